Context: an optimization exercise on an open-source flow, tuned for small area. The choices shown serve that exercise and are no tape-out recipe. At most, simulation tests tie the RTL to the original design; equivalence was not proved. Runs are listed by start time; runs that overlapped did not see each other's results, and the first one shown may already differ from the original design. Some runs may be left out. An edit can pass the tests and still lose a function that they never use. Function not checked in run 15: the RTL went through the layout flow alone. The clock input has no modelled driver; a real chip could not lean on it and would need a root buffer or a full tree. Power is estimated from default activity; no workload was simulated.

`run.sh`:
```
#!/bin/bash
# synth_recipe.tcl (not shown) runs the flow's synth.tcl, then flattens the netlist and writes it again
# the make line also repeats each setting of config.mk as NAME=value (left out here)
make -C /OpenROAD-flow-scripts/flow DESIGN_CONFIG=/design/flow/config.mk WORK_HOME=/design/flow/orfs CLKGATE_MAP_FILE= SYNTH_SCRIPT=/design/flow/synth_recipe.tcl finish
```
`config.mk`:
```
export PLATFORM = sky130hd
export DESIGN_NAME = main
export DESIGN_NICKNAME = main
export VERILOG_FILES = /design/flow/design.v
export SDC_FILE = /design/flow/constraint.sdc
export NUM_CORES = 4
export LEC_CHECK = 0
export CAP_MARGIN = 20
export CORE_MARGIN = 2
export CORE_UTILIZATION = 40
export PLACE_DENSITY = 0.6
export SLEW_MARGIN = 20
```
`constraint.sdc`:
```
create_clock -name core_clock -period 6.0 [get_ports {clk}]
set_input_delay 1.2000 -clock core_clock [delete_from_list [all_inputs] [get_ports {clk}]]
set_output_delay 1.2000 -clock core_clock [all_outputs]
set_load 0.01 [all_outputs]
```
`design.v`:
```
`timescale 1ns / 1ps
module bintochar(bin, char);
    input [4:0] bin;
	 output reg[6:0] char;
	 always @(bin)
	 begin
		case(bin) 
		5'b00000: char =7'b0000001; 
		5'b00001: char =7'b1001111; 
		5'b00010: char =7'b0010010; 
		5'b00011: char =7'b0000110; 
		5'b00100: char =7'b1001100; 
		5'b00101: char =7'b0100100; 
		5'b00110: char =7'b0100000; 
		5'b00111: char =7'b0001111; 
		5'b01000: char =7'b0000000; 
		5'b01001: char =7'b0000100; 
		5'b01010: char =7'b0001000; 
		5'b01011: char =7'b1100000; 
		5'b01100: char =7'b0110001; 
		5'b01101: char =7'b1000010; 
		5'b01110: char =7'b0110000; 
		5'b01111: char =7'b0111000; 
		5'b10000: char =7'b1110001; 
		5'b10001: char =7'b0011000; 
		5'b10010: char =7'b1101010; 
		5'b10011: char =7'b1000001; 
		5'b10100: char =7'b1111110; 
		5'b10101: char =7'b1110111; 
		5'b10110: char =7'b1111111; 
		default: char =7'b1111111; 
		endcase
	end
endmodule
`timescale 1ns / 1ps
module SSD_Driver(
   input             clk,
	input             rst,
	input             en,  
	input      [19:0] in,
	output reg [3:0]  AN_out,
	output reg [6:0]  CN_out
);
	reg  [1:0] count;
	wire [6:0] wire_disp0_out;
	wire [6:0] wire_disp1_out;
	wire [6:0] wire_disp2_out;
	wire [6:0] wire_disp3_out;
	bintochar disp0(in[4:0], wire_disp0_out);
	bintochar disp1(in[9:5], wire_disp1_out);
	bintochar disp2(in[14:10], wire_disp2_out);
	bintochar disp3(in[19:15], wire_disp3_out);
	always @ (posedge clk or posedge rst) begin
		if (rst) begin
			count <= 2'b00;
			AN_out <= 4'b1111;
			CN_out <= 7'b1111111;
		end
		else if (en) begin
		count <= count + 1;
		case (count)
			2'b00: begin
				AN_out <= 4'b1110;
				CN_out <= wire_disp0_out;
			end
			2'b01: begin
				AN_out <= 4'b1101;
				CN_out <= wire_disp1_out;
			end
			2'b10: begin
				AN_out <= 4'b1011;
				CN_out <= wire_disp2_out;
			end
			2'b11: begin
				AN_out <= 4'b0111;
				CN_out <= wire_disp3_out;
			end
		endcase
		end
	end
endmodule
`timescale 1ns / 1ps
module Clk_Divider(
input clk_in,
	input rst,
	output reg divided_clk,
	output tick  
    );
parameter toggle_value = 5'd31;
reg[4:0] cnt;
assign tick = (cnt==toggle_value) & ~divided_clk;
always@(posedge clk_in or posedge rst)
begin
	if (rst==1) begin
		cnt <= 0;
		divided_clk <= 0;
	end
	else begin
		if (cnt==toggle_value) begin
			cnt <= 0;
			divided_clk <= ~divided_clk;
		end
		else begin
			cnt <= cnt +1;
			divided_clk <= divided_clk;		
		end
	end
end
endmodule
`timescale 1ns / 1ps
module fast_clock(
input clk_in,
	input rst,
	output reg divided_clk,
	output tick  
    );
parameter toggle_value = 1'b1;
reg[0:0] cnt;
assign tick = (cnt==toggle_value) & ~divided_clk;
always@(posedge clk_in or posedge rst)
begin
	if (rst==1) begin
		cnt <= 0;
		divided_clk <= 0;
	end
	else begin
		if (cnt==toggle_value) begin
			cnt <= 0;
			divided_clk <= ~divided_clk;
		end
		else begin
			cnt <= cnt +1;
			divided_clk <= divided_clk;		
		end
	end
end
endmodule
`timescale 1ns / 1ps
module Debouncer(
	input 		clk,
	input 		rst,
	input 		en,  
	input 		noisy_in,  
	output reg 	clean_out  
);
reg noisy_in_reg;
reg clean_out_tmp1;  
reg clean_out_tmp2;  
always @(posedge clk or posedge rst)
begin
	if (rst==1'b1) begin
		noisy_in_reg <= 0;
		clean_out_tmp1 <= 0;
		clean_out_tmp2 <= 0;
		clean_out <= 0;
	end
	else if (en) begin
		noisy_in_reg <= noisy_in;
		clean_out_tmp1 <= noisy_in_reg;
		clean_out_tmp2 <= clean_out_tmp1;
		clean_out <= ~clean_out_tmp2 & clean_out_tmp1;  
	end
end
endmodule
module ASM (
	output reg [2:0]  led,
	output reg [19:0] ssd,
	input clk,
	input en,  
	input rst,
	input clr,
	input enter,
	input change,
	input [3:0] switch
); 
	reg [15:0] passwd;
	reg [15:0] in_passwd;
	reg [2:0]  current_state;
	reg [2:0]  next_state;
	reg [2:0]  counter_enter;
	reg [2:0]  backdoor_ct;
	reg [8:0]  timer;
	reg lockedflag;
	parameter idle                = 3'b000;
	parameter locked              = 3'b001;
	parameter enter_pass          = 3'b010;
	parameter unlocked            = 3'b011;
	parameter change_pass         = 3'b100;
	parameter await_in            = 3'b101;
	parameter backdoor            = 3'b110;
	parameter lockout             = 3'b111;
	parameter zero = 5'b00000; 
	parameter one = 5'b00001; 
	parameter two = 5'b00010; 
	parameter three = 5'b00011; 
	parameter four = 5'b00100; 
	parameter five = 5'b00101; 
	parameter six = 5'b00110; 
	parameter seven = 5'b00111; 
	parameter eight = 5'b01000; 
	parameter nine = 5'b01001; 
	parameter A = 5'b01010;  
	parameter B = 5'b01011;  
	parameter C = 5'b01100;  
	parameter D = 5'b01101;  
	parameter E = 5'b01110;   
	parameter F =  5'b01111;  
	parameter L = 5'b10000;  
	parameter P = 5'b10001;  
	parameter N = 5'b10010;  
	parameter V = 5'b10011;  
	parameter dash = 5'b10100;  
	parameter underscore = 5'b10101;  
	parameter blank = 5'b10110;  
always @ (posedge clk or posedge rst)
begin
	if (rst == 1)
		current_state <= idle;
	else if (en)
		current_state <= next_state;
end
always @ (*) begin
	if (current_state == idle ) begin
		if (backdoor_ct == 3'b110)
			next_state = backdoor;
		else if (enter == 1 && switch != 4'b1111)  
			next_state = await_in;  
		else
			next_state = current_state;
	end
	else if ( current_state == locked ) begin
		if (backdoor_ct == 3'b110)
			next_state = backdoor;
		if (enter == 1 && switch != 4'b1111)  
			next_state = await_in;
		else
			next_state = current_state;
	end
	else if ( current_state == await_in ) begin
		if (enter == 1) begin
			if (lockedflag == 1)
				next_state = enter_pass;  
			else
				next_state = change_pass;  
		end
		else if (rst == 1)
				next_state = idle;
		else if (timer == 9'b100101100 && !rst)
			next_state = lockout;
		else
			next_state = current_state;
	end
	else if ( current_state == enter_pass )
   begin
		if (counter_enter == 3'b100) 
		begin
			if (passwd == in_passwd) 
			begin
				if (lockedflag == 1)
					next_state = unlocked;
				else
					next_state = locked;
			end
		else 
		begin
				if (lockedflag == 1)
				begin
					next_state = locked;
				end
				else
				begin
					next_state = unlocked;
				end
			end
		 end
		else if (timer == 9'b100101100 && !rst)
		begin
			next_state = lockout;
		end
		else if (rst == 1)
		begin
			next_state = idle;
		end
		else
			next_state = current_state;
	end
	else if ( current_state == unlocked ) begin
		if (enter == 1)
			next_state = enter_pass;
		else if (change == 1)
			next_state = await_in;
		else if (timer == 9'b100101100 && !rst)
			next_state = lockout;
		else if (rst == 1)
			next_state = idle;
		else
			next_state = current_state;
	end
	else if ( current_state == change_pass )  begin
		if (counter_enter == 3'b101)
			next_state = unlocked;	
		else if (timer == 9'b100101100 && !rst)
			next_state = lockout;
		else if (rst == 1)
			next_state = idle;
		else
			next_state = current_state;
	end
	else if ( current_state == lockout ) begin
		if (timer == 9'b101101000)
			next_state = locked;
		else
			next_state = current_state;
	end
	else if ( current_state == backdoor ) begin
		if (timer == 9'b101000001)
			next_state = locked;
		else
			next_state = current_state;
	end
	else
		next_state = current_state;  
end
always @ (posedge clk or posedge rst) begin
	if (rst) begin
		in_passwd       <= 16'b0000000000000000;  
		passwd          <= 16'b0000000000000000;  
		counter_enter   <= 3'b000;
		backdoor_ct     <= 3'b000;
		timer           <= 9'b000000000;
		lockedflag      <= 1'b1;
	end
	else if (en) begin
		if ( current_state == idle ) begin
			if (switch == 4'b1111 && enter == 1)
				backdoor_ct <= backdoor_ct + 1'b1;
			else begin
				lockedflag <= 1'b1;
				timer <= 9'b000000000;
				counter_enter <= 3'b000;
				passwd <= 16'b0000000000000000;  
			end
		end
		else if ( current_state == unlocked ) begin
			counter_enter <= 3'b000;
			backdoor_ct <= 3'b000;
			timer <= timer + 1'b1;
			lockedflag <= 1'b0;
		end
		else if ( current_state == locked ) begin
			if (switch == 4'b1111 && enter == 1)
				backdoor_ct <= backdoor_ct + 1'b1;
			else begin
				lockedflag <= 1'b1;
				timer <= 9'b000000000;
				counter_enter <= 3'b000;  
			end
		end
		else if ( current_state == backdoor ) begin
			timer <= timer + 1'b1;
			passwd <= 16'b0011010001010110;
			backdoor_ct <= 0;
		end
		else if ( current_state == await_in ) begin
			if (enter == 1)
				timer <= 9'b000000000;  
			else begin
				timer <= timer + 1'b1;
				counter_enter <= 3'b000;
			end
		end
		else if ( current_state == lockout )
			timer <= timer + 1'b1;
		else if ( current_state == enter_pass ) begin
			if (enter == 1 && counter_enter == 3'b000) begin  
				timer <= 9'b000000000;
				counter_enter <= counter_enter + 1'b1;
				in_passwd[15:12] <= switch[3:0];
			end
			if (enter == 1 && counter_enter == 3'b001) begin  
				timer <= 9'b000000000;
				counter_enter <= counter_enter + 1'b1;
				in_passwd[11:8] <= switch[3:0];
			end
			if (enter == 1 && counter_enter == 3'b010) begin  
				timer <= 9'b000000000;
				counter_enter <= counter_enter + 1'b1;
				in_passwd[7:4] <= switch[3:0];
			end
			if (enter == 1 && counter_enter == 3'b011) begin  
				timer <= 9'b000000000;
				counter_enter <= counter_enter + 1'b1;
				in_passwd[3:0] <= switch[3:0];
			end
			else if (clr == 1) begin  
				counter_enter <= 3'b000;
				timer <= 9'b000000000;
				in_passwd <= 16'b0000000000000000;  
			end
			else  
				timer <= timer + 1'b1;
		end
		else if ( current_state == change_pass ) begin
			if (enter == 1 && counter_enter == 3'b000) begin  
				timer <= 9'b000000000;
				counter_enter <= counter_enter + 1'b1;
				in_passwd[15:12] <= switch[3:0];
			end
			if (enter == 1 && counter_enter == 3'b001) begin  
				timer <= 9'b000000000;
				counter_enter <= counter_enter + 1'b1;
				in_passwd[11:8] <= switch[3:0];
			end
			if (enter == 1 && counter_enter == 3'b010) begin  
				timer <= 9'b000000000;
				counter_enter <= counter_enter + 1'b1;
				in_passwd[7:4] <= switch[3:0];
			end
			if (enter == 1 && counter_enter == 3'b011) begin  
				timer <= 9'b000000000;
				counter_enter <= counter_enter + 1'b1;
				in_passwd[3:0] <= switch[3:0];
			end
			if (enter == 1 && counter_enter == 3'b100) begin  
				counter_enter <= counter_enter + 1'b1;
				passwd[15:0] <= in_passwd;
			end
			else if (clr == 1) begin  
				counter_enter <= 3'b000;
				timer <= 9'b000000000;
				in_passwd <= 16'b0000000000000000;  
			end
			else  
				timer <= timer + 1'b1;
		end
	end  
end  
always @ (posedge clk or posedge rst) begin
	if (rst) begin
		ssd <= {C, L, five, D};
		led <= 3'b000;
	end
	else if (!en) begin
	end
	else if (current_state == idle) begin
		ssd <= {C, L, five, D};	 
	end
	else if (current_state == locked)  begin
		ssd <= {C, L, five, D};	 
	end
	else if (current_state == unlocked) begin
		ssd <= {zero, P, E, N};  
		led[2:0] <= unlocked;
	end
	else if (current_state == await_in) begin
		ssd <= {underscore, underscore, underscore, underscore};
		led[2:0] <= await_in;
	end
	else if (current_state == enter_pass && counter_enter == 3'b000) begin
		ssd <= { 1'b0, switch, underscore, underscore, underscore};
		led[2:0] <= enter_pass;
	end 
	else if (current_state == enter_pass && counter_enter == 3'b001) begin
		ssd <= { dash, 1'b0, switch, underscore, underscore};
		led[2:0] <= enter_pass;
	end 
	else if (current_state == enter_pass && counter_enter == 3'b010) begin
		ssd <= {dash, dash, 1'b0, switch, underscore};
		led[2:0] <= enter_pass;
	end 
	else if (current_state == enter_pass && counter_enter == 3'b011) begin
		ssd <= {dash, dash, dash, 1'b0, switch};
		led[2:0] <= enter_pass;
	end 
	else if (current_state == change_pass && counter_enter == 3'b000) begin
		ssd <= { 1'b0, switch, underscore, underscore, underscore};
		led[2:0] <= change_pass;
	end 
	else if (current_state == change_pass && counter_enter == 3'b001) begin
		ssd <= {1'b0, in_passwd[15:12], switch, underscore, underscore};
		led[2:0] <= change_pass;
	end 
	else if (current_state == change_pass && counter_enter == 3'b010) begin
		ssd <= {1'b0, in_passwd[15:12], 1'b0, in_passwd[11:8], 1'b0, switch, underscore};
		led[2:0] <= change_pass;
	end 
	else if (current_state == change_pass && counter_enter == 3'b011) begin
		ssd <= { 1'b0, in_passwd[15:12], 1'b0, in_passwd[11:8], 1'b0, in_passwd[7:4], 1'b0, switch};
		led[2:0] <= change_pass;
	end
	else if (current_state == backdoor) begin
		if (timer == 9'b000000000) begin
			led[2:0] <= backdoor;
			ssd <= {blank, blank, blank, blank};
		end
		else if (timer == 9'b000010100) begin
			led[2:0] <= backdoor;
			ssd <= {blank, blank, blank, one};
		end
		else if (timer == 9'b000101000)
		begin
			led[2:0] <= backdoor;
			ssd <= {blank, blank, one, blank};
		end
		else if (timer == 9'b000111100)
		begin
			led[2:0] <= backdoor;
			ssd <= {blank, one, blank, L};
		end
		else if (timer == 9'b001010000)
		begin
			led[2:0] <= backdoor;
			ssd <= {one, blank, L, zero};
		end
		else if (timer == 9'b001100100)
		begin
			led[2:0] <= backdoor;
			ssd <= {blank, L, zero, V};
		end
		else if (timer == 9'b001111000)
		begin
			led[2:0] <= backdoor;
			ssd <= {L, zero, V, E};
		end
		else if (timer == 9'b010001100)
		begin
			led[2:0] <= backdoor;
			ssd <= {zero, V, E, blank};
		end
		else if (timer == 9'b010100000)
		begin
			led[2:0] <= backdoor;
			ssd <= {V,E,blank,E};
		end
		else if (timer == 9'b010110100)
		begin
			led[2:0] <= backdoor;
			ssd <= {E,blank,E,C};
		end
		else if (timer == 9'b011001000)
		begin
			led[2:0] <= backdoor;
			ssd <= {blank,E,C,three};
		end
		else if (timer == 9'b011011100)
		begin
			led[2:0] <= backdoor;
			ssd <= {E,C,three,one};
		end
		else if (timer == 9'b011110000)
		begin
			led[2:0] <= backdoor;
			ssd <= {C,three,one,one};
		end
		else if (timer == 9'b100000100)
		begin
			led[2:0] <= backdoor;
			ssd <= {three,one,one,blank};
		end
		else if (timer == 9'b100011000)
		begin
			led[2:0] <= backdoor;
			ssd <= {one,one,blank,blank};
		end
		else if (timer == 9'b100101100)
		begin
			led[2:0] <= backdoor;
			ssd <= {one,blank,blank,blank};
		end
		else if (timer == 9'b101000000)
		begin
			led[2:0] <= backdoor;
			ssd <= {blank,blank,blank,blank};
		end
		end
		else if(current_state == lockout)
		begin
		if (timer == 9'b100101110 || timer == 9'b101000000 || timer == 9'b101010100)
		begin
			led[2:0] <= lockout;
			ssd <= {blank,zero,V,seven};
		end
		else if(timer == 9'b100110110 || timer == 9'b101001010 || timer == 9'b101011110)
		begin
			led[2:0] <= lockout;
			ssd <= {blank,blank,blank,blank};
		end
	end
end
endmodule
`timescale 1ns / 1ps
module main(
	output [2:0] led,
	output [3:0] AN_out,
	output [6:0] CN_out,
	input clk, rst, clear, enter, change,
	input [3:0] switch
);
	wire [19:0] wire_ssd;
	wire deb_clear, deb_enter, deb_change, fast_as_fuk_boi, slow_clk;
	wire slow_tick, fast_tick;
	Clk_Divider slow_clk_driver(clk, rst, slow_clk, slow_tick);
	fast_clock fast_clk_driver(clk, rst, fast_as_fuk_boi, fast_tick);
	SSD_Driver ssd_driver(clk, rst, fast_tick, wire_ssd, AN_out, CN_out);
	Debouncer debounce_clr(clk, rst, slow_tick, clear, deb_clear);
	Debouncer debounce_ent(clk, rst, slow_tick, enter, deb_enter);
	Debouncer debounce_cng(clk, rst, slow_tick, change, deb_change);
	ASM asm(led, wire_ssd, clk, slow_tick, rst, deb_clear, deb_enter, deb_change, switch);
endmodule
```
==> run_results.csv, run 1 <==
group,metric,value,unit
timing,hold_viol,0,
pwr,p_int,0.00117,W
grt,grt_pass1_wl,38.5,mm
synthesis,yosysWarnings,6,
worst_setup_path,crit_path_max_fanout,32,
clock_network,clock-sinks,107,
placement,dp_hpwl,17.1,mm
clock_network,cts_htree_levels,3,
clock_network,clock_latency,0.37,ns
cells_and_area,fillers,2131,
synthesis,synth_area_leader_cell,"dfrtp_1",
worst_setup_path,cp.required,6.19,ns
cells_and_area,reg_top3,"asm.ssd (20), asm.in_passwd (16), asm.passwd (16)",
timing,clock.fmax,261,MHz
worst_setup_path,endpoint_kind,"flip-flop",
job,maxCapViolCount,0,
grt,grt.total_usage,0.215,
cells_and_area,diodes,0,
routing,wl_per_cell,18.2,um
routing,drt-total-wl,23.8,mm
timing,timing.final.crit_share,0.638,
clock_network,postCtsHoldBufs,0,
floorplan,dieArea,0.0224,mm^2
floorplan,io_pins,23,
synthesis,synth_edf_count,0,
worst_setup_path,crit_chain,"clkdlybuf4s50_1 -> nand4_1 -> nor2_1 -> o21ai_0 -> nand3_1 -> o21ai_0",
floorplan,initial_utilization,0.406,
synthesis,ys_ff_latch,107,
clock_network,cts_setup_buffers,0,
synthesis,synthMuxAreaShare,0.0324,
synthesis,syn_inst,1068,
pwr,pwr-share-clk,0.366,
synthesis,synth-compound-area-share,0.275,
pwr,power.leakage,3.61,nW
clock_network,path_clk_slew,0.07,ns
cells_and_area,nNetsFinal,1082,
floorplan,coreArea,0.0210,mm^2
timing,slew_violations,0,
timing,finClkSkew,0.0126,ns
clock_network,clock_path_buffers,2,
pwr,p_comb_frac,0.162,
synthesis,synth.distinct_cells,93,
outcome,outcome,"finished clean",
synthesis,yosysTopAreaCellShare,0.256,
grt,grt_pass1_vias,7183,
floorplan,fp.dieW,150,um
cells_and_area,final_layout_size_suffix_gt1_frac,0.0812,
grt,grt_max_degree,59,
timing,tightest_slew,0.966,ns
synthesis,synthArstFlopShare,1.00,
synthesis,synth-xor-area-share,0.0247,
routing,drtPass1Iterations,6,
cells_and_area,final_cell_area,0.00907,mm^2
routing,postRouteAntennaNets,0,
synthesis,synth_top_family_by_area,"compound AO/OA/AOI/OAI gates",
routing,route.detailed.drc,0,
worst_setup_path,cp_slowest_stage_delay,0.85,ns
synthesis,synth_fa_ha_area_frac,0.0633,
floorplan,rows,53,
pwr,vdd_drop_max,135,uV
timing,setup-tns-final,0,ns
pwr,seqPwrFrac,0.472,
synthesis,syn-num-nets,1120,
floorplan,die_y,150,um
placement,place.port_buffers,22,
clock_network,cts_tree,"built",
worst_setup_path,cp_data_arrival_time,4.02,ns
timing,rsz0062_at_grt,"false",
clock_network,clock-root-buffer,"clkbuf_16",
worst_setup_path,path_delay_family,"simple AND/OR/NAND/NOR gates",
routing,drt_iter0_drc,643,
clock_network,cts_resized,0,
synthesis,synth_area_leaders,"dfrtp_1, nand2_1, o21ai_0",
worst_setup_path,path_buf_inv,1,
worst_setup_path,crit_path_start_kind,"primary input",
cells_and_area,areaGrowthSynthToFinish,6.71,%
synthesis,ys.flop_type,"dfrtp_1",
worst_setup_path,crit_slowest_cell,"clkdlybuf4s50_1",
timing,fin_crit,3.83,ns
cells_and_area,regMostFlops,"asm.ssd",
grt,overflow,0,
synthesis,syn_area_per_cell,7.96,um^2
worst_hold_path,hold_path_class,"reg -> reg",
worst_setup_path,crit_type,"in -> reg",
timing,setup_violations,0,
worst_setup_path,worst_path_most_repeated_cell,"o21ai_0",
placement,place_area,0.00878,mm^2
placement,gp_congestion,0.925,
cells_and_area,largest_reg_flops,20,
timing,slew-limit-headroom,0.354,
synthesis,syn-cell-area,0.00850,mm^2
clock_network,cts_buffers,9,
pwr,p_sw_frac,0.292,
synthesis,yosys.area_share.simple,0.233,
synthesis,seq_area_frac_synth,0.318,
routing,vias,7836,
grt,antenna_found_initial,0,
pwr,switchingPower,0.000483,W
routing,vias_per_cell,5.98,
pwr,powerDensity,183,mW/mm^2
==> cell type report <==
type                            count  area, um^2  area share
Clock buffer                       11         233      0.0257
Clock inverter                      5        61.3     0.00676
Inverter                           34         130      0.0143
Multi-Input combinational cell    851        5340       0.589
Sequential cell                   107        2700       0.298
Tap cell                          275         344      0.0379
Timing Repair Buffer               27         258      0.0284
==> cells by family after synthesis <==
group           after synthesis
simple gates                406
flops                       107
fa+ha+maj                    43
xor+xnor                     24
compound gates              354
buf+inv                     110
mux                          24
==> synth_stat cells (20+ instances only) <==
library cell / n
nand3_1: 22
a31oi_1: 21
nor2_1: 87
clkbuf_1: 51
nand2_1: 169
inv_1: 33
xnor2_1: 20
o21ai_0: 109
dfstp_2: 20
a21oi_1: 72
ha_1: 43
dfrtp_1: 87
==> layer usage <==
layer  vias to the layer above  global-route usage  share of wire  wire, um
met4                         0              0.0750          0.032       773
li1                       3784                   -              -         -
met5                         -                   0              0         0
met2                       301               0.344           0.46     11000
met1                      3684               0.302           0.45     10600
met3                        67              0.0268          0.058      1370
==> through the flow <==
step | util | power (W) | cells | setup slack (ns) | hold slack (ns)
floorplan | - | 0.000983 | 1068 | 1.48 | 0.433
global placement | 0.419 | 0.00106 | 1294 | 1.88 | 0.445
detailed placement | 0.419 | 0.00106 | 1294 | 1.80 | 0.453
CTS | 0.433 | 0.00167 | 1310 | 2.17 | 0.463
global route | 0.433 | 0.00173 | 1310 | 1.92 | 0.484
finish | 0.433 | 0.00166 | 1310 | 2.17 | 0.459
==> final timing paths <==
| path | start | to | depth (start not counted) | slack [ns] |
|---|---|---|---|---|
| hold / removal | slow_clk_driver.cnt[0] | slow_clk_driver.cnt[0] | 1 | 0.46 |
| max in group asynchronous | rst | asm.led[2] | 3 | 3.35 |
| setup / recovery | switch[2] | asm.passwd[12] | 6 | 2.17 |
| min in group asynchronous | rst | debounce_cng.clean_out | 2 | 1.49 |
| hold reg to reg | slow_clk_driver.cnt[0] | slow_clk_driver.cnt[0] | 1 | 0.46 |
| setup reg to reg | asm.current_state[1] | asm.in_passwd[10] | 7 | 2.33 |
==> placed cells by master (no fill, tap or decap), types with 19 or more instances in the layout <==
cell	Yosys	final
nand3_1	22	22
a21oi_1	72	72
nor2b_1	19	19
dfstp_2	20	20
xnor2_1	20	20
dfrtp_1	87	87
nor2_1	87	87
a31oi_1	21	21
nand2_1	169	169
clkdlybuf4s50_1	0	22
o21ai_0	109	109
ha_1	43	43
inv_1	33	32
==> power groups by stage <==
stage / logic, W / registers, W / clock network [W]
4_1_cts: 0.000267 / 0.000782 / 0.000620
2_1_floorplan: 0.000208 / 0.000775 / 0
3_5_place_dp: 0.000266 / 0.000796 / 0
3_3_place_gp: 0.000266 / 0.000795 / 0
6_report: 0.000269 / 0.000783 / 0.000606
5_1_grt: 0.000299 / 0.000788 / 0.000645
==> run 2, diff against run 1 <==
==> design.v (replaced) <==
module main(
	output [2:0] led,
	output [3:0] AN_out,
	output [6:0] CN_out,
	input clk, rst, clear, enter, change,
	input [3:0] switch
);
	reg [5:0] d;
	reg st;                        
	wire slow = (d == 6'd29);
	wire fast = (d[1:0] == 2'b11);
	always @(posedge clk or posedge rst)
		if (rst) begin d <= 6'd62; st <= 1'b0; end
		else begin d <= d + 1'b1; if (fast) st <= 1'b1; end
	reg e0, e1, e2, E;
	reg [1:0] q0, q1, q2, qp;      
	always @(posedge clk or posedge rst)
		if (rst) begin e0 <= 0; e1 <= 0; e2 <= 0; E <= 0; end
		else if (slow) begin e0 <= enter; e1 <= e0; e2 <= e1; E <= e1 & ~e2; end
	always @(posedge clk)
		if (slow) begin q0 <= {change, clear}; q1 <= q0; q2 <= q1; qp <= q1 & ~q2; end
	wire C = qp[0], G = qp[1];
	localparam [2:0] S_I = 3'd0, S_L = 3'd1, S_EP = 3'd2, S_U = 3'd3,
	                 S_CP = 3'd4, S_A = 3'd5, S_BD = 3'd6, S_LO = 3'd7;
	localparam [3:0] M_CL0 = 4'b0000, M_CL2 = 4'b0001, M_CL6 = 4'b0010, M_CL7 = 4'b0011,
	                 M_OPEN = 4'b1100, M_US = 4'b1101, M_LO = 4'b1110, M_BD = 4'b1111;
	reg [2:0] state;
	reg lf;
	reg [2:0] cnt;
	reg [4:0] th;
	reg tb;
	reg [3:0] tu;
	reg [3:0] mode;
	reg [15:0] passwd;
	reg [15:0] inp;
	wire swf = (switch == 4'hF);
	wire match = (passwd == inp);
	wire x511 = (th == 5'd25) && tb && (tu == 4'd1);
	wire t300 = (th == 5'd14) && tb && (tu == 4'd9);
	wire t360 = (th == 5'd17) && tb && (tu == 4'd9);
	wire t321 = (th == 5'd16) && !tb && (tu == 4'd0);
	wire t302 = (th == 5'd15) && !tb && (tu == 4'd1);
	wire t6   = (th == 5'd0) && !tb && (tu == 4'd5);
	reg [4:0] nth; reg ntb; reg [3:0] ntu;   
	always @(*) begin
		nth = th; ntb = tb; ntu = tu + 1'b1;
		if (x511) begin nth = 5'd0; ntb = 1'b0; ntu = 4'd0; end
		else if (tu == 4'd9) begin
			ntu = 4'd0; ntb = ~tb;
			if (tb) nth = th + 1'b1;
		end
	end
	reg [2:0] ledv;
	always @(*)
		case (mode[3:2])
			2'b00: ledv = {mode[1], mode[1] | mode[0], mode[1] & mode[0]};
			2'b01: ledv = 3'd2;
			2'b10: ledv = 3'd4;
			default: case (mode[1:0]) 2'b00: ledv = 3'd3; 2'b01: ledv = 3'd5; 2'b10: ledv = 3'd7; default: ledv = 3'd6; endcase
		endcase
	assign led = ledv;
	wire [3:0] cl_mode = (mode[3:2] == 2'b00) ? mode :
	                     (mode[3:2] == 2'b01) ? M_CL2 :
	                     mode[0] ? M_CL6 : M_CL7;
	always @(posedge clk or posedge rst)
		if (rst) begin
			state <= S_I; lf <= 1'b1; cnt <= 3'd0;
			th <= 5'd25; tb <= 1'b1; tu <= 4'd1;
			mode <= M_CL0;
		end else if (slow) begin
			case (state)
			S_I: begin
				mode <= cl_mode;
				if (t6) begin state <= S_BD; {th, tb, tu} <= {5'd25, 1'b1, 4'd1}; end
				else if (E && !swf) begin state <= S_A; {th, tb, tu} <= {5'd25, 1'b1, 4'd1}; end
				else if (E) {th, tb, tu} <= {nth, ntb, ntu};
			end
			S_L: begin
				mode <= cl_mode;
				lf <= 1'b1; cnt <= 3'd0; {th, tb, tu} <= {5'd25, 1'b1, 4'd1};
				if (E && !swf) state <= S_A;
			end
			S_A: begin
				mode <= M_US;
				if (E) begin state <= lf ? S_EP : S_CP; {th, tb, tu} <= {5'd25, 1'b1, 4'd1}; end
				else begin {th, tb, tu} <= {nth, ntb, ntu}; if (t300) state <= S_LO; end
			end
			S_EP: begin
				if (cnt == 3'd4) state <= (match == lf) ? S_U : S_L;
				else if (t300) state <= S_LO;
				if (cnt[2] == 1'b0) mode <= {2'b01, cnt[1:0]};
				if (E && cnt == 3'd3) begin cnt <= 3'd4; {th, tb, tu} <= {5'd25, 1'b1, 4'd1}; end
				else if (C) begin cnt <= 3'd0; {th, tb, tu} <= {5'd25, 1'b1, 4'd1}; end
				else begin {th, tb, tu} <= {nth, ntb, ntu}; if (E && !cnt[2]) cnt <= cnt + 1'b1; end
			end
			S_U: begin
				mode <= M_OPEN;
				cnt <= 3'd0; lf <= 1'b0; {th, tb, tu} <= {nth, ntb, ntu};
				if (E) state <= S_EP;
				else if (G) state <= S_A;
				else if (t300) state <= S_LO;
			end
			S_CP: begin
				if (cnt == 3'd5) state <= S_U;
				else if (t300) state <= S_LO;
				if (cnt[2] == 1'b0) mode <= {2'b10, cnt[1:0]};
				if (E && cnt == 3'd4) cnt <= 3'd5;
				else if (C) begin cnt <= 3'd0; {th, tb, tu} <= {5'd25, 1'b1, 4'd1}; end
				else begin {th, tb, tu} <= {nth, ntb, ntu}; if (E && !cnt[2]) cnt <= cnt + 1'b1; end
			end
			S_LO: begin
				{th, tb, tu} <= {nth, ntb, ntu};
				if (t360) state <= S_L;
				if (t302) mode <= M_LO;
			end
			S_BD: begin
				{th, tb, tu} <= {nth, ntb, ntu};
				mode <= M_BD;
				if (t321) state <= S_L;
			end
			endcase
		end
	always @(posedge clk)
		if (slow) begin
			if (state == S_I) passwd <= 16'h0000;
			else if (state == S_BD) passwd <= 16'h3456;
			else if (state == S_CP && E && cnt == 3'd4) passwd <= inp;
		end
	wire wr = slow && (state == S_EP || state == S_CP) && !cnt[2];
	always @(posedge clk) begin
		if (wr && cnt[1:0] == 2'd0) inp[15:12] <= switch;
		if (wr && cnt[1:0] == 2'd1) inp[11:8] <= switch;
		if (wr && cnt[1:0] == 2'd2) inp[7:4] <= switch;
		if (wr && cnt[1:0] == 2'd3) inp[3:0] <= switch;
	end
	localparam [4:0] G_L = 5'h10, G_P = 5'h11, G_N = 5'h12, G_V = 5'h13,
	                 G_DASH = 5'h14, G_US = 5'h15, G_BL = 5'h16;
	function [4:0] bdtext(input [4:0] i);
		case (i)
		5'd4, 5'd14, 5'd15: bdtext = 5'd1;
		5'd6: bdtext = G_L;
		5'd7: bdtext = 5'd0;
		5'd8: bdtext = G_V;
		5'd9, 5'd11: bdtext = 5'd14;
		5'd12: bdtext = 5'd12;
		5'd13: bdtext = 5'd3;
		default: bdtext = G_BL;
		endcase
	endfunction
	wire [1:0] j = ~(d[3:2] + 1'b1);    
	reg [3:0] dig;
	always @(*)
		case (j)
			2'd0: dig = inp[15:12];
			2'd1: dig = inp[11:8];
			2'd2: dig = inp[7:4];
			default: dig = inp[3:0];
		endcase
	wire [1:0] k = mode[1:0];
	reg [4:0] glyph;
	always @(*)
		case (mode[3:2])
		2'b00:  
			case (j) 2'd0: glyph = 5'd12; 2'd1: glyph = G_L; 2'd2: glyph = 5'd5; default: glyph = 5'd13; endcase
		2'b01:  
			if (j < k) glyph = G_DASH;
			else if (j == k) glyph = {1'b0, dig};
			else glyph = G_US;
		2'b10:  
			if (j > k) glyph = G_US;
			else if (k == 2'd1 && j == 2'd0) glyph = {2'b00, inp[15:13]};
			else if (k == 2'd1 && j == 2'd1) glyph = {inp[12], inp[11:8]};
			else glyph = {1'b0, dig};
		default:
			case (mode[1:0])
			2'b00: case (j) 2'd0: glyph = 5'd0; 2'd1: glyph = G_P; 2'd2: glyph = 5'd14; default: glyph = G_N; endcase
			2'b01: glyph = G_US;
			2'b10:  
				if (tb || th == 5'd18) glyph = G_BL;
				else case (j) 2'd0: glyph = G_BL; 2'd1: glyph = 5'd0; 2'd2: glyph = G_V; default: glyph = 5'd7; endcase
			default: glyph = bdtext({1'b0, th[3:0]} + {3'b0, j});
			endcase
		endcase
	reg [4:0] ch;
	always @(posedge clk or posedge rst)
		if (rst) ch <= G_BL;
		else if (fast) ch <= glyph;
	assign AN_out = st ? ~(4'b0001 << d[3:2]) : 4'b1111;
	reg [6:0] seg;
	always @(*)
		if (!ch[4]) case (ch[3:0])
			4'h0: seg = 7'b0000001;
			4'h1: seg = 7'b1001111;
			4'h2: seg = 7'b0010010;
			4'h3: seg = 7'b0000110;
			4'h4: seg = 7'b1001100;
			4'h5: seg = 7'b0100100;
			4'h6: seg = 7'b0100000;
			4'h7: seg = 7'b0001111;
			4'h8: seg = 7'b0000000;
			4'h9: seg = 7'b0000100;
			4'hA: seg = 7'b0001000;
			4'hB: seg = 7'b1100000;
			4'hC: seg = 7'b0110001;
			4'hD: seg = 7'b1000010;
			4'hE: seg = 7'b0110000;
			default: seg = 7'b0111000;
		endcase
		else if (ch[3]) seg = 7'b1111111;
		else case (ch[2:0])
			3'd0: seg = 7'b1110001;
			3'd1: seg = 7'b0011000;
			3'd2: seg = 7'b1101010;
			3'd3: seg = 7'b1000001;
			3'd4: seg = 7'b1111110;
			3'd5: seg = 7'b1110111;
			default: seg = 7'b1111111;
		endcase
	assign CN_out = seg;
endmodule
--- a/config.mk
+++ b/config.mk
@@ -5,6 +5,7 @@
 export SDC_FILE = /design/flow/constraint.sdc
 export NUM_CORES = 4
 export LEC_CHECK = 0
+export ABC_AREA = 1
 export CAP_MARGIN = 20
 export CORE_MARGIN = 2
 export CORE_UTILIZATION = 40
==> run 2 against run 1 <==
  * Still clean on timing, DRC and antenna
  * Register-to-register slack better by 0.98 ns
  * Final area fell by 33%
  * Critical path depth up 6
  * Worst hold slack lost 0.036 ns
  * Routed wire length shrank 48%
  * Synthesized area shrank 36%
  * Die area decreased by 36%
  * Sequential share of layout area grew 5.5 points
  * Synthesized cell count fell by 33%
==> run_results.csv, run 2 <==
group,metric,value,unit
synthesis,synthTopCellsByCount,"nand2_1, inv_1, nor2_1, o21ai_0, edfxtp_1",
synthesis,syn-cell-area,0.00540,mm^2
synthesis,synth.distinct_cells,51,
synthesis,seq_area_frac_synth,0.397,
job,maxCapViolCount,0,
worst_setup_path,cp.required,4.80,ns
cells_and_area,reg_top3,"inp (16), passwd (16), d (6)",
routing,drt_iter0_drc,406,
synthesis,yosysWarnings,1,
synthesis,syn_inst,718,
timing,slew_violations,0,
synthesis,synth-xor-area-share,0.0146,
clock_network,cts_setup_buffers,0,
clock_network,cts_tree,"built",
timing,fin_crit,3.61,ns
cells_and_area,diodes,0,
timing,hold_viol,0,
synthesis,syn_area_per_cell,7.52,um^2
cells_and_area,final_cell_mix,"nand2_1, inv_1, nor2_1, o21ai_0, edfxtp_1",
timing,rsz0062_at_grt,"false",
cells_and_area,nNetsFinal,787,
cells_and_area,final_layout_size_suffix_gt1_frac,0.101,
synthesis,synth_edf_count,40,
timing,timing.final.crit_share,0.602,
routing,drt-total-wl,12.4,mm
clock_network,clock-sinks,77,
timing,clock.fmax,277,MHz
grt,grt_pass1_vias,4172,
worst_setup_path,crit_type,"reg -> out",
cells_and_area,areaGrowthSynthToFinish,12.4,%
clock_network,cts_resized,0,
clock_network,cts_buffers,9,
clock_network,clock_path_buffers,2,
grt,grt.total_usage,0.178,
floorplan,die_y,120,um
timing,setup-tns-final,0,ns
routing,route.detailed.drc,0,
timing,slew-limit-headroom,0.638,
synthesis,synth-compound-area-share,0.132,
routing,vias_per_cell,4.93,
grt,grt_max_degree,38,
floorplan,dieArea,0.0144,mm^2
cells_and_area,fillers,1345,
routing,postRouteAntennaNets,0,
worst_setup_path,crit_path_max_fanout,6,
clock_network,clock_latency,0.35,ns
worst_setup_path,crit_path_start_kind,"flip-flop",
synthesis,synthMuxAreaShare,0,
synthesis,yosys.area_share.simple,0.268,
worst_setup_path,endpoint_kind,"output port",
worst_setup_path,cp_data_arrival_time,2.41,ns
grt,grt_pass1_wl,20.5,mm
timing,tightest_slew,0.537,ns
synthesis,ys_ff_latch,77,
floorplan,rows,42,
worst_hold_path,hold_path_class,"reg -> reg",
routing,drtPass1Iterations,5,
timing,hold_ws,0.423,ns
cells_and_area,layout_commonest_cell,"nand2_1",
outcome,outcome,"finished clean",
routing,wl_per_cell,13.4,um
placement,gp_congestion,0.913,
synthesis,ys.flop_type,"edfxtp_1",
timing,setup_violations,0,
synthesis,synthArstFlopShare,0.481,
synthesis,synth_area_leader_cell,"edfxtp_1",
timing,finClkSkew,0.00718,ns
floorplan,io_pins,23,
synthesis,synthMostInstantiatedCell,"nand2_1",
synthesis,synth_area_leaders,"edfxtp_1, nand2_1, dfrtp_1",
floorplan,coreArea,0.0132,mm^2
clock_network,postCtsHoldBufs,0,
routing,vias,4563,
clock_network,cts_htree_levels,3,
floorplan,fp.dieW,120,um
synthesis,yosysTopAreaCellShare,0.222,
grt,overflow,0,
floorplan,initial_utilization,0.410,
placement,dp_hpwl,9.45,mm
clock_network,clock-root-buffer,"clkbuf_16",
synthesis,synth_top_family_by_area,"simple AND/OR/NAND/NOR gates",
placement,place.port_buffers,22,
synthesis,syn-num-nets,761,
synthesis,synth_fa_ha_area_frac,0.0801,
grt,antenna_found_initial,0,
clock_network,path_clk_slew,0.06,ns
run 2: cell types whose count changed after synthesis, sizes merged, moves of 20 or more:
cell and change:
o21ai -55, edfxtp +40, inv +101, a21oi -54
clkbuf -47, buf -20, dfrtp -64
run 2: kinds of logic (layout without fill, tap and decap cells):
family          count (synthesis)  count (layout)
xor+xnor                        9               9
flops                          77              77
simple gates                  329             329
compound gates                124             124
buf+inv                       145             176
fa+ha+maj                      34              34
run 2: layout make-up:
| class | instances | area (um^2) | share of cell area |
|---|---|---|---|
| inverters | 136 | 523 | 0.0861 |
| clock buffers | 10 | 229 | 0.0377 |
| well taps | 176 | 220 | 0.0363 |
| clock inverters | 6 | 48.8 | 0.00804 |
| flip-flops and latches | 77 | 2140 | 0.353 |
| multi-input cells | 496 | 2670 | 0.440 |
| repair buffers | 24 | 235 | 0.0387 |
run 2: path summary, 6_finish.rpt:
| check | startpoint | end | slack, ns | cells past startpoint |
|---|---|---|---|---|
| min | q0[0] | q1[0] | 0.42 | 0 |
| max in group asynchronous | rst | ch[1] | 4.37 | 3 |
| max | ch[0] | CN_out[3] | 2.39 | 12 |
| min in group asynchronous | rst | cnt[0] | 1.28 | 3 |
| max reg2reg | d[2] | ch[2] | 3.31 | 12 |
| min reg2reg | q0[0] | q1[0] | 0.42 | 0 |
run 2: critical path, cell delays in order, from the launching register on:
cell	delay [ns]
dfrtp_1	0.44
inv_1	0.14
ha_1	0.22
inv_1	0.06
nor2_1	0.05
nor2_1	0.15
inv_1	0.07
nor2_1	0.09
inv_1	0.06
nand2_1	0.08
nor3_1	0.05
a21oi_1	0.12
clkdlybuf4s50_1	0.54
run 2: metal layers:
metal | vias to the layer above | track usage | part of all wire
li1 | 2364 | - | -
met1 | 2097 | 0.234 | 0.48
met2 | 82 | 0.294 | 0.47
met3 | 20 | 0.0269 | 0.027
met4 | 0 | 0.0750 | 0.023
met5 | - | 0 | 0
run 2: through the flow:
step / cells / area (um^2) / utilization / setup slack [ns]
2_1_floorplan: 718 / 5400 / - / 3.38
3_3_place_gp: 909 / 5790 / 0.439 / 2.82
3_5_place_dp: 909 / 5790 / 0.439 / 2.75
4_1_cts: 925 / 6070 / 0.460 / 2.37
5_1_grt: 925 / 6070 / 0.460 / 2.20
6_report: 925 / 6070 / 0.460 / 2.39
Power of run 2 is not shown: the default activity estimate is doubtful for this run.
==> run 3, diff against run 2 <==
==> flow/run.sh (new file) <==
#!/bin/bash
# Own layout flow: the standard flow (standard.sh), with two synthesis
# changes that only touch combinational logic: no half/full-adder cell
# extraction (ADDER_MAP_FILE empty) and a stronger area-oriented ABC script
# (flow/abc_area.script, used through a copy of the ORFS scripts folder).
# Ports get the smallest buffer cell.
set -euo pipefail
W=$(pwd)
rm -rf "$W/xscripts"
cp -r "$FLOW_HOME/scripts" "$W/xscripts"
cp "$W/flow/abc_area.script" "$W/xscripts/abc_area.script"
bash "$W/standard.sh" SCRIPTS_DIR="$W/xscripts" ADDER_MAP_FILE= ABC_AREA=1 \
	BUFFER_PORTS_ARGS="-buffer_cell sky130_fd_sc_hd__buf_1" finish > "$W/make_flow.log" 2>&1
==> flow/abc_area.script (new file) <==
strash
&get -n
&fraig -x
&put
dc2
strash
&get -n
&deepsyn -T 60
&put
strash
&get -n
&dch -f
&nf -R 1000
&put
mfs2
strash
&get -n
&dch -f
&nf -R 1000
&put
==> standard.sh (new file) <==
#!/bin/bash
# synth_recipe.tcl (not shown) runs the flow's synth.tcl, then flattens the netlist and writes it again
# the make line also repeats each setting of config.mk as NAME=value (left out here)
make -C /OpenROAD-flow-scripts/flow DESIGN_CONFIG=/design/flow/config.mk WORK_HOME=/design/flow/orfs CLKGATE_MAP_FILE= SYNTH_SCRIPT=/design/flow/synth_recipe.tcl "${@:-finish}"
removed: run.sh
==> run 3 against run 2 <==
  * Non-clock buffer count did not move
  * Cell count decreased by 32%
  * Synthesized area shrank 22%
  * Still clean
  * Fmax up 5.3%
  * Clock skew is 0.0043 ns higher
  * Global-route usage is 1.7 points higher
  * First-iteration DRC count is 5.9% lower
  * Worst hold slack barely moved
==> run_results.csv, run 3 <==
group,metric,value,unit
outcome,outcome,"finished clean",
timing,clock.fmax,292,MHz
clock_network,cts_buffers,9,
placement,dp_hpwl,7.62,mm
cells_and_area,layout_commonest_cell,"nor2_1",
grt,grt-busiest-layer,"met2",
timing,slew-limit-headroom,0.465,
timing,slew_violations,0,
timing,tightest_slew,0.799,ns
floorplan,rows,37,
routing,wl_per_cell,16.7,um
timing,finClkSkew,0.0115,ns
cells_and_area,final_layout_size_suffix_gt1_frac,0.0586,
cells_and_area,final_cell_mix,"nor2_1, nand2_1, o21ai_0, edfxtp_1, clkinv_1",
synthesis,syn_inst,455,
clock_network,clock_path_buffers,2,
floorplan,dieArea,0.0113,mm^2
worst_setup_path,crit_path_start_kind,"flip-flop",
clock_network,clock_latency,0.35,ns
grt,antenna_found_initial,0,
clock_network,postCtsHoldBufs,0,
routing,drt_iter0_drc,382,
synthesis,syn_area_per_cell,9.20,um^2
worst_setup_path,crit_type,"reg -> out",
timing,timing.final.crit_share,0.572,
grt,grt_pass1_vias,3457,
job,maxCapViolCount,0,
synthesis,syn-cell-area,0.00419,mm^2
worst_setup_path,crit_path_start,"ch[1]",
worst_hold_path,hold_start,"q0[0]",
synthesis,synthMostInstantiatedCell,"nor2_1",
grt,use_met1,0.277,
worst_hold_path,min_path_cells,0,
cells_and_area,stdcell_count,631,
timing,setup-tns-final,0,ns
cells_and_area,diodes,0,
worst_setup_path,endpoint_kind,"output port",
worst_hold_path,hold_path_class,"reg -> reg",
routing,drt-total-wl,10.6,mm
floorplan,coreArea,0.0102,mm^2
cells_and_area,fillers,979,
timing,fin_crit,3.43,ns
placement,place.port_buffers,22,
floorplan,io_pins,23,
routing,vias_per_cell,5.93,
grt,grt.total_usage,0.195,
placement,dpl.cell_count,615,
synthesis,ys.flop_type,"edfxtp_1",
routing,route.detailed.drc,0,
clock_network,clock-sinks,77,
placement,gp_congestion,0.945,
worst_setup_path,r2r_start,"d[3]",
routing,drtPass1Iterations,5,
synthesis,synth.distinct_cells,53,
clock_network,path_clk_slew,0.08,ns
synthesis,synth_area_leader_cell,"edfxtp_1",
synthesis,synthArstFlopShare,0.481,
synthesis,yosysWarnings,1,
grt,grtUsageMet3,0.0386,
timing,hold_viol,0,
synthesis,synth_edf_count,40,
clock_network,cts_resized,0,
timing,setup_violations,0,
floorplan,fp.dieW,106,um
timing,rsz0062_at_grt,"false",
clock_network,cts_tree,"built",
routing,vias,3740,
clock_network,cts_htree_levels,3,
synthesis,ys_ff_latch,77,
worst_setup_path,cp_data_arrival_time,2.23,ns
floorplan,initial_utilization,0.409,
grt,grt_pass1_wl,17.5,mm
synthesis,seq_area_frac_synth,0.512,
grt,use_met2,0.298,
floorplan,die_y,106,um
synthesis,yosysTopAreaCellShare,0.287,
synthesis,synthTopCellsByCount,"nor2_1, nand2_1, o21ai_0, edfxtp_1, clkinv_1",
clock_network,cts_setup_buffers,0,
cells_and_area,reg_top3,"inp (16), passwd (16), d (6)",
clock_network,clock-root-buffer,"clkbuf_8",
grt,overflow,0,
routing,postRouteAntennaNets,0,
worst_setup_path,reg2reg_depth,10,
grt,grt_max_degree,38,
cells_and_area,areaGrowthSynthToFinish,10.5,%
synthesis,syn-num-nets,464,
worst_setup_path,crit_path_max_fanout,11,
worst_setup_path,cp.required,4.80,ns
synthesis,synth_area_leaders,"edfxtp_1, dfrtp_1, dfstp_2",
cells_and_area,nNetsFinal,499,
run 3: final timing paths:
check / endpoint / slack [ns]
max: CN_out[1] / 2.57
max reg2reg: th[4] / 3.00
min in group asynchronous: mode[0] / 0.92
max in group asynchronous: d[3] / 4.72
min: q1[0] / 0.42
min reg2reg: q1[0] / 0.42
run 3: stage by stage:
| stage | instance area (um^2) | hold slack (ns) | utilization | setup WS (ns) |
|---|---|---|---|---|
| final | 4630 | 0.423 | 0.452 | 2.57 |
| after global routing | 4630 | 0.432 | 0.452 | 2.41 |
| after CTS | 4630 | 0.424 | 0.452 | 2.55 |
| after detailed placement | 4460 | 0.405 | 0.435 | 2.95 |
| after global placement | 4460 | 0.406 | 0.435 | 3.05 |
| after floorplan | 4190 | 0.400 | - | 3.18 |
run 3: logic make-up (layout without fill, tap and decap cells):
family          after synthesis  in the layout  share of synthesized area
simple gates                192            192                      0.218
compound gates              144            144                      0.219
flops                        77             77                      0.512
xor+xnor                     11             11                     0.0230
buf+inv                      31             71                     0.0278
run 3: area by class of cell:
cell class,instances,area [um^2],share of cell area
multi-input cells,347,1930,0.416
clock buffers,14,163,0.0351
repair buffers,24,97.6,0.0211
inverters,31,116,0.0251
well taps,136,170,0.0368
clock inverters,2,10.0,0.00216
flip-flops and latches,77,2140,0.463
run 3: critical path, stage by stage (launching register included):
cell and delay [ns]:
dfstp_2 0.63, nor2b_1 0.24, o21ai_0 0.10, o21ai_0 0.11, a21oi_1 0.10, a21o_1 0.20
a211o_1 0.29, nand2_1 0.06, buf_1 0.15
run 3: per-layer routing:
metal,wire length [um],share of wire,up-vias
met5,0,0,-
met4,232,0.022,0
met3,653,0.062,23
met2,4790,0.45,155
met1,4890,0.46,1785
li1,-,-,1777
Power of run 3 is not shown: the default activity estimate is doubtful for this run.
==> run 4, diff against run 3 <==
--- a/config.mk
+++ b/config.mk
@@ -8,6 +8,9 @@
 export ABC_AREA = 1
 export CAP_MARGIN = 20
 export CORE_MARGIN = 2
-export CORE_UTILIZATION = 40
-export PLACE_DENSITY = 0.6
+export CORE_UTILIZATION = 60
+export CTS_BUF_LIST = sky130_fd_sc_hd__clkbuf_4
+export CTS_CLUSTER_DIAMETER = 60
+export CTS_CLUSTER_SIZE = 12
+export PLACE_DENSITY = 0.75
 export SLEW_MARGIN = 20
==> run 4 against run 3 <==
  * First-iteration DRC count grew 9.2%
  * Sequential share of layout area grew 1.1 points
  * Routed wire length shrank 6.9%
  * Fmax shrank 1.2%
  * Clock skew grew 0.0062 ns
  * Critical path type unchanged
  * Highest routed layer unchanged
==> run_results.csv, run 4 <==
group,metric,value,unit
routing,m1WireLength,4.31,mm
synthesis,synth_edf_count,40,
job,maxCapViolCount,0,
timing,setup_violations,0,
routing,vias,3822,
floorplan,rows,30,
synthesis,seq_area_frac_synth,0.512,
clock_network,cts_setup_buffers,0,
cells_and_area,diodes,0,
routing,vias_per_cell,6.65,
worst_setup_path,r2r-end,"th[4]",
clock_network,path_clk_slew,0.13,ns
cells_and_area,final_layout_size_suffix_gt1_frac,0.0646,
clock_network,clock_latency,0.41,ns
clock_network,clock-sinks,77,
floorplan,io_pins,23,
routing,drt_iter0_drc,417,
timing,fin_crit,3.47,ns
routing,met2_length,4.70,mm
clock_network,clock-root-buffer,"clkbuf_4",
synthesis,yosysTopAreaCellShare,0.287,
worst_setup_path,crit_path_max_fanout,11,
synthesis,syn-num-nets,464,
timing,slew-limit-headroom,0.517,
worst_setup_path,cp_data_arrival_time,2.27,ns
worst_setup_path,r2r_start,"d[3]",
synthesis,synth_area_leader_cell,"edfxtp_1",
timing,rsz0062_at_grt,"false",
floorplan,initial_utilization,0.620,
cells_and_area,final_cell_mix,"nor2_1, nand2_1, o21ai_0, edfxtp_1, clkinv_1",
clock_network,postCtsHoldBufs,0,
clock_network,cts_resized,0,
synthesis,ys.flop_type,"edfxtp_1",
worst_setup_path,r2r_setup_slack,2.94,ns
routing,maxUsedRoutingLayer,"met4",
worst_setup_path,path_delay_family,"compound AO/OA/AOI/OAI gates",
synthesis,yosysWarnings,1,
worst_setup_path,cp_slowest_stage_delay,0.63,ns
floorplan,fp.dieW,87.5,um
synthesis,synthTopCellsByCount,"nor2_1, nand2_1, o21ai_0, edfxtp_1, clkinv_1",
cells_and_area,areaGrowthSynthToFinish,8.04,%
floorplan,dieArea,0.00766,mm^2
worst_setup_path,endpoint_kind,"output port",
synthesis,syn-cell-area,0.00419,mm^2
clock_network,cts_buffers,9,
timing,setup-tns-final,0,ns
worst_hold_path,worst_hold_path.endpoint,"q1[0]",
cells_and_area,final_cell_area,0.00452,mm^2
timing,hold_viol,0,
grt,grt.total_usage,0.275,
worst_setup_path,reg2reg_depth,10,
timing,tightest_slew,0.721,ns
grt,grt_max_degree,38,
worst_setup_path,crit_chain,"nor2b_1 -> o21ai_0 -> o21ai_0 -> a21oi_1 -> a21o_1 -> a211o_1 -> nand2_1 -> buf_1",
cells_and_area,reg_top3,"inp (16), passwd (16), d (6)",
worst_setup_path,worst_path_most_repeated_cell,"o21ai_0",
grt,grt_pass1_vias,3458,
synthesis,synthMostInstantiatedCell,"nor2_1",
grt,grt_pass1_wl,16.5,mm
timing,finClkSkew,0.0177,ns
grt,antenna_found_initial,0,
synthesis,synth.distinct_cells,53,
clock_network,clock_path_buffers,2,
worst_setup_path,path_buf_inv,1,
worst_setup_path,crit_type,"reg -> out",
synthesis,ys_ff_latch,77,
placement,place.port_buffers,22,
placement,place_area,0.00439,mm^2
worst_setup_path,cp.depth,8,
routing,postRouteAntennaNets,0,
timing,timing.final.crit_share,0.579,
cells_and_area,nNetsFinal,499,
worst_setup_path,crit_path_start,"ch[1]",
worst_setup_path,crit_path_start_kind,"flip-flop",
routing,drt-total-wl,9.84,mm
timing,slew_violations,0,
cells_and_area,finish.utilization,0.670,
worst_hold_path,hold_start,"q0[0]",
clock_network,cts_tree,"built",
routing,route.detailed.drc,0,
floorplan,die_y,87.5,um
synthesis,synth_area_leaders,"edfxtp_1, dfrtp_1, dfstp_2",
worst_hold_path,min_path_cells,0,
synthesis,syn_inst,455,
synthesis,syn_area_per_cell,9.20,um^2
worst_hold_path,hold_path_class,"reg -> reg",
outcome,outcome,"finished clean",
worst_setup_path,cp.required,4.80,ns
routing,wl_met3,668,um
clock_network,cts_htree_levels,3,
worst_setup_path,crit_slowest_cell,"dfstp_2",
timing,clock.fmax,288,MHz
grt,overflow,0,
synthesis,synthArstFlopShare,0.481,
placement,gp_congestion,0.958,
placement,dp_hpwl,7.11,mm
cells_and_area,layout_commonest_cell,"nor2_1",
floorplan,coreArea,0.00676,mm^2
routing,wl_per_cell,17.1,um
routing,drtPass1Iterations,5,
==> run 4: cell count changes in the layout (fill, tap and decap cells not counted) <==
cell        delta
inv_4          +1
clkinv_2       -1
clkinvlp_4     +1
clkbuf_1       -3
clkbuf_4      +12
bufinv_16      +1
clkbuf_8      -11
==> run 4: how the worst max path moves through the flow <==
stage / end
2_1_floorplan: CN_out[6]
5_1_grt: CN_out[1]
4_1_cts: CN_out[1]
3_3_place_gp: CN_out[1]
3_5_place_dp: CN_out[1]
6_report: CN_out[1]
==> run 4: cell families (layout without fill, tap and decap cells) <==
logic type                count (synthesis)  in the layout  share of synthesized area
AOI/OAI and AO/OA                       144            144                      0.219
xor gates and xnor gates                 11             11                     0.0230
buffers and inverters                    31             71                     0.0278
DFF                                      77             77                      0.512
and+or+nand+nor                         192            192                      0.218
==> run 4: layout make-up <==
cell class                      instances  area [um^2]
Fill cell                             553         2230
Sequential cell                        77         2140
Multi-Input combinational cell        347         1930
Inverter                               31          116
Tap cell                               80          100
Timing Repair Buffer                   24         97.6
Clock buffer                           12         90.1
Clock inverter                          4         48.8
==> run 4: through the flow <==
step           hold slack (ns)  cells  worst slack (ns)
3_3_place_gp             0.404    559              3.06
3_5_place_dp             0.407    559              2.96
6_report                 0.441    575              2.53
5_1_grt                  0.459    575              2.32
4_1_cts                  0.439    575              2.50
2_1_floorplan            0.400    455              3.18
==> run 4: layer usage <==
metal  vias up  GRT usage
li1       1785          -
met1      1844      0.378
met2       174      0.451
met3        19     0.0537
met4         0     0.0797
met5         -          0
Power of run 4 is not shown: the default activity estimate is doubtful for this run.
==> run 5, diff against run 4 <==
==> flow/run.sh (replaced) <==
#!/bin/bash
# Own layout flow: the standard flow (standard.sh) with these changes:
# - synthesis: no half/full-adder cell extraction (ADDER_MAP_FILE empty) and a
#   stronger area-oriented ABC script (flow/abc_area.script, used through a
#   copy of the ORFS scripts folder); registers and their names are unchanged;
# - ports are buffered with the smallest buffer cell;
# - clock tree: small buffers and no dummy loads.
set -euo pipefail
W=$(pwd)
rm -rf "$W/xscripts"
cp -r "$FLOW_HOME/scripts" "$W/xscripts"
cp "$W/flow/abc_area.script" "$W/xscripts/abc_area.script"
CTS="-sink_clustering_enable -repair_clock_nets -dont_use_dummy_load -buf_list sky130_fd_sc_hd__clkbuf_4 -sink_clustering_size 8 -sink_clustering_max_diameter 40"
bash "$W/standard.sh" SCRIPTS_DIR="$W/xscripts" ADDER_MAP_FILE= ABC_AREA=1 \
	BUFFER_PORTS_ARGS="-buffer_cell sky130_fd_sc_hd__buf_1" \
	CTS_ARGS="$CTS" finish > "$W/make_flow.log" 2>&1
--- a/config.mk
+++ b/config.mk
@@ -9,8 +9,5 @@
 export CAP_MARGIN = 20
 export CORE_MARGIN = 2
 export CORE_UTILIZATION = 60
-export CTS_BUF_LIST = sky130_fd_sc_hd__clkbuf_4
-export CTS_CLUSTER_DIAMETER = 60
-export CTS_CLUSTER_SIZE = 12
 export PLACE_DENSITY = 0.75
 export SLEW_MARGIN = 20
==> run 5 against run 4 <==
  * Global-route usage grew 0.080 points
  * Clock skew is 0.011 ns higher
  * Synthesized area unchanged
  * Fmax grew 0.38%
==> run_results.csv, run 5 <==
group,metric,value,unit
outcome,outcome,"finished clean",
floorplan,fp.dieW,87.5,um
clock_network,postCtsHoldBufs,0,
routing,vias_per_cell,6.65,
cells_and_area,fillers,559,
clock_network,path_clk_slew,0.12,ns
clock_network,cts_setup_buffers,0,
clock_network,clock_latency,0.41,ns
worst_setup_path,crit_path_start_kind,"flip-flop",
floorplan,rows,30,
clock_network,clock-sinks,77,
placement,post-place-ws,2.96,ns
clock_network,cts_buffers,9,
cells_and_area,register_area,0.00214,mm^2
cells_and_area,diodes,0,
routing,route.detailed.drc,0,
synthesis,syn-num-nets,464,
timing,hold_ws,0.439,ns
grt,grt_pass1_wl,16.5,mm
timing,finClkSkew,0.0289,ns
synthesis,synthTopCellsByCount,"nor2_1, nand2_1, o21ai_0, edfxtp_1, clkinv_1",
worst_setup_path,crit_chain,"nor2b_1 -> o21ai_0 -> o21ai_0 -> a21oi_1 -> a21o_1 -> a211o_1 -> nand2_1 -> buf_1",
cells_and_area,multi_input_area,0.00193,mm^2
grt,grt_pass1_vias,3448,
synthesis,yosysWarnings,1,
timing,setup-tns-final,0,ns
floorplan,die_y,87.5,um
floorplan,dieArea,0.00766,mm^2
grt,grt_max_degree,38,
clock_network,cts_htree_levels,3,
cells_and_area,layout_commonest_cell,"nor2_1",
timing,tightest_slew,0.705,ns
worst_setup_path,cp_data_arrival_time,2.26,ns
cells_and_area,nNetsFinal,499,
worst_setup_path,endpoint_kind,"output port",
grt,grt.total_usage,0.276,
timing,slew-limit-headroom,0.528,
worst_setup_path,cp_slowest_stage_delay,0.62,ns
synthesis,synth_edf_count,40,
worst_setup_path,crit_type,"reg -> out",
timing,timing.final.crit_share,0.576,
timing,clock.fmax,289,MHz
floorplan,initial_utilization,0.620,
worst_setup_path,cp.required,4.80,ns
synthesis,syn-cell-area,0.00419,mm^2
floorplan,coreArea,0.00676,mm^2
synthesis,ys.flop_type,"edfxtp_1",
synthesis,syn_inst,455,
synthesis,synth_area_leaders,"edfxtp_1, dfrtp_1, dfstp_2",
timing,slew_violations,0,
worst_hold_path,hold_path_class,"reg -> reg",
routing,drtPass1Iterations,5,
timing,fin_crit,3.46,ns
placement,place.port_buffers,22,
timing,rsz0062_at_grt,"false",
clock_network,cts_tree,"built",
worst_setup_path,crit_path_max_fanout,11,
worst_setup_path,worst_path_most_repeated_cell,"o21ai_0",
synthesis,synth_area_leader_cell,"edfxtp_1",
worst_setup_path,crit_slowest_cell,"dfstp_2",
job,maxCapViolCount,0,
floorplan,io_pins,23,
synthesis,synth.distinct_cells,53,
placement,gp_congestion,0.958,
grt,overflow,0,
synthesis,syn_area_per_cell,9.20,um^2
synthesis,synthArstFlopShare,0.481,
cells_and_area,reg_top3,"inp (16), passwd (16), d (6)",
cells_and_area,finish.utilization,0.659,
cells_and_area,final_layout_size_suffix_gt1_frac,0.0512,
grt,antenna_found_initial,0,
timing,setup_violations,0,
clock_network,cts_resized,0,
synthesis,ys_ff_latch,77,
clock_network,clock_path_buffers,2,
routing,drt_iter0_drc,338,
timing,worst_slack,2.54,ns
cells_and_area,final_cell_mix,"nor2_1, nand2_1, o21ai_0, edfxtp_1, clkinv_1",
synthesis,synthMostInstantiatedCell,"nor2_1",
timing,hold_viol,0,
routing,wl_per_cell,17.4,um
routing,postRouteAntennaNets,0,
synthesis,yosysTopAreaCellShare,0.287,
placement,dp_hpwl,7.11,mm
clock_network,clock-root-buffer,"clkbuf_4",
cells_and_area,areaGrowthSynthToFinish,6.33,%
synthesis,seq_area_frac_synth,0.512,
routing,drt-total-wl,9.87,mm
routing,vias,3778,
[run 5: area by class of cell]
| cell class | count | area share |
|---|---|---|
| Inverter | 31 | 0.0261 |
| Clock buffer | 9 | 0.0152 |
| Timing Repair Buffer | 24 | 0.0219 |
| Tap cell | 80 | 0.0225 |
| Multi-Input combinational cell | 347 | 0.433 |
| Sequential cell | 77 | 0.482 |
[run 5: cell families after synthesis]
family	Yosys count	synth area share
AO/OA/AOI/OAI	144	0.219
XOR/XNOR	11	0.0230
buffers and inverters	31	0.0278
AND/OR/NAND/NOR	192	0.218
flip-flops	77	0.512
[run 5: worst max-delay path, delay by kind of cell, from the launching register on]
kind                   cells  cell delay, ns
DFF                        1            0.62
AOI/OAI and AO/OA          5            0.82
and+or+nand+nor            2            0.29
buffers and inverters      1            0.15
[run 5: routing by layer]
metal	wire length, um	up-vias	track usage
li1	-	1778	-
met1	4270	1795	0.375
met2	4680	179	0.449
met3	705	26	0.0660
met4	214	0	0.0769
met5	0	-	0
[run 5: path summary, 6_finish.rpt]
| path | startpoint | to | slack (ns) | cells after the start |
|---|---|---|---|---|
| setup reg to reg | d[3] | th[4] | 2.93 | 10 |
| setup / recovery | ch[1] | CN_out[1] | 2.54 | 8 |
| hold reg to reg | q0[0] | q1[0] | 0.44 | 0 |
| hold / removal | q0[0] | q1[0] | 0.44 | 0 |
| min in group asynchronous | rst | d[0] | 0.83 | 3 |
| max in group asynchronous | rst | ch[2] | 4.77 | 3 |
[run 5: through the flow]
stage | instances | cell area (um^2)
2_1_floorplan | 455 | 4190
3_3_place_gp | 559 | 4390
3_5_place_dp | 559 | 4390
4_1_cts | 568 | 4450
5_1_grt | 568 | 4450
6_report | 568 | 4450
Power of run 5 is not shown: the default activity estimate is doubtful for this run.
==> run 6, diff against run 5 <==
--- a/flow/run.sh
+++ b/flow/run.sh
@@ -10,7 +10,7 @@
 rm -rf "$W/xscripts"
 cp -r "$FLOW_HOME/scripts" "$W/xscripts"
 cp "$W/flow/abc_area.script" "$W/xscripts/abc_area.script"
-CTS="-sink_clustering_enable -repair_clock_nets -dont_use_dummy_load -buf_list sky130_fd_sc_hd__clkbuf_4 -sink_clustering_size 8 -sink_clustering_max_diameter 40"
+CTS="-sink_clustering_enable -repair_clock_nets -dont_use_dummy_load -buf_list sky130_fd_sc_hd__clkbuf_8"
 bash "$W/standard.sh" SCRIPTS_DIR="$W/xscripts" ADDER_MAP_FILE= ABC_AREA=1 \
 	BUFFER_PORTS_ARGS="-buffer_cell sky130_fd_sc_hd__buf_1" \
 	CTS_ARGS="$CTS" finish > "$W/make_flow.log" 2>&1
==> run 6 against run 5 <==
  * Clock skew shrank 0.011 ns
  * Critical path type unchanged
  * Setup slack gained 0.071 ns
  * Highest routed layer unchanged
  * Synthesized area is the same
  * Sequential share of layout area shrank 0.60 points
  * Via count shrank 1.4%
  * Still clean on timing, DRC and antenna
  * Register-to-register slack is essentially flat
  * Fmax grew 2.1%
  * Final area grew 1.3%
  * Synthesized cell count is the same
==> run_results.csv, run 6 <==
group,metric,value,unit
placement,gp_congestion,0.958,
routing,vias,3726,
clock_network,clock-root-buffer,"clkbuf_8",
routing,vias_per_cell,6.56,
floorplan,coreArea,0.00676,mm^2
cells_and_area,reg_top3,"inp (16), passwd (16), d (6)",
routing,drt_iter0_drc,350,
synthesis,synth_area_leader_cell,"edfxtp_1",
worst_setup_path,reg2reg_depth,10,
clock_network,cts_tree,"built",
synthesis,synthArstFlopShare,0.481,
grt,grt_max_degree,38,
floorplan,rows,30,
clock_network,clock-sinks,77,
placement,place.port_buffers,22,
clock_network,cts_buffers,9,
worst_setup_path,r2r_start,"d[3]",
timing,clock.fmax,295,MHz
timing,rsz0062_at_grt,"false",
clock_network,cts_setup_buffers,0,
routing,drtPass1Iterations,7,
cells_and_area,final_cell_area,0.00451,mm^2
timing,slew_violations,0,
grt,grt-busiest-layer,"met2",
grt,grt_pass1_vias,3457,
placement,dp_hpwl,7.11,mm
placement,dpl.cell_count,559,
clock_network,clock_path_buffers,2,
synthesis,seq_area_frac_synth,0.512,
timing,setup-tns-final,0,ns
synthesis,synth_edf_count,40,
worst_setup_path,crit_path_start,"ch[1]",
outcome,outcome,"finished clean",
clock_network,cts_resized,0,
grt,overflow,0,
synthesis,syn-num-nets,464,
worst_setup_path,crit_type,"reg -> out",
timing,hold_viol,0,
synthesis,yosysWarnings,1,
timing,timing.final.crit_share,0.565,
timing,tightest_slew,0.709,ns
routing,drt-total-wl,9.81,mm
clock_network,clock_latency,0.34,ns
timing,setup_violations,0,
cells_and_area,nNetsFinal,499,
synthesis,ys.flop_type,"edfxtp_1",
timing,fin_crit,3.39,ns
synthesis,yosysTopAreaCellShare,0.287,
worst_setup_path,endpoint_kind,"output port",
clock_network,path_clk_slew,0.08,ns
cells_and_area,final_cell_mix,"nor2_1, nand2_1, o21ai_0, edfxtp_1, clkinv_1",
floorplan,initial_utilization,0.620,
grt,use_met1,0.366,
cells_and_area,diodes,0,
floorplan,dieArea,0.00766,mm^2
synthesis,synthTopCellsByCount,"nor2_1, nand2_1, o21ai_0, edfxtp_1, clkinv_1",
cells_and_area,stdcell_count,568,
placement,post-place-ws,2.96,ns
cells_and_area,final_layout_size_suffix_gt1_frac,0.0512,
routing,postRouteAntennaNets,0,
timing,finClkSkew,0.0183,ns
synthesis,ys_ff_latch,77,
clock_network,postCtsHoldBufs,0,
worst_setup_path,r2r-end,"th[4]",
timing,slew-limit-headroom,0.526,
clock_network,cts_htree_levels,3,
floorplan,die_y,87.5,um
grt,antenna_found_initial,0,
routing,route.detailed.drc,0,
job,maxCapViolCount,0,
worst_setup_path,r2r_setup_slack,2.93,ns
worst_setup_path,crit_path_max_fanout,11,
worst_hold_path,hold_path_class,"reg -> reg",
worst_setup_path,cp_data_arrival_time,2.19,ns
synthesis,synth.distinct_cells,53,
synthesis,syn_area_per_cell,9.20,um^2
synthesis,synth_area_leaders,"edfxtp_1, dfrtp_1, dfstp_2",
grt,use_met2,0.455,
grt,grtUsageMet3,0.0622,
timing,worst_slack,2.61,ns
cells_and_area,layout_commonest_cell,"nor2_1",
floorplan,fp.dieW,87.5,um
synthesis,syn-cell-area,0.00419,mm^2
synthesis,synthMostInstantiatedCell,"nor2_1",
cells_and_area,areaGrowthSynthToFinish,7.68,%
placement,place_area,0.00439,mm^2
worst_setup_path,cp.required,4.80,ns
synthesis,syn_inst,455,
grt,grt.total_usage,0.275,
grt,grt_pass1_wl,16.4,mm
floorplan,io_pins,23,
worst_setup_path,crit_path_start_kind,"flip-flop",
routing,wl_per_cell,17.3,um
worst_hold_path,hold_start,"q0[0]",
worst_setup_path,crit_end,"CN_out[1]",
[run 6: how the worst min path moves through the flow]
stage            end  slack [ns]  cells after the start
3_5_place_dp   q1[0]        0.41                      0
4_1_cts        q1[0]        0.43                      0
2_1_floorplan  q1[0]        0.40                      0
6_report       q1[0]        0.43                      0
3_3_place_gp   q1[1]        0.40                      0
5_1_grt        q1[0]        0.45                      0
[run 6: cell families after synthesis]
| logic type | after synthesis | synth area share |
|---|---|---|
| compound gates | 144 | 0.219 |
| xor+xnor | 11 | 0.0230 |
| buf+inv | 31 | 0.0278 |
| flops | 77 | 0.512 |
| simple gates | 192 | 0.218 |
[run 6: stage by stage]
| step | utilization | hold WS [ns] |
|---|---|---|
| 4_1_cts | 0.667 | 0.427 |
| 5_1_grt | 0.667 | 0.447 |
| 6_report | 0.667 | 0.428 |
| 2_1_floorplan | - | 0.400 |
| 3_5_place_dp | 0.649 | 0.407 |
| 3_3_place_gp | 0.649 | 0.404 |
[run 6: worst max-delay path, stage by stage, from the launching register on]
cell	delay [ns]
dfstp_2	0.61
nor2b_1	0.23
o21ai_0	0.10
o21ai_0	0.11
a21oi_1	0.10
a21o_1	0.21
a211o_1	0.30
nand2_1	0.06
buf_1	0.15
[run 6: cell type report]
| class | instances | area [um^2] |
|---|---|---|
| multi-input cells | 347 | 1930 |
| flip-flops and latches | 77 | 2140 |
| well taps | 80 | 100 |
| repair buffers | 24 | 97.6 |
| fillers | 554 | 2250 |
| clock buffers | 9 | 124 |
| inverters | 31 | 116 |
[run 6: layer usage]
metal,wire [um],share of wire
met5,0,0
met4,170,0.017
met1,4230,0.43
met3,745,0.076
met2,4670,0.48
Power of run 6 is not shown: the default activity estimate is doubtful for this run.
==> run 7, diff against run 6 <==
--- a/design.v
+++ b/design.v
@@ -6,12 +6,11 @@
 	input [3:0] switch
 );
 	reg [5:0] d;
-	reg st;                        
 	wire slow = (d == 6'd29);
 	wire fast = (d[1:0] == 2'b11);
 	always @(posedge clk or posedge rst)
-		if (rst) begin d <= 6'd62; st <= 1'b0; end
-		else begin d <= d + 1'b1; if (fast) st <= 1'b1; end
+		if (rst) d <= 6'd62;
+		else d <= d + 1'b1;
 	reg e0, e1, e2, E;
 	reg [1:0] q0, q1, q2, qp;      
 	always @(posedge clk or posedge rst)
@@ -35,17 +34,18 @@
 	reg [15:0] inp;
 	wire swf = (switch == 4'hF);
 	wire match = (passwd == inp);
-	wire x511 = (th == 5'd25) && tb && (tu == 4'd1);
-	wire t300 = (th == 5'd14) && tb && (tu == 4'd9);
-	wire t360 = (th == 5'd17) && tb && (tu == 4'd9);
-	wire t321 = (th == 5'd16) && !tb && (tu == 4'd0);
-	wire t302 = (th == 5'd15) && !tb && (tu == 4'd1);
-	wire t6   = (th == 5'd0) && !tb && (tu == 4'd5);
+	wire tu9  = tu[3] & tu[0];
+	wire x511 = th[4] & th[3] & th[0] & tb & tu[0];
+	wire t300 = (th == 5'd14) & tb & tu9;
+	wire t360 = th[4] & th[0] & tb & tu9;         
+	wire t321 = th[4] & ~th[3];                    
+	wire t302 = (th == 5'd15) & ~tb & (tu == 4'd1);  
+	wire t6   = tu[2] & tu[0];                     
 	reg [4:0] nth; reg ntb; reg [3:0] ntu;   
 	always @(*) begin
 		nth = th; ntb = tb; ntu = tu + 1'b1;
 		if (x511) begin nth = 5'd0; ntb = 1'b0; ntu = 4'd0; end
-		else if (tu == 4'd9) begin
+		else if (tu9) begin
 			ntu = 4'd0; ntb = ~tb;
 			if (tb) nth = th + 1'b1;
 		end
@@ -169,7 +169,7 @@
 		2'b10:  
 			if (j > k) glyph = G_US;
 			else if (k == 2'd1 && j == 2'd0) glyph = {2'b00, inp[15:13]};
-			else if (k == 2'd1 && j == 2'd1) glyph = {inp[12], inp[11:8]};
+			else if (k == 2'd1 && j == 2'd1) glyph = {inp[12], inp[11:9], inp[8] & ~&inp[12:9]};
 			else glyph = {1'b0, dig};
 		default:
 			case (mode[1:0])
@@ -183,8 +183,9 @@
 		endcase
 	reg [4:0] ch;
 	always @(posedge clk or posedge rst)
-		if (rst) ch <= G_BL;
+		if (rst) ch <= 5'b11111;    
 		else if (fast) ch <= glyph;
+	wire st = ~&ch;
 	assign AN_out = st ? ~(4'b0001 << d[3:2]) : 4'b1111;
 	reg [6:0] seg;
 	always @(*)
--- a/flow/run.sh
+++ b/flow/run.sh
@@ -10,7 +10,7 @@
 rm -rf "$W/xscripts"
 cp -r "$FLOW_HOME/scripts" "$W/xscripts"
 cp "$W/flow/abc_area.script" "$W/xscripts/abc_area.script"
-CTS="-sink_clustering_enable -repair_clock_nets -dont_use_dummy_load -buf_list sky130_fd_sc_hd__clkbuf_8"
+CTS="-sink_clustering_enable -repair_clock_nets -dont_use_dummy_load -buf_list {sky130_fd_sc_hd__clkbuf_4 sky130_fd_sc_hd__clkbuf_8} -sink_clustering_size 8 -sink_clustering_max_diameter 40"
 bash "$W/standard.sh" SCRIPTS_DIR="$W/xscripts" ADDER_MAP_FILE= ABC_AREA=1 \
 	BUFFER_PORTS_ARGS="-buffer_cell sky130_fd_sc_hd__buf_1" \
 	CTS_ARGS="$CTS" finish > "$W/make_flow.log" 2>&1
==> flow/abc_area.script (replaced) <==
strash
&get -n
&fraig -x
&put
dc2
strash
&get -n
&deepsyn -T 120
&put
strash
&get -n
&dch -f
&nf -R 1000
&put
mfs2
strash
&get -n
&dch -f
&nf -R 1000
&put
mfs2
strash
&get -n
&dch -f
&nf -R 1000
&put
==> run 7 against run 6 <==
  * Highest routed layer unchanged
  * Synthesized area shrank 2.4%
  * Worst hold slack lost 0.0035 ns
  * Critical path depth is 2 lower
  * Register-to-register slack got worse by 0.40 ns
  * Fmax decreased by 2.3%
==> run_results.csv, run 7 <==
group,metric,value,unit
synthesis,syn_inst,446,
routing,drtPass1Iterations,5,
synthesis,synthMostInstantiatedCell,"nor2_1",
placement,dp_hpwl,6.90,mm
outcome,outcome,"finished clean",
floorplan,dieArea,0.00749,mm^2
job,maxCapViolCount,0,
grt,grt.total_usage,0.270,
routing,drt-total-wl,9.48,mm
floorplan,coreArea,0.00668,mm^2
synthesis,synth.distinct_cells,49,
timing,worst_slack,2.53,ns
grt,overflow,0,
timing,slew_violations,0,
worst_setup_path,crit_path_max_fanout,17,
worst_setup_path,cp.required,5.97,ns
cells_and_area,register_area,0.00212,mm^2
cells_and_area,areaGrowthSynthToFinish,8.05,%
worst_setup_path,r2r_start,"d[2]",
worst_setup_path,r2r_setup_slack,2.53,ns
worst_setup_path,cp_data_arrival_time,3.44,ns
clock_network,cts_setup_buffers,0,
routing,route.detailed.drc,0,
timing,hold_viol,0,
routing,vias_per_cell,6.35,
clock_network,clock-root-buffer,"clkbuf_8",
timing,hold_ws,0.424,ns
placement,place.port_buffers,22,
timing,slew-limit-headroom,0.335,
clock_network,path_clk_slew,0.07,ns
synthesis,synth_area_leader_cell,"edfxtp_1",
timing,setup-tns-final,0,ns
routing,vias,3555,
grt,grt_max_degree,37,
grt,grt_pass1_vias,3270,
synthesis,yosysTopAreaCellShare,0.294,
cells_and_area,reg_top3,"inp (16), passwd (16), d (6)",
timing,clock.fmax,288,MHz
synthesis,syn-num-nets,455,
cells_and_area,diodes,0,
worst_setup_path,crit_type,"reg -> reg",
clock_network,cts_buffers,9,
clock_network,clock_path_buffers,2,
cells_and_area,finish.utilization,0.661,
worst_setup_path,reg2reg_depth,6,
worst_hold_path,worst_hold_path.endpoint,"q1[0]",
synthesis,ys.flop_type,"edfxtp_1",
grt,antenna_found_initial,0,
cells_and_area,nNetsFinal,491,
routing,wl_per_cell,16.9,um
cells_and_area,fillers,587,
clock_network,postCtsHoldBufs,0,
worst_hold_path,hold_path_class,"reg -> reg",
floorplan,initial_utilization,0.612,
timing,timing.final.crit_share,0.578,
clock_network,cts_htree_levels,3,
routing,postRouteAntennaNets,0,
timing,rsz0062_at_grt,"false",
worst_setup_path,crit_path_start_kind,"flip-flop",
synthesis,synthArstFlopShare,0.474,
timing,finClkSkew,0.0288,ns
clock_network,cts_resized,0,
floorplan,fp.dieW,86.6,um
floorplan,io_pins,23,
floorplan,die_y,86.6,um
cells_and_area,final_layout_size_suffix_gt1_frac,0.0583,
routing,drt_iter0_drc,300,
placement,gp_congestion,0.897,
timing,tightest_slew,0.993,ns
worst_setup_path,r2r-end,"inp[11]",
synthesis,seq_area_frac_synth,0.519,
worst_hold_path,min_path_cells,0,
cells_and_area,multi_input_area,0.00189,mm^2
clock_network,clock-sinks,76,
synthesis,syn_area_per_cell,9.17,um^2
timing,fin_crit,3.47,ns
placement,post-place-ws,2.55,ns
synthesis,synth_edf_count,40,
synthesis,yosysWarnings,1,
synthesis,synthTopCellsByCount,"nor2_1, nand2_1, edfxtp_1, a21oi_1, o21ai_0",
cells_and_area,final_cell_mix,"nor2_1, nand2_1, edfxtp_1, a21oi_1, o21ai_0",
timing,setup_violations,0,
worst_hold_path,hold_start,"q0[0]",
worst_setup_path,endpoint_kind,"flip-flop",
cells_and_area,layout_commonest_cell,"nor2_1",
floorplan,rows,30,
clock_network,cts_tree,"built",
clock_network,clock_latency,0.35,ns
synthesis,ys_ff_latch,76,
synthesis,syn-cell-area,0.00409,mm^2
grt,grt_pass1_wl,15.7,mm
synthesis,synth_area_leaders,"edfxtp_1, dfrtp_1, dfstp_2",
run 7: kinds of logic (layout without fill, tap and decap cells):
logic type / after synthesis / in the layout / share of synthesized area
muxes: 3 / 3 / 0.00796
buffers and inverters: 21 / 55 / 0.0193
DFF: 76 / 76 / 0.519
AOI/OAI and AO/OA: 118 / 118 / 0.186
and+or+nand+nor: 214 / 214 / 0.237
xor gates and xnor gates: 14 / 14 / 0.0300
run 7: how the worst max path moves through the flow:
stage	from	endpoint	slack (ns)	depth (start not counted)
after floorplan	d[2]	inp[10]	3.15	6
after global placement	d[2]	inp[8]	2.71	6
after detailed placement	d[2]	inp[9]	2.55	6
after CTS	d[2]	inp[11]	2.52	6
after global routing	d[2]	inp[11]	2.26	6
final	d[2]	inp[11]	2.53	6
run 7: layer usage:
| layer | track usage | part of all wire |
|---|---|---|
| met5 | 0 | 0 |
| met1 | 0.358 | 0.44 |
| met2 | 0.437 | 0.48 |
| met3 | 0.0448 | 0.048 |
| met4 | 0.125 | 0.026 |
run 7: layout make-up:
class	count	share of cell area
Sequential cell	76	0.480
Timing Repair Buffer	25	0.0238
Multi-Input combinational cell	349	0.427
Inverter	21	0.0178
Clock buffer	9	0.0280
Tap cell	80	0.0227
run 7: critical path: stages, from the launching register on:
cell and delay (ns):
dfstp_2 0.69, and2_0 0.40, nand3_1 0.11, or3_1 0.51, clkinv_1 0.36, nand2_1 0.20
nor4b_1 0.82
run 7: metrics by stage:
step	area (um^2)	cells
CTS	4420	560
global route	4420	560
floorplan	4090	446
detailed placement	4290	551
finish	4420	560
global placement	4290	551
Power of run 7 is not shown: the default activity estimate is doubtful for this run.
==> run 8, diff against run 7 <==
--- a/flow/run.sh
+++ b/flow/run.sh
@@ -10,7 +10,7 @@
 rm -rf "$W/xscripts"
 cp -r "$FLOW_HOME/scripts" "$W/xscripts"
 cp "$W/flow/abc_area.script" "$W/xscripts/abc_area.script"
-CTS="-sink_clustering_enable -repair_clock_nets -dont_use_dummy_load -buf_list {sky130_fd_sc_hd__clkbuf_4 sky130_fd_sc_hd__clkbuf_8} -sink_clustering_size 8 -sink_clustering_max_diameter 40"
+CTS="-sink_clustering_enable -repair_clock_nets -dont_use_dummy_load -root_buf sky130_fd_sc_hd__clkbuf_8 -buf_list sky130_fd_sc_hd__clkbuf_4 -sink_clustering_size 8 -sink_clustering_max_diameter 40"
 bash "$W/standard.sh" SCRIPTS_DIR="$W/xscripts" ADDER_MAP_FILE= ABC_AREA=1 \
 	BUFFER_PORTS_ARGS="-buffer_cell sky130_fd_sc_hd__buf_1" \
 	CTS_ARGS="$CTS" finish > "$W/make_flow.log" 2>&1
==> run 8 against run 7 <==
  * Setup slack is the same
  * Via count is the same
  * Clock-buffer cell count is the same
  * Synthesized cell count is the same
  * Synthesized area is the same
  * First-iteration DRC count is the same
  * Worst hold slack is the same
  * Non-clock buffer count is the same
  * Routed wire length is the same
  * Fmax is the same
  * Die area is the same
  * Final area is the same
  * Critical path type unchanged
  * Critical endpoint unchanged
==> run_results.csv, run 8 <==
group,metric,value,unit
outcome,outcome,"finished clean",
floorplan,initial_utilization,0.612,
synthesis,seq_area_frac_synth,0.519,
worst_setup_path,endpoint_kind,"flip-flop",
clock_network,clock_path_buffers,2,
synthesis,syn_inst,446,
clock_network,cts_buffers,9,
placement,dp_hpwl,6.90,mm
timing,tightest_slew,0.993,ns
clock_network,postCtsHoldBufs,0,
worst_setup_path,crit_type,"reg -> reg",
routing,drt_iter0_drc,300,
floorplan,dieArea,0.00749,mm^2
worst_hold_path,min_path_cells,0,
timing,setup-tns-final,0,ns
synthesis,synth_area_leaders,"edfxtp_1, dfrtp_1, dfstp_2",
clock_network,path_clk_slew,0.07,ns
timing,rsz0062_at_grt,"false",
grt,grt_max_degree,37,
timing,slew-limit-headroom,0.335,
clock_network,cts_tree,"built",
grt,antenna_found_initial,0,
synthesis,synthTopCellsByCount,"nor2_1, nand2_1, edfxtp_1, a21oi_1, o21ai_0",
timing,timing.final.crit_share,0.578,
grt,grt_pass1_vias,3270,
worst_setup_path,r2r_start,"d[2]",
clock_network,clock-sinks,76,
floorplan,die_y,86.6,um
placement,gp_congestion,0.897,
timing,hold_viol,0,
grt,use_met1,0.358,
floorplan,rows,30,
cells_and_area,diodes,0,
synthesis,syn-num-nets,455,
timing,setup_violations,0,
clock_network,clock-root-buffer,"clkbuf_8",
worst_hold_path,worst_hold_path.endpoint,"q1[0]",
worst_hold_path,hold_path_class,"reg -> reg",
worst_setup_path,crit_path_start_kind,"flip-flop",
worst_setup_path,cp.depth,6,
worst_setup_path,crit_path_max_fanout,17,
timing,fin_crit,3.47,ns
timing,clock.fmax,288,MHz
synthesis,synth_edf_count,40,
worst_hold_path,hold_start,"q0[0]",
synthesis,synth.distinct_cells,49,
clock_network,cts_resized,0,
worst_setup_path,cp.required,5.97,ns
worst_setup_path,path_delay_family,"simple AND/OR/NAND/NOR gates",
worst_setup_path,r2r_setup_slack,2.53,ns
worst_setup_path,cp_data_arrival_time,3.44,ns
worst_setup_path,r2r-end,"inp[11]",
grt,overflow,0,
routing,route.detailed.drc,0,
synthesis,syn_area_per_cell,9.17,um^2
floorplan,io_pins,23,
clock_network,cts_setup_buffers,0,
synthesis,yosysTopAreaCellShare,0.294,
routing,drtPass1Iterations,5,
grt,grtUsageMet3,0.0448,
routing,wl_per_cell,16.9,um
floorplan,coreArea,0.00668,mm^2
cells_and_area,reg_top3,"inp (16), passwd (16), d (6)",
cells_and_area,final_layout_size_suffix_gt1_frac,0.0583,
job,maxCapViolCount,0,
synthesis,ys.flop_type,"edfxtp_1",
placement,place.port_buffers,22,
routing,drt-total-wl,9.48,mm
synthesis,yosysWarnings,1,
worst_setup_path,crit_slowest_cell,"nor4b_1",
floorplan,fp.dieW,86.6,um
synthesis,synthArstFlopShare,0.474,
grt,use_met2,0.437,
routing,postRouteAntennaNets,0,
clock_network,cts_htree_levels,3,
cells_and_area,final_cell_mix,"nor2_1, nand2_1, edfxtp_1, a21oi_1, o21ai_0",
routing,vias_per_cell,6.35,
synthesis,ys_ff_latch,76,
routing,vias,3555,
synthesis,synthMostInstantiatedCell,"nor2_1",
timing,slew_violations,0,
synthesis,syn-cell-area,0.00409,mm^2
cells_and_area,nNetsFinal,491,
grt,grt-busiest-layer,"met2",
cells_and_area,areaGrowthSynthToFinish,8.05,%
timing,finClkSkew,0.0288,ns
grt,grt.total_usage,0.270,
cells_and_area,fillers,587,
worst_setup_path,cp_slowest_stage_delay,0.82,ns
worst_setup_path,reg2reg_depth,6,
worst_setup_path,path_buf_inv,1,
worst_setup_path,crit_chain,"and2_0 -> nand3_1 -> or3_1 -> clkinv_1 -> nand2_1 -> nor4b_1",
synthesis,synth_area_leader_cell,"edfxtp_1",
clock_network,clock_latency,0.35,ns
cells_and_area,layout_commonest_cell,"nor2_1",
grt,grt_pass1_wl,15.7,mm
## run 8: routing by layer
metal / vias to the layer above / wire length [um]
met3: 25 / 458
met2: 134 / 4570
met5: - / 0
li1: 1726 / -
met1: 1670 / 4200
met4: 0 / 250
## run 8: area by class of cell
class / count / area (um^2) / share of cell area
inverter: 21 / 78.8 / 0.0178
sequential: 76 / 2120 / 0.480
timing repair buffer: 25 / 105 / 0.0238
clock buffer: 9 / 124 / 0.0280
tap: 80 / 100 / 0.0227
multi-input combinational: 349 / 1890 / 0.427
## run 8: how the worst max path moves through the flow
| stage | from | end | slack, ns |
|---|---|---|---|
| 2_1_floorplan | d[2] | inp[10] | 3.15 |
| 3_3_place_gp | d[2] | inp[8] | 2.71 |
| 3_5_place_dp | d[2] | inp[9] | 2.55 |
| 4_1_cts | d[2] | inp[11] | 2.52 |
| 5_1_grt | d[2] | inp[11] | 2.26 |
| 6_report | d[2] | inp[11] | 2.53 |
## run 8: cells by family (layout without fill, tap and decap cells)
group | Yosys count | after routing | synth area share
buffers and inverters | 21 | 55 | 0.0193
AND/OR/NAND/NOR | 214 | 214 | 0.237
XOR/XNOR | 14 | 14 | 0.0300
flip-flops | 76 | 76 | 0.519
multiplexers | 3 | 3 | 0.00796
AO/OA/AOI/OAI | 118 | 118 | 0.186
## run 8: metrics by stage
step | worst slack, ns | cells | cell area, um^2 | hold slack (ns) | utilization
2_1_floorplan | 3.15 | 446 | 4090 | 0.400 | -
6_report | 2.53 | 560 | 4420 | 0.424 | 0.661
3_5_place_dp | 2.55 | 551 | 4290 | 0.408 | 0.643
3_3_place_gp | 2.71 | 551 | 4290 | 0.404 | 0.643
4_1_cts | 2.52 | 560 | 4420 | 0.425 | 0.661
5_1_grt | 2.26 | 560 | 4420 | 0.438 | 0.661
Power of run 8 is not shown: the default activity estimate is doubtful for this run.
==> run 9, diff against run 8 <==
--- a/flow/run.sh
+++ b/flow/run.sh
@@ -10,7 +10,7 @@
 rm -rf "$W/xscripts"
 cp -r "$FLOW_HOME/scripts" "$W/xscripts"
 cp "$W/flow/abc_area.script" "$W/xscripts/abc_area.script"
-CTS="-sink_clustering_enable -repair_clock_nets -dont_use_dummy_load -root_buf sky130_fd_sc_hd__clkbuf_8 -buf_list sky130_fd_sc_hd__clkbuf_4 -sink_clustering_size 8 -sink_clustering_max_diameter 40"
+CTS="-sink_clustering_enable -repair_clock_nets -dont_use_dummy_load -buf_list sky130_fd_sc_hd__clkbuf_8 -sink_clustering_size 25 -sink_clustering_max_diameter 150"
 bash "$W/standard.sh" SCRIPTS_DIR="$W/xscripts" ADDER_MAP_FILE= ABC_AREA=1 \
 	BUFFER_PORTS_ARGS="-buffer_cell sky130_fd_sc_hd__buf_1" \
 	CTS_ARGS="$CTS" finish > "$W/make_flow.log" 2>&1
==> run 9 against run 8 <==
  * First-iteration DRC count is 12% higher
  * Critical path depth up 2
  * Core utilization up 0.14 points
  * Synthesized area increased by 1.4%
  * Global-route usage grew 0.33 points
  * Worst hold slack improved by 0.0077 ns
  * Die area rose by 1.4%
  * Sequential share of layout area shrank 0.63 points
  * Critical endpoint is now CN_out[5]
==> run_results.csv, run 9 <==
group,metric,value,unit
synthesis,ys_ff_latch,76,
synthesis,seq_area_frac_synth,0.512,
clock_network,cts_buffers,9,
outcome,outcome,"finished clean",
floorplan,fp.dieW,87.1,um
clock_network,cts_setup_buffers,0,
worst_setup_path,endpoint_kind,"output port",
worst_setup_path,crit_type,"reg -> out",
routing,route.detailed.drc,0,
synthesis,synth.distinct_cells,46,
cells_and_area,final_cell_mix,"nand2_1, nor2_1, edfxtp_1, o21ai_0, a21oi_1",
grt,grt_pass1_vias,3378,
timing,finClkSkew,0.0283,ns
synthesis,yosysWarnings,1,
clock_network,cts_resized,0,
clock_network,path_clk_slew,0.07,ns
worst_setup_path,cp.required,4.80,ns
cells_and_area,reg_top3,"inp (16), passwd (16), d (6)",
timing,hold_viol,0,
timing,worst_slack,2.52,ns
synthesis,synthArstFlopShare,0.474,
floorplan,dieArea,0.00759,mm^2
floorplan,initial_utilization,0.614,
worst_hold_path,hold_path_class,"reg -> reg",
synthesis,synth_area_leader_cell,"edfxtp_1",
cells_and_area,nNetsFinal,495,
synthesis,synthTopCellsByCount,"nand2_1, nor2_1, edfxtp_1, o21ai_0, a21oi_1",
routing,drt-total-wl,9.67,mm
floorplan,coreArea,0.00676,mm^2
timing,fin_crit,3.48,ns
synthesis,synthMostInstantiatedCell,"nand2_1",
timing,setup_violations,0,
routing,vias,3573,
placement,dp_hpwl,6.99,mm
clock_network,cts_tree,"built",
clock_network,cts_htree_levels,3,
floorplan,rows,30,
cells_and_area,layout_commonest_cell,"nand2_1",
timing,clock.fmax,287,MHz
timing,timing.final.crit_share,0.580,
routing,wl_per_cell,17.1,um
grt,grt.total_usage,0.273,
timing,slew_violations,0,
synthesis,synth_area_leaders,"edfxtp_1, dfrtp_1, dfstp_2",
placement,gp_congestion,0.908,
cells_and_area,register_area,0.00212,mm^2
synthesis,syn_area_per_cell,9.22,um^2
synthesis,syn_inst,450,
routing,vias_per_cell,6.34,
routing,drtPass1Iterations,5,
timing,rsz0062_at_grt,"false",
cells_and_area,diodes,0,
synthesis,synth_edf_count,40,
clock_network,clock_path_buffers,2,
placement,place.port_buffers,22,
timing,setup-tns-final,0,ns
routing,postRouteAntennaNets,0,
grt,grt_pass1_wl,16.1,mm
placement,post-place-ws,2.81,ns
synthesis,yosysTopAreaCellShare,0.290,
clock_network,clock-root-buffer,"clkbuf_8",
floorplan,die_y,87.1,um
cells_and_area,final_layout_size_suffix_gt1_frac,0.0579,
job,maxCapViolCount,0,
clock_network,postCtsHoldBufs,0,
grt,overflow,0,
grt,antenna_found_initial,0,
timing,slew-limit-headroom,0.281,
synthesis,syn-num-nets,459,
worst_setup_path,crit_path_start_kind,"flip-flop",
timing,tightest_slew,1.05,ns
floorplan,io_pins,23,
grt,grt_max_degree,37,
clock_network,clock_latency,0.36,ns
worst_setup_path,crit_path_max_fanout,11,
worst_setup_path,cp_data_arrival_time,2.28,ns
clock_network,clock-sinks,76,
cells_and_area,multi_input_area,0.00195,mm^2
cells_and_area,areaGrowthSynthToFinish,7.93,%
routing,drt_iter0_drc,335,
synthesis,syn-cell-area,0.00415,mm^2
cells_and_area,fillers,585,
synthesis,ys.flop_type,"edfxtp_1",
[run 9: changes by cell type after synthesis, moves of 4 or more]
cell      previous run  this run
a222oi_1             1         5
nand2b_1             5        13
nand2_1             56        61
and3_1               2         6
a31oi_1             12         7
a21o_1               1         6
o22ai_1              7        13
o21ai_0             27        35
nor2_1              79        58
and2_0               6        12
[run 9: final cells by class]
class,count,area share
flip-flops and latches,76,0.474
clock buffers,9,0.0277
repair buffers,25,0.0235
well taps,80,0.0224
multi-input cells,354,0.436
inverters,20,0.0168
[run 9: routing by layer]
layer | wire length (um) | track usage | vias up
met1 | 4230 | 0.366 | 1686
li1 | - | - | 1729
met5 | 0 | 0 | -
met2 | 4650 | 0.447 | 134
met4 | 253 | 0.102 | 0
met3 | 533 | 0.0493 | 24
[run 9: worst max-delay path, stage by stage (launching register included)]
cell and delay (ns):
dfstp_2 0.61, nor2b_1 0.23, nor2_1 0.07, or3_1 0.43, a21o_1 0.20, nand3_1 0.08
nor2_1 0.06, xnor2_1 0.12, buf_1 0.16
[run 9: worst paths after layout]
check	from	endpoint	slack, ns	cells after the start
max reg2reg	d[3]	tb	2.77	9
min in group asynchronous	rst	cnt[1]	0.93	3
max in group asynchronous	rst	ch[0]	4.72	3
min	q0[0]	q1[0]	0.43	0
min reg2reg	q0[0]	q1[0]	0.43	0
max	ch[2]	CN_out[5]	2.52	8
[run 9: stage by stage]
stage | instances | hold WS, ns | utilization | instance area, um^2
finish | 564 | 0.432 | 0.663 | 4480
global route | 564 | 0.455 | 0.663 | 4480
CTS | 564 | 0.435 | 0.663 | 4480
detailed placement | 555 | 0.414 | 0.644 | 4350
global placement | 555 | 0.404 | 0.644 | 4350
floorplan | 450 | 0.400 | - | 4150
[run 9: cell families (layout without fill, tap and decap cells)]
| logic type | Yosys count | count (layout) | synth area share |
|---|---|---|---|
| mux | 2 | 2 | 0.00483 |
| buf+inv | 20 | 54 | 0.0181 |
| simple gates | 213 | 213 | 0.242 |
| compound gates | 122 | 122 | 0.188 |
| xor+xnor | 17 | 17 | 0.0359 |
| flops | 76 | 76 | 0.512 |
Power of run 9 is not shown: the default activity estimate is doubtful for this run.
==> run 10, diff against run 9 <==
--- a/flow/run.sh
+++ b/flow/run.sh
@@ -10,7 +10,7 @@
 rm -rf "$W/xscripts"
 cp -r "$FLOW_HOME/scripts" "$W/xscripts"
 cp "$W/flow/abc_area.script" "$W/xscripts/abc_area.script"
-CTS="-sink_clustering_enable -repair_clock_nets -dont_use_dummy_load -buf_list sky130_fd_sc_hd__clkbuf_8 -sink_clustering_size 25 -sink_clustering_max_diameter 150"
+CTS="-sink_clustering_enable -repair_clock_nets -dont_use_dummy_load -buf_list sky130_fd_sc_hd__clkbuf_16 -sink_clustering_size 40 -sink_clustering_max_diameter 300"
 bash "$W/standard.sh" SCRIPTS_DIR="$W/xscripts" ADDER_MAP_FILE= ABC_AREA=1 \
 	BUFFER_PORTS_ARGS="-buffer_cell sky130_fd_sc_hd__buf_1" \
 	CTS_ARGS="$CTS" finish > "$W/make_flow.log" 2>&1
==> flow/abc_area.script (replaced) <==
strash
&get -n
&fraig -x
&put
dc2
strash
&get -n
&dch -f
&nf -R 1000
&put
mfs2
strash
&get -n
&dch -f
&nf -R 1000
&put
==> run 10 against run 9 <==
  * Still clean
  * Setup slack worse by 0.67 ns
  * Routed wire length is 4.1% higher
  * Final area is 4.6% higher
  * Fmax is 16% lower
  * Core utilization is 2.7 points higher
  * Largest cell class unchanged
==> run_results.csv, run 10 <==
group,metric,value,unit
worst_setup_path,crit_slowest_cell,"nor2_1",
timing,clock.fmax,241,MHz
worst_setup_path,cp.required,6.25,ns
synthesis,synth_top_family_by_area,"simple AND/OR/NAND/NOR gates",
synthesis,syn-num-nets,475,
synthesis,synth_area_leader_cell,"edfxtp_1",
routing,route.detailed.drc,0,
synthesis,yosysTopAreaCellShare,0.284,
worst_setup_path,crit_type,"reg -> reg",
routing,wl_per_cell,16.9,um
grt,grt_pass1_vias,3444,
synthesis,synth.distinct_cells,41,
cells_and_area,diodes,0,
timing,fin_crit,4.15,ns
clock_network,clock_path_buffers,2,
clock_network,clock_latency,0.34,ns
synthesis,synth_edf_count,40,
routing,drt_iter0_drc,297,
grt,antenna_found_initial,0,
worst_setup_path,endpoint_kind,"flip-flop",
floorplan,die_y,88.0,um
worst_setup_path,cp_data_arrival_time,4.40,ns
synthesis,synth_fa_ha_area_frac,0,
synthesis,seq_area_frac_synth,0.501,
clock_network,cts_resized,0,
synthesis,synthMuxAreaShare,0,
synthesis,synth-compound-area-share,0.178,
synthesis,synth-xor-area-share,0.0559,
timing,hold_viol,0,
worst_hold_path,hold_path_class,"reg -> reg",
timing,setup_violations,0,
grt,grt.total_usage,0.283,
worst_setup_path,crit_path_start,"d[2]",
timing,tightest_slew,0.863,ns
clock_network,cts_tree,"built",
synthesis,syn_area_per_cell,9.09,um^2
worst_setup_path,crit_path_start_kind,"flip-flop",
clock_network,clock-root-buffer,"clkbuf_16",
floorplan,fp.dieW,88.0,um
job,maxCapViolCount,0,
outcome,outcome,"finished clean",
worst_hold_path,hold_start,"q0[0]",
cells_and_area,nNetsFinal,511,
routing,drt-total-wl,10.1,mm
synthesis,syn-cell-area,0.00423,mm^2
timing,timing.final.crit_share,0.692,
floorplan,dieArea,0.00774,mm^2
cells_and_area,reg_top3,"inp (16), passwd (16), d (6)",
cells_and_area,layout_commonest_cell,"nor2_1",
floorplan,rows,30,
worst_setup_path,crit_chain,"and2_0 -> nand4_1 -> nor2_1 -> o211ai_1 -> nor3_1 -> nor3_1 -> a21oi_1 -> nand2_1 -> nor3b_1",
timing,slew_violations,0,
synthesis,synthArstFlopShare,0.474,
synthesis,ys.flop_type,"edfxtp_1",
placement,gp_congestion,0.919,
synthesis,synthTopCellsByCount,"nor2_1, nand2_1, edfxtp_1, a21oi_1, o21ai_0",
clock_network,cts_setup_buffers,0,
grt,grt_pass1_wl,16.7,mm
worst_setup_path,path_buf_inv,0,
timing,rsz0062_at_grt,"false",
worst_setup_path,worst_path_most_repeated_cell,"nor3_1",
floorplan,initial_utilization,0.623,
cells_and_area,final_cell_mix,"nor2_1, nand2_1, edfxtp_1, a21oi_1, o21ai_0",
synthesis,yosys.area_share.simple,0.253,
clock_network,path_clk_slew,0.05,ns
synthesis,yosysWarnings,1,
timing,finClkSkew,0.0150,ns
grt,grt_max_degree,37,
clock_network,postCtsHoldBufs,0,
clock_network,cts_buffers,9,
timing,slew-limit-headroom,0.422,
worst_setup_path,cp_slowest_stage_delay,0.81,ns
worst_setup_path,crit_path_max_fanout,17,
floorplan,coreArea,0.00679,mm^2
routing,drtPass1Iterations,5,
synthesis,synthMostInstantiatedCell,"nor2_1",
cells_and_area,final_layout_size_suffix_gt1_frac,0.0560,
worst_setup_path,path_delay_family,"simple AND/OR/NAND/NOR gates",
synthesis,syn_inst,466,
routing,vias,3732,
timing,setup-tns-final,0,ns
clock_network,cts_htree_levels,3,
synthesis,synth_area_leaders,"edfxtp_1, dfrtp_1, dfstp_2",
grt,overflow,0,
placement,dp_hpwl,7.22,mm
routing,vias_per_cell,6.26,
routing,postRouteAntennaNets,0,
floorplan,io_pins,23,
worst_setup_path,r2r_start,"d[2]",
cells_and_area,areaGrowthSynthToFinish,10.6,%
clock_network,clock-sinks,76,
placement,place.port_buffers,22,
synthesis,ys_ff_latch,76,
-- run 10: cell types whose count changed after synthesis, moves of 8 or more --
cell / delta
nor2_1: +19
a21oi_1: +13
nand2_1: -11
o22ai_1: -10
o21ai_0: -9
a211oi_1: +8
-- run 10: path summary, 6_finish.rpt --
path                       slack, ns  depth (start not counted)    end
setup / recovery                1.85                          9  tu[1]
hold / removal                  0.43                          0  q1[0]
setup reg to reg                1.85                          9  tu[1]
hold reg to reg                 0.43                          0  q1[0]
max in group asynchronous       4.71                          3   d[1]
min in group asynchronous       0.93                          3  tu[3]
-- run 10: layout make-up --
cell class,instances,area (um^2)
sequential,76,2120
fill,541,2110
multi-input combinational,376,2060
clock buffer,9,225
tap,96,120
timing repair buffer,25,105
inverter,14,52.6
-- run 10: through the flow --
stage	instances	setup slack, ns	util	hold WS [ns]	cell area, um^2
finish	596	1.85	0.690	0.427	4680
global route	596	1.44	0.690	0.449	4680
CTS	596	1.91	0.690	0.437	4680
detailed placement	587	1.93	0.656	0.412	4460
global placement	587	2.11	0.656	0.401	4460
floorplan	466	2.79	-	0.400	4230
-- run 10: logic make-up after synthesis --
family / count (synthesis)
AOI/OAI and AO/OA: 121
xor gates and xnor gates: 27
buffers and inverters: 14
DFF: 76
and+or+nand+nor: 228
-- run 10: per-layer routing --
metal	share of wire	wire, um	GRT usage	vias up
met5	0	0	0	-
met4	0.027	270	0.133	0
met3	0.062	625	0.0415	25
met2	0.50	4990	0.481	172
met1	0.42	4180	0.356	1746
li1	-	-	-	1789
-- run 10: worst reg2reg max path, cell delays in order (launching register included) --
cell,delay [ns]
dfstp_2,0.69
and2_0,0.48
nand4_1,0.65
nor2_1,0.81
o211ai_1,0.17
nor3_1,0.56
nor3_1,0.23
a21oi_1,0.18
nand2_1,0.10
nor3b_1,0.20
Power of run 10 is not shown: the default activity estimate is doubtful for this run.
==> run 11, diff against run 10 <==
--- a/flow/run.sh
+++ b/flow/run.sh
@@ -10,7 +10,7 @@
 rm -rf "$W/xscripts"
 cp -r "$FLOW_HOME/scripts" "$W/xscripts"
 cp "$W/flow/abc_area.script" "$W/xscripts/abc_area.script"
-CTS="-sink_clustering_enable -repair_clock_nets -dont_use_dummy_load -buf_list sky130_fd_sc_hd__clkbuf_16 -sink_clustering_size 40 -sink_clustering_max_diameter 300"
+CTS="-sink_clustering_enable -repair_clock_nets -dont_use_dummy_load -buf_list sky130_fd_sc_hd__clkbuf_16"
 bash "$W/standard.sh" SCRIPTS_DIR="$W/xscripts" ADDER_MAP_FILE= ABC_AREA=1 \
 	BUFFER_PORTS_ARGS="-buffer_cell sky130_fd_sc_hd__buf_1" \
 	CTS_ARGS="$CTS" finish > "$W/make_flow.log" 2>&1
==> run 11 against run 10 <==
  * Still clean on timing, DRC and antenna
  * Setup slack did not move
  * Synthesized cell count did not move
  * Die area did not move
  * Clock-buffer cell count did not move
  * Sequential cell count did not move
  * Sequential share of layout area did not move
  * Non-clock buffer count did not move
  * Clock skew did not move
  * Via count did not move
  * Global-route usage did not move
==> run_results.csv, run 11 <==
group,metric,value,unit
outcome,outcome,"finished clean",
synthesis,synth-xor-area-share,0.0559,
synthesis,seq_area_frac_synth,0.501,
timing,fin_crit,4.15,ns
synthesis,synth.distinct_cells,41,
clock_network,clock-root-buffer,"clkbuf_16",
routing,vias,3732,
synthesis,syn-cell-area,0.00423,mm^2
cells_and_area,diodes,0,
grt,grt_pass1_vias,3444,
routing,drt_iter0_drc,297,
synthesis,synth_area_leaders,"edfxtp_1, dfrtp_1, dfstp_2",
synthesis,synth-compound-area-share,0.178,
cells_and_area,reg_top3,"inp (16), passwd (16), d (6)",
routing,postRouteAntennaNets,0,
timing,slew_violations,0,
worst_hold_path,hold_path_class,"reg -> reg",
timing,slew-limit-headroom,0.422,
clock_network,clock_path_buffers,2,
grt,grt.total_usage,0.283,
grt,grt_max_degree,37,
synthesis,synth_fa_ha_area_frac,0,
floorplan,fp.dieW,88.0,um
floorplan,io_pins,23,
worst_setup_path,r2r-end,"tu[1]",
worst_setup_path,worst_path_most_repeated_cell,"nor3_1",
worst_setup_path,crit_path_start_kind,"flip-flop",
timing,finClkSkew,0.0150,ns
worst_setup_path,reg2reg_depth,9,
synthesis,yosysTopAreaCellShare,0.284,
grt,grt_pass1_wl,16.7,mm
timing,worst_slack,1.85,ns
grt,grt-busiest-layer,"met2",
worst_setup_path,path_buf_inv,0,
placement,gp_congestion,0.919,
routing,wl_per_cell,16.9,um
floorplan,initial_utilization,0.623,
synthesis,synth_area_leader_cell,"edfxtp_1",
synthesis,yosys.area_share.simple,0.253,
floorplan,die_y,88.0,um
worst_setup_path,crit_slowest_cell,"nor2_1",
worst_hold_path,hold_start,"q0[0]",
worst_setup_path,crit_chain,"and2_0 -> nand4_1 -> nor2_1 -> o211ai_1 -> nor3_1 -> nor3_1 -> a21oi_1 -> nand2_1 -> nor3b_1",
clock_network,cts_setup_buffers,0,
grt,antenna_found_initial,0,
routing,vias_per_cell,6.26,
synthesis,synth_top_family_by_area,"simple AND/OR/NAND/NOR gates",
worst_setup_path,cp_slowest_stage_delay,0.81,ns
clock_network,cts_tree,"built",
grt,overflow,0,
timing,clock.fmax,241,MHz
floorplan,coreArea,0.00679,mm^2
worst_hold_path,worst_hold_path.endpoint,"q1[0]",
timing,hold_viol,0,
clock_network,cts_htree_levels,3,
routing,drt-total-wl,10.1,mm
grt,use_met2,0.481,
placement,post-place-ws,1.93,ns
synthesis,syn_inst,466,
placement,place.port_buffers,22,
worst_setup_path,endpoint_kind,"flip-flop",
worst_setup_path,cp.required,6.25,ns
timing,setup-tns-final,0,ns
cells_and_area,areaGrowthSynthToFinish,10.6,%
floorplan,dieArea,0.00774,mm^2
synthesis,ys_ff_latch,76,
cells_and_area,nNetsFinal,511,
worst_setup_path,crit_type,"reg -> reg",
synthesis,synthMuxAreaShare,0,
clock_network,cts_resized,0,
clock_network,cts_buffers,9,
clock_network,postCtsHoldBufs,0,
cells_and_area,layout_commonest_cell,"nor2_1",
worst_setup_path,path_delay_family,"simple AND/OR/NAND/NOR gates",
worst_setup_path,crit_path_max_fanout,17,
cells_and_area,final_layout_size_suffix_gt1_frac,0.0560,
synthesis,ys.flop_type,"edfxtp_1",
clock_network,clock-sinks,76,
worst_setup_path,r2r_start,"d[2]",
synthesis,synthArstFlopShare,0.474,
worst_setup_path,cp_data_arrival_time,4.40,ns
grt,grtUsageMet3,0.0415,
timing,setup_violations,0,
synthesis,syn_area_per_cell,9.09,um^2
synthesis,synthMostInstantiatedCell,"nor2_1",
clock_network,clock_latency,0.34,ns
synthesis,synth_edf_count,40,
clock_network,path_clk_slew,0.05,ns
synthesis,syn-num-nets,475,
cells_and_area,final_cell_mix,"nor2_1, nand2_1, edfxtp_1, a21oi_1, o21ai_0",
timing,timing.final.crit_share,0.692,
routing,route.detailed.drc,0,
worst_setup_path,r2r_setup_slack,1.85,ns
timing,rsz0062_at_grt,"false",
job,maxCapViolCount,0,
synthesis,synthTopCellsByCount,"nor2_1, nand2_1, edfxtp_1, a21oi_1, o21ai_0",
timing,tightest_slew,0.863,ns
grt,use_met1,0.356,
floorplan,rows,30,
placement,dp_hpwl,7.22,mm
worst_hold_path,min_path_cells,0,
routing,drtPass1Iterations,5,
worst_setup_path,cp.depth,9,
synthesis,yosysWarnings,1,
[run 11: stage by stage]
stage	cell area [um^2]	hold slack, ns	instances	util
global placement	4460	0.401	587	0.656
global route	4680	0.449	596	0.690
finish	4680	0.427	596	0.690
CTS	4680	0.437	596	0.690
floorplan	4230	0.400	466	-
detailed placement	4460	0.412	587	0.656
[run 11: final cells by class]
type                    instances  area (um^2)
clock buffers                   9          225
fillers                       541         2110
flip-flops and latches         76         2120
inverters                      14         52.6
multi-input cells             376         2060
repair buffers                 25          105
well taps                      96          120
[run 11: logic make-up (layout without fill, tap and decap cells)]
group,Yosys count,in the layout
buffers and inverters,14,48
DFF,76,76
and+or+nand+nor,228,228
xor gates and xnor gates,27,27
AOI/OAI and AO/OA,121,121
[run 11: worst reg2reg max path, delay by kind of cell, from the launching register on]
family | cells | cell delay [ns]
flops | 1 | 0.69
compound gates | 2 | 0.35
simple gates | 7 | 3.03
[run 11: worst max path at each step]
| stage | from | endpoint |
|---|---|---|
| floorplan | d[2] | tu[1] |
| global placement | d[2] | tu[1] |
| detailed placement | d[2] | tu[1] |
| CTS | d[2] | tu[1] |
| global route | d[2] | tu[1] |
| finish | d[2] | tu[1] |
[run 11: per-layer routing]
metal	vias to the layer above	wire length [um]
li1	1789	-
met1	1746	4180
met2	172	4990
met3	25	625
met4	0	270
met5	-	0
Power of run 11 is not shown: the default activity estimate is doubtful for this run.
==> run 12, diff against run 11 <==
--- a/flow/run.sh
+++ b/flow/run.sh
@@ -10,7 +10,7 @@
 rm -rf "$W/xscripts"
 cp -r "$FLOW_HOME/scripts" "$W/xscripts"
 cp "$W/flow/abc_area.script" "$W/xscripts/abc_area.script"
-CTS="-sink_clustering_enable -repair_clock_nets -dont_use_dummy_load -buf_list sky130_fd_sc_hd__clkbuf_16"
+CTS="-sink_clustering_enable -repair_clock_nets -dont_use_dummy_load -buf_list sky130_fd_sc_hd__clkbuf_8"
 bash "$W/standard.sh" SCRIPTS_DIR="$W/xscripts" ADDER_MAP_FILE= ABC_AREA=1 \
 	BUFFER_PORTS_ARGS="-buffer_cell sky130_fd_sc_hd__buf_1" \
 	CTS_ARGS="$CTS" finish > "$W/make_flow.log" 2>&1
==> run 12 against run 11 <==
  * Routed wire length fell by 1.4%
  * Critical path depth is the same
  * Synthesized area unchanged
  * Setup slack lost 0.0072 ns
  * Core utilization shrank 1.5 points
  * Worst hold slack better by 0.012 ns
  * Sequential cell count did not move
  * Final area fell by 2.2%
  * Critical path type unchanged
  * Largest cell class unchanged
==> run_results.csv, run 12 <==
group,metric,value,unit
outcome,outcome,"finished clean",
clock_network,clock_latency,0.35,ns
floorplan,die_y,88.0,um
timing,finClkSkew,0.0262,ns
timing,clock.fmax,241,MHz
worst_setup_path,worst_path_most_repeated_cell,"nor3_1",
routing,postRouteAntennaNets,0,
floorplan,coreArea,0.00679,mm^2
grt,overflow,0,
worst_setup_path,endpoint_kind,"flip-flop",
placement,gp_congestion,0.919,
synthesis,syn_area_per_cell,9.09,um^2
synthesis,synth_area_leaders,"edfxtp_1, dfrtp_1, dfstp_2",
placement,place.port_buffers,22,
clock_network,clock-root-buffer,"clkbuf_8",
floorplan,io_pins,23,
cells_and_area,layout_commonest_cell,"nor2_1",
clock_network,cts_tree,"built",
worst_setup_path,crit_type,"reg -> reg",
floorplan,initial_utilization,0.623,
cells_and_area,nNetsFinal,511,
routing,drt-total-wl,9.93,mm
synthesis,syn-num-nets,475,
timing,tightest_slew,0.833,ns
synthesis,synthTopCellsByCount,"nor2_1, nand2_1, edfxtp_1, a21oi_1, o21ai_0",
placement,place_area,0.00446,mm^2
synthesis,syn_inst,466,
job,maxCapViolCount,0,
worst_setup_path,crit_path_start_kind,"flip-flop",
timing,hold_viol,0,
clock_network,cts_htree_levels,3,
grt,grtUsageMet3,0.0481,
floorplan,rows,30,
synthesis,ys.flop_type,"edfxtp_1",
worst_setup_path,cp.required,6.26,ns
timing,rsz0062_at_grt,"false",
cells_and_area,final_cell_mix,"nor2_1, nand2_1, edfxtp_1, a21oi_1, o21ai_0",
grt,grt_max_degree,37,
grt,use_met1,0.353,
worst_setup_path,path_delay_family,"simple AND/OR/NAND/NOR gates",
cells_and_area,final_cell_area,0.00458,mm^2
clock_network,clock-sinks,76,
routing,vias_per_cell,6.20,
synthesis,yosysWarnings,1,
synthesis,syn-cell-area,0.00423,mm^2
routing,drt_iter0_drc,301,
timing,fin_crit,4.16,ns
cells_and_area,stdcell_count,596,
grt,antenna_found_initial,0,
cells_and_area,reg_top3,"inp (16), passwd (16), d (6)",
clock_network,path_clk_slew,0.07,ns
worst_setup_path,crit_path_max_fanout,17,
grt,grt_pass1_vias,3392,
clock_network,cts_resized,0,
timing,timing.final.crit_share,0.693,
worst_setup_path,crit_slowest_cell,"nor2_1",
routing,wl_per_cell,16.7,um
grt,grt.total_usage,0.275,
grt,grt_pass1_wl,16.5,mm
synthesis,synth.distinct_cells,41,
worst_setup_path,cp_data_arrival_time,4.42,ns
worst_setup_path,crit_chain,"and2_0 -> nand4_1 -> nor2_1 -> o211ai_1 -> nor3_1 -> nor3_1 -> a21oi_1 -> nand2_1 -> nor3b_1",
synthesis,ys_ff_latch,76,
worst_hold_path,hold_path_class,"reg -> reg",
synthesis,synthMostInstantiatedCell,"nor2_1",
routing,vias,3693,
placement,dp_hpwl,7.22,mm
grt,grt-busiest-layer,"met2",
synthesis,synth_edf_count,40,
timing,slew-limit-headroom,0.442,
timing,setup-tns-final,0,ns
cells_and_area,diodes,0,
synthesis,yosysTopAreaCellShare,0.284,
timing,setup_violations,0,
placement,dpl.cell_count,587,
worst_setup_path,cp_slowest_stage_delay,0.80,ns
cells_and_area,areaGrowthSynthToFinish,8.24,%
routing,drtPass1Iterations,5,
worst_setup_path,path_buf_inv,0,
floorplan,dieArea,0.00774,mm^2
routing,route.detailed.drc,0,
cells_and_area,final_layout_size_suffix_gt1_frac,0.0560,
synthesis,seq_area_frac_synth,0.501,
clock_network,cts_buffers,9,
synthesis,synthArstFlopShare,0.474,
grt,use_met2,0.466,
clock_network,cts_setup_buffers,0,
floorplan,fp.dieW,88.0,um
synthesis,synth_area_leader_cell,"edfxtp_1",
clock_network,clock_path_buffers,2,
clock_network,postCtsHoldBufs,0,
timing,hold_ws,0.438,ns
timing,slew_violations,0,
## run 12: cell counts after synthesis
Identical to the previous run, type by type.
## run 12: cell type report
class / count / area [um^2]
fill: 564 / 2210
tap: 96 / 120
multi-input combinational: 376 / 2060
inverter: 14 / 52.6
sequential: 76 / 2120
timing repair buffer: 25 / 105
clock buffer: 9 / 124
## run 12: worst register-to-register path: stages (launching register included)
cell,delay [ns]
dfstp_2,0.69
and2_0,0.51
nand4_1,0.64
nor2_1,0.81
o211ai_1,0.17
nor3_1,0.56
nor3_1,0.23
a21oi_1,0.18
nand2_1,0.10
nor3b_1,0.20
## run 12: path summary, 6_finish.rpt
path / startpoint / to / slack, ns / cells after the start
min in group asynchronous: rst / tu[3] / 0.92 / 3
max: d[2] / tu[1] / 1.84 / 9
min: q0[0] / q1[0] / 0.44 / 0
max in group asynchronous: rst / d[1] / 4.72 / 3
min reg2reg: q0[0] / q1[0] / 0.44 / 0
max reg2reg: d[2] / tu[1] / 1.84 / 9
## run 12: cells by family after synthesis
kind of cell | Yosys count | share of synthesized area
and+or+nand+nor | 228 | 0.253
AOI/OAI and AO/OA | 121 | 0.178
DFF | 76 | 0.501
xor gates and xnor gates | 27 | 0.0559
buffers and inverters | 14 | 0.0124
## run 12: stage by stage
step | utilization | worst slack (ns)
6_report | 0.675 | 1.84
5_1_grt | 0.675 | 1.44
4_1_cts | 0.675 | 1.90
3_5_place_dp | 0.656 | 1.93
3_3_place_gp | 0.656 | 2.11
2_1_floorplan | - | 2.79
## run 12: layer usage
layer  vias to the layer above  share of wire  routed length [um]
met4                         0          0.025                 249
met3                        26          0.060                 597
li1                       1787              -                   -
met1                      1718           0.43                4290
met2                       162           0.48                4790
met5                         -              0                   0
Power of run 12 is not shown: the default activity estimate is doubtful for this run.
==> run 13, diff against run 12 <==
--- a/config.mk
+++ b/config.mk
@@ -6,8 +6,9 @@
 export NUM_CORES = 4
 export LEC_CHECK = 0
 export ABC_AREA = 1
-export CAP_MARGIN = 20
+export CAP_MARGIN = 0
 export CORE_MARGIN = 2
 export CORE_UTILIZATION = 60
+export GPL_TIMING_DRIVEN = 0
 export PLACE_DENSITY = 0.75
-export SLEW_MARGIN = 20
+export SLEW_MARGIN = 0
==> run 13 against run 12 <==
  * Cell count shrank 0.50%
  * Routed wire length shrank 4.6%
  * Sequential cell count is the same
  * Register-to-register slack lost 0.27 ns
  * First-iteration DRC count grew 25%
  * Via count shrank 2.0%
  * Clock-buffer cell count is the same
  * Die area is the same
  * Setup slack lost 0.27 ns
  * Final area shrank 0.30%
==> run_results.csv, run 13 <==
group,metric,value,unit
outcome,outcome,"finished clean",
timing,setup_violations,0,
worst_hold_path,hold_path_class,"reg -> reg",
synthesis,yosysWarnings,1,
synthesis,seq_area_frac_synth,0.501,
worst_setup_path,crit_path_max_fanout,17,
synthesis,synth_top_family_by_area,"simple AND/OR/NAND/NOR gates",
grt,grt_pass1_wl,16.0,mm
clock_network,path_clk_slew,0.08,ns
worst_setup_path,crit_chain,"and2_0 -> nand4_1 -> nor2_1 -> o211ai_1 -> nor3_1 -> nor3_1 -> a21oi_1 -> nand2_1 -> nor3b_1",
cells_and_area,diodes,0,
clock_network,postCtsHoldBufs,0,
cells_and_area,final_cell_mix,"nor2_1, nand2_1, edfxtp_1, a21oi_1, o21ai_0",
grt,overflow,0,
synthesis,synth_area_leaders,"edfxtp_1, dfrtp_1, dfstp_2",
synthesis,synth.distinct_cells,41,
floorplan,die_y,88.0,um
routing,met2_length,4.61,mm
routing,drtPass1Iterations,5,
cells_and_area,final_layout_size_suffix_gt1_frac,0.0563,
timing,clock.fmax,226,MHz
clock_network,cts_resized,0,
worst_setup_path,cp_data_arrival_time,4.69,ns
synthesis,syn-num-nets,475,
synthesis,synth-compound-area-share,0.178,
routing,postRouteAntennaNets,0,
synthesis,synthArstFlopShare,0.474,
timing,slew-limit-headroom,0.385,
floorplan,fp.dieW,88.0,um
synthesis,synth_fa_ha_area_frac,0,
clock_network,clock-sinks,76,
worst_setup_path,crit_path_start_kind,"flip-flop",
timing,tightest_slew,0.920,ns
grt,grt_pass1_vias,3365,
floorplan,dieArea,0.00774,mm^2
synthesis,synth_area_leader_cell,"edfxtp_1",
synthesis,syn_inst,466,
grt,antenna_found_initial,0,
routing,vias,3618,
routing,vias_per_cell,6.10,
synthesis,yosys.area_share.simple,0.253,
worst_setup_path,endpoint_kind,"flip-flop",
floorplan,initial_utilization,0.623,
cells_and_area,fillers,587,
routing,wl_met3,450,um
worst_setup_path,crit_type,"reg -> reg",
timing,fin_crit,4.43,ns
cells_and_area,reg_top3,"inp (16), passwd (16), d (6)",
synthesis,ys.flop_type,"edfxtp_1",
timing,hold_viol,0,
synthesis,synthTopCellsByCount,"nor2_1, nand2_1, edfxtp_1, a21oi_1, o21ai_0",
synthesis,synth_edf_count,40,
routing,route.detailed.drc,0,
placement,gp_congestion,0.906,
routing,wl_per_cell,16.0,um
clock_network,cts_tree,"built",
timing,finClkSkew,0.0192,ns
clock_network,clock-root-buffer,"clkbuf_8",
synthesis,ys_ff_latch,76,
worst_setup_path,cp.required,6.26,ns
placement,dp_hpwl,6.94,mm
worst_setup_path,cp_slowest_stage_delay,0.86,ns
routing,maxUsedRoutingLayer,"met4",
clock_network,cts_htree_levels,3,
cells_and_area,layout_commonest_cell,"nor2_1",
floorplan,coreArea,0.00679,mm^2
cells_and_area,nNetsFinal,508,
job,maxCapViolCount,0,
worst_setup_path,worst_path_most_repeated_cell,"nor3_1",
cells_and_area,areaGrowthSynthToFinish,7.92,%
placement,place.port_buffers,22,
synthesis,syn-cell-area,0.00423,mm^2
timing,slew_violations,0,
synthesis,synth-xor-area-share,0.0559,
clock_network,cts_setup_buffers,0,
routing,drt-total-wl,9.47,mm
floorplan,rows,30,
synthesis,synthMuxAreaShare,0,
routing,drt_iter0_drc,376,
timing,timing.final.crit_share,0.739,
synthesis,syn_area_per_cell,9.09,um^2
timing,rsz0062_at_grt,"false",
floorplan,io_pins,23,
clock_network,cts_buffers,9,
grt,grt_max_degree,37,
timing,setup-tns-final,0,ns
routing,m1WireLength,4.18,mm
clock_network,clock_latency,0.35,ns
worst_setup_path,crit_slowest_cell,"nor2_1",
grt,grt.total_usage,0.269,
clock_network,clock_path_buffers,2,
synthesis,yosysTopAreaCellShare,0.284,
synthesis,synthMostInstantiatedCell,"nor2_1",
-- run 13: routing by layer --
metal,global-route usage,vias up
met1,0.362,1707
met3,0.0386,22
met4,0.101,0
met2,0.446,117
met5,0,-
li1,-,1772
-- run 13: final timing paths --
kind | start | endpoint | slack, ns | cells past startpoint
setup / recovery | d[2] | tu[1] | 1.57 | 9
hold / removal | q0[1] | q1[1] | 0.44 | 0
setup reg to reg | d[2] | tu[1] | 1.57 | 9
hold reg to reg | q0[1] | q1[1] | 0.44 | 0
max in group asynchronous | rst | th[1] | 4.57 | 2
min in group asynchronous | rst | state[1] | 0.95 | 2
-- run 13: worst max-delay path, delay by kind of cell, from the launching register on --
kind	cells	cell delay [ns]
simple gates	7	3.26
compound gates	2	0.36
flops	1	0.73
-- run 13: area by class of cell --
class	count	area [um^2]	area share
clock buffers	9	124	0.0271
flip-flops and latches	76	2120	0.464
multi-input cells	376	2070	0.453
repair buffers	22	82.6	0.0181
inverters	14	52.6	0.0115
well taps	96	120	0.0263
-- run 13: cell families after synthesis --
| group | count (synthesis) |
|---|---|
| and+or+nand+nor | 228 |
| buffers and inverters | 14 |
| xor gates and xnor gates | 27 |
| DFF | 76 |
| AOI/OAI and AO/OA | 121 |
-- run 13: through the flow --
step,instances,setup slack [ns],utilization,cell area (um^2),hold slack [ns]
after floorplan,466,2.79,-,4230,0.400
after global placement,584,1.63,0.653,4440,0.403
after detailed placement,584,1.61,0.653,4440,0.426
after CTS,593,1.63,0.671,4560,0.444
after global routing,593,1.14,0.673,4570,0.449
final,593,1.57,0.673,4570,0.436
Power of run 13 is not shown: the default activity estimate is doubtful for this run.
==> run 14, diff against run 13 <==
==> flow/abc_area.script (replaced) <==
strash
&get -n
&fraig -x
&put
dc2
strash
&get -n
&deepsyn -T 120
&put
strash
&get -n
&dch -f
&nf -R 1000
&put
mfs2
strash
&get -n
&dch -f
&nf -R 1000
&put
mfs2
strash
&get -n
&dch -f
&nf -R 1000
&put
==> run 14 against run 13 <==
  * Still clean on timing, DRC and antenna
  * Critical path depth is 3 lower
  * Via count is 1.5% lower
  * Register-to-register slack gained 0.75 ns
  * Global-route usage decreased by 0.41 points
  * Clock-buffer cell count unchanged
  * First-iteration DRC count decreased by 12%
  * Sequential share of layout area increased by 1.7 points
  * Routed wire length fell by 3.4%
  * Synthesized area is 3.4% lower
==> run_results.csv, run 14 <==
group,metric,value,unit
routing,drtPass1Iterations,6,
grt,grt_pass1_vias,3238,
floorplan,fp.dieW,86.6,um
worst_setup_path,crit_path_start_kind,"flip-flop",
synthesis,synth_area_leaders,"edfxtp_1, dfrtp_1, dfstp_2",
synthesis,syn-cell-area,0.00409,mm^2
clock_network,postCtsHoldBufs,0,
placement,post-place-ws,2.33,ns
floorplan,rows,30,
synthesis,synth_edf_count,40,
synthesis,synthArstFlopShare,0.474,
grt,grt_pass1_wl,15.6,mm
synthesis,syn_area_per_cell,9.17,um^2
cells_and_area,stdcell_count,558,
cells_and_area,diodes,0,
timing,hold_viol,0,
cells_and_area,final_cell_mix,"nor2_1, nand2_1, edfxtp_1, a21oi_1, o21ai_0",
grt,overflow,0,
timing,tightest_slew,0.978,ns
cells_and_area,final_layout_size_suffix_gt1_frac,0.0586,
placement,dpl.cell_count,549,
routing,vias,3563,
clock_network,cts_buffers,9,
outcome,outcome,"finished clean",
timing,finClkSkew,0.0296,ns
worst_hold_path,hold_path_class,"reg -> reg",
floorplan,initial_utilization,0.612,
cells_and_area,areaGrowthSynthToFinish,7.77,%
worst_setup_path,endpoint_kind,"flip-flop",
clock_network,cts_resized,0,
cells_and_area,fillers,569,
worst_setup_path,cp_data_arrival_time,3.66,ns
synthesis,synthTopCellsByCount,"nor2_1, nand2_1, edfxtp_1, a21oi_1, o21ai_0",
timing,hold_ws,0.423,ns
timing,clock.fmax,272,MHz
routing,postRouteAntennaNets,0,
synthesis,synth.distinct_cells,49,
synthesis,synth_area_leader_cell,"edfxtp_1",
synthesis,seq_area_frac_synth,0.519,
clock_network,path_clk_slew,0.07,ns
cells_and_area,reg_top3,"inp (16), passwd (16), d (6)",
timing,setup_violations,0,
worst_setup_path,cp.required,5.98,ns
placement,place.port_buffers,22,
routing,vias_per_cell,6.39,
floorplan,die_y,86.6,um
placement,gp_congestion,0.944,
cells_and_area,nNetsFinal,489,
timing,fin_crit,3.68,ns
floorplan,coreArea,0.00668,mm^2
synthesis,syn_inst,446,
worst_setup_path,crit_path_max_fanout,17,
floorplan,io_pins,23,
synthesis,ys_ff_latch,76,
timing,slew-limit-headroom,0.345,
routing,drt_iter0_drc,330,
clock_network,cts_htree_levels,3,
grt,grt.total_usage,0.265,
clock_network,cts_tree,"built",
synthesis,ys.flop_type,"edfxtp_1",
timing,worst_slack,2.32,ns
timing,slew_violations,0,
timing,rsz0062_at_grt,"false",
routing,drt-total-wl,9.15,mm
routing,wl_per_cell,16.4,um
routing,route.detailed.drc,0,
clock_network,cts_setup_buffers,0,
synthesis,synthMostInstantiatedCell,"nor2_1",
grt,antenna_found_initial,0,
cells_and_area,layout_commonest_cell,"nor2_1",
timing,setup-tns-final,0,ns
worst_setup_path,crit_type,"reg -> reg",
placement,dp_hpwl,6.56,mm
clock_network,clock-sinks,76,
floorplan,dieArea,0.00749,mm^2
clock_network,clock_latency,0.36,ns
synthesis,syn-num-nets,455,
timing,timing.final.crit_share,0.614,
clock_network,clock_path_buffers,2,
synthesis,yosysTopAreaCellShare,0.294,
grt,grt_max_degree,37,
clock_network,clock-root-buffer,"clkbuf_8",
job,maxCapViolCount,0,
synthesis,yosysWarnings,1,
## run 14: critical path: stages, from the launching register on
cell and delay, ns:
dfstp_2 0.72, and2_0 0.50, nand3_1 0.12, or3_1 0.57, clkinv_1 0.41, nand2_1 0.22
nor4b_1 0.77
## run 14: worst paths after layout
path | from | end | slack, ns | cells past startpoint
setup / recovery | d[2] | inp[11] | 2.32 | 6
hold / removal | q0[1] | q1[1] | 0.42 | 0
setup reg to reg | d[2] | inp[11] | 2.32 | 6
hold reg to reg | q0[1] | q1[1] | 0.42 | 0
max in group asynchronous | rst | mode[0] | 4.58 | 2
min in group asynchronous | rst | tu[1] | 0.96 | 2
## run 14: logic make-up (layout without fill, tap and decap cells)
group	count (synthesis)	count (layout)	share of synthesized area
xor gates and xnor gates	14	14	0.0300
DFF	76	76	0.519
muxes	3	3	0.00796
AOI/OAI and AO/OA	118	118	0.186
and+or+nand+nor	214	214	0.237
buffers and inverters	21	53	0.0193
## run 14: stage by stage
step | area [um^2] | util
final | 4410 | 0.660
after global routing | 4410 | 0.660
after CTS | 4400 | 0.659
after detailed placement | 4280 | 0.640
after global placement | 4270 | 0.639
after floorplan | 4090 | -
## run 14: final cells by class
type	instances	area, um^2	area share
Clock buffer	9	124	0.0281
Sequential cell	76	2120	0.482
Multi-Input combinational cell	349	1890	0.429
Inverter	21	78.8	0.0179
Tap cell	80	100	0.0227
Timing Repair Buffer	23	90.1	0.0204
## run 14: metal layers
| layer | routed length, um | track usage | share of wire | up-vias |
|---|---|---|---|---|
| li1 | - | - | - | 1723 |
| met1 | 4040 | 0.373 | 0.44 | 1672 |
| met2 | 4360 | 0.420 | 0.48 | 144 |
| met3 | 522 | 0.0467 | 0.057 | 24 |
| met4 | 223 | 0.0923 | 0.024 | 0 |
| met5 | 0 | 0 | 0 | - |
Power of run 14 is not shown: the default activity estimate is doubtful for this run.
==> run 15, diff against run 14 <==
--- a/design.v
+++ b/design.v
@@ -19,13 +19,14 @@
 	always @(posedge clk)
 		if (slow) begin q0 <= {change, clear}; q1 <= q0; q2 <= q1; qp <= q1 & ~q2; end
 	wire C = qp[0], G = qp[1];
-	localparam [2:0] S_I = 3'd0, S_L = 3'd1, S_EP = 3'd2, S_U = 3'd3,
-	                 S_CP = 3'd4, S_A = 3'd5, S_BD = 3'd6, S_LO = 3'd7;
+	localparam [3:0] S_I = 4'd0, S_L = 4'd1, S_AL = 4'd2, S_AU = 4'd3,
+	                 S_EL = 4'd4, S_EU = 4'd5, S_EL4 = 4'd6, S_EU4 = 4'd7,
+	                 S_U = 4'd8, S_CP = 4'd9, S_CP4 = 4'd10, S_CP5 = 4'd11,
+	                 S_LO = 4'd12, S_BD = 4'd13;
 	localparam [3:0] M_CL0 = 4'b0000, M_CL2 = 4'b0001, M_CL6 = 4'b0010, M_CL7 = 4'b0011,
 	                 M_OPEN = 4'b1100, M_US = 4'b1101, M_LO = 4'b1110, M_BD = 4'b1111;
-	reg [2:0] state;
-	reg lf;
-	reg [2:0] cnt;
+	reg [3:0] state;
+	reg [1:0] cnt;
 	reg [4:0] th;
 	reg tb;
 	reg [3:0] tu;
@@ -62,51 +63,72 @@
 	wire [3:0] cl_mode = (mode[3:2] == 2'b00) ? mode :
 	                     (mode[3:2] == 2'b01) ? M_CL2 :
 	                     mode[0] ? M_CL6 : M_CL7;
+	localparam [9:0] XCLR = {5'd25, 1'b1, 4'd1};
 	always @(posedge clk or posedge rst)
 		if (rst) begin
-			state <= S_I; lf <= 1'b1; cnt <= 3'd0;
-			th <= 5'd25; tb <= 1'b1; tu <= 4'd1;
+			state <= S_I; cnt <= 2'd0;
+			{th, tb, tu} <= XCLR;
 			mode <= M_CL0;
 		end else if (slow) begin
 			case (state)
 			S_I: begin
 				mode <= cl_mode;
-				if (t6) begin state <= S_BD; {th, tb, tu} <= {5'd25, 1'b1, 4'd1}; end
-				else if (E && !swf) begin state <= S_A; {th, tb, tu} <= {5'd25, 1'b1, 4'd1}; end
+				if (t6) begin state <= S_BD; {th, tb, tu} <= XCLR; end
+				else if (E && !swf) begin state <= S_AL; {th, tb, tu} <= XCLR; end
 				else if (E) {th, tb, tu} <= {nth, ntb, ntu};
 			end
 			S_L: begin
 				mode <= cl_mode;
-				lf <= 1'b1; cnt <= 3'd0; {th, tb, tu} <= {5'd25, 1'b1, 4'd1};
-				if (E && !swf) state <= S_A;
-			end
-			S_A: begin
+				cnt <= 2'd0; {th, tb, tu} <= XCLR;
+				if (E && !swf) state <= S_AL;
+			end
+			S_AL, S_AU: begin
 				mode <= M_US;
-				if (E) begin state <= lf ? S_EP : S_CP; {th, tb, tu} <= {5'd25, 1'b1, 4'd1}; end
+				if (E) begin state <= state[0] ? S_CP : S_EL; {th, tb, tu} <= XCLR; end
 				else begin {th, tb, tu} <= {nth, ntb, ntu}; if (t300) state <= S_LO; end
 			end
-			S_EP: begin
-				if (cnt == 3'd4) state <= (match == lf) ? S_U : S_L;
-				else if (t300) state <= S_LO;
-				if (cnt[2] == 1'b0) mode <= {2'b01, cnt[1:0]};
-				if (E && cnt == 3'd3) begin cnt <= 3'd4; {th, tb, tu} <= {5'd25, 1'b1, 4'd1}; end
-				else if (C) begin cnt <= 3'd0; {th, tb, tu} <= {5'd25, 1'b1, 4'd1}; end
-				else begin {th, tb, tu} <= {nth, ntb, ntu}; if (E && !cnt[2]) cnt <= cnt + 1'b1; end
+			S_EL, S_EU: begin
+				mode <= {2'b01, cnt};
+				if (E && cnt == 2'd3) begin
+					{th, tb, tu} <= XCLR;
+					state <= t300 ? S_LO : {3'b011, state[0]};
+				end else begin
+					if (t300) state <= S_LO;
+					if (C) begin cnt <= 2'd0; {th, tb, tu} <= XCLR; end
+					else begin {th, tb, tu} <= {nth, ntb, ntu}; if (E) cnt <= cnt + 1'b1; end
+				end
+			end
+			S_CP: begin
+				mode <= {2'b10, cnt};
+				if (t300) state <= S_LO;
+				else if (E && cnt == 2'd3 && !C) state <= S_CP4;
+				if (C) begin cnt <= 2'd0; {th, tb, tu} <= XCLR; end
+				else begin {th, tb, tu} <= {nth, ntb, ntu}; if (E) cnt <= cnt + 1'b1; end
+			end
+			S_EL4, S_EU4: begin
+				state <= (match ^ state[0]) ? S_U : S_L;
+				if (C) {th, tb, tu} <= XCLR;
+				else {th, tb, tu} <= {nth, ntb, ntu};
 			end
 			S_U: begin
 				mode <= M_OPEN;
-				cnt <= 3'd0; lf <= 1'b0; {th, tb, tu} <= {nth, ntb, ntu};
-				if (E) state <= S_EP;
-				else if (G) state <= S_A;
+				cnt <= 2'd0; {th, tb, tu} <= {nth, ntb, ntu};
+				if (E) state <= S_EU;
+				else if (G) state <= S_AU;
 				else if (t300) state <= S_LO;
 			end
-			S_CP: begin
-				if (cnt == 3'd5) state <= S_U;
-				else if (t300) state <= S_LO;
-				if (cnt[2] == 1'b0) mode <= {2'b10, cnt[1:0]};
-				if (E && cnt == 3'd4) cnt <= 3'd5;
-				else if (C) begin cnt <= 3'd0; {th, tb, tu} <= {5'd25, 1'b1, 4'd1}; end
-				else begin {th, tb, tu} <= {nth, ntb, ntu}; if (E && !cnt[2]) cnt <= cnt + 1'b1; end
+			S_CP4: begin
+				if (t300) state <= S_LO;
+				else if (E) state <= S_CP5;
+				else if (C) state <= S_CP;
+				if (E) ;
+				else if (C) begin cnt <= 2'd0; {th, tb, tu} <= XCLR; end
+				else {th, tb, tu} <= {nth, ntb, ntu};
+			end
+			S_CP5: begin
+				state <= S_U;
+				if (C) {th, tb, tu} <= XCLR;
+				else {th, tb, tu} <= {nth, ntb, ntu};
 			end
 			S_LO: begin
 				{th, tb, tu} <= {nth, ntb, ntu};
@@ -118,20 +140,21 @@
 				mode <= M_BD;
 				if (t321) state <= S_L;
 			end
+			default: ;
 			endcase
 		end
 	always @(posedge clk)
 		if (slow) begin
 			if (state == S_I) passwd <= 16'h0000;
 			else if (state == S_BD) passwd <= 16'h3456;
-			else if (state == S_CP && E && cnt == 3'd4) passwd <= inp;
+			else if (state == S_CP4 && E) passwd <= inp;
 		end
-	wire wr = slow && (state == S_EP || state == S_CP) && !cnt[2];
+	wire wr = slow && (state == S_EL || state == S_EU || state == S_CP);
 	always @(posedge clk) begin
-		if (wr && cnt[1:0] == 2'd0) inp[15:12] <= switch;
-		if (wr && cnt[1:0] == 2'd1) inp[11:8] <= switch;
-		if (wr && cnt[1:0] == 2'd2) inp[7:4] <= switch;
-		if (wr && cnt[1:0] == 2'd3) inp[3:0] <= switch;
+		if (wr && cnt == 2'd0) inp[15:12] <= switch;
+		if (wr && cnt == 2'd1) inp[11:8] <= switch;
+		if (wr && cnt == 2'd2) inp[7:4] <= switch;
+		if (wr && cnt == 2'd3) inp[3:0] <= switch;
 	end
 	localparam [4:0] G_L = 5'h10, G_P = 5'h11, G_N = 5'h12, G_V = 5'h13,
 	                 G_DASH = 5'h14, G_US = 5'h15, G_BL = 5'h16;
==> run 15 against run 14 <==
  * Still clean on timing, DRC and antenna
  * Cell count is 6.3% higher
  * Global-route usage up 0.31 points
  * First-iteration DRC count grew 26%
  * Synthesized area rose by 2.7%
  * Worst hold slack gained 0.0021 ns
  * Final area up 3.1%
  * Setup slack worse by 0.35 ns
  * Core utilization grew 0.91 points
  * Synthesized cell count is 4.3% higher
  * Critical endpoint is now AN_out[3]
==> run_results.csv, run 15 <==
group,metric,value,unit
timing,setup-tns-final,0,ns
routing,drt-total-wl,9.65,mm
cells_and_area,areaGrowthSynthToFinish,8.19,%
worst_setup_path,r2r_setup_slack,2.03,ns
synthesis,synth-xor-area-share,0.0313,
clock_network,cts_setup_buffers,0,
timing,slew-limit-headroom,0.413,
timing,rsz0062_at_grt,"false",
cells_and_area,final_cell_area,0.00454,mm^2
cells_and_area,final_cell_mix,"nor2_1, nand2_1, edfxtp_1, o21ai_0, a21oi_1",
clock_network,path_clk_slew,0.08,ns
clock_network,clock-root-buffer,"clkbuf_8",
grt,grt_pass1_vias,3394,
synthesis,yosysWarnings,1,
timing,fin_crit,4.03,ns
placement,dp_hpwl,6.84,mm
cells_and_area,nNetsFinal,508,
synthesis,synth_area_leader_cell,"edfxtp_1",
synthesis,synthMostInstantiatedCell,"nor2_1",
worst_hold_path,hold_path_class,"reg -> reg",
synthesis,synth_area_leaders,"edfxtp_1, dfrtp_1, dfstp_2",
synthesis,seq_area_frac_synth,0.499,
clock_network,postCtsHoldBufs,0,
worst_setup_path,path_delay_family,"simple AND/OR/NAND/NOR gates",
synthesis,synthArstFlopShare,0.467,
placement,gp_congestion,0.972,
routing,vias_per_cell,6.31,
timing,clock.fmax,248,MHz
worst_setup_path,crit_path_start,"ch[1]",
worst_setup_path,endpoint_kind,"output port",
cells_and_area,reg_top3,"inp (16), passwd (16), d (6)",
grt,grt.total_usage,0.268,
worst_setup_path,r2r_start,"d[2]",
synthesis,syn_inst,465,
cells_and_area,fillers,580,
worst_setup_path,crit_type,"reg -> out",
worst_setup_path,cp.required,4.80,ns
worst_setup_path,crit_path_start_kind,"flip-flop",
timing,setup_violations,0,
timing,tightest_slew,0.881,ns
clock_network,cts_resized,0,
clock_network,clock-sinks,75,
cells_and_area,layout_commonest_cell,"nor2_1",
placement,place.port_buffers,22,
floorplan,dieArea,0.00768,mm^2
synthesis,syn-num-nets,474,
synthesis,synth_top_family_by_area,"simple AND/OR/NAND/NOR gates",
synthesis,synth.distinct_cells,51,
worst_setup_path,crit_slowest_cell,"dfstp_2",
floorplan,fp.dieW,87.7,um
clock_network,clock_path_buffers,2,
synthesis,ys_ff_latch,75,
routing,wl_per_cell,16.3,um
timing,slew_violations,0,
synthesis,syn-cell-area,0.00420,mm^2
cells_and_area,final_layout_size_suffix_gt1_frac,0.0563,
synthesis,yosysTopAreaCellShare,0.286,
synthesis,syn_area_per_cell,9.03,um^2
worst_setup_path,reg2reg_depth,10,
worst_setup_path,crit_path_max_fanout,11,
routing,vias,3739,
synthesis,synth_fa_ha_area_frac,0,
grt,overflow,0,
routing,postRouteAntennaNets,0,
clock_network,cts_buffers,9,
floorplan,coreArea,0.00679,mm^2
synthesis,yosys.area_share.simple,0.248,
floorplan,initial_utilization,0.618,
grt,antenna_found_initial,0,
floorplan,io_pins,23,
timing,hold_viol,0,
worst_setup_path,crit_end,"AN_out[3]",
synthesis,synthTopCellsByCount,"nor2_1, nand2_1, edfxtp_1, o21ai_0, a21oi_1",
worst_setup_path,path_buf_inv,1,
worst_setup_path,cp_data_arrival_time,2.83,ns
worst_setup_path,r2r-end,"tb",
floorplan,die_y,87.7,um
floorplan,rows,30,
synthesis,ys.flop_type,"edfxtp_1",
worst_setup_path,cp.depth,13,
synthesis,synth-compound-area-share,0.204,
routing,drt_iter0_drc,415,
placement,place_area,0.00442,mm^2
clock_network,cts_htree_levels,3,
synthesis,synthMuxAreaShare,0.00268,
clock_network,clock_latency,0.36,ns
worst_setup_path,worst_path_most_repeated_cell,"nor2_1",
routing,route.detailed.drc,0,
routing,drtPass1Iterations,5,
grt,grt_pass1_wl,16.0,mm
timing,timing.final.crit_share,0.672,
clock_network,cts_tree,"built",
cells_and_area,diodes,0,
job,maxCapViolCount,0,
synthesis,synth_edf_count,40,
worst_setup_path,crit_chain,"nor2b_1 -> nor2_1 -> a21oi_1 -> o41ai_1 -> nor2_1 -> nor2_1 -> nand2_1 -> o21ai_0 -> nor3_1 -> nor2_1 -> nand2_1 -> nand2_1 -> buf_1",
outcome,outcome,"finished clean",
grt,grt_max_degree,36,
worst_setup_path,cp_slowest_stage_delay,0.63,ns
timing,finClkSkew,0.0255,ns
[run 15: changes by cell type after synthesis, moves of 5 or more]
cell     delta
nand3_1     +7
and3_1      +5
and2_0      +6
o21ai_0     +7
nor2b_1     +5
nor3_1      -6
nor2_1     -10
nand2_1     +7
[run 15: how the worst min path moves through the flow]
| stage | start | endpoint | slack (ns) | cells after the start |
|---|---|---|---|---|
| after floorplan | q0[0] | q1[0] | 0.40 | 0 |
| after global placement | q0[0] | q1[0] | 0.40 | 0 |
| after detailed placement | q0[0] | q1[0] | 0.41 | 0 |
| after CTS | q0[0] | q1[0] | 0.43 | 0 |
| after global routing | q0[0] | q1[0] | 0.46 | 0 |
| final | q0[0] | q1[0] | 0.43 | 0 |
[run 15: final cells by class]
cell class | instances | area [um^2] | share of cell area
multi-input cells | 373 | 2050 | 0.451
inverters | 17 | 63.8 | 0.0140
flip-flops and latches | 75 | 2100 | 0.461
repair buffers | 23 | 90.1 | 0.0198
well taps | 96 | 120 | 0.0264
clock buffers | 9 | 124 | 0.0273
[run 15: cells by family after synthesis]
logic type / Yosys count
buf+inv: 17
xor+xnor: 15
flops: 75
simple gates: 223
mux: 1
compound gates: 134
[run 15: metrics by stage]
stage / hold slack, ns / util / setup WS [ns] / cells
floorplan: 0.400 / - / 2.44 / 465
global placement: 0.402 / 0.648 / 1.50 / 583
detailed placement: 0.408 / 0.650 / 2.10 / 584
CTS: 0.428 / 0.668 / 2.01 / 593
global route: 0.462 / 0.669 / 1.75 / 593
finish: 0.425 / 0.669 / 1.97 / 593
[run 15: worst reg2reg max path, stage by stage, from the launching register on]
cell and delay (ns):
dfstp_2 0.67, and2_0 0.73, nand4_1 0.64, clkinv_1 0.55, o21ai_0 0.15, nor2_1 0.29, and4_1 0.31, nand2b_1 0.20
a21o_1 0.18, nand3_1 0.09, o21a_1 0.11
[run 15: layer usage]
layer  GRT usage  routed length, um  vias to the layer above
li1            -                  -                     1800
met1       0.360               4200                     1754
met2       0.439               4540                      162
met3      0.0349                673                       23
met4       0.119                233                        0
met5           0                  0                        -
Power of run 15 is not shown: the default activity estimate is doubtful for this run.
==> run 16, diff against run 15 <==
--- a/design.v
+++ b/design.v
@@ -11,22 +11,22 @@
 	always @(posedge clk or posedge rst)
 		if (rst) d <= 6'd62;
 		else d <= d + 1'b1;
-	reg e0, e1, e2, E;
-	reg [1:0] q0, q1, q2, qp;      
-	always @(posedge clk or posedge rst)
-		if (rst) begin e0 <= 0; e1 <= 0; e2 <= 0; E <= 0; end
-		else if (slow) begin e0 <= enter; e1 <= e0; e2 <= e1; E <= e1 & ~e2; end
+	reg e0, e1, e2, e3;
+	reg [1:0] q0, q1, q2, q3;      
+	always @(posedge clk or posedge rst)
+		if (rst) begin e0 <= 0; e1 <= 0; e2 <= 0; e3 <= 0; end
+		else if (slow) begin e0 <= enter; e1 <= e0; e2 <= e1; e3 <= e2; end
 	always @(posedge clk)
-		if (slow) begin q0 <= {change, clear}; q1 <= q0; q2 <= q1; qp <= q1 & ~q2; end
-	wire C = qp[0], G = qp[1];
-	localparam [3:0] S_I = 4'd0, S_L = 4'd1, S_AL = 4'd2, S_AU = 4'd3,
-	                 S_EL = 4'd4, S_EU = 4'd5, S_EL4 = 4'd6, S_EU4 = 4'd7,
-	                 S_U = 4'd8, S_CP = 4'd9, S_CP4 = 4'd10, S_CP5 = 4'd11,
-	                 S_LO = 4'd12, S_BD = 4'd13;
+		if (slow) begin q0 <= {change, clear}; q1 <= q0; q2 <= q1; q3 <= q2; end
+	wire E = e2 & ~e3;
+	wire C = q2[0] & ~q3[0], G = q2[1] & ~q3[1];
+	localparam [2:0] S_I = 3'd0, S_L = 3'd1, S_EP = 3'd2, S_U = 3'd3,
+	                 S_CP = 3'd4, S_A = 3'd5, S_BD = 3'd6, S_LO = 3'd7;
 	localparam [3:0] M_CL0 = 4'b0000, M_CL2 = 4'b0001, M_CL6 = 4'b0010, M_CL7 = 4'b0011,
 	                 M_OPEN = 4'b1100, M_US = 4'b1101, M_LO = 4'b1110, M_BD = 4'b1111;
-	reg [3:0] state;
-	reg [1:0] cnt;
+	reg [2:0] state;
+	reg lf;
+	reg [2:0] cnt;
 	reg [4:0] th;
 	reg tb;
 	reg [3:0] tu;
@@ -63,72 +63,51 @@
 	wire [3:0] cl_mode = (mode[3:2] == 2'b00) ? mode :
 	                     (mode[3:2] == 2'b01) ? M_CL2 :
 	                     mode[0] ? M_CL6 : M_CL7;
-	localparam [9:0] XCLR = {5'd25, 1'b1, 4'd1};
 	always @(posedge clk or posedge rst)
 		if (rst) begin
-			state <= S_I; cnt <= 2'd0;
-			{th, tb, tu} <= XCLR;
+			state <= S_I; lf <= 1'b1; cnt <= 3'd0;
+			th <= 5'd25; tb <= 1'b1; tu <= 4'd1;
 			mode <= M_CL0;
 		end else if (slow) begin
 			case (state)
 			S_I: begin
 				mode <= cl_mode;
-				if (t6) begin state <= S_BD; {th, tb, tu} <= XCLR; end
-				else if (E && !swf) begin state <= S_AL; {th, tb, tu} <= XCLR; end
+				if (t6) begin state <= S_BD; {th, tb, tu} <= {5'd25, 1'b1, 4'd1}; end
+				else if (E && !swf) begin state <= S_A; {th, tb, tu} <= {5'd25, 1'b1, 4'd1}; end
 				else if (E) {th, tb, tu} <= {nth, ntb, ntu};
 			end
 			S_L: begin
 				mode <= cl_mode;
-				cnt <= 2'd0; {th, tb, tu} <= XCLR;
-				if (E && !swf) state <= S_AL;
-			end
-			S_AL, S_AU: begin
+				lf <= 1'b1; cnt <= 3'd0; {th, tb, tu} <= {5'd25, 1'b1, 4'd1};
+				if (E && !swf) state <= S_A;
+			end
+			S_A: begin
 				mode <= M_US;
-				if (E) begin state <= state[0] ? S_CP : S_EL; {th, tb, tu} <= XCLR; end
+				if (E) begin state <= lf ? S_EP : S_CP; {th, tb, tu} <= {5'd25, 1'b1, 4'd1}; end
 				else begin {th, tb, tu} <= {nth, ntb, ntu}; if (t300) state <= S_LO; end
 			end
-			S_EL, S_EU: begin
-				mode <= {2'b01, cnt};
-				if (E && cnt == 2'd3) begin
-					{th, tb, tu} <= XCLR;
-					state <= t300 ? S_LO : {3'b011, state[0]};
-				end else begin
-					if (t300) state <= S_LO;
-					if (C) begin cnt <= 2'd0; {th, tb, tu} <= XCLR; end
-					else begin {th, tb, tu} <= {nth, ntb, ntu}; if (E) cnt <= cnt + 1'b1; end
-				end
-			end
-			S_CP: begin
-				mode <= {2'b10, cnt};
-				if (t300) state <= S_LO;
-				else if (E && cnt == 2'd3 && !C) state <= S_CP4;
-				if (C) begin cnt <= 2'd0; {th, tb, tu} <= XCLR; end
-				else begin {th, tb, tu} <= {nth, ntb, ntu}; if (E) cnt <= cnt + 1'b1; end
-			end
-			S_EL4, S_EU4: begin
-				state <= (match ^ state[0]) ? S_U : S_L;
-				if (C) {th, tb, tu} <= XCLR;
-				else {th, tb, tu} <= {nth, ntb, ntu};
+			S_EP: begin
+				if (cnt == 3'd4) state <= (match == lf) ? S_U : S_L;
+				else if (t300) state <= S_LO;
+				if (cnt[2] == 1'b0) mode <= {2'b01, cnt[1:0]};
+				if (E && cnt == 3'd3) begin cnt <= 3'd4; {th, tb, tu} <= {5'd25, 1'b1, 4'd1}; end
+				else if (C) begin cnt <= 3'd0; {th, tb, tu} <= {5'd25, 1'b1, 4'd1}; end
+				else begin {th, tb, tu} <= {nth, ntb, ntu}; if (E && !cnt[2]) cnt <= cnt + 1'b1; end
 			end
 			S_U: begin
 				mode <= M_OPEN;
-				cnt <= 2'd0; {th, tb, tu} <= {nth, ntb, ntu};
-				if (E) state <= S_EU;
-				else if (G) state <= S_AU;
+				cnt <= 3'd0; lf <= 1'b0; {th, tb, tu} <= {nth, ntb, ntu};
+				if (E) state <= S_EP;
+				else if (G) state <= S_A;
 				else if (t300) state <= S_LO;
 			end
-			S_CP4: begin
-				if (t300) state <= S_LO;
-				else if (E) state <= S_CP5;
-				else if (C) state <= S_CP;
-				if (E) ;
-				else if (C) begin cnt <= 2'd0; {th, tb, tu} <= XCLR; end
-				else {th, tb, tu} <= {nth, ntb, ntu};
-			end
-			S_CP5: begin
-				state <= S_U;
-				if (C) {th, tb, tu} <= XCLR;
-				else {th, tb, tu} <= {nth, ntb, ntu};
+			S_CP: begin
+				if (cnt == 3'd5) state <= S_U;
+				else if (t300) state <= S_LO;
+				if (cnt[2] == 1'b0) mode <= {2'b10, cnt[1:0]};
+				if (E && cnt == 3'd4) cnt <= 3'd5;
+				else if (C) begin cnt <= 3'd0; {th, tb, tu} <= {5'd25, 1'b1, 4'd1}; end
+				else begin {th, tb, tu} <= {nth, ntb, ntu}; if (E && !cnt[2]) cnt <= cnt + 1'b1; end
 			end
 			S_LO: begin
 				{th, tb, tu} <= {nth, ntb, ntu};
@@ -140,21 +119,20 @@
 				mode <= M_BD;
 				if (t321) state <= S_L;
 			end
-			default: ;
 			endcase
 		end
-	always @(posedge clk)
-		if (slow) begin
-			if (state == S_I) passwd <= 16'h0000;
-			else if (state == S_BD) passwd <= 16'h3456;
-			else if (state == S_CP4 && E) passwd <= inp;
+	always @(posedge clk or posedge rst)
+		if (rst) passwd <= 16'h0000;
+		else if (slow) begin
+			if (state == S_BD) passwd <= 16'h3456;
+			else if (state == S_CP && E && cnt == 3'd4) passwd <= inp;
 		end
-	wire wr = slow && (state == S_EL || state == S_EU || state == S_CP);
+	wire wr = slow && (state == S_EP || state == S_CP) && !cnt[2];
 	always @(posedge clk) begin
-		if (wr && cnt == 2'd0) inp[15:12] <= switch;
-		if (wr && cnt == 2'd1) inp[11:8] <= switch;
-		if (wr && cnt == 2'd2) inp[7:4] <= switch;
-		if (wr && cnt == 2'd3) inp[3:0] <= switch;
+		if (wr && cnt[1:0] == 2'd0) inp[15:12] <= switch;
+		if (wr && cnt[1:0] == 2'd1) inp[11:8] <= switch;
+		if (wr && cnt[1:0] == 2'd2) inp[7:4] <= switch;
+		if (wr && cnt[1:0] == 2'd3) inp[3:0] <= switch;
 	end
 	localparam [4:0] G_L = 5'h10, G_P = 5'h11, G_N = 5'h12, G_V = 5'h13,
 	                 G_DASH = 5'h14, G_US = 5'h15, G_BL = 5'h16;
==> run 16 against run 15 <==
  * Still clean
  * Die area decreased by 2.7%
  * Sequential cell count increased by 1
  * Synthesized area decreased by 2.9%
  * Clock skew increased by 0.00099 ns
  * Register-to-register slack about the same
  * Sequential share of layout area increased by 0.42 points
  * Highest routed layer unchanged
==> run_results.csv, run 16 <==
group,metric,value,unit
placement,dp_hpwl,6.78,mm
grt,grt_pass1_vias,3328,
synthesis,syn_area_per_cell,8.96,um^2
synthesis,yosysWarnings,1,
timing,fin_crit,3.98,ns
floorplan,die_y,86.5,um
timing,slew_violations,0,
routing,drt_iter0_drc,364,
timing,setup-tns-final,0,ns
clock_network,clock-sinks,76,
timing,tightest_slew,1.29,ns
routing,vias,3594,
synthesis,synth_area_leader_cell,"dfrtp_1",
floorplan,coreArea,0.00668,mm^2
worst_setup_path,cp.depth,11,
synthesis,ys_ff_latch,76,
cells_and_area,register_area,0.00204,mm^2
routing,wl_per_cell,16.8,um
synthesis,synth.distinct_cells,42,
job,maxCapViolCount,0,
worst_setup_path,cp_slowest_stage_delay,0.70,ns
floorplan,dieArea,0.00747,mm^2
worst_setup_path,crit_slowest_cell,"dfstp_2",
cells_and_area,areaGrowthSynthToFinish,7.55,%
timing,rsz0062_at_grt,"false",
timing,slew-limit-headroom,0.133,
worst_setup_path,crit_chain,"and2_0 -> nand2_1 -> or3_1 -> a311oi_1 -> and2_0 -> clkinv_1 -> nor2_1 -> and2_0 -> a21oi_1 -> a21oi_1 -> a21o_1",
routing,postRouteAntennaNets,0,
cells_and_area,nNetsFinal,497,
worst_setup_path,r2r-end,"th[3]",
routing,vias_per_cell,6.35,
clock_network,clock_path_buffers,2,
worst_setup_path,cp.required,6.28,ns
worst_hold_path,hold_path_class,"reg -> reg",
worst_setup_path,path_buf_inv,1,
worst_setup_path,r2r_setup_slack,2.02,ns
cells_and_area,fillers,593,
grt,grt_pass1_wl,15.8,mm
grt,antenna_found_initial,0,
clock_network,clock_latency,0.35,ns
clock_network,cts_tree,"built",
floorplan,fp.dieW,86.5,um
worst_setup_path,endpoint_kind,"flip-flop",
routing,drtPass1Iterations,5,
clock_network,clock-root-buffer,"clkbuf_8",
timing,setup_violations,0,
floorplan,initial_utilization,0.610,
floorplan,rows,30,
cells_and_area,final_layout_size_suffix_gt1_frac,0.0535,
timing,timing.final.crit_share,0.663,
worst_setup_path,cp_data_arrival_time,4.26,ns
cells_and_area,layout_commonest_cell,"nor2_1",
synthesis,synth_area_leaders,"dfrtp_1, edfxtp_1, dfstp_2",
floorplan,io_pins,23,
cells_and_area,reg_top3,"inp (16), passwd (16), d (6)",
worst_setup_path,worst_path_most_repeated_cell,"and2_0",
cells_and_area,diodes,0,
timing,clock.fmax,251,MHz
synthesis,yosysTopAreaCellShare,0.221,
synthesis,synth_edf_count,24,
cells_and_area,multi_input_area,0.00193,mm^2
cells_and_area,final_cell_mix,"nor2_1, nand2_1, dfrtp_1, a21oi_1, clkinv_1",
worst_setup_path,crit_path_start_kind,"flip-flop",
worst_setup_path,reg2reg_depth,11,
timing,hold_viol,0,
clock_network,postCtsHoldBufs,0,
clock_network,path_clk_slew,0.07,ns
placement,place_area,0.00426,mm^2
outcome,outcome,"finished clean",
synthesis,seq_area_frac_synth,0.501,
synthesis,synthArstFlopShare,0.684,
cells_and_area,final_cell_area,0.00439,mm^2
grt,grt_max_degree,53,
placement,place.port_buffers,22,
clock_network,cts_buffers,9,
worst_setup_path,path_delay_family,"simple AND/OR/NAND/NOR gates",
grt,grt.total_usage,0.270,
clock_network,cts_resized,0,
routing,route.detailed.drc,0,
routing,drt-total-wl,9.49,mm
clock_network,cts_setup_buffers,0,
clock_network,cts_htree_levels,3,
worst_setup_path,crit_path_start,"d[2]",
synthesis,syn-num-nets,464,
worst_setup_path,crit_type,"reg -> reg",
timing,finClkSkew,0.0265,ns
synthesis,synthMostInstantiatedCell,"nor2_1",
synthesis,synthTopCellsByCount,"nor2_1, nand2_1, dfrtp_1, a21oi_1, clkinv_1",
placement,gp_congestion,0.914,
worst_setup_path,crit_path_max_fanout,15,
synthesis,syn-cell-area,0.00408,mm^2
worst_setup_path,crit_end,"th[3]",
synthesis,syn_inst,455,
worst_setup_path,r2r_start,"d[2]",
synthesis,ys.flop_type,"dfrtp_1",
grt,overflow,0,
run 16: cell types whose count changed in the layout (fill, tap and decap cells not counted), sizes merged, moves of 8 or more:
cell    delta
dfrtp     +16
edfxtp    -16
nand2     -15
clkinv    +12
o22ai     +10
o21ai      -8
run 16: how the worst min path moves through the flow:
stage                     depth (start not counted)  startpoint    end
final                                             0       q0[1]  q1[1]
after global routing                              0       q1[0]  q2[0]
after CTS                                         0       q0[1]  q1[1]
after detailed placement                          0       q0[1]  q1[1]
after global placement                            0       q0[0]  q1[0]
after floorplan                                   0       q0[0]  q1[0]
run 16: metal layers:
metal | share of wire | vias up | global-route usage
met5 | 0 | - | 0
met1 | 0.44 | 1690 | 0.355
met2 | 0.49 | 144 | 0.447
li1 | - | 1744 | -
met3 | 0.052 | 16 | 0.0552
met4 | 0.018 | 0 | 0.0966
run 16: through the flow:
stage | worst slack, ns | util | hold slack (ns) | instances
after global placement | 2.18 | 0.638 | 0.404 | 557
final | 2.02 | 0.657 | 0.420 | 566
after CTS | 2.06 | 0.657 | 0.426 | 566
after global routing | 1.73 | 0.657 | 0.431 | 566
after floorplan | 2.81 | - | 0.400 | 455
after detailed placement | 2.07 | 0.638 | 0.406 | 557
run 16: cell families after synthesis:
kind of cell              after synthesis  synth area share
AOI/OAI and AO/OA                     145             0.232
xor gates and xnor gates               12            0.0258
DFF                                    76             0.501
and+or+nand+nor                       194             0.216
buffers and inverters                  28            0.0258
run 16: final cells by class:
type,instances,area share
well taps,80,0.0228
inverters,28,0.0242
clock buffers,9,0.0282
flip-flops and latches,76,0.465
repair buffers,22,0.0188
multi-input cells,351,0.440
Power of run 16 is not shown: the default activity estimate is doubtful for this run.
==> run 17, diff against run 16 <==
--- a/design.v
+++ b/design.v
@@ -11,15 +11,14 @@
 	always @(posedge clk or posedge rst)
 		if (rst) d <= 6'd62;
 		else d <= d + 1'b1;
-	reg e0, e1, e2, e3;
-	reg [1:0] q0, q1, q2, q3;      
-	always @(posedge clk or posedge rst)
-		if (rst) begin e0 <= 0; e1 <= 0; e2 <= 0; e3 <= 0; end
-		else if (slow) begin e0 <= enter; e1 <= e0; e2 <= e1; e3 <= e2; end
+	reg e0, e1, e2, E;
+	reg [1:0] q0, q1, q2, qp;      
+	always @(posedge clk or posedge rst)
+		if (rst) begin e0 <= 0; e1 <= 0; e2 <= 0; E <= 0; end
+		else if (slow) begin e0 <= enter; e1 <= e0; e2 <= e1; E <= e1 & ~e2; end
 	always @(posedge clk)
-		if (slow) begin q0 <= {change, clear}; q1 <= q0; q2 <= q1; q3 <= q2; end
-	wire E = e2 & ~e3;
-	wire C = q2[0] & ~q3[0], G = q2[1] & ~q3[1];
+		if (slow) begin q0 <= {change, clear}; q1 <= q0; q2 <= q1; qp <= q1 & ~q2; end
+	wire C = qp[0], G = qp[1];
 	localparam [2:0] S_I = 3'd0, S_L = 3'd1, S_EP = 3'd2, S_U = 3'd3,
 	                 S_CP = 3'd4, S_A = 3'd5, S_BD = 3'd6, S_LO = 3'd7;
 	localparam [3:0] M_CL0 = 4'b0000, M_CL2 = 4'b0001, M_CL6 = 4'b0010, M_CL7 = 4'b0011,
@@ -121,10 +120,10 @@
 			end
 			endcase
 		end
-	always @(posedge clk or posedge rst)
-		if (rst) passwd <= 16'h0000;
-		else if (slow) begin
-			if (state == S_BD) passwd <= 16'h3456;
+	always @(posedge clk)
+		if (slow) begin
+			if (state == S_I) passwd <= 16'h0000;
+			else if (state == S_BD) passwd <= 16'h3456;
 			else if (state == S_CP && E && cnt == 3'd4) passwd <= inp;
 		end
 	wire wr = slow && (state == S_EP || state == S_CP) && !cnt[2];
--- a/flow/run.sh
+++ b/flow/run.sh
@@ -4,7 +4,8 @@
 #   stronger area-oriented ABC script (flow/abc_area.script, used through a
 #   copy of the ORFS scripts folder); registers and their names are unchanged;
 # - ports are buffered with the smallest buffer cell;
-# - clock tree: small buffers and no dummy loads.
+# - clock tree: no dummy loads, and its 8 leaf buffers merged into 3
+#   (flow/cts_merge.tcl, run after CTS).
 set -euo pipefail
 W=$(pwd)
 rm -rf "$W/xscripts"
@@ -13,4 +14,4 @@
 CTS="-sink_clustering_enable -repair_clock_nets -dont_use_dummy_load -buf_list sky130_fd_sc_hd__clkbuf_8"
 bash "$W/standard.sh" SCRIPTS_DIR="$W/xscripts" ADDER_MAP_FILE= ABC_AREA=1 \
 	BUFFER_PORTS_ARGS="-buffer_cell sky130_fd_sc_hd__buf_1" \
-	CTS_ARGS="$CTS" finish > "$W/make_flow.log" 2>&1
+	CTS_ARGS="$CTS" POST_CTS_TCL="$W/flow/cts_merge.tcl" finish > "$W/make_flow.log" 2>&1
==> flow/cts_merge.tcl (new file) <==
# POST_CTS hook: the tree CTS builds here is a root buffer driving 8 leaf
# buffers of ~10 flip-flops each; merge the leaves into 3 larger buffers
# (grouped by x position, each placed at the centre of its flip-flops).
# Nothing is changed unless the tree has exactly that two-level shape.
proc merge_clock_leaves { ngroups leafmaster } {
  set block [ord::get_db_block]
  set mnew [[ord::get_db] findMaster $leafmaster]
  set root [$block findInst clkbuf_0_clk]
  if {$root eq "NULL" || $root eq ""} { puts "merge_clock_leaves: no root buffer, skipped"; return }
  set rootnet [[$root findITerm X] getNet]
  set leaves {}
  foreach it [$rootnet getITerms] {
    set inst [$it getInst]
    if {$inst eq $root} continue
    if {![string match "sky130_fd_sc_hd__clkbuf_*" [[$inst getMaster] getName]]} { puts "merge_clock_leaves: unexpected load, skipped"; return }
    set net [[$inst findITerm X] getNet]
    foreach it2 [$net getITerms] {
      if {[$it2 getInst] ne $inst && [[$it2 getMTerm] getName] ne "CLK"} { puts "merge_clock_leaves: leaf drives a non-clock pin, skipped"; return }
    }
    lappend leaves [list [lindex [$inst getLocation] 0] $inst]
  }
  if {[llength $leaves] <= $ngroups} { puts "merge_clock_leaves: [llength $leaves] leaves, skipped"; return }
  set leaves [lsort -integer -index 0 $leaves]
  set per [expr {([llength $leaves] + $ngroups - 1) / $ngroups}]
  for {set g 0} {$g < $ngroups} {incr g} {
    set grp [lrange $leaves [expr {$g * $per}] [expr {($g + 1) * $per - 1}]]
    if {[llength $grp] == 0} continue
    set keep [lindex [lindex $grp 0] 1]
    set keepnet [[$keep findITerm X] getNet]
    foreach e [lrange $grp 1 end] {
      set inst [lindex $e 1]
      set net [[$inst findITerm X] getNet]
      foreach it [$net getITerms] {
        if {[$it getInst] ne $inst} { $it disconnect; $it connect $keepnet }
      }
      odb::dbInst_destroy $inst
      odb::dbNet_destroy $net
    }
    $keep swapMaster $mnew
    set sx 0; set sy 0; set k 0
    foreach it [$keepnet getITerms] {
      if {[$it getInst] ne $keep} { set l [[$it getInst] getLocation]; incr sx [lindex $l 0]; incr sy [lindex $l 1]; incr k }
    }
    if {$k > 0} { $keep setLocation [expr {$sx / $k}] [expr {$sy / $k}] }
  }
  puts "merge_clock_leaves: [llength $leaves] leaves merged into $ngroups $leafmaster"
  detailed_placement
  check_placement -verbose
}
merge_clock_leaves 3 sky130_fd_sc_hd__clkbuf_16
==> run 17 against run 16 <==
  * Routed wire length is 4.7% lower
  * Die area is 0.23% higher
  * Critical path type unchanged
  * Still clean
  * Sequential share of layout area is 2.0 points higher
  * Setup slack better by 0.22 ns
  * First-iteration DRC count is 17% lower
  * Non-clock buffer count is 1 higher
  * Critical path depth is 5 lower
  * Largest cell class unchanged
  * Register-to-register slack better by 0.22 ns
  * Critical endpoint is now inp[11]
  * Fmax is 5.8% higher
  * Core utilization is 0.22 points lower
==> run_results.csv, run 17 <==
group,metric,value,unit
outcome,outcome,"finished clean",
worst_setup_path,crit_chain,"and2_0 -> nand3_1 -> or3_1 -> clkinv_1 -> nand2_1 -> nor4b_1",
cells_and_area,stdcell_count,553,
clock_network,path_clk_slew,0.12,ns
synthesis,synth_area_leaders,"edfxtp_1, dfrtp_1, dfstp_2",
cells_and_area,final_cell_mix,"nor2_1, nand2_1, edfxtp_1, a21oi_1, o21ai_0",
worst_setup_path,crit_path_max_fanout,17,
routing,vias,3535,
timing,slew-limit-headroom,0.356,
synthesis,synthArstFlopShare,0.474,
floorplan,initial_utilization,0.612,
job,maxCapViolCount,0,
worst_setup_path,cp.required,5.93,ns
routing,drt_iter0_drc,303,
timing,finClkSkew,0.0401,ns
timing,slew_violations,0,
synthesis,syn-cell-area,0.00409,mm^2
floorplan,die_y,86.6,um
routing,wl_per_cell,16.4,um
grt,antenna_found_initial,0,
placement,dpl.cell_count,549,
synthesis,synthMostInstantiatedCell,"nor2_1",
routing,postRouteAntennaNets,0,
synthesis,synth_area_leader_cell,"edfxtp_1",
placement,gp_congestion,0.944,
placement,post-place-ws,2.33,ns
cells_and_area,layout_commonest_cell,"nor2_1",
grt,grt_max_degree,37,
synthesis,syn_inst,446,
placement,dp_hpwl,6.56,mm
synthesis,ys.flop_type,"edfxtp_1",
floorplan,coreArea,0.00668,mm^2
timing,timing.final.crit_share,0.627,
synthesis,seq_area_frac_synth,0.519,
routing,drt-total-wl,9.04,mm
timing,fin_crit,3.76,ns
placement,place.port_buffers,22,
floorplan,fp.dieW,86.6,um
cells_and_area,areaGrowthSynthToFinish,6.92,%
timing,tightest_slew,0.962,ns
worst_hold_path,hold_path_class,"reg -> reg",
timing,setup-tns-final,0,ns
timing,worst_slack,2.24,ns
synthesis,synth.distinct_cells,49,
grt,overflow,0,
synthesis,ys_ff_latch,76,
grt,grt_pass1_vias,3220,
timing,rsz0062_at_grt,"false",
routing,route.detailed.drc,0,
worst_setup_path,crit_path_start_kind,"flip-flop",
synthesis,syn-num-nets,455,
routing,drtPass1Iterations,4,
grt,grt.total_usage,0.260,
floorplan,io_pins,23,
routing,vias_per_cell,6.39,
synthesis,synth_edf_count,40,
cells_and_area,reg_top3,"inp (16), passwd (16), d (6)",
cells_and_area,diodes,0,
timing,hold_viol,0,
cells_and_area,final_layout_size_suffix_gt1_frac,0.0486,
timing,clock.fmax,266,MHz
worst_setup_path,cp_slowest_stage_delay,0.79,ns
worst_setup_path,endpoint_kind,"flip-flop",
cells_and_area,finish.utilization,0.654,
grt,grt_pass1_wl,15.4,mm
clock_network,clock_latency,0.34,ns
floorplan,rows,30,
timing,setup_violations,0,
synthesis,yosysTopAreaCellShare,0.294,
clock_network,clock-sinks,76,
floorplan,dieArea,0.00749,mm^2
synthesis,synthTopCellsByCount,"nor2_1, nand2_1, edfxtp_1, a21oi_1, o21ai_0",
cells_and_area,nNetsFinal,484,
synthesis,yosysWarnings,1,
worst_setup_path,crit_slowest_cell,"nor4b_1",
worst_setup_path,cp_data_arrival_time,3.69,ns
worst_setup_path,crit_type,"reg -> reg",
synthesis,syn_area_per_cell,9.17,um^2
## run 17: through the flow
stage / area [um^2] / hold slack [ns]
after global routing: 4370 / 0.441
final: 4370 / 0.437
after detailed placement: 4280 / 0.411
after global placement: 4270 / 0.403
after floorplan: 4090 / 0.400
## run 17: worst paths after layout
path	from	end	slack, ns	depth (start not counted)
setup reg to reg	d[2]	inp[11]	2.24	6
max in group asynchronous	rst	mode[1]	4.56	2
min in group asynchronous	rst	d[0]	0.94	2
hold / removal	q0[1]	q1[1]	0.44	0
setup / recovery	d[2]	inp[11]	2.24	6
hold reg to reg	q0[1]	q1[1]	0.44	0
## run 17: area by class of cell
type | count | area [um^2]
multi-input combinational | 349 | 1890
sequential | 76 | 2120
tap | 80 | 100
inverter | 21 | 78.8
timing repair buffer | 23 | 90.1
clock buffer | 4 | 88.8
fill | 570 | 2310
## run 17: worst max-delay path, delay by kind of cell (launching register included)
family	cells	cell delay [ns]
buffers and inverters	1	0.42
DFF	1	0.74
and+or+nand+nor	5	2.19
## run 17: metal layers
layer / global-route usage / vias to the layer above / wire, um
li1: - / 1716 / -
met1: 0.364 / 1666 / 3980
met2: 0.428 / 135 / 4400
met3: 0.0343 / 18 / 478
met4: 0.0753 / 0 / 184
met5: 0 / - / 0
## run 17: kinds of logic after synthesis
| family | count (synthesis) | share of synthesized area |
|---|---|---|
| buf+inv | 21 | 0.0193 |
| xor+xnor | 14 | 0.0300 |
| flops | 76 | 0.519 |
| compound gates | 118 | 0.186 |
| simple gates | 214 | 0.237 |
| mux | 3 | 0.00796 |
Power of run 17 is not shown: the default activity estimate is doubtful for this run.
==> run 18, diff against run 17 <==
--- a/flow/run.sh
+++ b/flow/run.sh
@@ -4,7 +4,7 @@
 #   stronger area-oriented ABC script (flow/abc_area.script, used through a
 #   copy of the ORFS scripts folder); registers and their names are unchanged;
 # - ports are buffered with the smallest buffer cell;
-# - clock tree: no dummy loads, and its 8 leaf buffers merged into 3
+# - clock tree: no dummy loads, and its 8 leaf buffers merged into 4
 #   (flow/cts_merge.tcl, run after CTS).
 set -euo pipefail
 W=$(pwd)
--- a/flow/cts_merge.tcl
+++ b/flow/cts_merge.tcl
@@ -1,5 +1,5 @@
 # POST_CTS hook: the tree CTS builds here is a root buffer driving 8 leaf
-# buffers of ~10 flip-flops each; merge the leaves into 3 larger buffers
+# buffers of ~10 flip-flops each; merge the leaves into 4 larger buffers
 # (grouped by x position, each placed at the centre of its flip-flops).
 # Nothing is changed unless the tree has exactly that two-level shape.
 proc merge_clock_leaves { ngroups leafmaster } {
@@ -47,4 +47,4 @@
   detailed_placement
   check_placement -verbose
 }
-merge_clock_leaves 3 sky130_fd_sc_hd__clkbuf_16
+merge_clock_leaves 4 sky130_fd_sc_hd__clkbuf_16
==> run 18 against run 17 <==
  * Still clean on timing, DRC and antenna
  * Non-clock buffer count unchanged
  * Sequential cell count unchanged
  * Clock-buffer cell count increased by 1
  * Global-route usage increased by 0.20 points
  * Setup slack improved by 0.059 ns
  * First-iteration DRC count increased by 14%
  * Synthesized cell count unchanged
  * Cell count increased by 0.18%
  * Critical endpoint unchanged
  * Largest cell class unchanged
==> run_results.csv, run 18 <==
group,metric,value,unit
outcome,outcome,"finished clean",
synthesis,syn-cell-area,0.00409,mm^2
clock_network,clock-sinks,76,
floorplan,fp.dieW,86.6,um
worst_setup_path,crit_path_start_kind,"flip-flop",
clock_network,path_clk_slew,0.09,ns
floorplan,die_y,86.6,um
worst_setup_path,endpoint_kind,"flip-flop",
synthesis,ys_ff_latch,76,
timing,slew-limit-headroom,0.334,
routing,drtPass1Iterations,5,
synthesis,synth_edf_count,40,
timing,slew_violations,0,
placement,dp_hpwl,6.56,mm
placement,gp_congestion,0.944,
cells_and_area,areaGrowthSynthToFinish,7.53,%
worst_hold_path,hold_path_class,"reg -> reg",
routing,drt-total-wl,9.15,mm
routing,postRouteAntennaNets,0,
synthesis,ys.flop_type,"edfxtp_1",
grt,antenna_found_initial,0,
worst_hold_path,worst_hold_path.endpoint,"q1[0]",
cells_and_area,diodes,0,
clock_network,clock_latency,0.34,ns
floorplan,coreArea,0.00668,mm^2
timing,clock.fmax,270,MHz
timing,rsz0062_at_grt,"false",
grt,overflow,0,
floorplan,rows,30,
grt,grt_max_degree,37,
worst_setup_path,cp.required,5.96,ns
grt,grt.total_usage,0.262,
timing,fin_crit,3.70,ns
routing,wl_per_cell,16.5,um
routing,vias,3549,
synthesis,synthArstFlopShare,0.474,
worst_setup_path,r2r_start,"d[2]",
cells_and_area,multi_input_area,0.00189,mm^2
worst_setup_path,reg2reg_depth,6,
timing,setup_violations,0,
cells_and_area,final_layout_size_suffix_gt1_frac,0.0506,
cells_and_area,fillers,564,
synthesis,syn-num-nets,455,
cells_and_area,register_area,0.00212,mm^2
synthesis,seq_area_frac_synth,0.519,
synthesis,synth_area_leaders,"edfxtp_1, dfrtp_1, dfstp_2",
job,maxCapViolCount,0,
timing,setup-tns-final,0,ns
worst_hold_path,hold_start,"q0[0]",
placement,place.port_buffers,22,
worst_setup_path,crit_type,"reg -> reg",
synthesis,synth.distinct_cells,49,
timing,finClkSkew,0.0206,ns
worst_setup_path,crit_path_max_fanout,17,
routing,vias_per_cell,6.41,
routing,drt_iter0_drc,346,
synthesis,syn_area_per_cell,9.17,um^2
cells_and_area,nNetsFinal,485,
floorplan,initial_utilization,0.612,
synthesis,synthMostInstantiatedCell,"nor2_1",
worst_setup_path,r2r-end,"inp[11]",
synthesis,syn_inst,446,
cells_and_area,reg_top3,"inp (16), passwd (16), d (6)",
worst_setup_path,r2r_setup_slack,2.30,ns
grt,grt_pass1_wl,15.5,mm
cells_and_area,final_cell_mix,"nor2_1, nand2_1, edfxtp_1, a21oi_1, o21ai_0",
floorplan,dieArea,0.00749,mm^2
worst_setup_path,cp_data_arrival_time,3.66,ns
worst_hold_path,min_path_cells,0,
routing,route.detailed.drc,0,
timing,tightest_slew,0.995,ns
cells_and_area,layout_commonest_cell,"nor2_1",
synthesis,yosysWarnings,1,
grt,grt_pass1_vias,3236,
timing,hold_viol,0,
floorplan,io_pins,23,
synthesis,synthTopCellsByCount,"nor2_1, nand2_1, edfxtp_1, a21oi_1, o21ai_0",
synthesis,synth_area_leader_cell,"edfxtp_1",
timing,timing.final.crit_share,0.617,
synthesis,yosysTopAreaCellShare,0.294,
-- run 18: worst max-delay path by stage --
| stage | start | endpoint | slack (ns) | cells past startpoint |
|---|---|---|---|---|
| final | d[2] | inp[11] | 2.30 | 6 |
| after global routing | d[2] | inp[11] | 1.99 | 6 |
| after detailed placement | d[2] | inp[8] | 2.33 | 6 |
| after global placement | d[2] | inp[8] | 2.35 | 6 |
| after floorplan | d[2] | inp[10] | 3.15 | 6 |
-- run 18: cells by family (layout without fill, tap and decap cells) --
logic type | Yosys count | after routing | share of synthesized area
AO/OA/AOI/OAI | 118 | 118 | 0.186
buffers and inverters | 21 | 49 | 0.0193
XOR/XNOR | 14 | 14 | 0.0300
multiplexers | 3 | 3 | 0.00796
flip-flops | 76 | 76 | 0.519
AND/OR/NAND/NOR | 214 | 214 | 0.237
-- run 18: worst max-delay path, stage by stage (launching register included) --
cell and delay [ns]:
dfstp_2 0.74, and2_0 0.47, nand3_1 0.12, or3_1 0.57, clkinv_1 0.40, nand2_1 0.22, nor4b_1 0.79
-- run 18: cell type report --
class	count	area share
repair buffers	23	0.0205
inverters	21	0.0179
flip-flops and latches	76	0.483
well taps	80	0.0228
multi-input cells	349	0.430
clock buffers	5	0.0259
-- run 18: per-layer routing --
layer	share of wire	vias to the layer above	wire, um	global-route usage
met1	0.44	1671	4030	0.363
met3	0.055	20	504	0.0352
met5	0	-	0	0
met4	0.023	0	211	0.0852
met2	0.48	141	4400	0.430
li1	-	1717	-	-
-- run 18: metrics by stage --
step                hold WS, ns  instance area (um^2)  std cells  utilization  worst slack [ns]
finish                    0.428                  4400        554        0.658              2.30
global route              0.431                  4400        554        0.658              1.99
detailed placement        0.411                  4280        549        0.640              2.33
global placement          0.403                  4270        548        0.639              2.35
floorplan                 0.400                  4090        446            -              3.15
Power of run 18 is not shown: the default activity estimate is doubtful for this run.
==> run 19, diff against run 18 <==
--- a/design.v
+++ b/design.v
@@ -11,14 +11,15 @@
 	always @(posedge clk or posedge rst)
 		if (rst) d <= 6'd62;
 		else d <= d + 1'b1;
-	reg e0, e1, e2, E;
-	reg [1:0] q0, q1, q2, qp;      
-	always @(posedge clk or posedge rst)
-		if (rst) begin e0 <= 0; e1 <= 0; e2 <= 0; E <= 0; end
-		else if (slow) begin e0 <= enter; e1 <= e0; e2 <= e1; E <= e1 & ~e2; end
+	reg e0, e1, e2, e3;
+	reg [1:0] q0, q1, q2, q3;      
+	always @(posedge clk or posedge rst)
+		if (rst) begin e0 <= 0; e1 <= 0; e2 <= 0; e3 <= 0; end
+		else if (slow) begin e0 <= enter; e1 <= e0; e2 <= e1; e3 <= e2; end
 	always @(posedge clk)
-		if (slow) begin q0 <= {change, clear}; q1 <= q0; q2 <= q1; qp <= q1 & ~q2; end
-	wire C = qp[0], G = qp[1];
+		if (slow) begin q0 <= {change, clear}; q1 <= q0; q2 <= q1; q3 <= q2; end
+	wire E = e2 & ~e3;
+	wire C = q2[0] & ~q3[0], G = q2[1] & ~q3[1];
 	localparam [2:0] S_I = 3'd0, S_L = 3'd1, S_EP = 3'd2, S_U = 3'd3,
 	                 S_CP = 3'd4, S_A = 3'd5, S_BD = 3'd6, S_LO = 3'd7;
 	localparam [3:0] M_CL0 = 4'b0000, M_CL2 = 4'b0001, M_CL6 = 4'b0010, M_CL7 = 4'b0011,
@@ -120,10 +121,10 @@
 			end
 			endcase
 		end
-	always @(posedge clk)
-		if (slow) begin
-			if (state == S_I) passwd <= 16'h0000;
-			else if (state == S_BD) passwd <= 16'h3456;
+	always @(posedge clk or posedge rst)
+		if (rst) passwd <= 16'h0000;
+		else if (slow) begin
+			if (state == S_BD) passwd <= 16'h3456;
 			else if (state == S_CP && E && cnt == 3'd4) passwd <= inp;
 		end
 	wire wr = slow && (state == S_EP || state == S_CP) && !cnt[2];
--- a/flow/run.sh
+++ b/flow/run.sh
@@ -4,7 +4,7 @@
 #   stronger area-oriented ABC script (flow/abc_area.script, used through a
 #   copy of the ORFS scripts folder); registers and their names are unchanged;
 # - ports are buffered with the smallest buffer cell;
-# - clock tree: no dummy loads, and its 8 leaf buffers merged into 4
+# - clock tree: no dummy loads, and its 8 leaf buffers merged into 3
 #   (flow/cts_merge.tcl, run after CTS).
 set -euo pipefail
 W=$(pwd)
--- a/flow/cts_merge.tcl
+++ b/flow/cts_merge.tcl
@@ -1,5 +1,5 @@
 # POST_CTS hook: the tree CTS builds here is a root buffer driving 8 leaf
-# buffers of ~10 flip-flops each; merge the leaves into 4 larger buffers
+# buffers of ~10 flip-flops each; merge the leaves into 3 larger buffers
 # (grouped by x position, each placed at the centre of its flip-flops).
 # Nothing is changed unless the tree has exactly that two-level shape.
 proc merge_clock_leaves { ngroups leafmaster } {
@@ -47,4 +47,4 @@
   detailed_placement
   check_placement -verbose
 }
-merge_clock_leaves 4 sky130_fd_sc_hd__clkbuf_16
+merge_clock_leaves 3 sky130_fd_sc_hd__clkbuf_16
==> run 19 against run 18 <==
  * Core utilization decreased by 0.67 points
  * Sequential cell count unchanged
  * Setup slack got worse by 0.28 ns
  * Register-to-register slack got worse by 0.28 ns
  * Via count unchanged
  * Synthesized area decreased by 0.24%
  * Worst hold slack got worse by 0.0017 ns
  * Critical endpoint is now th[3]
==> run_results.csv, run 19 <==
group,metric,value,unit
worst_setup_path,crit_path_start_kind,"flip-flop",
worst_setup_path,crit_slowest_cell,"dfstp_2",
timing,finClkSkew,0.0181,ns
worst_hold_path,hold_start,"q1[0]",
routing,postRouteAntennaNets,0,
timing,fin_crit,3.98,ns
timing,rsz0062_at_grt,"false",
cells_and_area,layout_commonest_cell,"nor2_1",
timing,slew-limit-headroom,0.122,
routing,drt_iter0_drc,339,
worst_hold_path,hold_path_class,"reg -> reg",
clock_network,clock-sinks,76,
worst_setup_path,endpoint_kind,"flip-flop",
worst_setup_path,r2r-end,"th[3]",
synthesis,seq_area_frac_synth,0.501,
grt,antenna_found_initial,0,
worst_setup_path,r2r_start,"d[2]",
synthesis,ys_ff_latch,76,
timing,clock.fmax,252,MHz
synthesis,synth_area_leaders,"dfrtp_1, edfxtp_1, dfstp_2",
routing,wl_per_cell,16.8,um
worst_setup_path,worst_path_most_repeated_cell,"and2_0",
timing,setup_violations,0,
cells_and_area,final_layout_size_suffix_gt1_frac,0.0437,
worst_hold_path,worst_hold_path.endpoint,"q2[0]",
synthesis,syn_inst,455,
cells_and_area,final_cell_mix,"nor2_1, nand2_1, dfrtp_1, a21oi_1, clkinv_1",
worst_setup_path,path_buf_inv,1,
floorplan,dieArea,0.00747,mm^2
grt,grt_max_degree,53,
routing,route.detailed.drc,0,
grt,grt_pass1_wl,15.7,mm
routing,met2_length,4.66,mm
synthesis,synthArstFlopShare,0.684,
outcome,outcome,"finished clean",
routing,vias,3549,
floorplan,die_y,86.5,um
floorplan,io_pins,23,
cells_and_area,areaGrowthSynthToFinish,6.69,%
job,maxCapViolCount,0,
clock_network,clock_latency,0.33,ns
placement,gp_congestion,0.914,
cells_and_area,nNetsFinal,492,
worst_hold_path,min_path_cells,0,
synthesis,syn-num-nets,464,
timing,setup-tns-final,0,ns
clock_network,path_clk_slew,0.10,ns
synthesis,synthTopCellsByCount,"nor2_1, nand2_1, dfrtp_1, a21oi_1, clkinv_1",
placement,dp_hpwl,6.78,mm
worst_setup_path,crit_path_start,"d[2]",
worst_setup_path,r2r_setup_slack,2.02,ns
timing,tightest_slew,1.30,ns
timing,slew_violations,0,
timing,timing.final.crit_share,0.663,
synthesis,synthMostInstantiatedCell,"nor2_1",
floorplan,coreArea,0.00668,mm^2
synthesis,syn_area_per_cell,8.96,um^2
cells_and_area,diodes,0,
routing,wl_met3,477,um
routing,vias_per_cell,6.33,
cells_and_area,reg_top3,"inp (16), passwd (16), d (6)",
synthesis,synth_edf_count,24,
routing,maxUsedRoutingLayer,"met4",
floorplan,initial_utilization,0.610,
synthesis,yosysWarnings,1,
grt,overflow,0,
worst_setup_path,crit_chain,"and2_0 -> nand2_1 -> or3_1 -> a311oi_1 -> and2_0 -> clkinv_1 -> nor2_1 -> and2_0 -> a21oi_1 -> a21oi_1 -> a21o_1",
routing,drt-total-wl,9.45,mm
synthesis,yosysTopAreaCellShare,0.221,
synthesis,synth_area_leader_cell,"dfrtp_1",
routing,m1WireLength,4.13,mm
worst_setup_path,cp.required,6.28,ns
floorplan,fp.dieW,86.5,um
timing,hold_viol,0,
floorplan,rows,30,
worst_setup_path,crit_path_max_fanout,15,
worst_setup_path,cp_data_arrival_time,4.26,ns
placement,place.port_buffers,22,
routing,drtPass1Iterations,5,
grt,grt_pass1_vias,3306,
worst_setup_path,path_delay_family,"simple AND/OR/NAND/NOR gates",
worst_setup_path,crit_type,"reg -> reg",
worst_setup_path,cp_slowest_stage_delay,0.72,ns
synthesis,ys.flop_type,"dfrtp_1",
grt,grt.total_usage,0.265,
worst_setup_path,reg2reg_depth,11,
synthesis,syn-cell-area,0.00408,mm^2
synthesis,synth.distinct_cells,42,
## run 19: cell families (layout without fill, tap and decap cells)
group,Yosys count,after routing,synth area share
and+or+nand+nor,194,194,0.216
DFF,76,76,0.501
xor gates and xnor gates,12,12,0.0258
AOI/OAI and AO/OA,145,145,0.232
buffers and inverters,28,54,0.0258
## run 19: how the worst max path moves through the flow
stage	endpoint	slack, ns	depth (start not counted)
floorplan	th[3]	2.81	11
global placement	th[3]	2.18	11
detailed placement	th[3]	2.07	11
global route	tb	1.71	10
finish	th[3]	2.02	11
## run 19: area by class of cell
class	count	area, um^2
Fill cell	593	2330
Sequential cell	76	2040
Multi-Input combinational cell	351	1930
Inverter	28	106
Tap cell	80	100
Clock buffer	4	88.8
Timing Repair Buffer	22	82.6
## run 19: per-stage QoR
stage / worst slack, ns / hold WS (ns) / area (um^2) / utilization / instances
3_5_place_dp: 2.07 / 0.406 / 4260 / 0.638 / 557
3_3_place_gp: 2.18 / 0.404 / 4260 / 0.638 / 557
6_report: 2.02 / 0.426 / 4350 / 0.651 / 561
5_1_grt: 1.71 / 0.434 / 4350 / 0.651 / 561
2_1_floorplan: 2.81 / 0.400 / 4080 / - / 455
## run 19: layer usage
| metal | global-route usage | vias to the layer above |
|---|---|---|
| li1 | - | 1738 |
| met1 | 0.351 | 1664 |
| met2 | 0.454 | 133 |
| met3 | 0.0390 | 14 |
| met4 | 0.0767 | 0 |
| met5 | 0 | - |
## run 19: worst reg2reg max path, delay by kind of cell (launching register included)
| family | cells | cell delay, ns |
|---|---|---|
| compound gates | 4 | 0.86 |
| buf+inv | 1 | 0.18 |
| flops | 1 | 0.72 |
| simple gates | 6 | 2.16 |
Power of run 19 is not shown: the default activity estimate is doubtful for this run.

==> static timing again, ports no longer ideal <==
How much do the figures lean on ideal ports? The routed layouts below were timed once more, with nothing changed but the port constraints.
Step 1 (the two cells are an assumption about what drives the block):
set clk [get_ports {clk}]
set_driving_cell -lib_cell sky130_fd_sc_hd__clkbuf_16 $clk
set_driving_cell -lib_cell sky130_fd_sc_hd__buf_2 [delete_from_list [all_inputs] $clk]
Step 2 also shifts input and output timing later by t, the mid clock arrival at the registers, as if the neighbouring blocks saw the same clock.
Three values: ideal, step 1, step 2; two values: the first two.
run | shift t [ns] | slack for setup (ns) | latest minus earliest clock arrival (ns)
run 1 | 0.408 | 2.175 / 2.192 / 1.783 | 0.012 / 0.013
run 2 | 0.384 | 2.389 / 2.349 / 2.733 | 0.007 / 0.008
run 3 | 0.379 | 2.571 / 2.539 / 2.918 | 0.012 / 0.012
run 4 | 0.429 | 2.529 / 2.501 / 2.930 | 0.018 / 0.018
run 5 | 0.424 | 2.542 / 2.514 / 2.927 | 0.029 / 0.029
run 6 | 0.359 | 2.613 / 2.583 / 2.929 | 0.019 / 0.019
run 7 | 0.368 | 2.531 / 2.531 / 2.531 | 0.028 / 0.029
run 8 | 0.368 | 2.531 / 2.531 / 2.531 | 0.028 / 0.029
run 9 | 0.371 | 2.517 / 2.487 / 2.768 | 0.028 / 0.028
run 10 | 0.364 | 1.849 / 1.849 / 1.849 | 0.016 / 0.016
run 11 | 0.364 | 1.849 / 1.849 / 1.849 | 0.016 / 0.016
run 12 | 0.367 | 1.842 / 1.842 / 1.842 | 0.027 / 0.027
run 13 | 0.373 | 1.568 / 1.568 / 1.568 | 0.019 / 0.020
run 14 | 0.378 | 2.317 / 2.317 / 2.317 | 0.030 / 0.030
run 15 | 0.378 | 1.966 / 1.936 / 2.033 | 0.026 / 0.026
run 16 | 0.374 | 2.022 / 2.022 / 2.022 | 0.027 / 0.026
run 17 | 0.350 | 2.240 / 2.240 / 2.240 | 0.040 / 0.040
run 18 | 0.363 | 2.299 / 2.299 / 2.299 | 0.021 / 0.021
run 19 | 0.352 | 2.024 / 2.024 / 2.024 | 0.018 / 0.018
After both steps every run listed still meets setup and hold. The setup slack of run 1, which loses most, moves by +0.017 ns with the drivers and by -0.392 ns with both steps.
